Source: an optimization exercise on an open RTL-to-GDS flow (aim: small area). Production flows keep margins and buffers that such runs may drop.
Where RTL was checked, it was by simulation tests only, not by an equivalence proof against the original.
Runs are listed by start time; runs that overlapped did not see each other's results, and the first one shown may already differ from the original design.
Not every run is shown, and edits may drop behaviour that the tests do not exercise.
For runs 4, 5 and 12, only the layout was checked, not whether the RTL still works.
In runs 11 to 15 the design's own scripts or RTL, not TritonCTS, make the clock network.
The clock input has no modelled driver; a real chip could not lean on it and would need a root buffer or a full tree.

--- design/flow/design.v ---
module clock_divider(
    input clk_50MHz,
    input reset,
    output reg clk_1Hz,
    output tick          
);
    parameter DIV = 7;   
    reg [2:0] counter;
    assign tick = (counter == DIV) && !clk_1Hz;
    always @(posedge clk_50MHz or posedge reset) begin
        if (reset) begin
            counter <= 0;
            clk_1Hz <= 0;
        end
        else begin
            if (counter == DIV) begin
                counter <= 0;
                clk_1Hz <= ~clk_1Hz;
            end
            else begin
                counter <= counter + 1;
            end
        end
    end
endmodule
module debounce(
    input clk_1Hz,        
    input reset,
    input button_in,      
    output reg button_out  
);
parameter MAX_COUNT = 3;  
reg [1:0] counter;
reg btn_stable;
always @(posedge clk_1Hz or posedge reset) begin
    if (reset) begin
        counter <= 0;
        btn_stable <= 1'b0;
        button_out <= 1'b0;
    end
    else begin
    if (button_in == 1'b0) begin   
        if (counter < MAX_COUNT) begin
            counter <= counter + 1;
        end
        else begin
            btn_stable <= 1'b1;   
        end
    end
    else begin   
        counter <= 0;
        btn_stable <= 1'b0;   
    end
    button_out <= btn_stable;  
    end
end
endmodule
module parking_fsm(
    input clk,
    input tick,                
    input reset,
    input [4:0] token_input,   
    input entry_sensor,
    input exit_sensor,
    input entry_btn,
    input exit_btn,
    output reg [6:0] HEX0, HEX1, HEX2, HEX3, HEX4, HEX5,   
    output reg [3:0] state,      
    output reg [4:0] token_code   
);
parameter WAIT        = 4'b0000;
parameter ENTRY       = 4'b0001;
parameter TOKEN_STATE = 4'b0010;
parameter OPEN_ENTRY  = 4'b0011;
parameter CLOSE_ENTRY = 4'b0100;
parameter EXIT        = 4'b0101;
parameter OPEN_EXIT   = 4'b0110;
parameter CLOSE_EXIT  = 4'b0111;
parameter ERROR_CODE  = 4'b1000;
reg [4:0] slots_available;   
reg [4:0] slots_used;
wire [4:0] total_slots = 5'd9;
reg [2:0] timer_count;
reg [4:0] lfsr;
reg [4:0] stored_tokens [0:8];   
reg token_valid;
reg [2:0] token_attempts;   
parameter S_0 = 7'b1000000;   
parameter S_1 = 7'b1111001;   
parameter S_2 = 7'b0100100;   
parameter S_3 = 7'b0110000;   
parameter S_4 = 7'b0011001;   
parameter S_5 = 7'b0010010;   
parameter S_6 = 7'b0000010;   
parameter S_7 = 7'b1111000;   
parameter S_8 = 7'b0000000;   
parameter S_9 = 7'b0010000;   
parameter S_P = 7'b0001100;   
parameter S_R = 7'b0101111;   
parameter S_E = 7'b0000110;   
parameter S_S = 7'b0010010;   
parameter S_O = 7'b1000000;   
parameter S_N = 7'b0101011;   
parameter S_C = 7'b1000110;   
parameter S_L = 7'b1000111;   
parameter S_A = 7'b0001000;   
parameter S_D = 7'b0100001;   
parameter S_U = 7'b1000001;   
parameter S_T = 7'b0000111;   
parameter S_BLANK = 7'b1111111;  
integer i;
always @(posedge clk or posedge reset) begin
    if (reset) begin
        state <= WAIT;
        timer_count <= 3'd0;
        slots_available <= 5'd9;
        slots_used <= 5'd0;
        lfsr <= 5'b00001;
        token_code <= 5'b00001;
        token_attempts <= 0;
        for (i = 0; i < 9; i = i + 1) begin
            stored_tokens[i] <= 5'b00000;   
        end
    end
    else if (tick) begin
        case (state)
            WAIT: begin
                timer_count <= 3'd0;
                token_attempts <= 0;
                if (entry_sensor && (slots_available > 0)) begin
                    state <= ENTRY;
                end
                else if (exit_sensor && (slots_used > 0)) begin
                    state <= EXIT;
                end
            end
            ENTRY: begin
                if (!entry_sensor) begin
                    state <= WAIT;
                end
                else if (entry_btn) begin
                lfsr <= {lfsr[3:0], lfsr[4] ^ lfsr[2]};
                if (lfsr == 5'b00000) lfsr <= 5'b00001;   
                    state <= TOKEN_STATE;
                end
            end
            TOKEN_STATE: begin
                token_valid = 1'b1;
                if (stored_tokens[0] == lfsr) token_valid = 1'b0;
                if (stored_tokens[1] == lfsr) token_valid = 1'b0;
                if (stored_tokens[2] == lfsr) token_valid = 1'b0;
                if (stored_tokens[3] == lfsr) token_valid = 1'b0;
                if (stored_tokens[4] == lfsr) token_valid = 1'b0;
                if (stored_tokens[5] == lfsr) token_valid = 1'b0;
                if (stored_tokens[6] == lfsr) token_valid = 1'b0;
                if (stored_tokens[7] == lfsr) token_valid = 1'b0;
                if (stored_tokens[8] == lfsr) token_valid = 1'b0;
                if (token_valid) begin
                    token_code <= lfsr;
                    if (timer_count < 3'd2) begin
                        timer_count <= timer_count + 1;
                    end
                    else begin
                        timer_count <= 3'd0;
                        state <= OPEN_ENTRY;
                    end
                end
                else if (token_attempts >= 3'd7) begin
                    state <= ERROR_CODE;
                    token_attempts <= 0;
                end
                else begin
                    token_attempts <= token_attempts + 1;
                end
            end
            OPEN_ENTRY: begin
                if (timer_count < 3'd5) begin
                    timer_count <= timer_count + 1;
                end
                else begin
                    timer_count <= 3'd0;
                    state <= CLOSE_ENTRY;
                end
            end
            CLOSE_ENTRY: begin
                if (timer_count < 3'd5) begin
                    timer_count <= timer_count + 1;
                end
                else begin
                    timer_count <= 3'd0;
                    slots_available <= slots_available - 1;
                    slots_used <= slots_used + 1;
                    if (stored_tokens[0] == 5'b00000) stored_tokens[0] <= token_code;
                    else if (stored_tokens[1] == 5'b00000) stored_tokens[1] <= token_code;
                    else if (stored_tokens[2] == 5'b00000) stored_tokens[2] <= token_code;
                    else if (stored_tokens[3] == 5'b00000) stored_tokens[3] <= token_code;
                    else if (stored_tokens[4] == 5'b00000) stored_tokens[4] <= token_code;
                    else if (stored_tokens[5] == 5'b00000) stored_tokens[5] <= token_code;
                    else if (stored_tokens[6] == 5'b00000) stored_tokens[6] <= token_code;
                    else if (stored_tokens[7] == 5'b00000) stored_tokens[7] <= token_code;
                    else if (stored_tokens[8] == 5'b00000) stored_tokens[8] <= token_code;
                    state <= WAIT;
                end
            end
            EXIT: begin
                timer_count <= 3'd0;
                if (exit_btn && exit_sensor) begin
                    token_valid = 1'b0;
                    if (stored_tokens[0] == token_input && token_input != 5'b00000) begin
                        token_valid = 1'b1;
                        stored_tokens[0] <= 5'b00000;
                    end
                    else if (stored_tokens[1] == token_input && token_input != 5'b00000) begin
                        token_valid = 1'b1;
                        stored_tokens[1] <= 5'b00000;
                    end
                    else if (stored_tokens[2] == token_input && token_input != 5'b00000) begin
                        token_valid = 1'b1;
                        stored_tokens[2] <= 5'b00000;
                    end
                    else if (stored_tokens[3] == token_input && token_input != 5'b00000) begin
                        token_valid = 1'b1;
                        stored_tokens[3] <= 5'b00000;
                    end
                    else if (stored_tokens[4] == token_input && token_input != 5'b00000) begin
                        token_valid = 1'b1;
                        stored_tokens[4] <= 5'b00000;
                    end
                    else if (stored_tokens[5] == token_input && token_input != 5'b00000) begin
                        token_valid = 1'b1;
                        stored_tokens[5] <= 5'b00000;
                    end
                    else if (stored_tokens[6] == token_input && token_input != 5'b00000) begin
                        token_valid = 1'b1;
                        stored_tokens[6] <= 5'b00000;
                    end
                    else if (stored_tokens[7] == token_input && token_input != 5'b00000) begin
                        token_valid = 1'b1;
                        stored_tokens[7] <= 5'b00000;
                    end
                    else if (stored_tokens[8] == token_input && token_input != 5'b00000) begin
                        token_valid = 1'b1;
                        stored_tokens[8] <= 5'b00000;
                    end
                    if (token_valid) begin
                        state <= OPEN_EXIT;
                    end
                    else begin
                        state <= ERROR_CODE;
                    end
                end
                else if (!exit_sensor) begin
                    state <= WAIT;
                end
            end
            OPEN_EXIT: begin
                if (timer_count < 3'd5) begin
                    timer_count <= timer_count + 1;
                end
                else begin
                    timer_count <= 3'd0;
                    state <= CLOSE_EXIT;
                end
            end
            CLOSE_EXIT: begin
                if (timer_count < 3'd5) begin
                    timer_count <= timer_count + 1;
                end
                else begin
                    timer_count <= 3'd0;
                    slots_available <= slots_available + 1;
                    slots_used <= slots_used - 1;
                    state <= WAIT;
                end
            end
            ERROR_CODE: begin
                if (timer_count < 3'd3) begin
                    timer_count <= timer_count + 1;
                end
                else begin
                    timer_count <= 3'd0;
                    state <= WAIT;
                end
            end
            default: state <= WAIT;
        endcase
    end
end
always @(*) begin
    case (state)
        WAIT: begin
            HEX0 = (slots_used == 0) ? S_0 : 
                  (slots_used == 1) ? S_1 :
                  (slots_used == 2) ? S_2 :
                  (slots_used == 3) ? S_3 :
                  (slots_used == 4) ? S_4 :
                  (slots_used == 5) ? S_5 :
                  (slots_used == 6) ? S_6 :
                  (slots_used == 7) ? S_7 :
                  (slots_used == 8) ? S_8 : S_9;
            HEX1 = S_BLANK;
            HEX2 = (slots_available == 0) ? S_0 : 
                  (slots_available == 1) ? S_1 :
                  (slots_available == 2) ? S_2 :
                  (slots_available == 3) ? S_3 :
                  (slots_available == 4) ? S_4 :
                  (slots_available == 5) ? S_5 :
                  (slots_available == 6) ? S_6 :
                  (slots_available == 7) ? S_7 :
                  (slots_available == 8) ? S_8 : S_9;
            HEX3 = S_BLANK;
            HEX4 = S_BLANK;
            HEX5 = (total_slots == 0) ? S_0 : 
                  (total_slots == 1) ? S_1 :
                  (total_slots == 2) ? S_2 :
                  (total_slots == 3) ? S_3 :
                  (total_slots == 4) ? S_4 :
                  (total_slots == 5) ? S_5 :
                  (total_slots == 6) ? S_6 :
                  (total_slots == 7) ? S_7 :
                  (total_slots == 8) ? S_8 : S_9;
        end
        ENTRY: begin
            HEX5 = S_P;
            HEX4 = S_R;
            HEX3 = S_E;
            HEX2 = S_S;
            HEX1 = S_S;
            HEX0 = S_BLANK;
        end
        TOKEN_STATE: begin
            HEX0 = (token_code[0]) ? S_1 : S_0;
            HEX1 = (token_code[1]) ? S_1 : S_0;
            HEX2 = (token_code[2]) ? S_1 : S_0;
            HEX3 = (token_code[3]) ? S_1 : S_0;
            HEX4 = (token_code[4]) ? S_1 : S_0;
            HEX5 = S_BLANK;
        end
        OPEN_ENTRY: begin
            HEX5 = S_O;
            HEX4 = S_P;
            HEX3 = S_E;
            HEX2 = S_N;
            HEX1 = S_1;
            HEX0 = S_BLANK;
        end
        CLOSE_ENTRY: begin
            HEX5 = S_C;
            HEX4 = S_L;
            HEX3 = S_O;
            HEX2 = S_S;
            HEX1 = S_E;
            HEX0 = S_BLANK;
        end
        EXIT: begin
            HEX5 = S_E;
            HEX4 = S_N;
            HEX3 = S_T;
            HEX2 = S_E;
            HEX1 = S_R;
            HEX0 = S_BLANK;
        end
        OPEN_EXIT: begin
            HEX5 = S_O;
            HEX4 = S_P;
            HEX3 = S_E;
            HEX2 = S_N;
            HEX1 = S_2;
            HEX0 = S_BLANK;
        end
        CLOSE_EXIT: begin
            HEX5 = S_C;
            HEX4 = S_L;
            HEX3 = S_O;
            HEX2 = S_S;
            HEX1 = S_E;
            HEX0 = S_BLANK;
        end
        ERROR_CODE: begin
            HEX5 = S_E;
            HEX4 = S_R;
            HEX3 = S_R;
            HEX2 = S_O;
            HEX1 = S_R;
            HEX0 = S_BLANK;
        end
        default: begin
            HEX0 = S_BLANK;
            HEX1 = S_BLANK;
            HEX2 = S_BLANK;
            HEX3 = S_BLANK;
            HEX4 = S_BLANK;
            HEX5 = S_BLANK;
        end
    endcase
end
endmodule
module top_park(
    input clk_50MHz,
    input reset,
    input [4:0] token_input,   
    input entry_sensor,
    input exit_sensor,
    input entry_btn_raw,       
    input exit_btn_raw,        
    output [6:0] HEX0, HEX1, HEX2, HEX3, HEX4, HEX5,   
    output [3:0] state,        
    output [4:0] token_code    
);
wire clk_1Hz;
wire tick_1Hz;
wire entry_btn_db;
wire exit_btn_db;
clock_divider clk_div (
    .clk_50MHz(clk_50MHz),
    .reset(reset),
    .clk_1Hz(clk_1Hz),
    .tick(tick_1Hz)
);
debounce db_entry (
    .clk_1Hz(clk_50MHz),
    .reset(reset),
    .button_in(entry_btn_raw),
    .button_out(entry_btn_db)
);
debounce db_exit (
    .clk_1Hz(clk_50MHz),
    .reset(reset),
    .button_in(exit_btn_raw),
    .button_out(exit_btn_db)
);
parking_fsm parking_system (
    .clk(clk_50MHz),
    .tick(tick_1Hz),
    .reset(reset),
    .token_input(token_input),
    .entry_sensor(~entry_sensor),
    .exit_sensor(~exit_sensor),
    .entry_btn(entry_btn_db),
    .exit_btn(exit_btn_db),
    .HEX0(HEX0),
    .HEX1(HEX1),
    .HEX2(HEX2),
    .HEX3(HEX3),
    .HEX4(HEX4),
    .HEX5(HEX5),
    .state(state),
    .token_code(token_code)
);
endmodule
--- design/flow/run.sh ---
#!/bin/bash
# synth_recipe.tcl (not shown) runs the flow's synth.tcl, then flattens the netlist and writes it again
# the make line also repeats each setting of config.mk as NAME=value (left out here)
make -C /OpenROAD-flow-scripts/flow DESIGN_CONFIG=/design/flow/config.mk WORK_HOME=/design/flow/orfs CLKGATE_MAP_FILE= SYNTH_SCRIPT=/design/flow/synth_recipe.tcl finish
--- design/flow/config.mk ---
export PLATFORM = sky130hd
export DESIGN_NAME = top_park
export DESIGN_NICKNAME = top_park
export VERILOG_FILES = /design/flow/design.v
export SDC_FILE = /design/flow/constraint.sdc
export NUM_CORES = 4
export LEC_CHECK = 0
export CAP_MARGIN = 20
export CORE_MARGIN = 2
export CORE_UTILIZATION = 40
export SLEW_MARGIN = 20
--- design/flow/constraint.sdc ---
create_clock -name core_clock -period 10.0 [get_ports {clk_50MHz}]
set_input_delay 2.0000 -clock core_clock [delete_from_list [all_inputs] [get_ports {clk_50MHz}]]
set_output_delay 2.0000 -clock core_clock [all_outputs]
set_load 0.01 [all_outputs]
==> results.cfg, run 1 <==
[outcome]
status = no timing/DRC/antenna violations

[routing]
vias = 5133
wl_per_cell_um = 18.5
totalWireLength_mm = 16.8
drtIter0Drc = 398
avgViaCountPerCell = 5.65
dr.pass1.iters = 5
drcViolationCount = 0
ant_nets = 0

[global_routing]
groute.usage.overall = 0.213
grt_max_degree = 88
grt_pass1_wl_mm = 27.2
antenna_found_initial = 0
grt_overflow_total = 0
grt_pass1_vias = 5032

[sta]
clock_skew_ns = 0.00626
setup_viol = 0
rsz0062_at_grt = no
max_freq_ghz = 0.193
hold_violations = 0
worst_pin_slew_ns = 0.880
post-route-min-period_ns = 5.18
fin_crit_sh = 0.518
fin_setup_tns_ns = 0
finalMaxSlewViolations = 0
timing.slew.headroom = 0.408

[yosys]
ys_async_sr_fraction = 1.00
synth_area_leader_cell = dfrtp_1
synthTopCellsByArea = dfrtp_1, xnor2_1, mux2_2
ys_types = 66
netlist_area_mm2 = 0.00615
netlist_instances = 680
yosysSeqAreaShare = 0.355
synth.avg_cell_area_um2 = 9.05
ys_warn_count = 4
synth_fp_nets = 708
yosys_most_used_dff = dfrtp_1
synth_edf_count = 0
synth_top_area_frac = 0.337
yosys_register_bits = 87

[clock_tree]
clock-sinks = 87
path_clk_slew_ns = 0.06
cts-buffers-inserted = 9
clockBufferDepth = 2
tritoncts = done
post-cts-setup-buffers = 0
cts-root-buf = clkbuf_16
hold_buffers = 0
clk_latency_ns = 0.35
cts_resized = 0
h-tree-depth = 3

[finish]
area_delta_synth_final_pct = 16.0
final.fill_count = 1420
drive_above_1_share = 0.118
nets = 744
seq_area_mm2 = 0.00218
antennaDiodeCount = 0
multi_input_area_mm2 = 0.00370

[critical_path]
cp.required_ns = 8.00
endpoint_kind = output pin
worstSetupPathType = reg -> out
worstSetupStartpointType = flip-flop
crit_arrival_ns = 3.18
worstPathMaxFanout = 24

[floorplan]
rows = 45
start_util = 0.406
dieArea_mm2 = 0.0164
boundaryPins = 62
die_w_um = 128
coreArea_mm2 = 0.0151
die_h_um = 128

[job]
max_cap_viol_count = 0

[hold_path]
hp-class = reg -> reg

[placed_design]
port_buffers = 61
hpwlAfterDp_mm = 12.2
gp_congestion = 0.875
## cells in the final DEF (no fill, tap or decap), types with 8 or more instances in the layout
cell and count:
a21oi_1 21, a31oi_1 8, clkbuf_16 9, clkdlybuf4s50_1 61
dfrtp_1 83, ha_1 17, inv_1 17, mux2_2 45
nand2_1 76, nand3_1 33, nor2_1 52, nor3_1 27
o21ai_0 32, o22ai_1 10, xnor2_1 70, xor2_1 35
## state kept, by name, indices dropped and copies added, names as in the netlist, 2 cells and up
name / count
parking_system.token_code: 5
clk_div.counter: 3
parking_system.stored_tokens: 45
parking_system.state: 4
parking_system.slots_available: 5
db_entry.counter: 2
parking_system.slots_used: 5
parking_system.timer_count: 3
db_exit.counter: 2
parking_system.token_attempts: 3
parking_system.lfsr: 5
## synthesized netlist by cell type (3+ instances only)
cell       n
o211ai_1   4
o31ai_1    7
nor3_1    27
a31oi_1    8
a21oi_1   21
buf_6      3
nor2b_1    5
o21ai_0   32
dfstp_2    4
and2_1     5
dfrtp_1   83
mux2_2    45
o41ai_1    3
nand2b_1   7
nor4_1     8
nand2_1   76
xor2_1    35
nor2_1    52
nand3_1   33
buf_2      5
nand4_1    3
mux2i_1    6
buf_4     10
mux2_4     5
xnor2_1   70
inv_1     18
and2_0     5
clkbuf_1  19
o22ai_1   10
or3_1      4
or4_1      7
ha_1      17
## metrics by stage
stage	hold WS [ns]	util	cells	setup slack, ns	cell area, µm²
floorplan	0.354	-	680	5.76	6150
global placement	0.368	0.450	893	4.92	6820
detailed placement	0.365	0.450	893	4.88	6820
CTS	0.381	0.470	909	4.84	7130
global route	0.385	0.471	909	4.60	7140
finish	0.377	0.471	909	4.82	7140
## path summary, 6_finish.rpt
path                                               from                                 end  slack [ns]  cells after the start
worst max-delay path            parking_system.state[3]                             HEX0[3]        4.82                      6
max in group asynchronous                         reset  parking_system.stored_tokens[1][1]        7.27                      3
worst min-delay path                db_entry.btn_stable                 db_entry.button_out        0.38                      0
worst max register to register  parking_system.state[3]  parking_system.stored_tokens[8][3]        6.48                      6
worst min register to register      db_entry.btn_stable                 db_entry.button_out        0.38                      0
min in group asynchronous                         reset                  db_exit.btn_stable        2.20                      3
## worst max-delay path, cell delays in order, from the launching register on
cell	delay, ns
dfrtp_1	0.66
nor4_1	0.88
buf_4	0.26
nand2_1	0.09
o21ai_0	0.25
o21bai_1	0.15
clkdlybuf4s50_1	0.55
## cell type report
cell class              count  share of cell area
repair buffers             64              0.0892
well taps                 188              0.0330
inverters                  20              0.0107
clock inverters             5             0.00911
flip-flops and latches     87               0.306
clock buffers              11              0.0340
multi-input cells         534               0.518
## cell families after synthesis
| logic type | share of synthesized area |
|---|---|
| compound gates | 0.119 |
| xor+xnor | 0.149 |
| fa+ha+maj | 0.0346 |
| buf+inv | 0.0468 |
| flops | 0.355 |
| mux | 0.104 |
| simple gates | 0.192 |
## per-layer routing
| metal | routed length (µm) | global-route usage | vias to the layer above | part of all wire |
|---|---|---|---|---|
| met5 | 0 | 0 | - | 0 |
| met4 | 393 | 0.0866 | 0 | 0.023 |
| met3 | 531 | 0.0292 | 28 | 0.032 |
| met2 | 8400 | 0.366 | 126 | 0.50 |
| met1 | 7520 | 0.270 | 2529 | 0.45 |
| li1 | - | - | 2450 | - |
Power of run 1 is not shown: the default activity estimate is doubtful for this run.
==> inputs of run 2 (changes only) <==
==> design/flow/design.v (replaced) <==
module top_park(
    input clk_50MHz,
    input reset,
    input [4:0] token_input,   
    input entry_sensor,
    input exit_sensor,
    input entry_btn_raw,       
    input exit_btn_raw,        
    output reg [6:0] HEX0, HEX1, HEX2, HEX3, HEX4, HEX5,   
    output reg [3:0] state,        
    output reg [4:0] token_code    
);
localparam WAIT        = 4'd0;
localparam ENTRY       = 4'd1;
localparam TOKEN_STATE = 4'd2;
localparam OPEN_ENTRY  = 4'd3;
localparam CLOSE_ENTRY = 4'd4;
localparam EXIT        = 4'd5;
localparam OPEN_EXIT   = 4'd6;
localparam CLOSE_EXIT  = 4'd7;
localparam ERROR_CODE  = 4'd8;
localparam S_0 = 7'b1000000, S_1 = 7'b1111001, S_2 = 7'b0100100, S_3 = 7'b0110000,
           S_4 = 7'b0011001, S_5 = 7'b0010010, S_6 = 7'b0000010, S_7 = 7'b1111000,
           S_8 = 7'b0000000, S_9 = 7'b0010000, S_P = 7'b0001100, S_R = 7'b0101111,
           S_E = 7'b0000110, S_S = 7'b0010010, S_O = 7'b1000000, S_N = 7'b0101011,
           S_C = 7'b1000110, S_L = 7'b1000111, S_T = 7'b0000111, S_BLANK = 7'b1111111;
reg [3:0] div;
wire tick = (div == 4'd7);
always @(posedge clk_50MHz or posedge reset)
    if (reset) div <= 4'd0;
    else       div <= div + 4'd1;
reg btn_low;
wire btn_raw = state[2] ? exit_btn_raw : entry_btn_raw;
always @(posedge clk_50MHz)
    if (div == 4'd2)
        btn_low <= ~btn_raw;
    else if (div == 4'd3 || div == 4'd4 || div == 4'd5)
        btn_low <= btn_low & ~btn_raw;
reg [31:1] used_tok;
reg [2:0]  timer;             
reg [3:0]  slots_used;        
reg [4:0]  lfsr;
wire car_in  = ~entry_sensor;
wire car_out = ~exit_sensor;
wire [4:0] addr = state[0] ? token_input : lfsr;    
wire [31:0] tok_vec = {used_tok, 1'b0};
wire hit = tok_vec[addr];
wire t5 = (timer == 3'd5);
wire exit_go   = btn_low & car_out;
wire store     = (state == CLOSE_ENTRY) & t5;
wire remove    = (state == EXIT) & exit_go & hit;
wire tok_write = tick & (store | remove);
wire tok_clear = (state == WAIT) & (slots_used == 4'd0);
integer i;
always @(posedge clk_50MHz)
    for (i = 1; i < 32; i = i + 1)
        if (tok_clear) used_tok[i] <= 1'b0;
        else if (tok_write && addr == i) used_tok[i] <= ~used_tok[i];
reg [3:0] nstate;
always @(*) begin
    nstate = state;
    case (state)
        WAIT:        if (car_in && slots_used != 4'd9) nstate = ENTRY;
                     else if (car_out && slots_used != 4'd0) nstate = EXIT;
        ENTRY:       if (!car_in) nstate = WAIT;
                     else if (btn_low) nstate = TOKEN_STATE;
        TOKEN_STATE: if (!hit) begin if (timer == 3'd2) nstate = OPEN_ENTRY; end
                     else if (timer == 3'd7) nstate = ERROR_CODE;
        OPEN_ENTRY:  if (t5) nstate = CLOSE_ENTRY;
        CLOSE_ENTRY: if (t5) nstate = WAIT;
        EXIT:        if (exit_go) nstate = hit ? OPEN_EXIT : ERROR_CODE;
                     else if (!car_out) nstate = WAIT;
        OPEN_EXIT:   if (t5) nstate = CLOSE_EXIT;
        CLOSE_EXIT:  if (t5) nstate = WAIT;
        ERROR_CODE:  if (timer == 3'd3) nstate = WAIT;
        default:     nstate = WAIT;
    endcase
end
always @(posedge clk_50MHz)
    if (tick) timer <= (nstate != state) ? 3'd0 : timer + 3'd1;
always @(posedge clk_50MHz or posedge reset) begin
    if (reset) begin
        state      <= WAIT;
        slots_used <= 4'd0;
        lfsr       <= 5'b00001;
        token_code <= 5'b00001;
    end else if (tick) begin
        state <= nstate;
        if (state == ENTRY && car_in && btn_low)
            lfsr <= {lfsr[3:0], lfsr[4] ^ lfsr[2]};
        if (state == TOKEN_STATE && !hit)
            token_code <= lfsr;
        if (store)
            slots_used <= slots_used + 4'd1;
        if (state == CLOSE_EXIT && t5)
            slots_used <= slots_used - 4'd1;
    end
end
function [6:0] seg;
    input [3:0] v;
    case (v)
        4'd0: seg = S_0; 4'd1: seg = S_1; 4'd2: seg = S_2; 4'd3: seg = S_3;
        4'd4: seg = S_4; 4'd5: seg = S_5; 4'd6: seg = S_6; 4'd7: seg = S_7;
        4'd8: seg = S_8; default: seg = S_9;
    endcase
endfunction
always @(*) begin
    case (state)
        WAIT:        {HEX5, HEX4, HEX3, HEX2, HEX1, HEX0} =
                     {S_9, S_BLANK, S_BLANK, seg(4'd9 - slots_used), S_BLANK, seg(slots_used)};
        ENTRY:       {HEX5, HEX4, HEX3, HEX2, HEX1, HEX0} = {S_P, S_R, S_E, S_S, S_S, S_BLANK};
        TOKEN_STATE: {HEX5, HEX4, HEX3, HEX2, HEX1, HEX0} =
                     {S_BLANK, token_code[4] ? S_1 : S_0, token_code[3] ? S_1 : S_0,
                      token_code[2] ? S_1 : S_0, token_code[1] ? S_1 : S_0, token_code[0] ? S_1 : S_0};
        OPEN_ENTRY:  {HEX5, HEX4, HEX3, HEX2, HEX1, HEX0} = {S_O, S_P, S_E, S_N, S_1, S_BLANK};
        CLOSE_ENTRY: {HEX5, HEX4, HEX3, HEX2, HEX1, HEX0} = {S_C, S_L, S_O, S_S, S_E, S_BLANK};
        EXIT:        {HEX5, HEX4, HEX3, HEX2, HEX1, HEX0} = {S_E, S_N, S_T, S_E, S_R, S_BLANK};
        OPEN_EXIT:   {HEX5, HEX4, HEX3, HEX2, HEX1, HEX0} = {S_O, S_P, S_E, S_N, S_2, S_BLANK};
        CLOSE_EXIT:  {HEX5, HEX4, HEX3, HEX2, HEX1, HEX0} = {S_C, S_L, S_O, S_S, S_E, S_BLANK};
        ERROR_CODE:  {HEX5, HEX4, HEX3, HEX2, HEX1, HEX0} = {S_E, S_R, S_R, S_O, S_R, S_BLANK};
        default:     {HEX5, HEX4, HEX3, HEX2, HEX1, HEX0} = {6{S_BLANK}};
    endcase
end
endmodule
--- a/design/flow/config.mk
+++ b/design/flow/config.mk
@@ -5,6 +5,7 @@
 export SDC_FILE = /design/flow/constraint.sdc
 export NUM_CORES = 4
 export LEC_CHECK = 0
+export ABC_AREA = 1
 export CAP_MARGIN = 20
 export CORE_MARGIN = 2
 export CORE_UTILIZATION = 40
==> results.cfg, run 2 <==
[yosys]
synth_top_area_frac = 0.161
yosys_most_used_dff = dfxtp_1
synth_edf_count = 4
ys_async_sr_fraction = 0.386
synth_fp_nets = 675
post-synth-top-count-cell = nand2_1
ys_warn_count = 1
synth.avg_cell_area_um2 = 6.55
synthTopCellsByCount = nand2_1, nor2_1, inv_1
synthTopCellsByArea = nand2_1, dfxtp_1, dfrtp_1
yosys_register_bits = 57
ys_types = 40
netlist_instances = 645
synth_area_leader_cell = nand2_1
netlist_area_mm2 = 0.00422
yosysSeqAreaShare = 0.306

[finish]
largest_reg_flops = 31
largestRegisters = used_tok x31, lfsr x5, token_code x5
area_delta_synth_final_pct = 20.1
final_common_cell = nand2_1
fin_area_mm2 = 0.00507
final_cell_mix = nand2_1, nor2_1, inv_1
drive_above_1_share = 0.0655
nets = 727
regMostFlops = used_tok
antennaDiodeCount = 0

[floorplan]
coreArea_mm2 = 0.0103
die_h_um = 107
die_w_um = 107
dieArea_mm2 = 0.0114
start_util = 0.411
rows = 37
boundaryPins = 62

[placed_design]
hpwlAfterDp_mm = 8.64
port_buffers = 61
gp_congestion = 0.916
dp_slack_ns = 5.27
placed_cell_area_mm2 = 0.00487

[global_routing]
groute.usage.overall = 0.206
grt_pass1_wl_mm = 18.9
grt_max_degree = 32
antenna_found_initial = 0
grt_pass1_vias = 3843
grt_overflow_total = 0

[clock_tree]
path_clk_slew_ns = 0.06
clk_latency_ns = 0.34
clock-sinks = 57
tritoncts = done
hold_buffers = 0
cts-buffers-inserted = 9
clockBufferDepth = 2
h-tree-depth = 3
cts-root-buf = clkbuf_8
post-cts-setup-buffers = 0
cts_resized = 0

[routing]
drtIter0Drc = 335
vias = 4142
avgViaCountPerCell = 4.94
totalWireLength_mm = 11.4
ant_nets = 0
dr.pass1.iters = 5
drcViolationCount = 0
wl_per_cell_um = 13.6

[hold_path]
hp-class = reg -> reg

[critical_path]
worstSetupPathType = reg -> out
cp_common_cell = nor2_1
critPathSlowestCell = dfrtp_1
cp.required_ns = 8.00
endpoint_kind = output pin
worstSetupStartpointType = flip-flop
reg2reg_slack_ns = 6.72
crit_path_max_incr_delay_ns = 0.64
worstPathMaxFanout = 15
crit_arrival_ns = 3.10
worstPathCellList = nor2_1 > inv_1 > nor2_1 > clkinv_1 > nor2_1 > o211ai_1 > nand3_1 > clkdlybuf4s50_1

[sta]
fin_crit_sh = 0.510
worst_hold_slack_ns = 0.483
hold_violations = 0
max_freq_ghz = 0.196
setup_viol = 0
finalMaxSlewViolations = 0
worst_pin_slew_ns = 0.963
post-route-min-period_ns = 5.10
rsz0062_at_grt = no
fin_ws_ns = 4.90
fin_setup_tns_ns = 0
clock_skew_ns = 0.0157
timing.slew.headroom = 0.355

[job]
max_cap_viol_count = 0

[outcome]
status = no timing/DRC/antenna violations
run 2: area by class of cell:
class	instances	area [µm²]
fill	1058	5210
multi-input combinational	482	2460
sequential	57	1290
timing repair buffer	62	618
inverter	85	322
tap	136	170
clock buffer	12	155
clock inverter	4	50.0
run 2: worst max-delay path: cells and delay by family (launching register included):
kind | cells | cell delay [ns]
compound gates | 1 | 0.14
buf+inv | 3 | 0.97
flops | 1 | 0.64
simple gates | 4 | 1.01
run 2: final timing paths:
path                          start      endpoint  cells after the start
max                        state[0]       HEX2[6]                      8
max reg2reg                state[0]  used_tok[17]                     10
max in group asynchronous     reset       lfsr[1]                      2
min reg2reg                 lfsr[1]       lfsr[1]                      2
min in group asynchronous     reset        div[2]                      2
min                         lfsr[1]       lfsr[1]                      2
run 2: kinds of logic (layout without fill, tap and decap cells):
family	count (synthesis)	count (layout)	share of synthesized area
AOI/OAI and AO/OA	64	64	0.0857
xor gates and xnor gates	33	33	0.0685
adders and majority gates	19	19	0.0581
buffers and inverters	106	163	0.111
DFF	57	57	0.306
and+or+nand+nor	366	366	0.370
run 2: through the flow:
step | util | instances
2_1_floorplan | - | 645
3_3_place_gp | 0.473 | 822
3_5_place_dp | 0.473 | 822
4_1_cts | 0.493 | 838
5_1_grt | 0.493 | 838
6_report | 0.493 | 838
run 2: routing by layer:
| layer | vias to the layer above | routed length [µm] | global-route usage |
|---|---|---|---|
| met2 | 140 | 4960 | 0.316 |
| met3 | 13 | 794 | 0.0413 |
| met1 | 1884 | 5500 | 0.293 |
| met5 | - | 0 | 0 |
| met4 | 0 | 141 | 0.0622 |
| li1 | 2105 | - | - |
Power of run 2 is not shown: the default activity estimate is doubtful for this run.
==> inputs of run 3 (changes only) <==
==> design/flow/flow/run.sh (new file) <==
#!/bin/bash
# Own layout flow: the standard ORFS flow with
#  - an area-oriented ABC mapping script in synthesis (registers untouched),
#  - the smallest buffer (buf_1) for the port buffers,
#  - a small-buffer clock tree without dummy loads.
# Each tool's full output goes to a log file in the work folder.
set -euo pipefail
W=$(pwd)
F=$W/flow

# synthesis: synth_recipe.tcl with only the ABC script replaced
{
  head -1 $W/synth_recipe.tcl
  cat <<EOT
proc abc {args} {
  set i [lsearch \$args -script]
  set args [lreplace \$args \$i [expr {\$i + 1}] -script $F/area.abc]
  yosys abc {*}\$args
}
EOT
  tail -n +2 $W/synth_recipe.tcl
} > $W/area_synth.tcl

ARGS=(
  SYNTH_SCRIPT=$W/area_synth.tcl
  "BUFFER_PORTS_ARGS=-buffer_cell sky130_fd_sc_hd__buf_1"
  "CTS_ARGS=$(cat $F/cts_args)"
)
if [[ -f $F/extra_args ]]; then
  while read -r a; do [[ -n "$a" ]] && ARGS+=("$a"); done < $F/extra_args
fi

bash $W/standard.sh "${ARGS[@]}" synth > $W/flow_synth.log 2>&1
bash $W/standard.sh "${ARGS[@]}" finish > $W/flow_finish.log 2>&1
==> design/flow/flow/area.abc (new file) <==
strash
dch
amap
topo
==> design/flow/flow/cts_args (new file) <==
-sink_clustering_enable -repair_clock_nets -buf_list sky130_fd_sc_hd__clkbuf_4 -dont_use_dummy_load
==> design/flow/flow/extra_args (new file) <==
==> design/flow/standard.sh (new file) <==
#!/bin/bash
# synth_recipe.tcl (not shown) runs the flow's synth.tcl, then flattens the netlist and writes it again
# the make line also repeats each setting of config.mk as NAME=value (left out here)
make -C /OpenROAD-flow-scripts/flow DESIGN_CONFIG=/design/flow/config.mk WORK_HOME=/design/flow/orfs CLKGATE_MAP_FILE= SYNTH_SCRIPT=/design/flow/synth_recipe.tcl "${@:-finish}"
removed: design/flow/run.sh
==> results.cfg, run 3 <==
[routing]
wl_per_cell_um = 15.6
vias = 3543
totalWireLength_mm = 9.67
ant_nets = 0
dr.pass1.iters = 5
avgViaCountPerCell = 5.73
drcViolationCount = 0
drtIter0Drc = 200

[yosys]
synth.avg_cell_area_um2 = 7.88
yosys_most_used_dff = dfxtp_1
yosysSeqAreaShare = 0.371
ys_types = 40
netlist_area_mm2 = 0.00349
synth_top_area_frac = 0.178
synthTopCellsByCount = nor2_1, clkinv_1, o22ai_1
ys_async_sr_fraction = 0.386
netlist_instances = 443
synth_fp_nets = 473
synthTopCellsByArea = dfxtp_1, dfrtp_1, nor2_1
post-synth-top-count-cell = nor2_1
ys_warn_count = 1
synth_edf_count = 4
synth_area_leader_cell = dfxtp_1
yosys_register_bits = 57

[finish]
final_common_cell = nor2_1
largestRegisters = used_tok x31, lfsr x5, token_code x5
drive_above_1_share = 0.0314
regMostFlops = used_tok
area_delta_synth_final_pct = 12.1
multi_input_area_mm2 = 0.00197
antennaDiodeCount = 0
final.fill_count = 874
largest_reg_flops = 31
final_cell_mix = nor2_1, buf_1, clkinv_1
nets = 542
final_core_util = 0.455
seq_area_mm2 = 0.00129

[floorplan]
coreArea_mm2 = 0.00859
die_h_um = 97.4
die_w_um = 97.4
start_util = 0.406
rows = 34
boundaryPins = 62
dieArea_mm2 = 0.00949

[placed_design]
hpwlAfterDp_mm = 7.10
gp_congestion = 0.877
port_buffers = 61

[outcome]
status = no timing/DRC/antenna violations

[global_routing]
grt_overflow_total = 0
antenna_found_initial = 0
grt_pass1_vias = 3214
grt_max_degree = 32
groute.usage.overall = 0.208
grt_pass1_wl_mm = 16.0

[critical_path]
crit_arrival_ns = 5.83
worstSetupStartpointType = input port
worstSetupPathType = in -> reg
cp.required_ns = 10.23
endpoint_kind = flip-flop
worstPathMaxFanout = 16

[sta]
fin_crit_sh = 0.560
hold_violations = 0
post-route-min-period_ns = 5.60
setup_viol = 0
fin_setup_tns_ns = 0
finalMaxSlewViolations = 0
clock_skew_ns = 0.0447
max_freq_ghz = 0.179
rsz0062_at_grt = no
worst_pin_slew_ns = 0.848
timing.slew.headroom = 0.431

[clock_tree]
h-tree-depth = 3
cts-root-buf = clkbuf_4
tritoncts = done
path_clk_slew_ns = 0.06
hold_buffers = 0
clk_latency_ns = 0.42
cts-buffers-inserted = 9
cts_resized = 0
post-cts-setup-buffers = 0
clock-sinks = 57
clockBufferDepth = 2

[hold_path]
hp-class = reg -> reg

[job]
max_cap_viol_count = 0
-- run 3: cell types whose count changed after synthesis, sizes merged, moves of 9 or more --
cell    previous run  this run
xor2              31         0
inv               84         0
o22ai              0        39
o21ai             32        19
nor2             111        72
nand2            199        32
or3                0         9
clkbuf             9         0
nand3             35         6
nor3               5        15
clkinv             1        51
nor4               0        31
nand4             10         0
a211oi             3        33
-- run 3: area by class of cell --
| class | instances | share of cell area |
|---|---|---|
| Clock buffer | 9 | 0.0173 |
| Inverter | 51 | 0.0489 |
| Multi-Input combinational cell | 329 | 0.504 |
| Sequential cell | 57 | 0.331 |
| Tap cell | 108 | 0.0345 |
| Timing Repair Buffer | 64 | 0.0643 |
-- run 3: metal layers --
| metal | up-vias | routed length, µm | track usage |
|---|---|---|---|
| met2 | 122 | 4230 | 0.311 |
| met1 | 1611 | 4650 | 0.290 |
| met5 | - | 0 | 0 |
| met3 | 22 | 523 | 0.0374 |
| li1 | 1788 | - | - |
| met4 | 0 | 259 | 0.0983 |
-- run 3: worst paths after layout --
check                          startpoint  endpoint  slack [ns]  cells after the start
min                                div[3]    div[3]        0.47                      1
min reg2reg                        div[3]    div[3]        0.47                      1
max                        token_input[0]  timer[1]        4.40                     14
max reg2reg                      state[0]  timer[1]        4.94                     14
max in group asynchronous           reset    div[0]        7.94                      2
min in group asynchronous           reset   lfsr[3]        1.60                      2
-- run 3: critical path, stage by stage --
cell	delay (ns)
buf_1	0.08
o22ai_1	0.46
clkinv_1	0.39
nand2_1	0.47
o22ai_1	0.14
a21oi_1	0.16
o22ai_1	0.09
o32ai_1	0.61
nor2_1	0.15
a211oi_1	0.40
nor2_1	0.06
a2111oi_0	0.41
o2111ai_1	0.26
nor2_1	0.14
-- run 3: stage by stage --
step / setup slack, ns / hold slack [ns] / instances / area (µm²)
final: 4.40 / 0.470 / 618 / 3910
after detailed placement: 4.08 / 0.456 / 609 / 3840
after CTS: 4.47 / 0.474 / 618 / 3910
after floorplan: 4.60 / 0.436 / 443 / 3490
after global placement: 4.30 / 0.451 / 609 / 3840
after global routing: 3.96 / 0.490 / 618 / 3910
-- run 3: logic make-up (layout without fill, tap and decap cells) --
| group | count (synthesis) | count (layout) | synth area share |
|---|---|---|---|
| AND/OR/NAND/NOR | 177 | 177 | 0.237 |
| adder cells (fa/ha/maj) | 19 | 19 | 0.0703 |
| buffers and inverters | 57 | 124 | 0.0678 |
| flip-flops | 57 | 57 | 0.371 |
| AO/OA/AOI/OAI | 133 | 133 | 0.254 |
Power of run 3 is not shown: the default activity estimate is doubtful for this run.
==> inputs of run 4 (changes only) <==
==> design/flow/design.v (replaced) <==
module top_park(
    input clk_50MHz,
    input reset,
    input [4:0] token_input,   
    input entry_sensor,
    input exit_sensor,
    input entry_btn_raw,       
    input exit_btn_raw,        
    output reg [6:0] HEX0, HEX1, HEX2, HEX3, HEX4, HEX5,   
    output reg [3:0] state,        
    output reg [4:0] token_code    
);
localparam S_0 = 7'b1000000, S_1 = 7'b1111001, S_2 = 7'b0100100, S_9 = 7'b0010000,
           S_P = 7'b0001100, S_R = 7'b0101111, S_E = 7'b0000110, S_S = 7'b0010010,
           S_O = 7'b1000000, S_N = 7'b0101011, S_C = 7'b1000110, S_L = 7'b1000111,
           S_T = 7'b0000111, S_BLANK = 7'b1111111;
reg [3:0] div;
wire tick = (div == 4'd7);
always @(posedge clk_50MHz or posedge reset)
    if (reset) div <= 4'd0;
    else       div <= div + 4'd1;
wire s3 = state[3], s2 = state[2], s1 = state[1], s0 = state[0];
wire st_wait   = ~s3 & ~s2 & ~s1 & ~s0;
wire st_entry  = ~s2 & ~s1 &  s0;
wire st_token  = ~s2 &  s1 & ~s0;
wire st_close_e =  s2 & ~s1 & ~s0;
wire st_exit   =  s2 & ~s1 &  s0;
reg btn_low;
wire btn_raw = s2 ? exit_btn_raw : entry_btn_raw;
always @(posedge clk_50MHz)
    if (!(div[2] & div[1]))
        btn_low <= ~btn_raw & (btn_low | ~(div[2] | div[0]));
reg [31:1] used_tok;          
reg [2:0]  timer;             
reg [3:0]  slots_used;        
reg [4:0]  lfsr;
wire car_in  = ~entry_sensor;
wire car_out = ~exit_sensor;
wire exit_go = btn_low & car_out;
wire u_zero  = (slots_used == 4'd0);
wire u_full  = slots_used[3] & slots_used[0];     
wire [4:0] addr = s0 ? token_input : lfsr;
wire tok_clear = u_zero & ~s2;
wire [3:0] lo = tok_clear ? 4'hf : (4'd1 << addr[1:0]);
wire [7:0] hi = tok_clear ? 8'hff : (8'd1 << addr[4:2]);
wire [31:0] dec;
genvar g;
generate for (g = 0; g < 32; g = g + 1) begin : dcd
    assign dec[g] = lo[g % 4] & hi[g / 4];
end endgenerate
wire hit = |({used_tok, 1'b0} & dec);
wire tok_val = (hit | st_close_e) & ~(tick & st_exit & exit_go) & ~tok_clear;
integer i;
always @(posedge clk_50MHz)
    for (i = 1; i < 32; i = i + 1)
        if (dec[i]) used_tok[i] <= tok_val;
reg done;
always @(*) begin
    if (s3) done = timer[1] & timer[0];                         
    else case (state[2:0])
        3'd2:    done = hit ? &timer : timer[1];                
        3'd3, 3'd4, 3'd6, 3'd7: done = timer[2] & timer[0];     
        default: done = 1'b1;                                   
    endcase
end
reg [3:0] nstate;
always @(*) begin
    if (s3) nstate = done ? 4'd0 : 4'd8;
    else case (state[2:0])
        3'd0: nstate = (car_in & ~u_full) ? 4'd1 : (car_out & ~u_zero) ? 4'd5 : 4'd0;
        3'd1: nstate = ~car_in ? 4'd0 : btn_low ? 4'd2 : 4'd1;
        3'd2: nstate = ~done ? 4'd2 : hit ? 4'd8 : 4'd3;
        3'd3: nstate = done ? 4'd4 : 4'd3;
        3'd4: nstate = done ? 4'd0 : 4'd4;
        3'd5: nstate = exit_go ? (hit ? 4'd6 : 4'd8) : ~car_out ? 4'd0 : 4'd5;
        3'd6: nstate = done ? 4'd7 : 4'd6;
        3'd7: nstate = done ? 4'd0 : 4'd7;
    endcase
end
always @(posedge clk_50MHz)
    if (tick) timer <= done ? 3'd0 : timer + 3'd1;
wire count = done & s2 & (s1 ~^ s0);     
always @(posedge clk_50MHz or posedge reset) begin
    if (reset) begin
        state      <= 4'd0;
        slots_used <= 4'd0;
        lfsr       <= 5'b00001;
        token_code <= 5'b00001;
    end else if (tick) begin
        state <= nstate;
        if (st_entry & car_in & btn_low)
            lfsr <= {lfsr[3:0], lfsr[4] ^ lfsr[2]};
        if (st_token & ~hit)
            token_code <= lfsr;
        if (count)
            slots_used <= s1 ? slots_used - 4'd1 : slots_used + 4'd1;
    end
end
wire u3 = slots_used[3], u2 = slots_used[2], u1 = slots_used[1], u0 = slots_used[0];
wire [6:0] seg_u = {
    ~u3 & ~u2 & ~u1 | u2 & u1 & u0,
    ~u3 & ~u2 & u0 | ~u2 & u1 | u1 & u0,
    u2 & ~u1 | u0,
    ~u3 & ~u2 & ~u1 & u0 | u2 & ~u1 & ~u0 | u2 & u1 & u0,
    ~u2 & u1 & ~u0,
    u2 & ~u1 & u0 | u2 & u1 & ~u0,
    ~u3 & ~u2 & ~u1 & u0 | u2 & ~u1 & ~u0 };
wire [6:0] seg_a = {
    u3 | ~u2 & u1 & ~u0,
    ~(~u3 & ~u1 | ~u2 & u0),
    u2 & ~u1 | ~u0,
    ~(~u3 & ~u1 & ~u0 | ~u2 & u0 | u2 & u1),
    u2 & u1 & u0,
    ~u2 & u1 & u0 | u2 & ~u1 & ~u0,
    u3 & ~u0 | u2 & ~u1 & u0 };
wire [4:0] t = token_code;
always @(*) begin
    if (s3) {HEX5, HEX4, HEX3, HEX2, HEX1, HEX0} = {S_E, S_R, S_R, S_O, S_R, S_BLANK};
    else case (state[2:0])
        3'd0: {HEX5, HEX4, HEX3, HEX2, HEX1, HEX0} = {S_9, S_BLANK, S_BLANK, seg_a, S_BLANK, seg_u};
        3'd1: {HEX5, HEX4, HEX3, HEX2, HEX1, HEX0} = {S_P, S_R, S_E, S_S, S_S, S_BLANK};
        3'd2: {HEX5, HEX4, HEX3, HEX2, HEX1, HEX0} = {S_BLANK,
                  1'b1, t[4], t[4], t[4], 2'b00, t[4],
                  1'b1, t[3], t[3], t[3], 2'b00, t[3],
                  1'b1, t[2], t[2], t[2], 2'b00, t[2],
                  1'b1, t[1], t[1], t[1], 2'b00, t[1],
                  1'b1, t[0], t[0], t[0], 2'b00, t[0]};
        3'd3: {HEX5, HEX4, HEX3, HEX2, HEX1, HEX0} = {S_O, S_P, S_E, S_N, S_1, S_BLANK};
        3'd4: {HEX5, HEX4, HEX3, HEX2, HEX1, HEX0} = {S_C, S_L, S_O, S_S, S_E, S_BLANK};
        3'd5: {HEX5, HEX4, HEX3, HEX2, HEX1, HEX0} = {S_E, S_N, S_T, S_E, S_R, S_BLANK};
        3'd6: {HEX5, HEX4, HEX3, HEX2, HEX1, HEX0} = {S_O, S_P, S_E, S_N, S_2, S_BLANK};
        3'd7: {HEX5, HEX4, HEX3, HEX2, HEX1, HEX0} = {S_C, S_L, S_O, S_S, S_E, S_BLANK};
    endcase
end
endmodule
==> design/flow/flow/area.abc (replaced) <==
strash
&get -n
&deepsyn -T 60
&put
dch
amap
topo
==> design/flow/flow/cts_args (replaced) <==
-sink_clustering_enable -sink_clustering_size 60 -sink_clustering_max_diameter 300 -buf_list sky130_fd_sc_hd__clkbuf_16 -root_buf sky130_fd_sc_hd__clkbuf_16 -dont_use_dummy_load -repair_clock_nets
==> design/flow/flow/extra_args (replaced) <==
ADDER_MAP_FILE=
==> results.cfg, run 4 <==
[clock_tree]
clockBufferDepth = 2
path_clk_slew_ns = 0.05
h-tree-depth = 3
post-cts-setup-buffers = 0
cts-buffers-inserted = 9
hold_buffers = 0
cts-root-buf = clkbuf_16
clk_latency_ns = 0.32
tritoncts = done
clock-sinks = 57
cts_resized = 0

[sta]
worst_pin_slew_ns = 0.802
finalMaxSlewViolations = 0
clock_skew_ns = 0.0151
setup_viol = 0
fin_crit_sh = 0.609
post-route-min-period_ns = 6.09
timing.slew.headroom = 0.462
hold_violations = 0
rsz0062_at_grt = no
fin_setup_tns_ns = 0
max_freq_ghz = 0.164

[placed_design]
gp_congestion = 0.865
placed_cell_area_mm2 = 0.00329
hpwlAfterDp_mm = 5.51
port_buffers = 61
place_inst = 494

[global_routing]
groute.usage.overall = 0.185
grt_pass1_wl_mm = 11.9
met1_usage = 0.263
grt_overflow_total = 0
use_met2 = 0.275
grt_util_met3 = 0.0484
grt_pass1_vias = 2394
antenna_found_initial = 0
grt_max_degree = 32
grt-busiest-layer = met2

[finish]
final.fill_count = 723
final_common_cell = nor2_1
layout.cells.non_filler = 504
nets = 418
regMostFlops = used_tok
largest_reg_flops = 31
final_core_util = 0.486
fin_area_mm2 = 0.00352
area_delta_synth_final_pct = 17.9
antennaDiodeCount = 0
final_cell_mix = nor2_1, buf_1, clkinv_1
largestRegisters = used_tok x31, lfsr x5, token_code x5
drive_above_1_share = 0.0346

[floorplan]
rows = 31
die_h_um = 90.4
boundaryPins = 62
dieArea_mm2 = 0.00818
start_util = 0.412
die_w_um = 90.4
coreArea_mm2 = 0.00725

[critical_path]
cp_common_cell = clkinv_1
crit_arrival_ns = 4.09
worstPathMaxFanout = 13
crit_buf_inv = 5
worstSetupStartpointType = flip-flop
crit_path_max_incr_delay_ns = 0.66
critical-path-top-delay-family = simple AND/OR/NAND/NOR gates
endpoint_kind = output pin
cp.required_ns = 8.00
worstSetupPathType = reg -> out
critPathSlowestCell = dfrtp_1
worstPathCellList = clkinv_1 > nor2_1 > nor3_1 > nor3_1 > clkinv_1 > a21oi_1 > clkinv_1 > nor2_1 > clkinv_1 > a22o_1 > nor2_1 > o21a_1 > o21a_1 > buf_1

[routing]
vias = 2612
dr.pass1.iters = 5
ant_nets = 0
drcViolationCount = 0
drtIter0Drc = 154
avgViaCountPerCell = 5.18
totalWireLength_mm = 7.38
wl_per_cell_um = 14.6

[yosys]
ys_async_sr_fraction = 0.386
synth_top_area_frac = 0.352
ys_types = 32
synth.avg_cell_area_um2 = 8.71
synth_fp_nets = 354
yosysSeqAreaShare = 0.537
yosys_register_bits = 57
netlist_area_mm2 = 0.00299
synthTopCellsByCount = nor2_1, clkinv_1, edfxtp_1
synth_area_leader_cell = edfxtp_1
synthTopCellsByArea = edfxtp_1, dfrtp_1, nor2_1
post-synth-top-count-cell = nor2_1
netlist_instances = 343
ys_warn_count = 1
synth_edf_count = 35
yosys_most_used_dff = edfxtp_1

[outcome]
status = no timing/DRC/antenna violations

[job]
max_cap_viol_count = 0

[hold_path]
hp-class = reg -> reg
-- run 4: changes by cell type after synthesis, moves of 4 or more --
cell,change
nor2_1,+23
nor4_1,-27
o22ai_1,-27
buf_4,+4
dfxtp_1,-31
or3_1,-6
nor3_1,-6
a211oi_1,-30
a22o_1,+9
nand2_1,-7
clkinv_1,-6
edfxtp_1,+31
ha_1,-18
-- run 4: worst paths after layout --
check	start	end	slack [ns]	depth (start not counted)
min in group asynchronous	reset	div[2]	1.70	2
max	state[0]	HEX2[3]	3.91	14
min reg2reg	div[3]	div[3]	0.49	2
max reg2reg	state[0]	slots_used[3]	5.32	19
min	div[3]	div[3]	0.49	2
max in group asynchronous	reset	token_code[4]	7.91	2
-- run 4: routing by layer --
layer | routed length, µm | part of all wire
met3 | 361 | 0.049
met1 | 3690 | 0.50
met4 | 97 | 0.013
met5 | 0 | 0
met2 | 3230 | 0.44
-- run 4: through the flow --
stage	worst slack [ns]	hold WS, ns
after global placement	4.22	0.467
final	3.91	0.492
after global routing	3.48	0.532
after CTS	3.94	0.491
after detailed placement	4.30	0.476
after floorplan	4.92	0.446
-- run 4: logic make-up after synthesis --
group / Yosys count / share of synthesized area
DFF: 57 / 0.537
AOI/OAI and AO/OA: 80 / 0.172
buffers and inverters: 55 / 0.0817
and+or+nand+nor: 151 / 0.210
-- run 4: layout make-up --
cell class	count	area, µm²	share of cell area
Multi-Input combinational cell	231	1150	0.327
Tap cell	99	124	0.0352
Inverter	45	169	0.0480
Timing Repair Buffer	63	248	0.0703
Sequential cell	57	1600	0.455
Clock buffer	9	225	0.0639
-- run 4: worst min-delay path: stages (launching register included) --
cell and delay (ns):
dfrtp_1 0.35, nand2_1 0.05, nand2_1 0.05
Power of run 4 is not shown: the default activity estimate is doubtful for this run.
==> inputs of run 5 (changes only) <==
==> design/flow/flow/cts_args (replaced) <==
-sink_clustering_enable -sink_clustering_size 30 -sink_clustering_max_diameter 100 -buf_list sky130_fd_sc_hd__clkbuf_8 -dont_use_dummy_load -repair_clock_nets
==> results.cfg, run 5 <==
[finish]
multi_input_area_mm2 = 0.00115
largest_reg_flops = 31
final_common_cell = nor2_1
nets = 418
antennaDiodeCount = 0
drive_above_1_share = 0.0346
area_delta_synth_final_pct = 14.5
seq_area_mm2 = 0.00160
final_cell_mix = nor2_1, buf_1, clkinv_1
regMostFlops = used_tok
final.fill_count = 729
largestRegisters = used_tok x31, lfsr x5, token_code x5

[critical_path]
crit_path_max_incr_delay_ns = 0.66
critPathSlowestCell = dfrtp_1
worstSetupStartpointType = flip-flop
worstPathCellList = clkinv_1 > nor2_1 > nor3_1 > nor3_1 > clkinv_1 > a21oi_1 > clkinv_1 > nor2_1 > clkinv_1 > a22o_1 > nor2_1 > o21a_1 > o21a_1 > buf_1
cp_common_cell = clkinv_1
worstPathMaxFanout = 13
worstSetupPathType = reg -> out
crit_arrival_ns = 4.11
cp.required_ns = 8.00
endpoint_kind = output pin

[yosys]
synth_fp_nets = 354
yosys_most_used_dff = edfxtp_1
netlist_instances = 343
synth_edf_count = 35
post-synth-top-count-cell = nor2_1
synth_area_leader_cell = edfxtp_1
synthTopCellsByCount = nor2_1, clkinv_1, edfxtp_1
ys_warn_count = 1
synth.avg_cell_area_um2 = 8.71
yosys_register_bits = 57
ys_async_sr_fraction = 0.386
yosysSeqAreaShare = 0.537
synthTopCellsByArea = edfxtp_1, dfrtp_1, nor2_1
netlist_area_mm2 = 0.00299
ys_types = 32
synth_top_area_frac = 0.352

[global_routing]
grt_pass1_wl_mm = 11.9
groute.usage.overall = 0.185
grt_pass1_vias = 2380
grt_max_degree = 32
grt_overflow_total = 0
antenna_found_initial = 0

[routing]
wl_per_cell_um = 14.5
dr.pass1.iters = 5
avgViaCountPerCell = 5.18
ant_nets = 0
drtIter0Drc = 186
totalWireLength_mm = 7.33
drcViolationCount = 0
vias = 2612

[hold_path]
hp-class = reg -> reg

[sta]
finalMaxSlewViolations = 0
rsz0062_at_grt = no
hold_violations = 0
setup_viol = 0
fin_setup_tns_ns = 0
post-route-min-period_ns = 6.11
fin_crit_sh = 0.611
max_freq_ghz = 0.164
clock_skew_ns = 0.0225
worst_pin_slew_ns = 0.804
timing.slew.headroom = 0.461

[floorplan]
die_h_um = 90.4
boundaryPins = 62
coreArea_mm2 = 0.00725
start_util = 0.412
die_w_um = 90.4
rows = 31
dieArea_mm2 = 0.00818

[clock_tree]
cts-root-buf = clkbuf_8
clockBufferDepth = 2
h-tree-depth = 3
clock-sinks = 57
hold_buffers = 0
clk_latency_ns = 0.34
tritoncts = done
cts-buffers-inserted = 9
path_clk_slew_ns = 0.06
cts_resized = 0
post-cts-setup-buffers = 0

[placed_design]
port_buffers = 61
hpwlAfterDp_mm = 5.51
gp_congestion = 0.865

[outcome]
status = no timing/DRC/antenna violations

[job]
max_cap_viol_count = 0
[run 5: cell families after synthesis]
family | Yosys count | share of synthesized area
buffers and inverters | 55 | 0.0817
flip-flops | 57 | 0.537
AND/OR/NAND/NOR | 151 | 0.210
AO/OA/AOI/OAI | 80 | 0.172
[run 5: worst max-delay path: cells and delay by family, from the launching register on]
family	cells	cell delay (ns)
compound gates	4	0.77
buf+inv	5	1.08
flops	1	0.66
simple gates	5	1.27
[run 5: per-stage QoR]
step / instances / hold WS (ns) / setup WS, ns / util / cell area, µm²
after floorplan: 343 / 0.446 / 4.92 / - / 2990
after global placement: 494 / 0.467 / 4.22 / 0.453 / 3290
after detailed placement: 494 / 0.476 / 4.30 / 0.453 / 3290
after CTS: 503 / 0.495 / 3.92 / 0.470 / 3410
after global routing: 504 / 0.536 / 3.45 / 0.472 / 3420
final: 504 / 0.497 / 3.89 / 0.472 / 3420
[run 5: final cells by class]
type | instances | share of cell area
Inverter | 45 | 0.0494
Timing Repair Buffer | 63 | 0.0724
Multi-Input combinational cell | 231 | 0.337
Tap cell | 99 | 0.0362
Clock buffer | 9 | 0.0362
Sequential cell | 57 | 0.469
[run 5: per-layer routing]
metal  up-vias  routed length [µm]  global-route usage
met5         -                   0                   0
met4         0                  68              0.0474
met3         8                 386              0.0609
met2        63                3210               0.273
met1      1225                3670               0.263
li1       1316                   -                   -
[run 5: path summary, 6_finish.rpt]
path / start / to / slack, ns / cells after the start
worst min register to register: div[3] / div[3] / 0.50 / 2
worst max register to register: state[0] / slots_used[3] / 5.33 / 19
worst max-delay path: state[0] / HEX2[3] / 3.89 / 14
max in group asynchronous: reset / token_code[4] / 7.92 / 2
worst min-delay path: div[3] / div[3] / 0.50 / 2
min in group asynchronous: reset / div[2] / 1.68 / 2
Power of run 5 is not shown: the default activity estimate is doubtful for this run.
==> inputs of run 6 (changes only) <==
==> design/flow/design.v (replaced) <==
module top_park(
    input clk_50MHz,
    input reset,
    input [4:0] token_input,   
    input entry_sensor,
    input exit_sensor,
    input entry_btn_raw,       
    input exit_btn_raw,        
    output reg [6:0] HEX0, HEX1, HEX2, HEX3, HEX4, HEX5,   
    output reg [3:0] state,        
    output reg [4:0] token_code    
);
localparam WAIT        = 4'd0;
localparam ENTRY       = 4'd1;
localparam TOKEN_STATE = 4'd2;
localparam OPEN_ENTRY  = 4'd3;
localparam CLOSE_ENTRY = 4'd4;
localparam EXIT        = 4'd5;
localparam OPEN_EXIT   = 4'd6;
localparam CLOSE_EXIT  = 4'd7;
localparam ERROR_CODE  = 4'd8;
localparam S_0 = 7'b1000000, S_1 = 7'b1111001, S_2 = 7'b0100100, S_3 = 7'b0110000,
           S_4 = 7'b0011001, S_5 = 7'b0010010, S_6 = 7'b0000010, S_7 = 7'b1111000,
           S_8 = 7'b0000000, S_9 = 7'b0010000, S_P = 7'b0001100, S_R = 7'b0101111,
           S_E = 7'b0000110, S_S = 7'b0010010, S_O = 7'b1000000, S_N = 7'b0101011,
           S_C = 7'b1000110, S_L = 7'b1000111, S_T = 7'b0000111, S_BLANK = 7'b1111111;
reg [3:0] div;
wire tick = (div == 4'd7);
always @(posedge clk_50MHz or posedge reset)
    if (reset) div <= 4'd0;
    else       div <= div + 4'd1;
reg btn_low;
wire btn_raw = state[2] ? exit_btn_raw : entry_btn_raw;
always @(posedge clk_50MHz)
    if (div == 4'd2)
        btn_low <= ~btn_raw;
    else if (div == 4'd3 || div == 4'd4 || div == 4'd5)
        btn_low <= btn_low & ~btn_raw;
reg [31:1] used_tok;
reg [2:0]  timer;             
reg [3:0]  slots_used;        
reg [4:0]  lfsr;
wire car_in  = ~entry_sensor;
wire car_out = ~exit_sensor;
wire [4:0] addr = state[0] ? token_input : lfsr;
wire tok_clear = (state == WAIT) & (slots_used == 4'd0);
wire [3:0] lo = tok_clear ? 4'hf : (4'd1 << addr[1:0]);
wire [7:0] hi = tok_clear ? 8'hff : (8'd1 << addr[4:2]);
wire [31:0] dec;
genvar g;
generate for (g = 0; g < 32; g = g + 1) begin : dcd
    assign dec[g] = lo[g % 4] & hi[g / 4];
end endgenerate
wire hit = |({used_tok, 1'b0} & dec);
wire t5 = (timer == 3'd5);
wire exit_go = btn_low & car_out;
wire store   = (state == CLOSE_ENTRY) & t5;
wire tok_val = ~tok_clear & (tick & store | hit & ~(tick & (state == EXIT) & exit_go));
integer i;
always @(posedge clk_50MHz)
    for (i = 1; i < 32; i = i + 1)
        if (dec[i]) used_tok[i] <= tok_val;
reg [3:0] nstate;
always @(*) begin
    nstate = state;
    case (state)
        WAIT:        if (car_in && slots_used != 4'd9) nstate = ENTRY;
                     else if (car_out && slots_used != 4'd0) nstate = EXIT;
        ENTRY:       if (!car_in) nstate = WAIT;
                     else if (btn_low) nstate = TOKEN_STATE;
        TOKEN_STATE: if (!hit) begin if (timer == 3'd2) nstate = OPEN_ENTRY; end
                     else if (timer == 3'd7) nstate = ERROR_CODE;
        OPEN_ENTRY:  if (t5) nstate = CLOSE_ENTRY;
        CLOSE_ENTRY: if (t5) nstate = WAIT;
        EXIT:        if (exit_go) nstate = hit ? OPEN_EXIT : ERROR_CODE;
                     else if (!car_out) nstate = WAIT;
        OPEN_EXIT:   if (t5) nstate = CLOSE_EXIT;
        CLOSE_EXIT:  if (t5) nstate = WAIT;
        ERROR_CODE:  if (timer == 3'd3) nstate = WAIT;
        default:     nstate = WAIT;
    endcase
end
always @(posedge clk_50MHz)
    if (tick) timer <= (nstate != state) ? 3'd0 : timer + 3'd1;
always @(posedge clk_50MHz or posedge reset) begin
    if (reset) begin
        state      <= WAIT;
        slots_used <= 4'd0;
        lfsr       <= 5'b00001;
        token_code <= 5'b00001;
    end else if (tick) begin
        state <= nstate;
        if (state == ENTRY && car_in && btn_low)
            lfsr <= {lfsr[3:0], lfsr[4] ^ lfsr[2]};
        if (state == TOKEN_STATE && !hit)
            token_code <= lfsr;
        if (store)
            slots_used <= slots_used + 4'd1;
        if (state == CLOSE_EXIT && t5)
            slots_used <= slots_used - 4'd1;
    end
end
function [6:0] seg;
    input [3:0] v;
    case (v)
        4'd0: seg = S_0; 4'd1: seg = S_1; 4'd2: seg = S_2; 4'd3: seg = S_3;
        4'd4: seg = S_4; 4'd5: seg = S_5; 4'd6: seg = S_6; 4'd7: seg = S_7;
        4'd8: seg = S_8; default: seg = S_9;
    endcase
endfunction
always @(*) begin
    case (state)
        WAIT:        {HEX5, HEX4, HEX3, HEX2, HEX1, HEX0} =
                     {S_9, S_BLANK, S_BLANK, seg(4'd9 - slots_used), S_BLANK, seg(slots_used)};
        ENTRY:       {HEX5, HEX4, HEX3, HEX2, HEX1, HEX0} = {S_P, S_R, S_E, S_S, S_S, S_BLANK};
        TOKEN_STATE: {HEX5, HEX4, HEX3, HEX2, HEX1, HEX0} =
                     {S_BLANK, token_code[4] ? S_1 : S_0, token_code[3] ? S_1 : S_0,
                      token_code[2] ? S_1 : S_0, token_code[1] ? S_1 : S_0, token_code[0] ? S_1 : S_0};
        OPEN_ENTRY:  {HEX5, HEX4, HEX3, HEX2, HEX1, HEX0} = {S_O, S_P, S_E, S_N, S_1, S_BLANK};
        CLOSE_ENTRY: {HEX5, HEX4, HEX3, HEX2, HEX1, HEX0} = {S_C, S_L, S_O, S_S, S_E, S_BLANK};
        EXIT:        {HEX5, HEX4, HEX3, HEX2, HEX1, HEX0} = {S_E, S_N, S_T, S_E, S_R, S_BLANK};
        OPEN_EXIT:   {HEX5, HEX4, HEX3, HEX2, HEX1, HEX0} = {S_O, S_P, S_E, S_N, S_2, S_BLANK};
        CLOSE_EXIT:  {HEX5, HEX4, HEX3, HEX2, HEX1, HEX0} = {S_C, S_L, S_O, S_S, S_E, S_BLANK};
        ERROR_CODE:  {HEX5, HEX4, HEX3, HEX2, HEX1, HEX0} = {S_E, S_R, S_R, S_O, S_R, S_BLANK};
        default:     {HEX5, HEX4, HEX3, HEX2, HEX1, HEX0} = {6{S_BLANK}};
    endcase
end
endmodule
==> design/flow/flow/cts_args (replaced) <==
-sink_clustering_enable -repair_clock_nets -buf_list sky130_fd_sc_hd__clkbuf_4 -dont_use_dummy_load
==> results.cfg, run 6 <==
[finish]
area_delta_synth_final_pct = 13.4
antennaDiodeCount = 0
layout.cells.non_filler = 503
final_cell_mix = nor2_1, buf_1, clkinv_1
regMostFlops = used_tok
final_common_cell = nor2_1
nets = 417
largestRegisters = used_tok x31, lfsr x5, token_code x5
final_core_util = 0.467
largest_reg_flops = 31
drive_above_1_share = 0.0371

[clock_tree]
post-cts-setup-buffers = 0
hold_buffers = 0
cts_resized = 0
clockBufferDepth = 2
h-tree-depth = 3
clock-sinks = 57
clk_latency_ns = 0.38
cts-root-buf = clkbuf_4
path_clk_slew_ns = 0.09
tritoncts = done
cts-buffers-inserted = 9

[routing]
ant_nets = 0
drcViolationCount = 0
wl_per_cell_um = 15.1
drtIter0Drc = 135
totalWireLength_mm = 7.60
dr.pass1.iters = 4
vias = 2701
avgViaCountPerCell = 5.37

[hold_path]
whs_path_depth = 1
hp-class = reg -> reg
whs_endpoint = div[0]
min_from = div[0]

[sta]
timing.slew.headroom = 0.324
post-route-min-period_ns = 5.40
hold_violations = 0
finalMaxSlewViolations = 0
rsz0062_at_grt = no
fin_crit_sh = 0.540
fin_setup_tns_ns = 0
clock_skew_ns = 0.0359
worst_pin_slew_ns = 1.01
max_freq_ghz = 0.185
worst_hold_slack_ns = 0.470
setup_viol = 0

[critical_path]
reg2reg_slack_ns = 5.41
crit_path_max_incr_delay_ns = 0.64
r2r_cells = 15
critical-path-top-delay-family = compound AO/OA/AOI/OAI gates
r2r_start = state[1]
worstSetupPathType = reg -> out
cp.required_ns = 8.00
crit_arrival_ns = 3.40
critPathSlowestCell = dfrtp_1
crit_buf_inv = 2
r2r_end = used_tok[11]
worstPathCellList = clkinv_1 > nor2_1 > nand2_1 > o21ai_0 > nor2_1 > o21ai_0 > a21oi_1 > o21ai_0 > o22ai_1 > a21o_1 > o21bai_1 > buf_1
endpoint_kind = output pin
worstPathMaxFanout = 13
worstSetupStartpointType = flip-flop
cp_common_cell = o21ai_0

[yosys]
ys_types = 31
synth_area_leader_cell = edfxtp_1
post-synth-top-count-cell = nor2_1
yosys_register_bits = 57
ys_async_sr_fraction = 0.386
synth_fp_nets = 349
netlist_instances = 338
yosys_most_used_dff = edfxtp_1
netlist_area_mm2 = 0.00299
yosysSeqAreaShare = 0.537
synthTopCellsByArea = edfxtp_1, dfrtp_1, nor2_1
synth_top_area_frac = 0.352
synth.avg_cell_area_um2 = 8.84
synthTopCellsByCount = nor2_1, clkinv_1, edfxtp_1
ys_warn_count = 1
synth_edf_count = 35

[floorplan]
dieArea_mm2 = 0.00817
rows = 31
die_h_um = 90.4
coreArea_mm2 = 0.00725
start_util = 0.412
boundaryPins = 62
die_w_um = 90.4

[outcome]
status = no timing/DRC/antenna violations

[placed_design]
port_buffers = 61
place_inst = 494
hpwlAfterDp_mm = 5.81
gp_congestion = 0.833

[global_routing]
groute.usage.overall = 0.190
grt_max_degree = 32
grt_pass1_wl_mm = 12.3
grt_pass1_vias = 2564
antenna_found_initial = 0
grt_overflow_total = 0

[job]
max_cap_viol_count = 0
==> run 6: worst max path at each step <==
stage / start / end / cells past startpoint
3_5_place_dp: token_input[2] / token_code[2] / 16
6_report: state[0] / HEX2[3] / 12
2_1_floorplan: token_input[2] / used_tok[10] / 13
5_1_grt: state[0] / HEX2[3] / 12
3_3_place_gp: token_input[2] / used_tok[26] / 14
4_1_cts: state[0] / HEX2[3] / 12
==> run 6: logic make-up after synthesis <==
group,after synthesis,synth area share
AO/OA/AOI/OAI,99,0.210
buffers and inverters,54,0.0754
flip-flops,57,0.537
AND/OR/NAND/NOR,128,0.177
==> run 6: cell type report <==
type | count | area, µm²
multi-input cells | 227 | 1170
well taps | 99 | 124
clock buffers | 9 | 67.6
fillers | 722 | 3870
flip-flops and latches | 57 | 1600
repair buffers | 63 | 244
inverters | 48 | 180
==> run 6: per-stage QoR <==
step | area (µm²) | setup WS, ns
2_1_floorplan | 2990 | 5.29
3_3_place_gp | 3320 | 4.67
3_5_place_dp | 3320 | 4.62
4_1_cts | 3390 | 4.57
5_1_grt | 3390 | 4.19
6_report | 3390 | 4.60
==> run 6: metal layers <==
metal,vias to the layer above,GRT usage,share of wire
met3,8,0.0367,0.052
met1,1265,0.263,0.48
met4,0,0.0756,0.012
li1,1335,-,-
met5,-,0,0
met2,93,0.296,0.46
Power of run 6 is not shown: the default activity estimate is doubtful for this run.
==> inputs of run 7 (changes only) <==
==> design/flow/design.v (replaced) <==
module top_park(
    input clk_50MHz,
    input reset,
    input [4:0] token_input,   
    input entry_sensor,
    input exit_sensor,
    input entry_btn_raw,       
    input exit_btn_raw,        
    output reg [6:0] HEX0, HEX1, HEX2, HEX3, HEX4, HEX5,   
    output reg [3:0] state,        
    output reg [4:0] token_code    
);
localparam S_0 = 7'b1000000, S_1 = 7'b1111001, S_2 = 7'b0100100, S_9 = 7'b0010000,
           S_P = 7'b0001100, S_R = 7'b0101111, S_E = 7'b0000110, S_S = 7'b0010010,
           S_O = 7'b1000000, S_N = 7'b0101011, S_C = 7'b1000110, S_L = 7'b1000111,
           S_T = 7'b0000111, S_BLANK = 7'b1111111;
reg [3:0] div;
wire tick = (div == 4'd7);
always @(posedge clk_50MHz or posedge reset)
    if (reset) div <= 4'd0;
    else       div <= div + 4'd1;
wire s3 = state[3], s2 = state[2], s1 = state[1], s0 = state[0];
wire st_wait   = ~s3 & ~s2 & ~s1 & ~s0;
wire st_entry  = ~s2 & ~s1 &  s0;
wire st_token  = ~s2 &  s1 & ~s0;
wire st_close_e =  s2 & ~s1 & ~s0;
wire st_exit   =  s2 & ~s1 &  s0;
reg btn_low;
wire btn_raw = s2 ? exit_btn_raw : entry_btn_raw;
always @(posedge clk_50MHz)
    btn_low <= (btn_low | ~(div[2] | div[0])) & (~btn_raw | (div[2] & div[1]));
reg [31:1] used_tok;          
reg [2:0]  timer;             
reg [3:0]  slots_used;        
reg [4:0]  lfsr;
wire car_in  = ~entry_sensor;
wire car_out = ~exit_sensor;
wire exit_go = btn_low & car_out;
wire u_zero  = (slots_used == 4'd0);
wire u_full  = slots_used[3] & slots_used[0];     
wire [4:0] addr = s0 ? token_input : lfsr;
wire tok_clear = u_zero & ~s2;
wire [3:0] lo = tok_clear ? 4'hf : (4'd1 << addr[1:0]);
wire [7:0] hi = tok_clear ? 8'hff : (8'd1 << addr[4:2]);
wire [31:0] dec;
genvar g;
generate for (g = 0; g < 32; g = g + 1) begin : dcd
    assign dec[g] = lo[g % 4] & hi[g / 4];
end endgenerate
wire hit = |({used_tok, 1'b0} & dec);
wire tok_val = (hit | st_close_e) & ~(tick & st_exit & exit_go) & ~tok_clear;
integer i;
always @(posedge clk_50MHz)
    for (i = 1; i < 32; i = i + 1)
        if (dec[i]) used_tok[i] <= tok_val;
reg done;
always @(*) begin
    if (s3) done = timer[1] & timer[0];                         
    else case (state[2:0])
        3'd2:    done = hit ? &timer : timer[1];                
        3'd3, 3'd4, 3'd6, 3'd7: done = timer[2] & timer[0];     
        default: done = 1'b1;                                   
    endcase
end
reg [3:0] nstate;
always @(*) begin
    if (s3) nstate = done ? 4'd0 : 4'd8;
    else case (state[2:0])
        3'd0: nstate = (car_in & ~u_full) ? 4'd1 : (car_out & ~u_zero) ? 4'd5 : 4'd0;
        3'd1: nstate = ~car_in ? 4'd0 : btn_low ? 4'd2 : 4'd1;
        3'd2: nstate = ~done ? 4'd2 : hit ? 4'd8 : 4'd3;
        3'd3: nstate = done ? 4'd4 : 4'd3;
        3'd4: nstate = done ? 4'd0 : 4'd4;
        3'd5: nstate = exit_go ? (hit ? 4'd6 : 4'd8) : ~car_out ? 4'd0 : 4'd5;
        3'd6: nstate = done ? 4'd7 : 4'd6;
        3'd7: nstate = done ? 4'd0 : 4'd7;
    endcase
end
always @(posedge clk_50MHz)
    timer <= (tick & done) ? 3'd0 : timer + {2'b00, tick};
wire count = done & s2 & (s1 ~^ s0);     
always @(posedge clk_50MHz or posedge reset) begin
    if (reset) begin
        state      <= 4'd0;
        slots_used <= 4'd0;
        lfsr       <= 5'b00001;
        token_code <= 5'b00001;
    end else if (tick) begin
        state <= nstate;
        if (st_entry & car_in & btn_low)
            lfsr <= {lfsr[3:0], lfsr[4] ^ lfsr[2]};
        if (st_token & ~hit)
            token_code <= lfsr;
        if (count)
            slots_used <= s1 ? slots_used - 4'd1 : slots_used + 4'd1;
    end
end
wire u3 = slots_used[3], u2 = slots_used[2], u1 = slots_used[1], u0 = slots_used[0];
wire [6:0] seg_u = {
    ~u3 & ~u2 & ~u1 | u2 & u1 & u0,
    ~u3 & ~u2 & u0 | ~u2 & u1 | u1 & u0,
    u2 & ~u1 | u0,
    ~u3 & ~u2 & ~u1 & u0 | u2 & ~u1 & ~u0 | u2 & u1 & u0,
    ~u2 & u1 & ~u0,
    u2 & ~u1 & u0 | u2 & u1 & ~u0,
    ~u3 & ~u2 & ~u1 & u0 | u2 & ~u1 & ~u0 };
wire [6:0] seg_a = {
    u3 | ~u2 & u1 & ~u0,
    ~(~u3 & ~u1 | ~u2 & u0),
    u2 & ~u1 | ~u0,
    ~(~u3 & ~u1 & ~u0 | ~u2 & u0 | u2 & u1),
    u2 & u1 & u0,
    ~u2 & u1 & u0 | u2 & ~u1 & ~u0,
    u3 & ~u0 | u2 & ~u1 & u0 };
wire [4:0] t = token_code;
always @(*) begin
    if (s3) {HEX5, HEX4, HEX3, HEX2, HEX1, HEX0} = {S_E, S_R, S_R, S_O, S_R, S_BLANK};
    else case (state[2:0])
        3'd0: {HEX5, HEX4, HEX3, HEX2, HEX1, HEX0} = {S_9, S_BLANK, S_BLANK, seg_a, S_BLANK, seg_u};
        3'd1: {HEX5, HEX4, HEX3, HEX2, HEX1, HEX0} = {S_P, S_R, S_E, S_S, S_S, S_BLANK};
        3'd2: {HEX5, HEX4, HEX3, HEX2, HEX1, HEX0} = {S_BLANK,
                  1'b1, t[4], t[4], t[4], 2'b00, t[4],
                  1'b1, t[3], t[3], t[3], 2'b00, t[3],
                  1'b1, t[2], t[2], t[2], 2'b00, t[2],
                  1'b1, t[1], t[1], t[1], 2'b00, t[1],
                  1'b1, t[0], t[0], t[0], 2'b00, t[0]};
        3'd3: {HEX5, HEX4, HEX3, HEX2, HEX1, HEX0} = {S_O, S_P, S_E, S_N, S_1, S_BLANK};
        3'd4: {HEX5, HEX4, HEX3, HEX2, HEX1, HEX0} = {S_C, S_L, S_O, S_S, S_E, S_BLANK};
        3'd5: {HEX5, HEX4, HEX3, HEX2, HEX1, HEX0} = {S_E, S_N, S_T, S_E, S_R, S_BLANK};
        3'd6: {HEX5, HEX4, HEX3, HEX2, HEX1, HEX0} = {S_O, S_P, S_E, S_N, S_2, S_BLANK};
        3'd7: {HEX5, HEX4, HEX3, HEX2, HEX1, HEX0} = {S_C, S_L, S_O, S_S, S_E, S_BLANK};
    endcase
end
endmodule
==> design/flow/flow/run.sh (replaced) <==
#!/bin/bash
# Own layout flow: the standard ORFS flow (standard.sh) with
#  - synthesis: synth_recipe.tcl unchanged except the ABC mapping step, which
#    tries the area-oriented scripts area*.abc and keeps the smallest result
#    (ABC only maps combinational logic; registers are untouched);
#  - no adder extraction (ADDER_MAP_FILE empty), left to ABC;
#  - the smallest buffer (buf_1) for the port buffers;
#  - a clock tree of small buffers without dummy loads (cts_args).
# Each tool's full output goes to a log file in the work folder.
set -euo pipefail
W=$(pwd)
F=$W/flow

{
  head -1 $W/synth_recipe.tcl
  cat <<EOT
proc abc {args} {
  set i [lsearch \$args -script]
  set base [lreplace \$args \$i [expr {\$i + 1}]]
  set libs {}
  foreach k [lsearch -all \$args -liberty] { lappend libs -liberty [lindex \$args [expr {\$k + 1}]] }
  yosys design -save pre_abc
  set best ""
  foreach sc [lsort [glob $F/area*.abc]] {
    yosys design -load pre_abc
    yosys abc -script \$sc {*}\$base
    set out [tee -q -s result.string stat {*}\$libs]
    if {![regexp {Chip area for module '[^']*': ([0-9.]+)} \$out -> a]} { set a 1e9 }
    puts "ABC script \$sc: area \$a"
    if {\$best eq "" || \$a < \$best} { set best \$a; yosys design -save best_abc }
  }
  yosys design -load best_abc
  puts "ABC best area \$best"
}
EOT
  tail -n +2 $W/synth_recipe.tcl
} > $W/area_synth.tcl

ARGS=(
  SYNTH_SCRIPT=$W/area_synth.tcl
  ADDER_MAP_FILE=
  "BUFFER_PORTS_ARGS=-buffer_cell sky130_fd_sc_hd__buf_1"
  "CTS_ARGS=$(cat $F/cts_args)"
)

bash $W/standard.sh "${ARGS[@]}" synth > $W/flow_synth.log 2>&1
bash $W/standard.sh "${ARGS[@]}" finish > $W/flow_finish.log 2>&1
==> design/flow/flow/area0.abc (new file) <==
strash
dch
amap
topo
==> design/flow/flow/area1.abc (new file) <==
strash
&get -n
&deepsyn -T 40 -S 1
&put
dch
amap
topo
==> design/flow/flow/area11.abc (new file) <==
strash
&get -n
&deepsyn -T 40 -S 11
&put
dch
amap
topo
==> design/flow/flow/area3.abc (new file) <==
strash
&get -n
&deepsyn -T 40 -S 3
&put
dch
amap
topo
==> design/flow/flow/area7.abc (new file) <==
strash
&get -n
&deepsyn -T 40 -S 7
&put
dch
amap
topo
removed: design/flow/flow/area.abc
removed: design/flow/flow/extra_args
==> results.cfg, run 7 <==
[outcome]
status = no timing/DRC/antenna violations

[floorplan]
boundaryPins = 62
die_h_um = 89.3
start_util = 0.408
coreArea_mm2 = 0.00714
rows = 31
dieArea_mm2 = 0.00797
die_w_um = 89.3

[yosys]
ys_async_sr_fraction = 0.386
netlist_instances = 334
synthTopCellsByArea = edfxtp_1, dfrtp_1, nor2_1
synth.avg_cell_area_um2 = 8.71
synthTopCellsByCount = nor2_1, clkinv_1, edfxtp_1
synth_top_area_frac = 0.320
yosys_register_bits = 57
yosysSeqAreaShare = 0.537
ys_warn_count = 1
ys_types = 28
synth_area_leader_cell = edfxtp_1
synth_edf_count = 31
synth_fp_nets = 345
post-synth-top-count-cell = nor2_1
netlist_area_mm2 = 0.00291
yosys_most_used_dff = edfxtp_1

[routing]
vias = 2598
avgViaCountPerCell = 5.26
dr.pass1.iters = 4
totalWireLength_mm = 7.34
drtIter0Drc = 186
drcViolationCount = 0
wl_per_cell_um = 14.9
ant_nets = 0

[sta]
worst_hold_slack_ns = 0.481
setup_viol = 0
worst_pin_slew_ns = 0.832
fin_setup_tns_ns = 0
clock_skew_ns = 0.0315
timing.slew.headroom = 0.442
rsz0062_at_grt = no
hold_violations = 0
post-route-min-period_ns = 5.63
fin_ws_ns = 4.37
finalMaxSlewViolations = 0
fin_crit_sh = 0.563
max_freq_ghz = 0.178

[critical_path]
worstSetupStartpointType = flip-flop
crit_arrival_ns = 3.63
worstPathMaxFanout = 10
cp.required_ns = 8.00
endpoint_kind = output pin
worstSetupPathType = reg -> out
cp_common_cell = nor2_1
critPathSlowestCell = dfrtp_1
worstPathCellList = clkinv_1 > nor2_1 > clkinv_1 > nand3_1 > nand2_1 > nor2_1 > nor2_1 > o21ai_0 > clkinv_1 > nor2_1 > o21ai_0 > nor2_1 > o21a_1 > o21a_1 > buf_1
crit_path_max_incr_delay_ns = 0.54

[placed_design]
gp_congestion = 0.877
placed_cell_area_mm2 = 0.00320
hpwlAfterDp_mm = 5.54
dp_slack_ns = 4.31
port_buffers = 61

[finish]
final_common_cell = nor2_1
largestRegisters = used_tok x31, lfsr x5, token_code x5
antennaDiodeCount = 0
fin_area_mm2 = 0.00327
final_cell_mix = nor2_1, buf_1, clkinv_1
area_delta_synth_final_pct = 12.3
largest_reg_flops = 31
drive_above_1_share = 0.0329
nets = 408
regMostFlops = used_tok

[global_routing]
grt_pass1_wl_mm = 11.6
grt_overflow_total = 0
grt_max_degree = 32
antenna_found_initial = 0
groute.usage.overall = 0.191
grt_pass1_vias = 2348

[clock_tree]
post-cts-setup-buffers = 0
cts_resized = 0
hold_buffers = 0
clock-sinks = 57
cts-root-buf = clkbuf_4
clk_latency_ns = 0.39
tritoncts = done
h-tree-depth = 3
path_clk_slew_ns = 0.07
cts-buffers-inserted = 9
clockBufferDepth = 2

[hold_path]
hp-class = reg -> reg

[job]
max_cap_viol_count = 0
run 7: routing by layer:
metal / wire length [µm] / share of wire / track usage / vias up
met4: 95 / 0.013 / 0.0665 / 0
met3: 324 / 0.044 / 0.0388 / 8
li1: - / - / - / 1290
met1: 3440 / 0.47 / 0.274 / 1242
met2: 3480 / 0.47 / 0.290 / 58
met5: 0 / 0 / 0 / -
run 7: final timing paths:
path / startpoint / to / slack, ns / cells past startpoint
max: state[0] / HEX2[3] / 4.37 / 15
min: div[3] / div[3] / 0.48 / 2
max reg2reg: state[0] / slots_used[3] / 5.33 / 17
min reg2reg: div[3] / div[3] / 0.48 / 2
max in group asynchronous: reset / div[0] / 7.95 / 2
min in group asynchronous: reset / lfsr[2] / 1.65 / 2
run 7: cell type report:
type                    count  area [µm²]
clock buffers               9        67.6
fillers                   726        3870
inverters                  42         158
multi-input cells         225        1120
flip-flops and latches     57        1560
well taps                  99         124
repair buffers             62         236
run 7: through the flow:
stage | util | std cells
finish | 0.458 | 494
floorplan | - | 334
CTS | 0.458 | 494
detailed placement | 0.448 | 485
global placement | 0.448 | 485
global route | 0.458 | 494
run 7: worst max-delay path: cells and delay by family (launching register included):
family | cells | cell delay (ns)
compound gates | 4 | 0.67
buf+inv | 4 | 0.84
flops | 1 | 0.54
simple gates | 7 | 1.19
run 7: logic make-up (layout without fill, tap and decap cells):
logic type,count (synthesis),after routing,synth area share
DFF,57,57,0.537
AOI/OAI and AO/OA,86,86,0.186
buffers and inverters,52,113,0.0800
and+or+nand+nor,139,139,0.197
Power of run 7 is not shown: the default activity estimate is doubtful for this run.
==> inputs of run 8 (changes only) <==
--- a/design/flow/design.v
+++ b/design/flow/design.v
@@ -29,30 +29,39 @@
 wire btn_raw = s2 ? exit_btn_raw : entry_btn_raw;
 always @(posedge clk_50MHz)
     btn_low <= (btn_low | ~(div[2] | div[0])) & (~btn_raw | (div[2] & div[1]));
-reg [31:1] used_tok;          
 reg [2:0]  timer;             
 reg [3:0]  slots_used;        
 reg [4:0]  lfsr;
+reg [4:0]  exit_tok;          
 wire car_in  = ~entry_sensor;
 wire car_out = ~exit_sensor;
 wire exit_go = btn_low & car_out;
 wire u_zero  = (slots_used == 4'd0);
 wire u_full  = slots_used[3] & slots_used[0];     
-wire [4:0] addr = s0 ? token_input : lfsr;
+wire st_open_x = s2 & s1 & ~s0;
+reg [15:0] ring0, ring1;
+wire head_l = &(lfsr[3:0] ^ div);
+wire head_x = &(exit_tok[3:0] ^ div);
 wire tok_clear = u_zero & ~s2;
-wire [3:0] lo = tok_clear ? 4'hf : (4'd1 << addr[1:0]);
-wire [7:0] hi = tok_clear ? 8'hff : (8'd1 << addr[4:2]);
-wire [31:0] dec;
+wire set0 = st_close_e & head_l & ~lfsr[4];
+wire set1 = st_close_e & head_l &  lfsr[4];
+wire clr0 = st_open_x & head_x & ~exit_tok[4];
+wire clr1 = st_open_x & head_x &  exit_tok[4];
+always @(posedge clk_50MHz) begin
+    ring0 <= {ring0[14:0], ~tok_clear & (set0 | ring0[15] & ~clr0)};
+    ring1 <= {ring1[14:0], ~tok_clear & (set1 | ring1[15] & ~clr1)};
+end
+always @(posedge clk_50MHz)
+    if (st_exit) exit_tok <= token_input;
+wire [4:0] addr = s0 ? token_input : lfsr;        
+wire [31:0] tok_vec;
 genvar g;
-generate for (g = 0; g < 32; g = g + 1) begin : dcd
-    assign dec[g] = lo[g % 4] & hi[g / 4];
+generate for (g = 0; g < 16; g = g + 1) begin : tv
+    if (g == 0) assign tok_vec[0] = 1'b0;          
+    else        assign tok_vec[g] = ring0[(g + 7) % 16];
+    assign tok_vec[g + 16] = ring1[(g + 7) % 16];
 end endgenerate
-wire hit = |({used_tok, 1'b0} & dec);
-wire tok_val = (hit | st_close_e) & ~(tick & st_exit & exit_go) & ~tok_clear;
-integer i;
-always @(posedge clk_50MHz)
-    for (i = 1; i < 32; i = i + 1)
-        if (dec[i]) used_tok[i] <= tok_val;
+wire hit = tok_vec[addr];
 reg done;
 always @(*) begin
     if (s3) done = timer[1] & timer[0];                         
==> results.cfg, run 8 <==
[outcome]
status = no timing/DRC/antenna violations

[yosys]
netlist_area_mm2 = 0.00277
yosys_most_used_dff = dfxtp_1
yosys_register_bits = 63
synth_top_area_frac = 0.261
yosysSeqAreaShare = 0.515
synth_fp_nets = 343
netlist_instances = 332
synth.avg_cell_area_um2 = 8.33
synth-compound-area-share = 0.205
synth_top_family_by_area = compound AO/OA/AOI/OAI gates
ys_async_sr_fraction = 0.349
ys_warn_count = 1
synthMuxAreaShare = 0
synthAdderAreaFrac = 0
synth_edf_count = 5
synthTopCellsByArea = dfxtp_1, dfrtp_1, nor2_1
yosys.area_share.simple = 0.188
synthTopCellsByCount = nor2_1, clkinv_1, dfxtp_1
ys_types = 34
synth_area_leader_cell = dfxtp_1
synth_xor_area_frac = 0
post-synth-top-count-cell = nor2_1

[critical_path]
r2r_end = slots_used[3]
r2r_start = state[0]
worstSetupPathType = reg -> out
crit_path_end = HEX2[3]
crit_arrival_ns = 3.59
startpoint = state[1]
endpoint_kind = output pin
worstPathMaxFanout = 11
cp.required_ns = 8.00
reg2reg_slack_ns = 6.17
r2r_cells = 19
worstSetupStartpointType = flip-flop

[finish]
drive_above_1_share = 0.0281
area_delta_synth_final_pct = 11.6
final_cell_mix = buf_1, nor2_1, clkinv_1
largestRegisters = ring0 x16, ring1 x16
final_common_cell = buf_1
nets = 405
antennaDiodeCount = 0

[placed_design]
hpwlAfterDp_mm = 6.00
gp_congestion = 0.935
port_buffers = 61

[global_routing]
grt_pass1_wl_mm = 12.3
grt_max_degree = 23
grt_overflow_total = 0
groute.usage.overall = 0.214
antenna_found_initial = 0
grt_pass1_vias = 2460

[hold_path]
whs_path_depth = 0
hp-class = reg -> reg

[routing]
avgViaCountPerCell = 5.66
wl_per_cell_um = 16.5
dr.pass1.iters = 5
ant_nets = 0
drtIter0Drc = 193
vias = 2672
totalWireLength_mm = 7.81
drcViolationCount = 0

[sta]
fin_setup_tns_ns = 0
worst_pin_slew_ns = 0.845
max_freq_ghz = 0.179
worst_hold_slack_ns = 0.332
hold_violations = 0
finalMaxSlewViolations = 0
post-route-min-period_ns = 5.59
clock_skew_ns = 0.0320
setup_viol = 0
timing.slew.headroom = 0.433
fin_crit_sh = 0.559
rsz0062_at_grt = no

[floorplan]
start_util = 0.409
boundaryPins = 62
coreArea_mm2 = 0.00676
die_w_um = 87.2
dieArea_mm2 = 0.00760
die_h_um = 87.2
rows = 30

[job]
max_cap_viol_count = 0

[clock_tree]
cts-root-buf = clkbuf_4
clock-sinks = 63
cts_resized = 0
clk_latency_ns = 0.40
path_clk_slew_ns = 0.10
hold_buffers = 0
h-tree-depth = 3
cts-buffers-inserted = 9
clockBufferDepth = 2
post-cts-setup-buffers = 0
tritoncts = done
## run 8: cell types whose count changed in the layout (fill, tap and decap cells not counted), moves of 5 or more
cell	delta
edfxtp_1	-26
o22ai_1	+8
dfxtp_1	+32
a21oi_1	-7
a22o_1	-8
nor2_1	-22
or3_1	+5
clkinv_1	+6
## run 8: worst min path at each step
stage | end | start | slack, ns
final | ring0[4] | ring0[3] | 0.33
after global routing | ring0[8] | ring0[7] | 0.34
after CTS | ring0[4] | ring0[3] | 0.34
after detailed placement | ring0[8] | ring0[7] | 0.31
after global placement | ring0[8] | ring0[7] | 0.31
after floorplan | ring0[8] | ring0[7] | 0.31
## run 8: layer usage
metal	GRT usage	routed length, µm	up-vias
met3	0.0502	573	11
met1	0.292	3650	1226
met2	0.322	3470	146
met5	0	0	-
li1	-	-	1289
met4	0.0979	121	0
## run 8: final cells by class
cell class / instances / area (µm²)
well taps: 80 / 100
clock buffers: 9 / 67.6
multi-input cells: 211 / 1090
repair buffers: 61 / 229
inverters: 48 / 180
flip-flops and latches: 63 / 1420
fillers: 703 / 3670
## run 8: cells by family after synthesis
group                  after synthesis
AO/OA/AOI/OAI                       89
buffers and inverters               58
flip-flops                          63
AND/OR/NAND/NOR                    122
## run 8: critical path, stage by stage (launching register included)
cell,delay [ns]
dfrtp_1,0.63
clkinv_1,0.41
nor2_1,0.25
nor2_1,0.08
nor2_1,0.21
clkinv_1,0.19
a21oi_1,0.30
nand2_1,0.21
nand2_1,0.16
or3_1,0.15
o21a_1,0.23
a31o_1,0.16
o22ai_1,0.07
buf_1,0.15
## run 8: through the flow
stage	instances	instance area [µm²]	setup slack, ns	utilization
after floorplan	332	2770	5.58	-
after global routing	472	3090	4.20	0.457
after detailed placement	463	3020	4.99	0.447
final	472	3090	4.41	0.457
after CTS	472	3090	4.53	0.457
after global placement	463	3020	4.97	0.447
Power of run 8 is not shown: the default activity estimate is doubtful for this run.
==> inputs of run 9 (changes only) <==
--- a/design/flow/design.v
+++ b/design/flow/design.v
@@ -15,10 +15,10 @@
            S_O = 7'b1000000, S_N = 7'b0101011, S_C = 7'b1000110, S_L = 7'b1000111,
            S_T = 7'b0000111, S_BLANK = 7'b1111111;
 reg [3:0] div;
-wire tick = (div == 4'd7);
+wire tick = (div == 4'b1101);                      
 always @(posedge clk_50MHz or posedge reset)
     if (reset) div <= 4'd0;
-    else       div <= div + 4'd1;
+    else       div <= {div[2:0], div[3] ^ div[2] ^ ~|div[2:0]};
 wire s3 = state[3], s2 = state[2], s1 = state[1], s0 = state[0];
 wire st_wait   = ~s3 & ~s2 & ~s1 & ~s0;
 wire st_entry  = ~s2 & ~s1 &  s0;
@@ -30,14 +30,37 @@
 always @(posedge clk_50MHz)
     btn_low <= (btn_low | ~(div[2] | div[0])) & (~btn_raw | (div[2] & div[1]));
 reg [2:0]  timer;             
-reg [3:0]  slots_used;        
+reg [3:0]  slots_q;           
 reg [4:0]  lfsr;
 reg [4:0]  exit_tok;          
 wire car_in  = ~entry_sensor;
 wire car_out = ~exit_sensor;
 wire exit_go = btn_low & car_out;
-wire u_zero  = (slots_used == 4'd0);
-wire u_full  = slots_used[3] & slots_used[0];     
+wire [3:0] q = slots_q;
+wire seg_u0 = ~q[2] & ~q[1];
+wire seg_u1 = ~q[3] & q[2] & ~q[0];
+wire seg_u2 = q[2] & q[0];
+wire seg_u3 = q[3] & ~q[1] | ~q[3] & ~q[2] & ~q[0];
+wire seg_u4 = ~(~q[3] & q[0] | q[2] & q[1]);
+wire seg_u5 = ~(q[3] & ~q[1] | ~q[2] & q[0] | q[2] & ~q[0]);
+wire seg_u6 = q[3] & q[2] | ~q[3] & ~q[2] & ~q[0];
+wire seg_a0 = q[2] & ~q[1] | ~q[3] & ~q[2] & q[0];
+wire seg_a1 = q[3] & ~q[2] & ~q[0];
+wire seg_a2 = ~q[3] & ~q[2] & q[1] & ~q[0];
+wire seg_a3 = ~q[3] & q[0] | q[2] & ~q[1];
+wire seg_a4 = q[2] | ~q[3] & q[0] | q[3] & ~q[1];
+wire seg_a5 = ~q[3] & q[1];
+wire seg_a6 = q[0];
+wire u_zero = q[3] & q[2];
+wire u_full = q[3] & q[0];
+wire q_inc0 = ~q[3] & ~q[2];
+wire q_dec0 = q[3] & q[1];
+wire q_inc1 = ~q[3];
+wire q_dec1 = ~q[2];
+wire q_inc2 = ~q[1];
+wire q_dec2 = q[1] & ~q[0] | ~q[3] & ~q[2] & ~q[1];
+wire q_inc3 = q[0] | q[3] & ~q[2] & q[1];
+wire q_dec3 = ~q[1];
 wire st_open_x = s2 & s1 & ~s0;
 reg [15:0] ring0, ring1;
 wire head_l = &(lfsr[3:0] ^ div);
@@ -56,10 +79,11 @@
 wire [4:0] addr = s0 ? token_input : lfsr;        
 wire [31:0] tok_vec;
 genvar g;
+localparam [63:0] PLACE_AT_TICK = {4'd6, 4'd5, 4'd4, 4'd1, 4'd3, 4'd13, 4'd0, 4'd11, 4'd7, 4'd2, 4'd14, 4'd12, 4'd8, 4'd15, 4'd9, 4'd10};
 generate for (g = 0; g < 16; g = g + 1) begin : tv
     if (g == 0) assign tok_vec[0] = 1'b0;          
-    else        assign tok_vec[g] = ring0[(g + 7) % 16];
-    assign tok_vec[g + 16] = ring1[(g + 7) % 16];
+    else        assign tok_vec[g] = ring0[PLACE_AT_TICK[4*g +: 4]];
+    assign tok_vec[g + 16] = ring1[PLACE_AT_TICK[4*g +: 4]];
 end endgenerate
 wire hit = tok_vec[addr];
 reg done;
@@ -91,7 +115,7 @@
 always @(posedge clk_50MHz or posedge reset) begin
     if (reset) begin
         state      <= 4'd0;
-        slots_used <= 4'd0;
+        slots_q    <= 4'd14;
         lfsr       <= 5'b00001;
         token_code <= 5'b00001;
     end else if (tick) begin
@@ -101,26 +125,11 @@
         if (st_token & ~hit)
             token_code <= lfsr;
         if (count)
-            slots_used <= s1 ? slots_used - 4'd1 : slots_used + 4'd1;
+            slots_q <= s1 ? {q_dec3, q_dec2, q_dec1, q_dec0} : {q_inc3, q_inc2, q_inc1, q_inc0};
     end
 end
-wire u3 = slots_used[3], u2 = slots_used[2], u1 = slots_used[1], u0 = slots_used[0];
-wire [6:0] seg_u = {
-    ~u3 & ~u2 & ~u1 | u2 & u1 & u0,
-    ~u3 & ~u2 & u0 | ~u2 & u1 | u1 & u0,
-    u2 & ~u1 | u0,
-    ~u3 & ~u2 & ~u1 & u0 | u2 & ~u1 & ~u0 | u2 & u1 & u0,
-    ~u2 & u1 & ~u0,
-    u2 & ~u1 & u0 | u2 & u1 & ~u0,
-    ~u3 & ~u2 & ~u1 & u0 | u2 & ~u1 & ~u0 };
-wire [6:0] seg_a = {
-    u3 | ~u2 & u1 & ~u0,
-    ~(~u3 & ~u1 | ~u2 & u0),
-    u2 & ~u1 | ~u0,
-    ~(~u3 & ~u1 & ~u0 | ~u2 & u0 | u2 & u1),
-    u2 & u1 & u0,
-    ~u2 & u1 & u0 | u2 & ~u1 & ~u0,
-    u3 & ~u0 | u2 & ~u1 & u0 };
+wire [6:0] seg_u = {seg_u6, seg_u5, seg_u4, seg_u3, seg_u2, seg_u1, seg_u0};
+wire [6:0] seg_a = {seg_a6, seg_a5, seg_a4, seg_a3, seg_a2, seg_a1, seg_a0};
 wire [4:0] t = token_code;
 always @(*) begin
     if (s3) {HEX5, HEX4, HEX3, HEX2, HEX1, HEX0} = {S_E, S_R, S_R, S_O, S_R, S_BLANK};
==> results.cfg, run 9 <==
[critical_path]
cp_common_cell = nor2_1
worstSetupStartpointType = flip-flop
worstPathCellList = clkinv_1 > nor2_1 > nand2_1 > clkinv_1 > nor2_1 > nand2_1 > a21oi_1 > o21ai_0 > nand2_1 > nor2_1 > a21oi_1 > nor2_1 > o31a_1 > buf_1
critPathSlowestCell = dfrtp_1
crit_buf_inv = 3
worstPathMaxFanout = 12
crit_arrival_ns = 3.53
crit_path_max_incr_delay_ns = 0.56
cp.required_ns = 8.00
critical-path-top-delay-family = simple AND/OR/NAND/NOR gates
endpoint_kind = output pin
worstSetupPathType = reg -> out

[sta]
finalMaxSlewViolations = 0
rsz0062_at_grt = no
clock_skew_ns = 0.0462
fin_crit_sh = 0.553
post-route-min-period_ns = 5.53
worst_pin_slew_ns = 0.789
hold_violations = 0
fin_setup_tns_ns = 0
setup_viol = 0
max_freq_ghz = 0.181
timing.slew.headroom = 0.471

[floorplan]
coreArea_mm2 = 0.00672
die_w_um = 87.1
boundaryPins = 62
rows = 30
dieArea_mm2 = 0.00758
start_util = 0.411
die_h_um = 87.1

[routing]
drtIter0Drc = 226
totalWireLength_mm = 7.09
dr.pass1.iters = 5
ant_nets = 0
avgViaCountPerCell = 5.57
wl_per_cell_um = 15.3
vias = 2578
drcViolationCount = 0

[yosys]
synth_area_leader_cell = dfxtp_1
ys_types = 35
yosys.area_share.simple = 0.166
yosysSeqAreaShare = 0.517
synthMuxAreaShare = 0
synthTopCellsByCount = nor2_1, clkinv_1, dfxtp_1
netlist_area_mm2 = 0.00276
synth_xor_area_frac = 0
ys_async_sr_fraction = 0.349
synth-compound-area-share = 0.224
synth_top_area_frac = 0.261
synthAdderAreaFrac = 0
synthTopCellsByArea = dfxtp_1, dfrtp_1, nor2_1
synth_edf_count = 5
ys_warn_count = 1
synth.avg_cell_area_um2 = 8.57
yosys_register_bits = 63
synth_top_family_by_area = compound AO/OA/AOI/OAI gates
netlist_instances = 322
synth_fp_nets = 333
yosys_most_used_dff = dfxtp_1
post-synth-top-count-cell = nor2_1

[clock_tree]
path_clk_slew_ns = 0.08
tritoncts = done
post-cts-setup-buffers = 0
clk_latency_ns = 0.40
h-tree-depth = 3
cts-buffers-inserted = 9
hold_buffers = 0
clockBufferDepth = 2
cts_resized = 0
clock-sinks = 63
cts-root-buf = clkbuf_4

[hold_path]
hp-class = reg -> reg

[global_routing]
groute.usage.overall = 0.200
grt_overflow_total = 0
grt_pass1_vias = 2369
grt_max_degree = 23
antenna_found_initial = 0
grt_pass1_wl_mm = 11.7

[finish]
final_cell_mix = buf_1, nor2_1, clkinv_1
nets = 396
final.fill_count = 669
antennaDiodeCount = 0
final_common_cell = buf_1
drive_above_1_share = 0.0392
area_delta_synth_final_pct = 11.9
largestRegisters = ring0 x16, ring1 x16

[job]
max_cap_viol_count = 0

[outcome]
status = no timing/DRC/antenna violations

[placed_design]
gp_congestion = 0.924
hpwlAfterDp_mm = 5.60
port_buffers = 61
## run 9: logic make-up after synthesis
kind of cell / after synthesis
flip-flops: 63
AND/OR/NAND/NOR: 106
AO/OA/AOI/OAI: 95
buffers and inverters: 58
## run 9: stage by stage
step	cells	setup slack, ns	cell area [µm²]	utilization	hold slack (ns)
2_1_floorplan	322	5.14	2760	-	0.310
6_report	463	4.47	3090	0.460	0.332
5_1_grt	463	4.10	3090	0.460	0.340
3_3_place_gp	454	4.54	3020	0.450	0.317
4_1_cts	463	4.51	3090	0.460	0.334
3_5_place_dp	454	4.49	3020	0.450	0.315
## run 9: layout make-up
| class | instances | area [µm²] | share of cell area |
|---|---|---|---|
| timing repair buffer | 62 | 236 | 0.0765 |
| tap | 80 | 100 | 0.0324 |
| clock buffer | 9 | 67.6 | 0.0219 |
| inverter | 48 | 180 | 0.0583 |
| multi-input combinational | 201 | 1080 | 0.349 |
| sequential | 63 | 1430 | 0.462 |
## run 9: final timing paths
check                           from          to  slack, ns  cells past startpoint
setup / recovery            state[0]     HEX2[0]       4.47                     14
hold / removal             ring0[10]   ring0[11]       0.33                      0
setup reg to reg            state[0]  slots_q[0]       5.51                     16
hold reg to reg            ring0[10]   ring0[11]       0.33                      0
max in group asynchronous      reset      div[2]       7.97                      2
min in group asynchronous      reset     lfsr[1]       1.60                      2
## run 9: routing by layer
layer / vias up / wire [µm] / share of wire / track usage
met4: 0 / 134 / 0.019 / 0.0952
met5: - / 0 / 0 / 0
li1: 1252 / - / - / -
met2: 124 / 3130 / 0.44 / 0.307
met1: 1188 / 3330 / 0.47 / 0.278
met3: 14 / 487 / 0.069 / 0.0275
Power of run 9 is not shown: the default activity estimate is doubtful for this run.
==> inputs of run 10 (changes only) <==
==> design/flow/flow/area00.abc (new file) <==
strash
dch
amap
topo
==> design/flow/flow/area01.abc (new file) <==
strash
&get -n
&deepsyn -T 40 -S 1
&put
dch
amap
topo
==> design/flow/flow/area02.abc (new file) <==
strash
&get -n
&deepsyn -T 40 -S 2
&put
dch
amap
topo
==> design/flow/flow/area03.abc (new file) <==
strash
&get -n
&deepsyn -T 40 -S 3
&put
dch
amap
topo
==> design/flow/flow/area05.abc (new file) <==
strash
&get -n
&deepsyn -T 40 -S 5
&put
dch
amap
topo
==> design/flow/flow/area07.abc (new file) <==
strash
&get -n
&deepsyn -T 40 -S 7
&put
dch
amap
topo
==> design/flow/flow/area13.abc (new file) <==
strash
&get -n
&deepsyn -T 40 -S 13
&put
dch
amap
topo
==> design/flow/flow/area17.abc (new file) <==
strash
&get -n
&deepsyn -T 40 -S 17
&put
dch
amap
topo
==> design/flow/flow/area19.abc (new file) <==
strash
&get -n
&deepsyn -T 40 -S 19
&put
dch
amap
topo
removed: design/flow/flow/area0.abc
removed: design/flow/flow/area1.abc
removed: design/flow/flow/area3.abc
removed: design/flow/flow/area7.abc
==> results.cfg, run 10 <==
[outcome]
status = no timing/DRC/antenna violations

[sta]
max_freq_ghz = 0.181
worst_pin_slew_ns = 0.789
finalMaxSlewViolations = 0
hold_violations = 0
fin_crit_sh = 0.553
worst_hold_slack_ns = 0.332
post-route-min-period_ns = 5.53
timing.slew.headroom = 0.471
setup_viol = 0
clock_skew_ns = 0.0462
rsz0062_at_grt = no
fin_setup_tns_ns = 0

[floorplan]
boundaryPins = 62
dieArea_mm2 = 0.00758
start_util = 0.411
die_w_um = 87.1
die_h_um = 87.1
coreArea_mm2 = 0.00672
rows = 30

[finish]
largestRegisters = ring0 x16, ring1 x16
final_cell_mix = buf_1, nor2_1, clkinv_1
fin_area_mm2 = 0.00309
area_delta_synth_final_pct = 11.9
antennaDiodeCount = 0
nets = 396
drive_above_1_share = 0.0392
final_core_util = 0.460
final.fill_count = 669
final_common_cell = buf_1

[clock_tree]
hold_buffers = 0
clock-sinks = 63
post-cts-setup-buffers = 0
cts-root-buf = clkbuf_4
cts-buffers-inserted = 9
path_clk_slew_ns = 0.08
cts_resized = 0
tritoncts = done
h-tree-depth = 3
clk_latency_ns = 0.40
clockBufferDepth = 2

[routing]
vias = 2578
dr.pass1.iters = 5
wl_per_cell_um = 15.3
avgViaCountPerCell = 5.57
totalWireLength_mm = 7.09
ant_nets = 0
drtIter0Drc = 226
drcViolationCount = 0

[yosys]
synth_xor_area_frac = 0
synth_edf_count = 5
synth.avg_cell_area_um2 = 8.57
netlist_area_mm2 = 0.00276
yosysSeqAreaShare = 0.517
synth_top_area_frac = 0.261
ys_async_sr_fraction = 0.349
synthTopCellsByCount = nor2_1, clkinv_1, dfxtp_1
synth-compound-area-share = 0.224
yosys_register_bits = 63
netlist_instances = 322
ys_types = 35
synthAdderAreaFrac = 0
yosys.area_share.simple = 0.166
yosys_most_used_dff = dfxtp_1
ys_warn_count = 1
synth_top_family_by_area = compound AO/OA/AOI/OAI gates
synth_area_leader_cell = dfxtp_1
synth_fp_nets = 333
post-synth-top-count-cell = nor2_1
synthMuxAreaShare = 0
synthTopCellsByArea = dfxtp_1, dfrtp_1, nor2_1

[critical_path]
worstPathCellList = clkinv_1 > nor2_1 > nand2_1 > clkinv_1 > nor2_1 > nand2_1 > a21oi_1 > o21ai_0 > nand2_1 > nor2_1 > a21oi_1 > nor2_1 > o31a_1 > buf_1
critical-path-top-delay-family = simple AND/OR/NAND/NOR gates
worstSetupPathType = reg -> out
endpoint_kind = output pin
cp.required_ns = 8.00
crit_buf_inv = 3
cp_common_cell = nor2_1
critPathSlowestCell = dfrtp_1
worstPathMaxFanout = 12
crit_arrival_ns = 3.53
worstSetupStartpointType = flip-flop
crit_path_max_incr_delay_ns = 0.56

[placed_design]
placed_cell_area_mm2 = 0.00302
gp_congestion = 0.924
hpwlAfterDp_mm = 5.60
port_buffers = 61

[job]
max_cap_viol_count = 0

[global_routing]
groute.usage.overall = 0.200
grt_overflow_total = 0
grt_pass1_wl_mm = 11.7
grt_max_degree = 23
antenna_found_initial = 0
grt_pass1_vias = 2369

[hold_path]
hp-class = reg -> reg
[run 10: cell counts after synthesis]
Identical to the previous run, type by type.
[run 10: per-stage QoR]
stage	instances	setup WS, ns
4_1_cts	463	4.51
2_1_floorplan	322	5.14
3_3_place_gp	454	4.54
5_1_grt	463	4.10
6_report	463	4.47
3_5_place_dp	454	4.49
[run 10: layout make-up]
cell class / instances / area [µm²] / area share
repair buffers: 62 / 236 / 0.0765
flip-flops and latches: 63 / 1430 / 0.462
multi-input cells: 201 / 1080 / 0.349
clock buffers: 9 / 67.6 / 0.0219
well taps: 80 / 100 / 0.0324
inverters: 48 / 180 / 0.0583
[run 10: final timing paths]
check                        endpoint  slack, ns  startpoint  cells after the start
max                           HEX2[0]       4.47    state[0]                     14
max reg2reg                slots_q[0]       5.51    state[0]                     16
max in group asynchronous      div[2]       7.97       reset                      2
min reg2reg                 ring0[11]       0.33   ring0[10]                      0
min in group asynchronous     lfsr[1]       1.60       reset                      2
min                         ring0[11]       0.33   ring0[10]                      0
[run 10: cell families (layout without fill, tap and decap cells)]
family                 Yosys count  in the layout
AOI/OAI and AO/OA               95             95
buffers and inverters           58            119
and+or+nand+nor                106            106
DFF                             63             63
[run 10: layer usage]
metal  track usage  vias up  part of all wire
met4        0.0952        0             0.019
met1         0.278     1188              0.47
met3        0.0275       14             0.069
li1              -     1252                 -
met5             0        -                 0
met2         0.307      124              0.44
Power of run 10 is not shown: the default activity estimate is doubtful for this run.
==> inputs of run 11 (changes only) <==
--- a/design/flow/flow/run.sh
+++ b/design/flow/flow/run.sh
@@ -5,7 +5,8 @@
 #    (ABC only maps combinational logic; registers are untouched);
 #  - no adder extraction (ADDER_MAP_FILE empty), left to ABC;
 #  - the smallest buffer (buf_1) for the port buffers;
-#  - a clock tree of small buffers without dummy loads (cts_args).
+#  - a one-level clock distribution (manual_cts.tcl, run as the PRE_CTS hook)
+#    of four clkbuf_8 in place of TritonCTS's two-level H-tree.
 # Each tool's full output goes to a log file in the work folder.
 set -euo pipefail
 W=$(pwd)
@@ -40,7 +41,9 @@
   SYNTH_SCRIPT=$W/area_synth.tcl
   ADDER_MAP_FILE=
   "BUFFER_PORTS_ARGS=-buffer_cell sky130_fd_sc_hd__buf_1"
-  "CTS_ARGS=$(cat $F/cts_args)"
+  PRE_CTS_TCL=$F/manual_cts.tcl
+  FLOW_CTS_CELL=sky130_fd_sc_hd__clkbuf_8
+  FLOW_CTS_GROUPS=4
 )
 
 bash $W/standard.sh "${ARGS[@]}" synth > $W/flow_synth.log 2>&1
==> design/flow/flow/manual_cts.tcl (new file) <==
# PRE_CTS hook of the own flow. The design has few registers, so instead of
# TritonCTS's H-tree the clock is distributed in one level: the register
# clock pins are split into FLOW_CTS_GROUPS groups by position (k-means,
# deterministic start) and each group is driven by one FLOW_CTS_CELL clock
# buffer placed at the group's centre (legalised by the detailed placement
# that cts.tcl runs next). The clock port feeds only these buffers. The
# buffers are balanced by construction (one level, similar loads); no
# register's clock is delayed on purpose.
proc my_clock_buffers {cell k} {
  set block [ord::get_db_block]
  set master [[ord::get_db] findMaster $cell]
  set clknet [$block findNet clk_50MHz]
  set its {}
  set xs {}
  set ys {}
  foreach it [$clknet getITerms] {
    set loc [[$it getInst] getLocation]
    lappend its $it
    lappend xs [lindex $loc 0]
    lappend ys [lindex $loc 1]
  }
  set n [llength $its]
  set order [lsort -integer -indices [lmap x $xs y $ys {expr {$x + $y}}]]
  set cx {}
  set cy {}
  for {set j 0} {$j < $k} {incr j} {
    set idx [lindex $order [expr {int(($j + 0.5) * $n / $k)}]]
    lappend cx [lindex $xs $idx]
    lappend cy [lindex $ys $idx]
  }
  for {set iter 0} {$iter < 50} {incr iter} {
    set asg {}
    foreach x $xs y $ys {
      set best 0
      set bd 1e30
      for {set j 0} {$j < $k} {incr j} {
        set d [expr {abs($x - [lindex $cx $j]) + abs($y - [lindex $cy $j])}]
        if {$d < $bd} { set bd $d; set best $j }
      }
      lappend asg $best
    }
    set sx [lrepeat $k 0]
    set sy [lrepeat $k 0]
    set sn [lrepeat $k 0]
    foreach x $xs y $ys a $asg {
      lset sx $a [expr {[lindex $sx $a] + $x}]
      lset sy $a [expr {[lindex $sy $a] + $y}]
      lset sn $a [expr {[lindex $sn $a] + 1}]
    }
    for {set j 0} {$j < $k} {incr j} {
      if {[lindex $sn $j] > 0} {
        lset cx $j [expr {[lindex $sx $j] / [lindex $sn $j]}]
        lset cy $j [expr {[lindex $sy $j] / [lindex $sn $j]}]
      }
    }
  }
  for {set j 0} {$j < $k} {incr j} {
    if {[lindex $sn $j] == 0} continue
    set inst [odb::dbInst_create $block $master my_clkbuf_$j]
    set net [odb::dbNet_create $block my_clknet_$j]
    $net setSigType CLOCK
    foreach it $its a $asg {
      if {$a == $j} { $it disconnect; $it connect $net }
    }
    [$inst findITerm A] connect $clknet
    [$inst findITerm X] connect $net
    $inst setLocation [lindex $cx $j] [lindex $cy $j]
    $inst setPlacementStatus PLACED
    puts "bench clock buffer my_clkbuf_$j ($cell) drives [lindex $sn $j] register clock pins"
  }
}

rename clock_tree_synthesis my_tritoncts_unused
proc clock_tree_synthesis {args} {
  my_clock_buffers $::env(FLOW_CTS_CELL) $::env(FLOW_CTS_GROUPS)
}
removed: design/flow/flow/cts_args
==> results.cfg, run 11 <==
[finish]
final_common_cell = buf_1
fin_area_mm2 = 0.00308
largestRegisters = ring0 x16, ring1 x16
antennaDiodeCount = 0
final.fill_count = 673
drive_above_1_share = 0.0265
final_cell_mix = buf_1, nor2_1, clkinv_1
nets = 391
area_delta_synth_final_pct = 11.5

[clock_tree]
path_clk_slew_ns = 0.11
hold_buffers = 0
cts_resized = 0
clk_latency_ns = 0.17
post-cts-setup-buffers = 0

[yosys]
netlist_instances = 322
yosys_register_bits = 63
netlist_area_mm2 = 0.00276
synth.avg_cell_area_um2 = 8.57
synthTopCellsByArea = dfxtp_1, dfrtp_1, nor2_1
synthTopCellsByCount = nor2_1, clkinv_1, dfxtp_1
synth_fp_nets = 333
ys_warn_count = 1
ys_types = 35
post-synth-top-count-cell = nor2_1
ys_async_sr_fraction = 0.349
synth_area_leader_cell = dfxtp_1
yosys_most_used_dff = dfxtp_1
synth_top_area_frac = 0.261
yosysSeqAreaShare = 0.517
synth_edf_count = 5

[sta]
hold_violations = 0
max_freq_ghz = 0.186
setup_viol = 0
worst_hold_slack_ns = 0.335
post-route-min-period_ns = 5.39
timing.slew.headroom = 0.474
fin_ws_ns = 4.61
rsz0062_at_grt = no
fin_crit_sh = 0.539
worst_pin_slew_ns = 0.784
fin_setup_tns_ns = 0
finalMaxSlewViolations = 0
clock_skew_ns = 0.0325

[critical_path]
worstPathMaxFanout = 5
worstSetupPathType = in -> reg
endpoint_kind = flip-flop
worstSetupStartpointType = input port
crit_arrival_ns = 5.44
cp.required_ns = 10.06

[routing]
avgViaCountPerCell = 5.52
drtIter0Drc = 218
vias = 2526
dr.pass1.iters = 4
drcViolationCount = 0
wl_per_cell_um = 15.2
totalWireLength_mm = 6.97
ant_nets = 0

[floorplan]
die_w_um = 87.1
start_util = 0.411
rows = 30
die_h_um = 87.1
boundaryPins = 62
coreArea_mm2 = 0.00672
dieArea_mm2 = 0.00758

[global_routing]
grt_overflow_total = 0
groute.usage.overall = 0.187
grt_max_degree = 23
grt_pass1_wl_mm = 11.6
antenna_found_initial = 0
grt_pass1_vias = 2305

[placed_design]
gp_congestion = 0.924
hpwlAfterDp_mm = 5.60
placed_cell_area_mm2 = 0.00302
port_buffers = 61
dp_slack_ns = 4.49

[job]
max_cap_viol_count = 0

[hold_path]
hp-class = reg -> reg

[outcome]
status = no timing/DRC/antenna violations
[run 11: cell counts after synthesis]
Identical to the previous run, type by type.
[run 11: kinds of logic (layout without fill, tap and decap cells)]
group	count (synthesis)	count (layout)	synth area share
compound gates	95	95	0.224
flops	63	63	0.517
buf+inv	58	114	0.0925
simple gates	106	106	0.166
[run 11: area by class of cell]
type | count | area [µm²] | area share
flip-flops and latches | 63 | 1430 | 0.464
multi-input cells | 201 | 1080 | 0.350
repair buffers | 62 | 236 | 0.0769
inverters | 48 | 180 | 0.0586
well taps | 80 | 100 | 0.0325
plain buffers | 4 | 55.1 | 0.0179
[run 11: worst paths after layout]
check / startpoint / endpoint / slack (ns) / cells past startpoint
max: token_input[0] / slots_q[0] / 4.61 / 16
min: ring0[10] / ring0[11] / 0.33 / 0
max reg2reg: state[0] / slots_q[0] / 5.50 / 16
min reg2reg: ring0[10] / ring0[11] / 0.33 / 0
max in group asynchronous: reset / state[3] / 7.77 / 2
min in group asynchronous: reset / lfsr[1] / 1.83 / 2
[run 11: critical path, stage by stage]
cell	delay (ns)
buf_1	0.10
o22ai_1	0.27
clkinv_1	0.14
nor2_1	0.31
clkinv_1	0.23
o22ai_1	0.21
nor3_1	0.08
o21ai_0	0.20
a31oi_1	0.17
o31ai_1	0.33
clkinv_1	0.15
nor2_1	0.23
clkinv_1	0.21
o31ai_1	0.52
o22a_1	0.20
o21ai_0	0.08
[run 11: stage by stage]
stage,utilization,instances
finish,0.458,458
global route,0.458,458
CTS,0.458,458
detailed placement,0.450,454
global placement,0.450,454
floorplan,-,322
[run 11: routing by layer]
metal  global-route usage  share of wire  vias up
li1                     -              -     1247
met1                0.278           0.47     1150
met2                0.305           0.44      116
met3               0.0123          0.076       13
met4               0.0313          0.019        0
met5                    0              0        -
Power of run 11 is not shown: the default activity estimate is doubtful for this run.
==> inputs of run 12 (changes only) <==
--- a/design/flow/design.v
+++ b/design/flow/design.v
@@ -32,7 +32,7 @@
 reg [2:0]  timer;             
 reg [3:0]  slots_q;           
 reg [4:0]  lfsr;
-reg [4:0]  exit_tok;          
+reg [4:0]  wr_tok;            
 wire car_in  = ~entry_sensor;
 wire car_out = ~exit_sensor;
 wire exit_go = btn_low & car_out;
@@ -63,20 +63,19 @@
 wire q_dec3 = ~q[1];
 wire st_open_x = s2 & s1 & ~s0;
 reg [15:0] ring0, ring1;
-wire head_l = &(lfsr[3:0] ^ div);
-wire head_x = &(exit_tok[3:0] ^ div);
+wire head = &(wr_tok[3:0] ^ div);
 wire tok_clear = u_zero & ~s2;
-wire set0 = st_close_e & head_l & ~lfsr[4];
-wire set1 = st_close_e & head_l &  lfsr[4];
-wire clr0 = st_open_x & head_x & ~exit_tok[4];
-wire clr1 = st_open_x & head_x &  exit_tok[4];
+wire set0 = st_close_e & head & ~wr_tok[4];
+wire set1 = st_close_e & head &  wr_tok[4];
+wire clr0 = st_open_x & head & ~wr_tok[4];
+wire clr1 = st_open_x & head &  wr_tok[4];
 always @(posedge clk_50MHz) begin
     ring0 <= {ring0[14:0], ~tok_clear & (set0 | ring0[15] & ~clr0)};
     ring1 <= {ring1[14:0], ~tok_clear & (set1 | ring1[15] & ~clr1)};
 end
+wire [4:0] addr = s0 ? token_input : lfsr;        
 always @(posedge clk_50MHz)
-    if (st_exit) exit_tok <= token_input;
-wire [4:0] addr = s0 ? token_input : lfsr;        
+    if (st_token | st_exit) wr_tok <= addr;
 wire [31:0] tok_vec;
 genvar g;
 localparam [63:0] PLACE_AT_TICK = {4'd6, 4'd5, 4'd4, 4'd1, 4'd3, 4'd13, 4'd0, 4'd11, 4'd7, 4'd2, 4'd14, 4'd12, 4'd8, 4'd15, 4'd9, 4'd10};
==> results.cfg, run 12 <==
[critical_path]
worstSetupStartpointType = input port
cp.required_ns = 10.06
critical-path-top-delay-family = compound AO/OA/AOI/OAI gates
worstPathCellList = buf_1 > o22ai_1 > clkinv_1 > nand2_1 > o221ai_1 > o22ai_1 > a21oi_1 > nor2_1 > o32ai_1 > nor2_1 > clkinv_1 > o21ai_0 > o21a_1 > o22ai_1 > nor2_1 > clkinv_1 > nor2_1 > clkinv_1 > a31oi_1 > o22ai_1
crit_buf_inv = 5
worstPathMaxFanout = 8
endpoint_kind = flip-flop
worstSetupPathType = in -> reg
crit_arrival_ns = 5.05
critPathSlowestCell = nor2_1
crit_path_max_incr_delay_ns = 0.30

[yosys]
post-synth-top-count-cell = nor2_1
yosys_register_bits = 63
netlist_area_mm2 = 0.00273
ys_async_sr_fraction = 0.349
netlist_instances = 321
synth_area_leader_cell = dfxtp_1
synthTopCellsByArea = dfxtp_1, dfrtp_1, nor2_1
yosysSeqAreaShare = 0.524
synth_top_area_frac = 0.264
ys_types = 34
yosys_most_used_dff = dfxtp_1
synth.avg_cell_area_um2 = 8.49
ys_warn_count = 1
synth_edf_count = 5
synthTopCellsByCount = nor2_1, clkinv_1, dfxtp_1
synth_fp_nets = 332

[clock_tree]
hold_buffers = 0
path_clk_slew_ns = 0.09
cts_resized = 0
post-cts-setup-buffers = 0
clk_latency_ns = 0.16

[sta]
hold_violations = 0
setup_viol = 0
max_freq_ghz = 0.200
rsz0062_at_grt = no
finalMaxSlewViolations = 0
post-route-min-period_ns = 4.99
timing.slew.headroom = 0.459
fin_crit_sh = 0.499
fin_setup_tns_ns = 0
worst_hold_slack_ns = 0.340
worst_pin_slew_ns = 0.806
clock_skew_ns = 0.0318

[finish]
final_cell_mix = buf_1, nor2_1, clkinv_1
antennaDiodeCount = 0
area_delta_synth_final_pct = 11.6
final.fill_count = 665
seq_area_mm2 = 0.00143
final_common_cell = buf_1
largestRegisters = ring0 x16, ring1 x16
drive_above_1_share = 0.0265
nets = 390
multi_input_area_mm2 = 0.00104

[global_routing]
grt_max_degree = 23
grt_pass1_wl_mm = 11.2
grt_pass1_vias = 2272
antenna_found_initial = 0
groute.usage.overall = 0.181
grt_overflow_total = 0

[routing]
wl_per_cell_um = 15.0
dr.pass1.iters = 5
ant_nets = 0
drcViolationCount = 0
totalWireLength_mm = 6.85
vias = 2456
drtIter0Drc = 176
avgViaCountPerCell = 5.37

[floorplan]
die_h_um = 86.6
die_w_um = 86.6
rows = 30
boundaryPins = 62
dieArea_mm2 = 0.00749
coreArea_mm2 = 0.00668
start_util = 0.408

[job]
max_cap_viol_count = 0

[outcome]
status = no timing/DRC/antenna violations

[placed_design]
port_buffers = 61
gp_congestion = 0.830
hpwlAfterDp_mm = 5.35

[hold_path]
hp-class = reg -> reg
==> run 12: changes by cell type after synthesis, moves of 5 or more <==
cell,delta
o22ai_1,+11
a21oi_1,+5
nand2_1,-7
nor3_1,+6
==> run 12: final timing paths <==
path,depth (start not counted),from,slack [ns],end
hold / removal,0,ring0[10],0.34,ring0[11]
setup / recovery,20,token_input[4],5.01,slots_q[3]
max in group asynchronous,2,reset,7.73,slots_q[0]
hold reg to reg,0,ring0[10],0.34,ring0[11]
setup reg to reg,20,state[0],5.69,slots_q[3]
min in group asynchronous,2,reset,1.85,lfsr[1]
==> run 12: per-stage QoR <==
step	setup WS, ns	utilization	cell area [µm²]	cells
6_report	5.01	0.455	3040	457
5_1_grt	4.61	0.455	3040	457
4_1_cts	4.91	0.455	3040	457
3_5_place_dp	4.93	0.447	2990	453
3_3_place_gp	5.13	0.447	2990	453
2_1_floorplan	5.53	-	2730	321
==> run 12: layout make-up <==
cell class	count	share of cell area
plain buffers	4	0.0181
flip-flops and latches	63	0.469
multi-input cells	199	0.342
inverters	49	0.0604
repair buffers	62	0.0777
well taps	80	0.0329
==> run 12: cell families after synthesis <==
kind of cell | count (synthesis) | share of synthesized area
flip-flops | 63 | 0.524
AO/OA/AOI/OAI | 97 | 0.220
AND/OR/NAND/NOR | 102 | 0.161
buffers and inverters | 59 | 0.0950
==> run 12: routing by layer <==
metal | part of all wire | routed length, µm | track usage
met5 | 0 | 0 | 0
met2 | 0.44 | 3030 | 0.269
met3 | 0.060 | 408 | 0.0143
met1 | 0.49 | 3340 | 0.293
met4 | 0.011 | 76 | 0.0270
Power of run 12 is not shown: the default activity estimate is doubtful for this run.
==> inputs of run 13 (changes only) <==
--- a/design/flow/design.v
+++ b/design/flow/design.v
@@ -6,7 +6,7 @@
     input exit_sensor,
     input entry_btn_raw,       
     input exit_btn_raw,        
-    output reg [6:0] HEX0, HEX1, HEX2, HEX3, HEX4, HEX5,   
+    output [6:0] HEX0, HEX1, HEX2, HEX3, HEX4, HEX5,   
     output reg [3:0] state,        
     output reg [4:0] token_code    
 );
@@ -130,22 +130,46 @@
 wire [6:0] seg_u = {seg_u6, seg_u5, seg_u4, seg_u3, seg_u2, seg_u1, seg_u0};
 wire [6:0] seg_a = {seg_a6, seg_a5, seg_a4, seg_a3, seg_a2, seg_a1, seg_a0};
 wire [4:0] t = token_code;
-always @(*) begin
-    if (s3) {HEX5, HEX4, HEX3, HEX2, HEX1, HEX0} = {S_E, S_R, S_R, S_O, S_R, S_BLANK};
-    else case (state[2:0])
-        3'd0: {HEX5, HEX4, HEX3, HEX2, HEX1, HEX0} = {S_9, S_BLANK, S_BLANK, seg_a, S_BLANK, seg_u};
-        3'd1: {HEX5, HEX4, HEX3, HEX2, HEX1, HEX0} = {S_P, S_R, S_E, S_S, S_S, S_BLANK};
-        3'd2: {HEX5, HEX4, HEX3, HEX2, HEX1, HEX0} = {S_BLANK,
-                  1'b1, t[4], t[4], t[4], 2'b00, t[4],
-                  1'b1, t[3], t[3], t[3], 2'b00, t[3],
-                  1'b1, t[2], t[2], t[2], 2'b00, t[2],
-                  1'b1, t[1], t[1], t[1], 2'b00, t[1],
-                  1'b1, t[0], t[0], t[0], 2'b00, t[0]};
-        3'd3: {HEX5, HEX4, HEX3, HEX2, HEX1, HEX0} = {S_O, S_P, S_E, S_N, S_1, S_BLANK};
-        3'd4: {HEX5, HEX4, HEX3, HEX2, HEX1, HEX0} = {S_C, S_L, S_O, S_S, S_E, S_BLANK};
-        3'd5: {HEX5, HEX4, HEX3, HEX2, HEX1, HEX0} = {S_E, S_N, S_T, S_E, S_R, S_BLANK};
-        3'd6: {HEX5, HEX4, HEX3, HEX2, HEX1, HEX0} = {S_O, S_P, S_E, S_N, S_2, S_BLANK};
-        3'd7: {HEX5, HEX4, HEX3, HEX2, HEX1, HEX0} = {S_C, S_L, S_O, S_S, S_E, S_BLANK};
-    endcase
-end
+assign HEX5[0] = ~s2 & s1 & ~s0;
+assign HEX5[1] = ~(~s2 & s0 | ~s3 & ~s2 & ~s1 | s2 & s1 & ~s0);
+assign HEX5[2] = ~(~s2 & s1 & s0 | s2 & s1 & ~s0 | ~s3 & ~s2 & ~s1 & ~s0);
+assign HEX5[3] = ~s2 & ~s1 & s0 | ~s2 & s1 & ~s0;
+assign HEX5[4] = ~s3 & ~s2 & ~s0;
+assign HEX5[5] = ~s2 & s1 & ~s0;
+assign HEX5[6] = s1 | s2 & ~s0;
+assign HEX4[0] = ~s1 | s2 & s0 | ~s2 & ~s0 & t[4];
+assign HEX4[1] = ~s1 | s2 & s0;
+assign HEX4[2] = ~(~s2 & s1 & ~s0 | s2 & ~s1 & s0);
+assign HEX4[3] = ~(s2 & ~s1 & ~s0 | s2 & s1 & s0 | ~s2 & s1 & ~s0 & ~t[4]);
+assign HEX4[4] = ~(s3 | s2 | s0 | s1 & ~t[4]);
+assign HEX4[5] = ~(s2 & ~s0 | s1 & s0 | s1 & ~t[4]);
+assign HEX4[6] = ~s3 & ~s2 & ~s0 | ~s3 & ~s1 & ~s0 | s2 & s1 & s0;
+assign HEX3[0] = ~s2 & ~s1 & ~s0 | ~s2 & ~s0 & t[3] | s2 & ~s1 & s0;
+assign HEX3[1] = ~(~s2 & s1 & ~s0 | s2 & ~s1 & ~s0 | s2 & s1 & s0);
+assign HEX3[2] = ~(~s2 & s1 & ~s0 | s2 & ~s1 & ~s0 | s2 & s1 & s0);
+assign HEX3[3] = ~(s2 | s0 | s1 & ~t[3]);
+assign HEX3[4] = ~(s3 | s2 | s0 | s1 & ~t[3]);
+assign HEX3[5] = ~(s2 | s0 | s1 & ~t[3]);
+assign HEX3[6] = ~s3 & ~s2 & ~s0 | ~s3 & ~s1 & ~s0 | s2 & s1 & s0;
+assign HEX2[0] = ~s2 & s1 & s0 | ~s2 & s1 & t[2] | s2 & s1 & ~s0 | ~s3 & ~s2 & ~s1 & ~s0 & seg_a0;
+assign HEX2[1] = s2 | s0 | ~s3 & ~s1 & seg_a1;
+assign HEX2[2] = s2 & ~s1 & s0 | ~s3 & ~s2 & ~s1 & ~s0 & seg_a2;
+assign HEX2[3] = ~s2 & s1 & s0 | ~s2 & s1 & t[2] | s2 & s1 & ~s0 | ~s3 & ~s2 & ~s1 & ~s0 & seg_a3;
+assign HEX2[4] = ~s2 & ~s1 & s0 | s2 & ~s1 & ~s0 | s2 & s1 & s0 | ~s3 & ~s2 & ~s1 & seg_a4 | ~s2 & s1 & ~s0 & t[2];
+assign HEX2[5] = ~s2 & s1 & s0 | ~s2 & s1 & t[2] | s2 & s1 & ~s0 | ~s3 & ~s2 & ~s1 & ~s0 & seg_a5;
+assign HEX2[6] = ~(s2 | s0 | ~s3 & ~s1 & ~seg_a6);
+assign HEX1[0] = ~(s2 & s1 | s2 & ~s0 | ~s2 & ~s1 & s0 | s1 & ~s0 & ~t[1]);
+assign HEX1[1] = ~s1 | s2 & s0;
+assign HEX1[2] = s2 | ~s1 & ~s0;
+assign HEX1[3] = ~(s2 & s1 | s2 & ~s0 | ~s2 & ~s1 & s0 | s1 & ~s0 & ~t[1]);
+assign HEX1[4] = ~(s3 | s2 | s1 & ~s0 & ~t[1]);
+assign HEX1[5] = ~(~s2 & ~s1 & s0 | s2 & ~s1 & ~s0 | s2 & s1 & s0 | ~s2 & s1 & ~s0 & ~t[1]);
+assign HEX1[6] = ~s2 & s1 | ~s3 & ~s2 & ~s0;
+assign HEX0[0] = ~(~s2 & s1 & ~s0 & ~t[0] | ~s3 & ~s2 & ~s1 & ~s0 & ~seg_u0);
+assign HEX0[1] = s3 | s2 | s0 | ~s1 & seg_u1;
+assign HEX0[2] = s3 | s2 | s0 | ~s1 & seg_u2;
+assign HEX0[3] = ~(~s2 & s1 & ~s0 & ~t[0] | ~s3 & ~s2 & ~s1 & ~s0 & ~seg_u3);
+assign HEX0[4] = ~(~s2 & s1 & ~s0 & ~t[0] | ~s3 & ~s2 & ~s1 & ~s0 & ~seg_u4);
+assign HEX0[5] = ~(~s2 & s1 & ~s0 & ~t[0] | ~s3 & ~s2 & ~s1 & ~s0 & ~seg_u5);
+assign HEX0[6] = ~(~s3 & ~s2 & ~s1 & ~s0 & ~seg_u6);
 endmodule
==> results.cfg, run 13 <==
[yosys]
synth_top_family_by_area = compound AO/OA/AOI/OAI gates
yosysSeqAreaShare = 0.530
synth_fp_nets = 323
synth.avg_cell_area_um2 = 8.63
synth-compound-area-share = 0.202
synth_area_leader_cell = dfxtp_1
netlist_instances = 312
yosys_most_used_dff = dfxtp_1
synth_top_area_frac = 0.268
netlist_area_mm2 = 0.00269
synthAdderAreaFrac = 0
synthTopCellsByCount = nor2_1, clkinv_1, dfxtp_1
synthTopCellsByArea = dfxtp_1, dfrtp_1, nor2_1
ys_types = 32
yosys.area_share.simple = 0.180
post-synth-top-count-cell = nor2_1
yosys_register_bits = 63
synthMuxAreaShare = 0
synth_xor_area_frac = 0
ys_warn_count = 1
ys_async_sr_fraction = 0.349
synth_edf_count = 5

[floorplan]
start_util = 0.419
die_w_um = 86.0
boundaryPins = 62
dieArea_mm2 = 0.00740
rows = 29
coreArea_mm2 = 0.00642
die_h_um = 86.0

[sta]
fin_crit_sh = 0.531
clock_skew_ns = 0.0267
setup_viol = 0
finalMaxSlewViolations = 0
max_freq_ghz = 0.188
post-route-min-period_ns = 5.31
worst_pin_slew_ns = 0.812
timing.slew.headroom = 0.456
rsz0062_at_grt = no
hold_violations = 0
fin_setup_tns_ns = 0

[routing]
drtIter0Drc = 150
drcViolationCount = 0
wl_per_cell_um = 15.0
totalWireLength_mm = 6.66
dr.pass1.iters = 4
ant_nets = 0
avgViaCountPerCell = 5.39
vias = 2393

[global_routing]
grt_overflow_total = 0
groute.usage.overall = 0.177
grt_pass1_vias = 2258
antenna_found_initial = 0
grt_max_degree = 23
grt_pass1_wl_mm = 10.9

[placed_design]
hpwlAfterDp_mm = 5.15
gp_congestion = 0.859
port_buffers = 61

[finish]
final.fill_count = 639
largestRegisters = ring0 x16, ring1 x16
antennaDiodeCount = 0
drive_above_1_share = 0.0272
multi_input_area_mm2 = 0.00103
final_common_cell = buf_1
area_delta_synth_final_pct = 11.3
final_cell_mix = buf_1, nor2_1, clkinv_1
nets = 380
seq_area_mm2 = 0.00143

[clock_tree]
clk_latency_ns = 0.16
path_clk_slew_ns = 0.11
hold_buffers = 0
post-cts-setup-buffers = 0
cts_resized = 0

[critical_path]
endpoint_kind = flip-flop
worstPathMaxFanout = 8
worstSetupStartpointType = input port
crit_arrival_ns = 5.37
worstSetupPathType = in -> reg
cp.required_ns = 10.06

[hold_path]
hp-class = reg -> reg

[job]
max_cap_viol_count = 0

[outcome]
status = no timing/DRC/antenna violations
run 13: cell types whose count changed in the layout (fill, tap and decap cells not counted), sizes merged, moves of 3 or more:
| cell | before | now |
|---|---|---|
| o31ai | 4 | 0 |
| nor3 | 16 | 10 |
| nand3 | 2 | 5 |
| o22ai | 32 | 15 |
| a222oi | 0 | 6 |
| nor2 | 54 | 60 |
| nand2 | 18 | 24 |
| and3 | 0 | 6 |
| a2111oi | 0 | 3 |
| clkinv | 49 | 41 |
run 13: metrics by stage:
stage	instances	utilization	setup WS, ns	hold slack [ns]	cell area [µm²]
2_1_floorplan	312	-	5.16	0.310	2690
3_3_place_gp	440	0.458	4.65	0.313	2940
3_5_place_dp	440	0.458	4.57	0.320	2940
4_1_cts	444	0.467	4.56	0.320	3000
5_1_grt	444	0.467	4.28	0.338	3000
6_report	444	0.467	4.69	0.327	3000
run 13: cell type report:
cell class                 count  share of cell area
buffer                         4              0.0184
timing repair buffer          62              0.0789
tap                           77              0.0321
multi-input combinational    197               0.343
inverter                      41              0.0513
sequential                    63               0.476
run 13: worst paths after layout:
kind	startpoint	end	slack, ns	cells after the start
worst max-delay path	token_input[0]	slots_q[2]	4.69	17
worst min-delay path	ring1[2]	ring1[3]	0.33	0
worst max register to register	state[0]	slots_q[2]	5.17	17
worst min register to register	ring1[2]	ring1[3]	0.33	0
max in group asynchronous	reset	div[1]	7.73	2
min in group asynchronous	reset	lfsr[3]	1.85	2
run 13: per-layer routing:
metal  up-vias  GRT usage  part of all wire
met1      1125      0.270              0.49
li1       1198          -                 -
met3         4     0.0115             0.054
met2        66      0.285              0.45
met5         -          0                 0
met4         0     0.0159            0.0084
run 13: kinds of logic after synthesis:
kind of cell,Yosys count
flip-flops,63
AND/OR/NAND/NOR,114
buffers and inverters,52
AO/OA/AOI/OAI,83
run 13: critical path: stages:
cell,delay [ns]
buf_1,0.07
o22ai_1,0.21
clkinv_1,0.20
nor2_1,0.44
a222oi_1,0.17
and3_1,0.20
o21ai_0,0.15
a31oi_1,0.20
a31oi_1,0.21
nor3_1,0.08
a31o_1,0.23
nor2_1,0.29
clkinv_1,0.18
nand2_1,0.22
clkinv_1,0.12
a222oi_1,0.30
clkinv_1,0.11
Power of run 13 is not shown: the default activity estimate is doubtful for this run.
==> inputs of run 14 (changes only) <==
==> design/flow/flow/run.sh (replaced) <==
#!/bin/bash
# Own layout flow: the standard ORFS flow (standard.sh) with
#  - synthesis: synth_recipe.tcl unchanged except the ABC mapping step, which
#    maps with each area-oriented script in seeds.txt (four at a time) and
#    keeps the smallest result (ABC only maps combinational logic; registers
#    are untouched);
#  - no adder extraction (ADDER_MAP_FILE empty), left to ABC;
#  - the smallest buffer (buf_1) for the port buffers;
#  - a one-level clock distribution (manual_cts.tcl, run as the PRE_CTS hook)
#    of four clkbuf_8 in place of TritonCTS's two-level H-tree.
# Each tool's full output goes to a log file in the work folder.
set -euo pipefail
W=$(pwd)
F=$W/flow

{
  head -1 $W/synth_recipe.tcl
  echo "source $F/parallel_abc.tcl"
  tail -n +2 $W/synth_recipe.tcl
} > $W/area_synth.tcl

ARGS=(
  SYNTH_SCRIPT=$W/area_synth.tcl
  FLOW_FLOW_DIR=$F
  FLOW_ABC_DIR=$W/abc_runs
  ADDER_MAP_FILE=
  "BUFFER_PORTS_ARGS=-buffer_cell sky130_fd_sc_hd__buf_1"
  PRE_CTS_TCL=$F/manual_cts.tcl
  FLOW_CTS_CELL=sky130_fd_sc_hd__clkbuf_8
  FLOW_CTS_GROUPS=4
)

bash $W/standard.sh "${ARGS[@]}" synth > $W/flow_synth.log 2>&1
bash $W/standard.sh "${ARGS[@]}" finish > $W/flow_finish.log 2>&1
==> design/flow/flow/parallel_abc.tcl (new file) <==
# Sourced by the flow's synthesis script (area_synth.tcl) before ORFS's
# synth.tcl. Replaces the abc command that synth.tcl calls once to map the
# combinational logic: the same pre-ABC netlist is mapped with each ABC script
# line of seeds.txt (plain amap and deepsyn with several seeds), four runs at
# a time in separate yosys processes, and the netlist with the smallest cell
# area is kept. Registers are not touched by ABC.
proc abc {args} {
  set flowdir $::env(FLOW_FLOW_DIR)
  set ys [expr {[info exists ::env(YOSYS_EXE)] ? $::env(YOSYS_EXE) : "yosys"}]
  set d $::env(FLOW_ABC_DIR)
  set i [lsearch $args -script]
  set base [lreplace $args $i [expr {$i + 1}]]
  set libs {}
  foreach k [lsearch -all $args -liberty] {
    lappend libs -liberty [lindex $args [expr {$k + 1}]]
  }
  file mkdir $d
  yosys write_rtlil $d/pre_abc.il
  set fh [open $flowdir/seeds.txt]
  set lines [split [string trim [read $fh]] "\n"]
  close $fh
  set n [llength $lines]
  for {set k 0} {$k < $n} {incr k} {
    set f [open $d/run$k.abc w]
    puts $f [string map {";" "\n"} [lindex $lines $k]]
    close $f
  }
  for {set j 0} {$j < $n} {incr j 4} {
    set cmd ""
    for {set k $j} {$k < $n && $k < $j + 4} {incr k} {
      set p "read_rtlil $d/pre_abc.il; abc -script $d/run$k.abc $base;"
      append p " tee -q -o $d/run$k.stat stat $libs; write_rtlil $d/run$k.il"
      append cmd "$ys -q -l $d/run$k.log -p '$p' > /dev/null 2>&1 & "
    }
    append cmd "wait"
    exec sh -c $cmd
  }
  set best ""
  set bestn -1
  for {set k 0} {$k < $n} {incr k} {
    set a ""
    if {[file exists $d/run$k.stat] && [file exists $d/run$k.il]} {
      set f [open $d/run$k.stat]
      set out [read $f]
      close $f
      regexp {Chip area for module '[^']*': ([0-9.]+)} $out -> a
    }
    puts "ABC run $k ([lindex $lines $k]): area $a"
    if {$a ne "" && ($best eq "" || $a < $best)} {
      set best $a
      set bestn $k
    }
  }
  if {$bestn < 0} {
    error "no ABC run finished"
  }
  puts "ABC best: run $bestn, area $best"
  yosys design -reset
  yosys read_rtlil $d/run$bestn.il
}
==> design/flow/flow/seeds.txt (new file) <==
strash;dch;amap;topo
strash;&get -n;&deepsyn -T 40 -S 1;&put;dch;amap;topo
strash;&get -n;&deepsyn -T 40 -S 2;&put;dch;amap;topo
strash;&get -n;&deepsyn -T 40 -S 3;&put;dch;amap;topo
strash;&get -n;&deepsyn -T 40 -S 5;&put;dch;amap;topo
strash;&get -n;&deepsyn -T 40 -S 7;&put;dch;amap;topo
strash;&get -n;&deepsyn -T 40 -S 11;&put;dch;amap;topo
strash;&get -n;&deepsyn -T 40 -S 13;&put;dch;amap;topo
strash;&get -n;&deepsyn -T 40 -S 17;&put;dch;amap;topo
strash;&get -n;&deepsyn -T 40 -S 19;&put;dch;amap;topo
strash;&get -n;&deepsyn -T 40 -S 21;&put;dch;amap;topo
strash;&get -n;&deepsyn -T 40 -S 23;&put;dch;amap;topo
strash;&get -n;&deepsyn -T 40 -S 29;&put;dch;amap;topo
strash;&get -n;&deepsyn -T 40 -S 31;&put;dch;amap;topo
strash;&get -n;&deepsyn -T 40 -S 37;&put;dch;amap;topo
strash;&get -n;&deepsyn -T 40 -S 41;&put;dch;amap;topo
strash;&get -n;&deepsyn -T 40 -S 43;&put;dch;amap;topo
strash;&get -n;&deepsyn -T 40 -S 47;&put;dch;amap;topo
strash;&get -n;&deepsyn -T 40 -S 53;&put;dch;amap;topo
strash;&get -n;&deepsyn -T 40 -S 59;&put;dch;amap;topo
strash;&get -n;&deepsyn -T 40 -S 61;&put;dch;amap;topo
strash;&get -n;&deepsyn -T 40 -S 67;&put;dch;amap;topo
strash;&get -n;&deepsyn -T 40 -S 71;&put;dch;amap;topo
strash;&get -n;&deepsyn -T 40 -S 73;&put;dch;amap;topo
strash;&get -n;&deepsyn -T 40 -S 79;&put;dch;amap;topo
strash;&get -n;&deepsyn -T 40 -S 83;&put;dch;amap;topo
strash;&get -n;&deepsyn -T 40 -S 89;&put;dch;amap;topo
strash;&get -n;&deepsyn -T 40 -S 97;&put;dch;amap;topo
removed: design/flow/flow/area00.abc
removed: design/flow/flow/area01.abc
removed: design/flow/flow/area02.abc
removed: design/flow/flow/area03.abc
removed: design/flow/flow/area05.abc
removed: design/flow/flow/area07.abc
removed: design/flow/flow/area11.abc
removed: design/flow/flow/area13.abc
removed: design/flow/flow/area17.abc
removed: design/flow/flow/area19.abc
==> results.cfg, run 14 <==
[hold_path]
hp-class = reg -> reg
min_from = ring0[10]

[clock_tree]
hold_buffers = 0
post-cts-setup-buffers = 0
clk_latency_ns = 0.15
path_clk_slew_ns = 0.09
cts_resized = 0

[placed_design]
dp_slack_ns = 4.43
hpwlAfterDp_mm = 5.19
port_buffers = 61
gp_congestion = 0.928

[floorplan]
rows = 30
dieArea_mm2 = 0.00746
die_h_um = 86.4
die_w_um = 86.4
start_util = 0.406
coreArea_mm2 = 0.00668
boundaryPins = 62

[finish]
final_common_cell = buf_1
final_core_util = 0.451
area_delta_synth_final_pct = 11.1
drive_above_1_share = 0.0244
antennaDiodeCount = 0
nets = 382
largestRegisters = ring0 x16, ring1 x16
final_cell_mix = buf_1, nor2_1, clkinv_1

[yosys]
netlist_instances = 315
synth-compound-area-share = 0.214
synth_area_leader_cell = dfxtp_1
yosys_register_bits = 63
synth_xor_area_frac = 0
synthTopCellsByArea = dfxtp_1, dfrtp_1, nor2_1
synthAdderAreaFrac = 0
ys_types = 35
yosys_most_used_dff = dfxtp_1
yosysSeqAreaShare = 0.526
synth_top_family_by_area = compound AO/OA/AOI/OAI gates
ys_warn_count = 1
post-synth-top-count-cell = nor2_1
ys_async_sr_fraction = 0.349
synthTopCellsByCount = nor2_1, clkinv_1, dfxtp_1
synth.avg_cell_area_um2 = 8.61
yosys.area_share.simple = 0.161
synth_top_area_frac = 0.266
synth_edf_count = 5
netlist_area_mm2 = 0.00271
synthMuxAreaShare = 0
synth_fp_nets = 326

[sta]
finalMaxSlewViolations = 0
max_freq_ghz = 0.183
post-route-min-period_ns = 5.45
setup_viol = 0
clock_skew_ns = 0.00943
fin_ws_ns = 4.55
fin_crit_sh = 0.545
timing.slew.headroom = 0.456
fin_setup_tns_ns = 0
worst_pin_slew_ns = 0.811
rsz0062_at_grt = no
hold_violations = 0

[routing]
drtIter0Drc = 183
vias = 2435
drcViolationCount = 0
avgViaCountPerCell = 5.42
dr.pass1.iters = 4
wl_per_cell_um = 14.9
totalWireLength_mm = 6.71
ant_nets = 0

[critical_path]
worstPathCellList = buf_1 > o22ai_1 > clkinv_1 > nor2_1 > a222oi_1 > a32oi_1 > nor2_1 > o32ai_1 > nor3_1 > nor4_1 > nor2_1 > nand2_1 > clkinv_1 > o21bai_1 > or3_1 > a221oi_1 > a221o_1
r2r_start = state[0]
cp_common_cell = nor2_1
endpoint_kind = flip-flop
worstSetupPathType = in -> reg
crit_arrival_ns = 5.53
startpoint = token_input[2]
worstPathMaxFanout = 8
crit_path_max_incr_delay_ns = 0.47
critPathSlowestCell = nor2_1
cp.required_ns = 10.08
worstSetupStartpointType = input port

[global_routing]
grt_max_degree = 23
grt_overflow_total = 0
antenna_found_initial = 0
grt_pass1_vias = 2244
grt_pass1_wl_mm = 10.8
groute.usage.overall = 0.176

[outcome]
status = no timing/DRC/antenna violations

[job]
max_cap_viol_count = 0
## run 14: per-layer routing
metal	vias up	track usage	wire, µm
met3	9	0.0133	415
met2	74	0.274	3010
met5	-	0	0
li1	1206	-	-
met4	0	0.0199	97
met1	1146	0.276	3190
## run 14: final timing paths
check / end / cells past startpoint / slack (ns)
min: ring0[11] / 0 / 0.34
max: slots_q[3] / 17 / 4.55
min in group asynchronous: token_code[1] / 2 / 1.87
max in group asynchronous: state[1] / 2 / 7.74
max reg2reg: slots_q[3] / 17 / 5.08
min reg2reg: ring0[11] / 0 / 0.34
## run 14: layout make-up
class / instances / area [µm²]
plain buffers: 4 / 55.1
inverters: 49 / 184
repair buffers: 61 / 229
well taps: 80 / 100
fillers: 678 / 3670
multi-input cells: 192 / 1020
flip-flops and latches: 63 / 1430
## run 14: cells by family (layout without fill, tap and decap cells)
family	Yosys count	in the layout
AO/OA/AOI/OAI	88	88
buffers and inverters	60	114
flip-flops	63	63
AND/OR/NAND/NOR	104	104
## run 14: stage by stage
stage,cells,hold WS [ns],area (µm²)
final,449,0.338,3010
after detailed placement,445,0.318,2960
after floorplan,315,0.310,2710
after global placement,445,0.313,2960
after global routing,449,0.343,3010
after CTS,449,0.318,3010
## run 14: worst max-delay path, delay by kind of cell
| family | cells | cell delay, ns |
|---|---|---|
| simple gates | 7 | 1.41 |
| compound gates | 7 | 1.68 |
| buf+inv | 3 | 0.42 |
Power of run 14 is not shown: the default activity estimate is doubtful for this run.
==> inputs of run 15 (changes only) <==
--- a/design/flow/design.v
+++ b/design/flow/design.v
@@ -20,11 +20,8 @@
     if (reset) div <= 4'd0;
     else       div <= {div[2:0], div[3] ^ div[2] ^ ~|div[2:0]};
 wire s3 = state[3], s2 = state[2], s1 = state[1], s0 = state[0];
-wire st_wait   = ~s3 & ~s2 & ~s1 & ~s0;
 wire st_entry  = ~s2 & ~s1 &  s0;
 wire st_token  = ~s2 &  s1 & ~s0;
-wire st_close_e =  s2 & ~s1 & ~s0;
-wire st_exit   =  s2 & ~s1 &  s0;
 reg btn_low;
 wire btn_raw = s2 ? exit_btn_raw : entry_btn_raw;
 always @(posedge clk_50MHz)
@@ -61,21 +58,18 @@
 wire q_dec2 = q[1] & ~q[0] | ~q[3] & ~q[2] & ~q[1];
 wire q_inc3 = q[0] | q[3] & ~q[2] & q[1];
 wire q_dec3 = ~q[1];
-wire st_open_x = s2 & s1 & ~s0;
 reg [15:0] ring0, ring1;
-wire head = &(wr_tok[3:0] ^ div);
+wire head = &(wr_tok[3:0] ^ div) & s2 & ~s0;
+wire wr0 = head & ~wr_tok[4];
+wire wr1 = head &  wr_tok[4];
 wire tok_clear = u_zero & ~s2;
-wire set0 = st_close_e & head & ~wr_tok[4];
-wire set1 = st_close_e & head &  wr_tok[4];
-wire clr0 = st_open_x & head & ~wr_tok[4];
-wire clr1 = st_open_x & head &  wr_tok[4];
 always @(posedge clk_50MHz) begin
-    ring0 <= {ring0[14:0], ~tok_clear & (set0 | ring0[15] & ~clr0)};
-    ring1 <= {ring1[14:0], ~tok_clear & (set1 | ring1[15] & ~clr1)};
+    ring0 <= {ring0[14:0], wr0 ? ~s1 : ring0[15] & ~tok_clear};
+    ring1 <= {ring1[14:0], wr1 ? ~s1 : ring1[15] & ~tok_clear};
 end
 wire [4:0] addr = s0 ? token_input : lfsr;        
 always @(posedge clk_50MHz)
-    if (st_token | st_exit) wr_tok <= addr;
+    if (s2 ~^ s0) wr_tok <= addr;
 wire [31:0] tok_vec;
 genvar g;
 localparam [63:0] PLACE_AT_TICK = {4'd6, 4'd5, 4'd4, 4'd1, 4'd3, 4'd13, 4'd0, 4'd11, 4'd7, 4'd2, 4'd14, 4'd12, 4'd8, 4'd15, 4'd9, 4'd10};
==> results.cfg, run 15 <==
[clock_tree]
cts_resized = 0
path_clk_slew_ns = 0.10
post-cts-setup-buffers = 0
clk_latency_ns = 0.15
hold_buffers = 0

[critical_path]
r2r_start = state[0]
worstPathCellList = buf_1 > o22ai_1 > clkinv_1 > nor2_1 > a222oi_1 > and3_1 > a31oi_1 > a32oi_1 > nand2_1 > o211ai_1 > o2111ai_1 > o21ai_0 > nor2b_1 > o21ai_0 > clkinv_1 > a2111oi_0
worstSetupPathType = in -> reg
cp.required_ns = 10.03
r2r_cells = 16
crit_arrival_ns = 4.94
critPathSlowestCell = a2111oi_0
endpoint_kind = flip-flop
worstSetupStartpointType = input port
reg2reg_slack_ns = 5.73
r2r_end = state[2]
worstPathMaxFanout = 5
crit_path_max_incr_delay_ns = 0.38

[yosys]
yosys_register_bits = 63
netlist_area_mm2 = 0.00270
synth_edf_count = 5
ys_warn_count = 1
synth.avg_cell_area_um2 = 8.78
yosysSeqAreaShare = 0.530
ys_types = 33
synthTopCellsByCount = nor2_1, clkinv_1, dfxtp_1
synth_fp_nets = 318
yosys_most_used_dff = dfxtp_1
synth_area_leader_cell = dfxtp_1
synthTopCellsByArea = dfxtp_1, dfrtp_1, nor2_1
ys_async_sr_fraction = 0.349
synth_top_area_frac = 0.267
post-synth-top-count-cell = nor2_1
netlist_instances = 307

[finish]
nets = 374
area_delta_synth_final_pct = 11.0
seq_area_mm2 = 0.00143
final_cell_mix = buf_1, nor2_1, clkinv_1
multi_input_area_mm2 = 0.00102
final.fill_count = 645
largestRegisters = ring0 x16, ring1 x16
antennaDiodeCount = 0
final_common_cell = buf_1
drive_above_1_share = 0.0249

[global_routing]
antenna_found_initial = 0
grt_max_degree = 23
grt_overflow_total = 0
grt_pass1_wl_mm = 11.0
grt-busiest-layer = met2
grt_util_met3 = 0.0115
met1_usage = 0.281
groute.usage.overall = 0.180
grt_pass1_vias = 2199
use_met2 = 0.285

[routing]
avgViaCountPerCell = 5.57
dr.pass1.iters = 5
ant_nets = 0
drtIter0Drc = 174
drcViolationCount = 0
vias = 2439
totalWireLength_mm = 6.80
wl_per_cell_um = 15.5

[floorplan]
coreArea_mm2 = 0.00642
die_w_um = 86.1
die_h_um = 86.1
dieArea_mm2 = 0.00741
start_util = 0.420
boundaryPins = 62
rows = 29

[placed_design]
gp_congestion = 0.923
hpwlAfterDp_mm = 5.37
port_buffers = 61

[sta]
finalMaxSlewViolations = 0
worst_pin_slew_ns = 0.809
fin_setup_tns_ns = 0
max_freq_ghz = 0.204
hold_violations = 0
rsz0062_at_grt = no
timing.slew.headroom = 0.456
post-route-min-period_ns = 4.91
fin_crit_sh = 0.491
setup_viol = 0
clock_skew_ns = 0.0197

[hold_path]
hp-class = reg -> reg
min_from = ring0[10]
whs_path_depth = 0
whs_endpoint = ring0[11]

[job]
max_cap_viol_count = 0

[outcome]
status = no timing/DRC/antenna violations
==> run 15: changes by cell type after synthesis, sizes merged, moves of 3 or more <==
cell / delta
nor2: -12
or2: +6
nand2: +5
a21oi: +4
clkinv: -4
a222oi: +3
and3: -3
==> run 15: worst max path at each step <==
stage / startpoint / endpoint / slack (ns) / cells past startpoint
detailed placement: token_input[2] / state[2] / 4.94 / 16
floorplan: token_input[2] / state[2] / 5.56 / 15
finish: token_input[2] / state[2] / 5.09 / 16
CTS: token_input[2] / state[2] / 4.93 / 16
global route: token_input[1] / state[2] / 4.67 / 16
global placement: token_input[2] / state[2] / 5.12 / 16
==> run 15: worst max-delay path: cells and delay by family <==
family | cells | cell delay [ns]
and+or+nand+nor | 4 | 0.88
buffers and inverters | 3 | 0.40
AOI/OAI and AO/OA | 9 | 1.67
==> run 15: cell families after synthesis <==
logic type	share of synthesized area
compound gates	0.224
buf+inv	0.0933
flops	0.530
simple gates	0.153
==> run 15: layer usage <==
metal  part of all wire  routed length (µm)
met3              0.053                 362
met2               0.46                3100
met1               0.48                3270
met5                  0                   0
met4             0.0096                  65
==> run 15: cell type report <==
type | count | area share
inverter | 45 | 0.0564
tap | 77 | 0.0322
buffer | 4 | 0.0184
sequential | 63 | 0.477
multi-input combinational | 188 | 0.339
timing repair buffer | 61 | 0.0765
==> run 15: per-stage QoR <==
step / std cells / util / setup slack (ns) / area [µm²] / hold slack, ns
3_5_place_dp: 434 / 0.457 / 4.94 / 2940 / 0.317
4_1_cts: 438 / 0.466 / 4.93 / 2990 / 0.318
2_1_floorplan: 307 / - / 5.56 / 2700 / 0.310
3_3_place_gp: 434 / 0.457 / 5.12 / 2940 / 0.312
5_1_grt: 438 / 0.466 / 4.67 / 2990 / 0.343
6_report: 438 / 0.466 / 5.09 / 2990 / 0.335
Power of run 15 is not shown: the default activity estimate is doubtful for this run.

afterwards: timing with drivers on the ports:
In the flow no input, the clock included, has a driving cell. The finished layouts below were timed again as built, in two steps.
Step 1 (the two cells are an assumption about what drives the block):
set clk [get_ports {clk_50MHz}]
set_driving_cell -lib_cell sky130_fd_sc_hd__clkbuf_16 $clk
set_driving_cell -lib_cell sky130_fd_sc_hd__buf_2 [delete_from_list [all_inputs] $clk]
Step 2, shift: input delay + t, output delay - t, t = (earliest + latest rising clock arrival at the registers) / 2. This alone moves slack from input paths to output paths.
a / b / c = ideal / step 1 / step 2; a / b = the first two.
| run | t (ns) | setup WS [ns] | hold WS [ns] | pins driven straight from the clock port |
|---|---|---|---|---|
| run 1 | 0.388 | 4.819 / 4.777 / 4.856 | 0.377 / 0.377 / 0.377 | 1 |
| run 2 | 0.367 | 4.904 / 4.869 / 5.200 | 0.483 / 0.483 / 0.483 | 1 |
| run 3 | 0.423 | 4.401 / 4.410 / 3.987 | 0.470 / 0.470 / 0.470 | 1 |
| run 4 | 0.348 | 3.914 / 3.882 / 4.229 | 0.492 / 0.492 / 0.492 | 1 |
| run 5 | 0.356 | 3.894 / 3.867 / 4.223 | 0.497 / 0.497 / 0.497 | 1 |
| run 6 | 0.390 | 4.598 / 4.572 / 4.590 | 0.470 / 0.470 / 0.470 | 1 |
| run 7 | 0.397 | 4.372 / 4.345 / 4.224 | 0.481 / 0.481 / 0.481 | 1 |
| run 8 | 0.413 | 4.408 / 4.381 / 4.794 | 0.332 / 0.332 / 0.332 | 1 |
| run 9 | 0.402 | 4.468 / 4.444 / 4.418 | 0.332 / 0.332 / 0.332 | 1 |
| run 10 | 0.402 | 4.468 / 4.444 / 4.418 | 0.332 / 0.332 / 0.332 | 1 |
| run 11 | 0.210 | 4.612 / 4.590 / 4.441 | 0.335 / 0.335 / 0.335 | 4 |
| run 12 | 0.206 | 5.006 / 5.047 / 4.841 | 0.340 / 0.340 / 0.340 | 4 |
| run 13 | 0.206 | 4.687 / 4.721 / 4.516 | 0.327 / 0.327 / 0.327 | 4 |
| run 14 | 0.206 | 4.549 / 4.588 / 4.382 | 0.338 / 0.338 / 0.338 | 4 |
| run 15 | 0.200 | 5.095 / 5.107 / 4.927 | 0.335 / 0.335 / 0.335 | 4 |
After both steps every run listed still meets setup and hold. For run 3, which loses most, drivers alone change the setup slack by +0.009 ns; drivers and shift together by -0.414 ns.
